This is an optimization exercise on Yosys and OpenROAD, whose aim is small area, not a production implementation.
Where RTL was checked, it was by simulation tests only, not by an equivalence proof against the original.
Runs are listed by start time; runs that overlapped did not see each other's results, and the first one shown may already differ from the original design.
The series may have gaps, and a smaller design here may also do less where the tests do not look.
Function not checked in runs 1, 2, 6 to 8, 13 and 14: the RTL went through the layout flow alone.

==> flow/design.v <==
`timescale 1ns/100ps
module mul1 (
    input clock,
    input reset,
    input logic FU_unit,
    input [32-1:0]regA,
    input [32-1:0]regB,
    input logic [4:0] func,
    input logic rollback,
    input logic [$clog2(64)-1:0] tag_in,
    output logic [32-1:0]result,
    output logic [$clog2(64)-1:0] tag_out,
    output done
);
    localparam logic [4:0] ALU_MUL    = 5'h0a;
    localparam logic [4:0] ALU_MULH   = 5'h0b;
    localparam logic [4:0] ALU_MULHSU = 5'h0c;
    localparam logic [4:0] ALU_MULHU  = 5'h0d;
    logic start;
    logic changed_tag;
    logic [4:0] func_out;
    logic [5:0] tag_old;
    wire [63:0] result1;
    assign changed_tag = (tag_old != tag_in);
    assign start  = ((changed_tag||(tag_in==6'd0|FU_unit)) & (func == ALU_MUL || func == ALU_MULH || func == ALU_MULHSU || func == ALU_MULHU)) ? 1 : 0;
    wire [63:0] opA, opB;
    assign opA = (func == ALU_MUL || func == ALU_MULH || func == ALU_MULHSU) ? {{32{regA[31]}},regA}: {{32{1'b0}},regA};  	
	assign opB = (func == ALU_MUL || func == ALU_MULH ) ? {{32{regB[31]}},regB}: {{32{1'b0}},regB} ; 
    logic [63:0] mcand_out, mplier_out;
    logic [((4-1)*64)-1 :0] internal_products, internal_mcands, internal_mpliers;
    logic [(4-2):0] internal_dones, tinternal_dones; 
    assign tinternal_dones = (rollback) ? 0: internal_dones; 
    logic [17:0] internal_tags;
    logic [14:0] internal_funcs; 
    mult_stage2 mstage2 [3:0](
        .clock(clock),
        .reset(reset),
        .func_in({internal_funcs, func}),
        .func_out({func_out, internal_funcs}),
        .product_in({internal_products,64'h0}),
        .mplier_in({internal_mpliers,opB}),
        .mcand_in({internal_mcands,opA}),
        .start({tinternal_dones,start}),
        .product_out({result1,internal_products}),
        .mplier_out({mplier_out,internal_mpliers}),
        .mcand_out({mcand_out,internal_mcands}),
        .done({done,internal_dones}),
        .tag_in({internal_tags, tag_in}),
        .tag_out({tag_out, internal_tags})
    );
    assign result = ((func_out == ALU_MULH) || (func_out == ALU_MULHSU) || (func_out == ALU_MULHU) ) ? result1[63 : 32 ] : result1 [32 - 1: 0] ;
    always_ff@(posedge clock) begin
        if(reset)
            tag_old <= -1;
        else if(FU_unit) begin
            tag_old <= tag_in;
        end
    end
endmodule
module mult_stage2 (
    input clock,
    input reset,
    input start,
    input logic [4:0] func_in,
    output logic [4:0] func_out,
    input [63:0]product_in, mplier_in, mcand_in,
    input  logic [$clog2(64)-1:0] tag_in,
    output logic [$clog2(64)-1:0] tag_out,
    output logic done,
    output logic [63:0] product_out, mplier_out, mcand_out
);
    logic [63:0] prod_in_reg, partial_prod_reg;
    logic [63:0] partial_product, next_mplier, next_mcand;
    assign product_out = prod_in_reg + partial_prod_reg;
    assign partial_product = mplier_in[(64/4 -1):0] * mcand_in;
    assign next_mplier = mplier_in >>(64/4);
    assign next_mcand  = mcand_in <<(64/4);
    always_ff @(posedge clock) begin
        prod_in_reg      <= product_in;
        partial_prod_reg <= partial_product;
        mplier_out       <= next_mplier;
        mcand_out        <= next_mcand;
    end
    always_ff @(posedge clock) begin
        if(reset) begin
            done <=  1'b0;
            tag_out <= 6'b0;
            func_out <= 0;
        end
        else begin
            done <= start;
            tag_out <= tag_in;
            func_out <= func_in;
        end
    end
endmodule
==> flow/run.sh <==
#!/bin/bash
# synth_recipe.tcl (not shown) runs the flow's synth.tcl, then flattens the netlist and writes it again
# the make line also repeats each setting of config.mk as NAME=value (left out here)
make -C /OpenROAD-flow-scripts/flow DESIGN_CONFIG=/design/flow/config.mk WORK_HOME=/design/flow/orfs CLKGATE_MAP_FILE= SYNTH_SCRIPT=/design/flow/synth_recipe.tcl finish
==> flow/config.mk <==
export PLATFORM = sky130hd
export DESIGN_NAME = mul1
export DESIGN_NICKNAME = mul1
export VERILOG_FILES = /design/flow/design.v
export SDC_FILE = /design/flow/constraint.sdc
export NUM_CORES = 4
export LEC_CHECK = 0
export CAP_MARGIN = 20
export CORE_MARGIN = 2
export CORE_UTILIZATION = 45
export PLACE_DENSITY = 0.6
export SLEW_MARGIN = 20
==> flow/constraint.sdc <==
create_clock -name core_clock -period 10.0 [get_ports {clock}]
set_input_delay 2.0000 -clock core_clock [delete_from_list [all_inputs] [get_ports {clock}]]
set_output_delay 2.0000 -clock core_clock [all_outputs]
set_load 0.01 [all_outputs]
==> results of run 1 <==
-- worst paths after layout --
path | start | depth (start not counted) | to
min | mstage2[2].prod_in_reg[12] | 0 | mstage2[3].prod_in_reg[12]
min reg2reg | mstage2[2].prod_in_reg[12] | 0 | mstage2[3].prod_in_reg[12]
max | func[2] | 26 | mstage2[0].partial_prod_reg[61]
max reg2reg | mstage2[0].mplier_out[2] | 21 | mstage2[1].partial_prod_reg[61]
-- stage by stage --
| stage | setup slack, ps | instance area [um2] |
|---|---|---|
| after floorplan | 1650 | 58000 |
| after global placement | 249 | 61400 |
| after detailed placement | 198 | 61400 |
| after CTS | 839 | 63300 |
| after global routing | 340 | 63300 |
| final | 800 | 63300 |
-- synth_stat cells, types with 19 or more instances --
cell type	n	share of area
a211oi_1	28	0.0036
a21o_1	97	0.013
a21oi_1	182	0.016
a31oi_1	21	0.0023
and2_1	329	0.035
and3_1	34	0.0037
clkbuf_1	209	0.014
dfxtp_1	506	0.17
fa_1	1219	0.42
ha_1	320	0.069
inv_1	1208	0.078
mux2_2	19	0.0037
nand2_1	879	0.057
nand2b_1	31	0.0033
nand3_1	42	0.0036
nand4_1	20	0.0022
nor2_1	123	0.0080
nor2b_1	83	0.0089
nor3_1	39	0.0034
o21a_1	29	0.0038
o21ai_0	43	0.0037
o21ai_1	68	0.0059
o21bai_1	31	0.0040
xnor2_1	181	0.027
xor2_1	55	0.0083
-- cells by family (layout without fill, tap and decap cells) --
family                     after synthesis  in the layout  synth area share
and+or+nand+nor                       1639           1639             0.133
adders and majority gates             1539           1539             0.489
buffers and inverters                 1423           1543            0.0920
AOI/OAI and AO/OA                      627            627            0.0713
DFF                                    506            506             0.175
xor gates and xnor gates               236            236            0.0356
muxes                                   24             24           0.00457
other                                    0              3                 0
-- layout by cell type (no fill, tap or decap), types with 12 or more instances in the layout --
cell,count
xor2_1,55
a21oi_1,182
o21a_1,29
a211o_1,12
and3_1,34
dfxtp_2,13
or3_1,12
o21bai_1,31
fa_1,1219
clkdlybuf4s50_1,116
o31ai_1,15
clkbuf_16,54
a31oi_1,21
xnor2_1,181
inv_1,1208
a21o_1,97
nand4_1,20
nand2b_1,31
and2_1,329
nor3_1,39
nand2_1,879
o21ai_0,43
nor2_1,123
nand3_1,42
mux2_2,19
o21ai_1,68
ha_1,320
a211oi_1,28
nor2b_1,83
dfxtp_1,493
buf_4,115
-- final cells by class --
class                      instances  share of cell area
antenna                            3            0.000119
clock buffer                      73              0.0242
clock inverter                    28             0.00587
inverter                        1209              0.0717
multi-input combinational       4065               0.673
sequential                       506               0.160
tap                             1662              0.0328
timing repair buffer             233              0.0324
-- metal layers --
layer,vias to the layer above,share of wire,track usage
li1,18265,-,-
met1,20522,0.45,0.338
met2,1160,0.47,0.400
met3,238,0.057,0.0328
met4,0,0.025,0.0565
met5,-,0,0
==> impl_metrics.tcl, run 1 <==
set metrics [dict create \
    status "no timing/DRC/antenna violations" \
    rsz0062_at_grt "false" \
    clock-sinks 506 \
    cts_resized 0 \
    slew_violations 0 \
    synth-main-ff-cell "dfxtp_1" \
    post-cts-setup-buffer-count 0 \
    synth_nets 7612 \
    drt_iter0_markers 2597 \
    yosysSeqAreaShare 0.175 \
    ff2ff_setup_slack_ps 2190 \
    wire_per_inst_um 19.9 \
    antenna_found_initial 12 \
    num_rows 131 \
    maxCapViolCount 0 \
    hold_viol 0 \
    grt_pass1_wl_um 247000 \
    seqCellArea_um2 10100 \
    dieWidth_um 363 \
    numPortBuffers 117 \
    finalCritPeriodShare 0.920 \
    start_util 0.454 \
    holdWs_ps 300 \
    critPathKind "input port to flop" \
    dieHeight_um 363 \
    slew-limit-headroom 0.218 \
    synth_edf_count 0 \
    clk_latency_ps 650 \
    dp_cells 7675 \
    worstPathArrival_ps 9680 \
    route.detailed.drc 0 \
    period_needed_ps 9200 \
    path_common_cell "fa_1" \
    ctsHoldBuffers 0 \
    path_clk_slew_ps 70 \
    critical-path-max-stage-delay_ps 910 \
    end_kind "flop" \
    crit_path_max_fanout 17 \
    cp_slowest_cell "a21oi_1" \
    clockBufferDepth 3 \
    syn_inst 5994 \
    drt-pass1-iter-count 5 \
    grt.total_usage 0.242 \
    layout.nets 7687 \
    fill_cells 11930 \
    drive_gt1_frac 0.0435 \
    hp-class "flop to flop" \
    crit_required_ps 10480 \
    grt_max_degree 53 \
    ys.warnings.count 2 \
    area_growth_pct 9.05 \
    grt-ovfl-total 0 \
    largest_reg_flops 192 \
    globalplace.congestion 0.900 \
    skew_ps 63.4 \
    crit_family "adder cells" \
    path_buf_inv 8 \
    grt_pass1_vias 42951 \
    netlist_area_um2 58000 \
    finalSetupViolations 0 \
    vias 40185 \
    place_hpwl_um 128000 \
    cts_max_level 2 \
    clock.fmax_mhz 109 \
    multiInputGateArea_um2 42600 \
    finalWirelength_um 155000 \
    ys_ff_latch 506 \
    fin_util 0.495 \
    tightest_slew_ps 1170 \
    coreArea_um2 128000 \
    avgSynthCellArea_um2 9.68 \
    cts_tree "built" \
    tns_ps 0 \
    finalNonFillerCells 7779 \
    viasPerCell 5.17 \
    synth_cell_types 81 \
    cts-root-buf "clkbuf_16" \
    ios 118 \
    ant_nets 0 \
    cp-start-kind "input port" \
    die-area_um2 132000 \
    async_flop_share 0 \
    cts_inserted_buffers 54 \
]
Power of run 1 is not shown: default switching activity piles up to over one toggle a cycle in this logic, so the estimate is an artifact.
## Run 2: large edit since run 1, in outline
flow/design.v: 96 -> 3787 lines; modules unchanged: 0
  mul1: edited, 58 -> 3773 lines, shown in part
  mul1_fa: new, 4 lines
  mul1_ha: new, 4 lines
  mul1_bsel: new, 3 lines
  mul1_bseln: new, 3 lines
  removed: mult_stage2
  code outside the modules changed too, not shown
==> module mul1, changes in run 2, first 44 of 3813 lines <==
@@ -3,11 +3,11 @@
     input reset,
     input logic FU_unit,
-    input [32-1:0]regA,
-    input [32-1:0]regB,
+    input [31:0] regA,
+    input [31:0] regB,
     input logic [4:0] func,
     input logic rollback,
-    input logic [$clog2(64)-1:0] tag_in,
-    output logic [32-1:0]result,
-    output logic [$clog2(64)-1:0] tag_out,
+    input logic [5:0] tag_in,
+    output logic [31:0] result,
+    output logic [5:0] tag_out,
     output done
 );
@@ -16,43 +16,3758 @@
     localparam logic [4:0] ALU_MULHSU = 5'h0c;
     localparam logic [4:0] ALU_MULHU  = 5'h0d;
-    logic start;
-    logic changed_tag;
-    logic [4:0] func_out;
     logic [5:0] tag_old;
-    wire [63:0] result1;
-    assign changed_tag = (tag_old != tag_in);
-    assign start  = ((changed_tag||(tag_in==6'd0|FU_unit)) & (func == ALU_MUL || func == ALU_MULH || func == ALU_MULHSU || func == ALU_MULHU)) ? 1 : 0;
-    wire [63:0] opA, opB;
-    assign opA = (func == ALU_MUL || func == ALU_MULH || func == ALU_MULHSU) ? {{32{regA[31]}},regA}: {{32{1'b0}},regA};  	
-	assign opB = (func == ALU_MUL || func == ALU_MULH ) ? {{32{regB[31]}},regB}: {{32{1'b0}},regB} ; 
-    logic [63:0] mcand_out, mplier_out;
-    logic [((4-1)*64)-1 :0] internal_products, internal_mcands, internal_mpliers;
-    logic [(4-2):0] internal_dones, tinternal_dones; 
-    assign tinternal_dones = (rollback) ? 0: internal_dones; 
-    logic [17:0] internal_tags;
-    logic [14:0] internal_funcs; 
-    mult_stage2 mstage2 [3:0](
-        .clock(clock),
-        .reset(reset),
-        .func_in({internal_funcs, func}),
-        .func_out({func_out, internal_funcs}),
-        .product_in({internal_products,64'h0}),
-        .mplier_in({internal_mpliers,opB}),
-        .mcand_in({internal_mcands,opA}),
==> module mul1_fa as of run 2 <==
module mul1_fa (input a, input b, input c, output s, output co);
    assign s  = a ^ b ^ c;
    assign co = (a & b) | (a & c) | (b & c);
endmodule
==> module mul1_ha as of run 2 <==
module mul1_ha (input a, input b, output s, output co);
    assign s  = a ^ b;
    assign co = a & b;
endmodule
==> module mul1_bsel as of run 2 <==
module mul1_bsel (input one, input two, input neg, input a0, input a1, output pp);
    assign pp = ((one & a0) | (two & a1)) ^ neg;
endmodule
==> module mul1_bseln as of run 2 <==
module mul1_bseln (input one, input two, input neg, input a0, input a1, output pp);
    assign pp = ~(((one & a0) | (two & a1)) ^ neg);
endmodule
--- a/flow/config.mk
+++ b/flow/config.mk
@@ -6,4 +6,5 @@
 export NUM_CORES = 4
 export LEC_CHECK = 0
+export ABC_AREA = 1
 export CAP_MARGIN = 20
 export CORE_MARGIN = 2
@@ -11,2 +12,4 @@
 export PLACE_DENSITY = 0.6
 export SLEW_MARGIN = 20
+export SYNTH_HIERARCHICAL = 1
+export SYNTH_MINIMUM_KEEP_SIZE = 0
==> run 2 against run 1 <==
Still clean. Register-to-register slack worse by 360 ps. Synthesized area down 52%. Global-route usage up 9.7 points. Critical path type is now flop to flop.
==> impl_metrics.tcl, run 2 <==
set metrics [dict create \
    skew_ps 22.4 \
    synth_nets 3481 \
    synth-main-ff-cell "dfxtp_1" \
    synth_top_cell_area_share 0.369 \
    die-area_um2 63700 \
    place_hpwl_um 74600 \
    dieWidth_um 252 \
    ys.warnings.count 7 \
    ant_nets 0 \
    synth_common_cells "xor2_1, fa_1, o22ai_1" \
    slew_violations 0 \
    drt_iter0_markers 2666 \
    grt_pass1_wl_um 157000 \
    cts_max_level 4 \
    tightest_slew_ps 1050 \
    r2r_cells 27 \
    synth_most_common_cell "xor2_1" \
    tns_ps 0 \
    status "no timing/DRC/antenna violations" \
    ys_ff_latch 197 \
    finalCritPeriodShare 0.817 \
    antenna_found_initial 3 \
    numPortBuffers 117 \
    dp_cells 3486 \
    synth_area_leaders "fa_1, xor2_1, dfxtp_1" \
    mostFrequentLayoutCell "xor2_1" \
    hold_start "tag1[2]" \
    ff2ff_setup_slack_ps 1830 \
    fill_cells 5526 \
    cp-start-kind "flop" \
    area_growth_pct 8.71 \
    ios 118 \
    hold_end "tag2[2]" \
    cts_tree "built" \
    r2r-end "res2[19]" \
    cts-root-buf "clkbuf_16" \
    crit_required_ps 10420 \
    mostFrequentLayoutCells "xor2_1, o22ai_1, fa_1" \
    cts_inserted_buffers 17 \
    drive_gt1_frac 0.0733 \
    clk_latency_ps 500 \
    finalWirelength_um 107000 \
    globalplace.congestion 1.04 \
    async_flop_share 0 \
    start_util 0.452 \
    r2r-start "opb[5]" \
    hp-class "flop to flop" \
    viasPerCell 6.61 \
    clock-sinks 197 \
    finalNonFillerCells 3519 \
    num_rows 91 \
    post-cts-setup-buffer-count 0 \
    grt_pass1_vias 24838 \
    hold_viol 0 \
    critPathKind "flop to flop" \
    maxCapViolCount 0 \
    synth.largest_area_cell "fa_1" \
    vias 23250 \
    cts_resized 0 \
    slew-limit-headroom 0.301 \
    clock.fmax_mhz 122 \
    holdPathStages 0 \
    netlist_area_um2 27800 \
    yosysSeqAreaShare 0.142 \
    worstPathArrival_ps 8590 \
    placed_cell_area_um2 29600 \
    syn_inst 2766 \
    path_clk_slew_ps 90 \
    clockBufferDepth 2 \
    finalSetupViolations 0 \
    dieHeight_um 252 \
    period_needed_ps 8170 \
    avgSynthCellArea_um2 10.0 \
    synth_edf_count 0 \
    layout.nets 3430 \
    grt_max_degree 46 \
    end_kind "flop" \
    ctsHoldBuffers 0 \
    coreArea_um2 61400 \
    drt-pass1-iter-count 5 \
    grt.total_usage 0.339 \
    crit_path_max_fanout 15 \
    rsz0062_at_grt "false" \
    fin_area_um2 30200 \
    grt-ovfl-total 0 \
    synth_cell_types 37 \
    route.detailed.drc 0 \
    wire_per_inst_um 30.5 \
]
run 2: cell count changes after synthesis, sizes merged, moves of 73 or more:
cell,before,now
nor2b,84,0
and2,329,0
buf,5,132
o22ai,5,511
fa,1219,511
a21oi,183,37
o21ai,111,38
dfxtp,506,197
ha,320,125
xnor2,181,24
inv,1209,118
a21o,97,6
xor2,55,574
nand2,879,233
run 2: critical path: stages (launching register included):
cell and delay (ps):
dfxtp_2 710, nor2_1 180, inv_1 80, nand2_1 360, o22ai_1 340, xor2_1 470, inv_1 130, fa_1 490
fa_1 550, fa_1 450, fa_1 460, fa_1 600, fa_1 450, ha_1 290, ha_1 350, a21o_1 200
nand3_1 70, nand2_1 60, nand2_1 60, nand3_1 110, a21oi_4 180, nand2_4 100, nand3_1 80, nand2_1 60
fa_1 390, xor2_1 650, nand2_1 120, o21ai_0 110
run 2: how the worst max path moves through the flow:
stage | start | to | slack, ps | cells after the start
6_report | opb[5] | res2[19] | 1830 | 27
5_1_grt | opb[5] | res2[31] | 1630 | 31
4_1_cts | opb[5] | res2[31] | 2070 | 31
3_5_place_dp | opb[5] | res2[31] | 2120 | 31
3_3_place_gp | opb[5] | res2[31] | 2160 | 31
2_1_floorplan | opb[31] | res2[31] | 3530 | 32
run 2: cell families after synthesis:
family | share of synthesized area
and+or+nand+nor | 0.0472
AOI/OAI and AO/OA | 0.140
buffers and inverters | 0.0573
adders and majority gates | 0.425
xor gates and xnor gates | 0.189
DFF | 0.142
run 2: area by class of cell:
cell class                 count  area, um2  share of cell area
antenna                        1       2.50           0.0000829
tap                          790        988              0.0328
clock buffer                  17        425              0.0141
inverter                     120        450              0.0149
sequential                   197       3960               0.131
clock inverter                15        181             0.00601
multi-input combinational   2176      22300               0.741
timing repair buffer         203       1820              0.0602
run 2: routing by layer:
| metal | vias up | part of all wire | global-route usage | wire length (um) |
|---|---|---|---|---|
| li1 | 9208 | - | - | - |
| met1 | 11650 | 0.37 | 0.420 | 39400 |
| met2 | 1889 | 0.44 | 0.509 | 46800 |
| met3 | 501 | 0.12 | 0.111 | 13400 |
| met4 | 2 | 0.071 | 0.216 | 7590 |
| met5 | - | 0.00011 | 0 | 12 |
run 2: stage by stage:
step	utilization	setup WS, ps	hold WS [ps]
5_1_grt	0.492	1630	336
3_3_place_gp	0.482	2160	311
6_report	0.492	1830	311
2_1_floorplan	-	3530	310
3_5_place_dp	0.482	2120	312
4_1_cts	0.492	2070	322
run 2: modules after synthesis, one instance, submodules excluded:
module / cells / area, um2
mul1_fa: 1 / 20.0
mul1_ha: 1 / 12.5
mul1: 2224 / 17400
Power of run 2 is left out for the same reason.
==> run 3, diff against run 2 <==
--- a/flow/design.v
+++ b/flow/design.v
@@ -25,13 +25,9 @@
     logic [5:0]  tag1, tag2, tag3, tag4;
     logic        v1, v2, v3, v4;
-    logic [31:0] opa, opb;
-    logic a32, b32, hi;
-    always_ff @(posedge clock) begin
-        opa <= regA;
-        opb <= regB;
-        a32 <= sign_a & regA[31];
-        b32 <= sign_b & regB[31];
-        hi  <= hi_in;
-    end
+    wire [31:0] opa = regA;
+    wire [31:0] opb = regB;
+    wire a32 = sign_a & regA[31];
+    wire b32 = sign_b & regB[31];
+    wire hi  = hi_in;
     wire [63:0] prod;
     wire neg0;
@@ -3750,5 +3746,5 @@
     end
     always_ff @(posedge clock) begin
-        res2 <= r0; res3 <= res2; res4 <= res3;
+        res1 <= r0; res2 <= res1; res3 <= res2; res4 <= res3;
     end
     always_ff @(posedge clock) begin
==> run 3 against run 2 <==
Still clean. First-iteration DRC count down 5.4%. Global-route usage down 0.77 points. Clock-buffer cell count is the same. Synthesized cell count down 3.6%. Sequential cell count is 35 lower. Cell area fell by 1.8%. Synthesized area shrank 3.7%. Worst setup slack lost 1200 ps.
==> impl_metrics.tcl, run 3 <==
set metrics [dict create \
    setup.worst_path.start "regB[8]" \
    synth_nets 3380 \
    coreArea_um2 58900 \
    drt_iter0_markers 2523 \
    rsz0062_at_grt "false" \
    netlist_area_um2 26700 \
    worstPathArrival_ps 9690 \
    globalplace.congestion 0.995 \
    synth_area_leaders "fa_1, xor2_1, dfxtp_1" \
    mostFrequentLayoutCells "xor2_1, o22ai_1, fa_1" \
    ys_ff_latch 162 \
    ff2ff_setup_slack_ps 8850 \
    hp-class "flop to flop" \
    mostFrequentLayoutCell "xor2_1" \
    cp-start-kind "input port" \
    num_rows 89 \
    grt_pass1_vias 23601 \
    drive_gt1_frac 0.0956 \
    cts-root-buf "clkbuf_16" \
    post-cts-setup-buffer-count 0 \
    path_clk_slew_ps 90 \
    die-area_um2 61300 \
    finalWirelength_um 100000 \
    grtUsageMet1 0.433 \
    end_kind "flop" \
    cts_max_level 4 \
    vias 22318 \
    dp_cells 3441 \
    ant_nets 0 \
    synth.largest_area_cell "fa_1" \
    synth_top_cell_area_share 0.383 \
    critPathKind "input port to flop" \
    yosysSeqAreaShare 0.121 \
    async_flop_share 0 \
    cts_inserted_buffers 17 \
    viasPerCell 6.42 \
    dieWidth_um 248 \
    grt.total_usage 0.331 \
    grt-ovfl-total 0 \
    path_common_cell "fa_1" \
    layout.nets 3401 \
    crit_required_ps 10350 \
    crit_path_max_fanout 15 \
    synth_cell_types 36 \
    tns_ps 0 \
    r2r-end "v1" \
    clock.fmax_mhz 107 \
    place_hpwl_um 72800 \
    cts_resized 0 \
    wire_per_inst_um 28.8 \
    synth_most_common_cell "xor2_1" \
    critical-path-max-stage-delay_ps 550 \
    drt-pass1-iter-count 8 \
    busiest_layer "met2" \
    clk_latency_ps 450 \
    grt_max_degree 53 \
    slew_violations 0 \
    r2r_cells 6 \
    finalSetupViolations 0 \
    start_util 0.454 \
    route.detailed.drc 0 \
    r2r-start "tag_old[1]" \
    finalNonFillerCells 3474 \
    avgSynthCellArea_um2 10.0 \
    cts_tree "built" \
    maxCapViolCount 0 \
    cp_slowest_cell "xor2_1" \
    grt_pass1_wl_um 150000 \
    numPortBuffers 117 \
    ys.warnings.count 7 \
    area_growth_pct 10.9 \
    clock-sinks 162 \
    use_met2 0.505 \
    hold_viol 0 \
    endpoint "res1[15]" \
    slew-limit-headroom 0.376 \
    skew_ps 23.3 \
    status "no timing/DRC/antenna violations" \
    dieHeight_um 248 \
    syn_inst 2666 \
    synth_edf_count 0 \
    tightest_slew_ps 934 \
    clockBufferDepth 2 \
    ctsHoldBuffers 0 \
    synth_common_cells "xor2_1, o22ai_1, fa_1" \
    finalCritPeriodShare 0.934 \
    period_needed_ps 9340 \
    gr-usage-met3 0.0762 \
    synth-main-ff-cell "dfxtp_1" \
    ios 118 \
    antenna_found_initial 4 \
]
==> run 3: cell count changes in the layout (fill, tap and decap cells not counted), moves of 17 or more <==
cell / delta
nand2_1: -73
buf_4: +54
nor2_1: +32
xor2_1: -29
inv_1: +23
dfxtp_1: -19
o21ai_0: +17
==> run 3: cell type report <==
cell class | instances | area, um2
diodes | 1 | 2.50
clock buffers | 17 | 425
clock inverters | 15 | 164
fillers | 5344 | 29300
inverters | 123 | 462
multi-input cells | 2112 | 22000
flip-flops and latches | 162 | 3240
well taps | 773 | 967
repair buffers | 271 | 2420
==> run 3: metrics by stage <==
stage / utilization / area [um2] / setup slack [ps] / hold WS [ps]
floorplan: - / 26700 / 1650 / 310
global placement: 0.493 / 29100 / 481 / 311
detailed placement: 0.493 / 29100 / 400 / 312
CTS: 0.503 / 29600 / 857 / 317
global route: 0.503 / 29600 / 358 / 328
finish: 0.503 / 29600 / 662 / 313
==> run 3: worst max-delay path, delay by kind of cell <==
| kind | cells | cell delay, ps |
|---|---|---|
| adders and majority gates | 9 | 3660 |
| xor gates and xnor gates | 2 | 750 |
| and+or+nand+nor | 11 | 1550 |
| buffers and inverters | 4 | 950 |
| AOI/OAI and AO/OA | 5 | 760 |
==> run 3: kinds of logic (layout without fill, tap and decap cells) <==
group                    Yosys count  after routing  share of synthesized area
AO/OA/AOI/OAI                    638            638                      0.148
adder cells (fa/ha/maj)          635            635                      0.441
XOR/XNOR                         561            561                      0.184
buffers and inverters            392            426                     0.0591
AND/OR/NAND/NOR                  265            265                     0.0414
flip-flops                       162            162                      0.121
multiplexers                      12             12                    0.00506
other                              1              2                   0.000140
==> run 3: modules after synthesis (local to each module, per instance) <==
module | times used | cells inside
mul1_ha | 62 | 1
mul1_fa | 480 | 1
mul1 | 1 | 2124
==> run 3: metal layers <==
metal,share of wire,wire (um)
met3,0.11,11000
met5,0.000070,7
met2,0.44,44300
met4,0.062,6200
met1,0.39,38600
==> run 3: worst min-delay path by stage <==
stage                     cells after the start     start  endpoint
after floorplan                               0   res1[0]   res2[0]
after global placement                        0   tag1[3]   tag2[3]
after detailed placement                      0   res1[5]   res2[5]
after CTS                                     0  res2[19]  res3[19]
after global routing                          0   res2[2]   res3[2]
final                                         0  res2[19]  res3[19]
Power of run 3 is left out for the same reason.
==> run 4, diff against run 3 <==
--- a/flow/config.mk
+++ b/flow/config.mk
@@ -7,9 +7,9 @@
 export LEC_CHECK = 0
 export ABC_AREA = 1
-export CAP_MARGIN = 20
+export CAP_MARGIN = 0
 export CORE_MARGIN = 2
 export CORE_UTILIZATION = 45
 export PLACE_DENSITY = 0.6
-export SLEW_MARGIN = 20
+export SLEW_MARGIN = 0
 export SYNTH_HIERARCHICAL = 1
 export SYNTH_MINIMUM_KEEP_SIZE = 0
==> run 4 against run 3 <==
Fmax stayed put. Utilization stayed put. Die area stayed put. Final cell count stayed put. Critical endpoint unchanged. Highest routed layer unchanged.
==> impl_metrics.tcl, run 4 <==
set metrics [dict create \
    status "no timing/DRC/antenna violations" \
    synth_most_common_cell "xor2_1" \
    drive_gt1_frac 0.0956 \
    hold_start "res2[19]" \
    async_flop_share 0 \
    cts_resized 0 \
    ys_ff_latch 162 \
    syn_inst 2666 \
    tightest_slew_ps 934 \
    critical-path-max-stage-delay_ps 550 \
    finalSetupViolations 0 \
    ant_nets 0 \
    clk_latency_ps 450 \
    mostFrequentLayoutCells "xor2_1, o22ai_1, fa_1" \
    cp-start-kind "input port" \
    clock.fmax_mhz 107 \
    skew_ps 23.3 \
    synth-main-ff-cell "dfxtp_1" \
    maxCapViolCount 0 \
    setup.worst_path.start "regB[8]" \
    grt.total_usage 0.331 \
    cts_max_level 4 \
    tns_ps 0 \
    place_hpwl_um 72800 \
    end_kind "flop" \
    grt_max_degree 53 \
    area_growth_pct 10.9 \
    synth_nets 3380 \
    clockBufferDepth 2 \
    hold_viol 0 \
    crit_required_ps 10350 \
    antenna_found_initial 4 \
    synth_cell_types 36 \
    numPortBuffers 117 \
    vias 22318 \
    synth_edf_count 0 \
    rsz0062_at_grt "false" \
    worstPathArrival_ps 9690 \
    ctsHoldBuffers 0 \
    wire_per_inst_um 28.8 \
    cp_slowest_cell "xor2_1" \
    hp-class "flop to flop" \
    viasPerCell 6.42 \
    grt_pass1_wl_um 150000 \
    coreArea_um2 58900 \
    post-cts-setup-buffer-count 0 \
    num_rows 89 \
    grtUsageMet1 0.433 \
    crit_path_max_fanout 15 \
    gr-usage-met3 0.0762 \
    pre_cts_slack_ps 400 \
    r2r-start "tag_old[1]" \
    dieHeight_um 248 \
    period_needed_ps 9340 \
    drt_iter0_markers 2523 \
    cts_inserted_buffers 17 \
    path_clk_slew_ps 90 \
    finalNonFillerCells 3474 \
    drt-pass1-iter-count 8 \
    use_met2 0.505 \
    globalplace.congestion 0.995 \
    dieWidth_um 248 \
    slew_violations 0 \
    start_util 0.454 \
    clock-sinks 162 \
    die-area_um2 61300 \
    mostFrequentLayoutCell "xor2_1" \
    avgSynthCellArea_um2 10.0 \
    synth_area_leaders "fa_1, xor2_1, dfxtp_1" \
    grt_pass1_vias 23601 \
    synth_top_cell_area_share 0.383 \
    dp_cells 3441 \
    ys.warnings.count 7 \
    yosysSeqAreaShare 0.121 \
    finalCritPeriodShare 0.934 \
    netlist_area_um2 26700 \
    path_common_cell "fa_1" \
    ios 118 \
    busiest_layer "met2" \
    layout.nets 3401 \
    fin_ws_ps 662 \
    fill_cells 5344 \
    synth.largest_area_cell "fa_1" \
    grt-ovfl-total 0 \
    slew-limit-headroom 0.376 \
    route.detailed.drc 0 \
    holdPathStages 0 \
    r2r_cells 6 \
    critPathKind "input port to flop" \
    cts-root-buf "clkbuf_16" \
    cts_tree "built" \
    synth_common_cells "xor2_1, o22ai_1, fa_1" \
    finalWirelength_um 100000 \
]
==> run 4: cell counts in the layout (fill, tap and decap cells not counted) <==
Identical to the previous run, type by type.
==> run 4: area by class of cell <==
class | count | area, um2 | share of cell area
inverter | 123 | 462 | 0.0156
antenna | 1 | 2.50 | 0.0000844
sequential | 162 | 3240 | 0.109
clock inverter | 15 | 164 | 0.00553
timing repair buffer | 271 | 2420 | 0.0817
multi-input combinational | 2112 | 22000 | 0.741
tap | 773 | 967 | 0.0326
clock buffer | 17 | 425 | 0.0144
==> run 4: per-stage QoR <==
| step | utilization | hold slack (ps) | area, um2 |
|---|---|---|---|
| after floorplan | - | 310 | 26700 |
| after global placement | 0.493 | 311 | 29100 |
| after detailed placement | 0.493 | 312 | 29100 |
| after CTS | 0.503 | 317 | 29600 |
| after global routing | 0.503 | 328 | 29600 |
| final | 0.503 | 313 | 29600 |
==> run 4: worst paths after layout <==
| check | endpoint | slack [ps] |
|---|---|---|
| hold / removal | res3[19] | 310 |
| setup / recovery | res1[15] | 660 |
| hold reg to reg | res3[19] | 310 |
| setup reg to reg | v1 | 8850 |
==> run 4: worst max-delay path: cells and delay by family <==
family                     cells  cell delay, ps
buffers and inverters          4             950
adders and majority gates      9            3660
xor gates and xnor gates       2             750
AOI/OAI and AO/OA              5             760
and+or+nand+nor               11            1550
==> run 4: logic make-up (layout without fill, tap and decap cells) <==
kind of cell             after synthesis  count (layout)  share of synthesized area
AO/OA/AOI/OAI                        638             638                      0.148
XOR/XNOR                             561             561                      0.184
adder cells (fa/ha/maj)              635             635                      0.441
buffers and inverters                392             426                     0.0591
flip-flops                           162             162                      0.121
multiplexers                          12              12                    0.00506
other                                  1               2                   0.000140
AND/OR/NAND/NOR                      265             265                     0.0414
==> run 4: metal layers <==
metal / vias to the layer above / routed length (um)
met5: - / 7
met4: 2 / 6200
met3: 330 / 11000
met2: 1631 / 44300
met1: 11268 / 38600
li1: 9087 / -
==> run 4: per-module statistics from Yosys, one instance, submodules excluded <==
module   times used  flip-flops and latches  cell area (um2)
mul1              1                     162            16300
mul1_fa         480                       0             20.0
mul1_ha          62                       0             12.5
Power of run 4 is left out for the same reason.
==> run 5, diff against run 4 <==
--- a/flow/config.mk
+++ b/flow/config.mk
@@ -7,9 +7,9 @@
 export LEC_CHECK = 0
 export ABC_AREA = 1
-export CAP_MARGIN = 0
+export CAP_MARGIN = 20
 export CORE_MARGIN = 2
-export CORE_UTILIZATION = 45
-export PLACE_DENSITY = 0.6
-export SLEW_MARGIN = 0
+export CORE_UTILIZATION = 70
+export PLACE_DENSITY = 0.8
+export SLEW_MARGIN = 20
 export SYNTH_HIERARCHICAL = 1
 export SYNTH_MINIMUM_KEEP_SIZE = 0
==> run 5 against run 4 <==
Critical path type unchanged. Largest cell class unchanged. Synthesized cell count did not move. Global-route usage rose by 18 points. First-iteration DRC count rose by 35%. Wire length fell by 0.66%. Utilization rose by 27 points. Critical endpoint is now res1[13]. Critical path depth fell by 5.
==> impl_metrics.tcl, run 5 <==
set metrics [dict create \
    fin_util 0.773 \
    synth_top_cell_area_share 0.383 \
    clock.fmax_mhz 102 \
    multiInputGateArea_um2 22000 \
    start_util 0.709 \
    hold_viol 0 \
    fill_cells 2518 \
    cts_inserted_buffers 17 \
    finalWirelength_um 99500 \
    clockBufferDepth 2 \
    syn_inst 2666 \
    slew-limit-headroom 0.254 \
    die-area_um2 39800 \
    wire_per_inst_um 31.0 \
    critPathKind "input port to flop" \
    route.detailed.drc 0 \
    fin_area_um2 29100 \
    r2r-start "tag_old[4]" \
    viasPerCell 7.32 \
    antenna_found_initial 6 \
    dieWidth_um 199 \
    area_growth_pct 8.93 \
    synth_most_common_cell "xor2_1" \
    finalCritPeriodShare 0.978 \
    synth_edf_count 0 \
    ys.warnings.count 7 \
    synth_area_leaders "fa_1, xor2_1, dfxtp_1" \
    cts_max_level 4 \
    tightest_slew_ps 1110 \
    ctsHoldBuffers 0 \
    grt.total_usage 0.513 \
    crit_path_max_fanout 9 \
    drt_iter0_markers 3407 \
    finalNonFillerCells 3204 \
    period_needed_ps 9780 \
    synth_cell_types 36 \
    layout.nets 3389 \
    cts-root-buf "clkbuf_16" \
    numPortBuffers 117 \
    rsz0062_at_grt "false" \
    synth-main-ff-cell "dfxtp_1" \
    synth_common_cells "xor2_1, o22ai_1, fa_1" \
    grt_max_degree 53 \
    path_clk_slew_ps 70 \
    crit_required_ps 10280 \
    grt_pass1_vias 24800 \
    dp_cells 3167 \
    placed_cell_area_um2 28500 \
    synth.largest_area_cell "fa_1" \
    cp-start-kind "input port" \
    netlist_area_um2 26700 \
    cts_tree "built" \
    synth_nets 3380 \
    clock-sinks 162 \
    ys_ff_latch 162 \
    mostFrequentLayoutCell "xor2_1" \
    seqCellArea_um2 3240 \
    post-cts-setup-buffer-count 0 \
    end_kind "flop" \
    hold_start "res1[21]" \
    globalplace.congestion 1.05 \
    vias 23468 \
    clk_latency_ps 440 \
    drive_gt1_frac 0.0911 \
    grt-ovfl-total 0 \
    cts_resized 0 \
    worstPathArrival_ps 10060 \
    slew_violations 0 \
    grt_pass1_wl_um 148000 \
    maxCapViolCount 0 \
    place_hpwl_um 69600 \
    status "no timing/DRC/antenna violations" \
    drt-pass1-iter-count 9 \
    ant_nets 0 \
    coreArea_um2 37700 \
    tns_ps 0 \
    dieHeight_um 199 \
    ios 118 \
    finalSetupViolations 0 \
    avgSynthCellArea_um2 10.0 \
    async_flop_share 0 \
    setup.worst_path.start "regB[24]" \
    hp-class "flop to flop" \
    skew_ps 11.7 \
    yosysSeqAreaShare 0.121 \
    num_rows 71 \
    mostFrequentLayoutCells "xor2_1, o22ai_1, fa_1" \
]
==> run 5: area by class of cell <==
| class | count | area share |
|---|---|---|
| multi-input combinational | 2112 | 0.754 |
| sequential | 162 | 0.111 |
| timing repair buffer | 259 | 0.0754 |
| tap | 511 | 0.0220 |
| inverter | 123 | 0.0159 |
| clock buffer | 18 | 0.0147 |
| clock inverter | 14 | 0.00589 |
| antenna | 5 | 0.000430 |
==> run 5: worst paths after layout <==
kind	cells after the start	slack, ps	to
hold / removal	0	320	res2[21]
setup reg to reg	6	8690	v1
hold reg to reg	0	320	res2[21]
setup / recovery	26	220	res1[13]
==> run 5: cells by family (layout without fill, tap and decap cells) <==
family / count (synthesis) / in the layout / share of synthesized area
buffers and inverters: 392 / 414 / 0.0591
other: 1 / 6 / 0.000140
AOI/OAI and AO/OA: 638 / 638 / 0.148
muxes: 12 / 12 / 0.00506
adders and majority gates: 635 / 635 / 0.441
and+or+nand+nor: 265 / 265 / 0.0414
DFF: 162 / 162 / 0.121
xor gates and xnor gates: 561 / 561 / 0.184
==> run 5: per-module statistics from Yosys (local to each module, per instance) <==
module | area [um2] | times used | cells inside | flip-flops and latches
mul1 | 16300 | 1 | 2124 | 162
mul1_fa | 20.0 | 480 | 1 | 0
mul1_ha | 12.5 | 62 | 1 | 0
==> run 5: metrics by stage <==
stage	setup slack, ps	hold WS (ps)
floorplan	1650	310
global placement	547	310
detailed placement	369	312
CTS	754	320
global route	195	330
finish	223	315
==> run 5: worst max-delay path: stages <==
cell and delay (ps):
clkdlybuf4s50_1 480, nor2_1 260, inv_1 70, nand2_1 610
buf_4 300, o22ai_1 110, xor2_1 210, fa_1 440
fa_1 500, fa_1 420, fa_1 410, fa_1 410
fa_1 500, ha_1 300, ha_1 320, a21o_1 190
nor2_1 90, nand2_1 50, a21oi_1 210, nand2_4 180
a21oi_1 290, o21bai_1 140, fa_1 390, xor2_1 730
nand2_1 160, o21ai_0 250
==> run 5: per-layer routing <==
| layer | part of all wire | vias up | track usage |
|---|---|---|---|
| met3 | 0.15 | 713 | 0.201 |
| li1 | - | 9055 | - |
| met1 | 0.33 | 11329 | 0.612 |
| met5 | 0.00049 | - | 0 |
| met4 | 0.091 | 6 | 0.379 |
| met2 | 0.43 | 2365 | 0.756 |
Power of run 5 is left out for the same reason.
## Run 6: large edit since run 5, in outline
flow/design.v: 3783 -> 3717 lines; modules unchanged: 4
  mul1: edited, 3769 -> 3703 lines, shown in part
==> module mul1 as of run 6, first 79 of 3703 lines <==
module mul1 (
    input clock,
    input reset,
    input logic FU_unit,
    input [31:0] regA,
    input [31:0] regB,
    input logic [4:0] func,
    input logic rollback,
    input logic [5:0] tag_in,
    output logic [31:0] result,
    output logic [5:0] tag_out,
    output done
);
    localparam logic [4:0] ALU_MUL    = 5'h0a;
    localparam logic [4:0] ALU_MULH   = 5'h0b;
    localparam logic [4:0] ALU_MULHSU = 5'h0c;
    localparam logic [4:0] ALU_MULHU  = 5'h0d;
    logic [5:0] tag_old;
    wire is_mul = (func == ALU_MUL) || (func == ALU_MULH) || (func == ALU_MULHSU) || (func == ALU_MULHU);
    wire start  = is_mul & ((tag_old != tag_in) | (tag_in == 6'd0) | FU_unit);
    wire sign_a = func[1] | ~func[0];    
    wire sign_b = func[1];               
    wire hi_in  = ~func[1] | func[0];    
    logic [31:0] res1, res2, res3, res4;
    logic [5:0]  tag1, tag2, tag3, tag4;
    logic        v1, v2, v3, v4;
    wire [31:0] opa = regA;
    wire [31:0] opb = regB;
    wire a32 = sign_a & regA[31];
    wire b32 = sign_b & regB[31];
    wire hi  = hi_in;
    wire [63:0] prod;
    wire neg0;
    wire one1;
    wire two2;
    wire pp3;
    wire pp4;
    wire pp5;
    wire pp6;
    wire pp7;
    wire pp8;
    wire pp9;
    wire pp10;
    wire pp11;
    wire pp12;
    wire pp13;
    wire pp14;
    wire pp15;
    wire pp16;
    wire pp17;
    wire pp18;
    wire pp19;
    wire pp20;
    wire pp21;
    wire pp22;
    wire pp23;
    wire pp24;
    wire pp25;
    wire pp26;
    wire pp27;
    wire pp28;
    wire pp29;
    wire pp30;
    wire pp31;
    wire pp32;
    wire pp33;
    wire pp34;
    wire pp35;
    wire ppn36;
    wire neg37;
    wire one38;
    wire two39;
    wire pp40;
    wire pp41;
    wire pp42;
    wire pp43;
    wire pp44;
    wire pp45;
    wire pp46;
removed: flow/run.sh
==> flow/flow/run.sh (new file) <==
#!/bin/bash
# Standard ORFS layout (standard.sh, standard synthesis unchanged) with
# minimum-size port buffers and power/area recovery after global routing.
set -euo pipefail
bash standard.sh BUFFER_PORTS_ARGS="-buffer_cell sky130_fd_sc_hd__buf_1" RECOVER_POWER=100 finish > standard.log 2>&1
==> flow/standard.sh (new file) <==
#!/bin/bash
# synth_recipe.tcl (not shown) runs the flow's synth.tcl, then flattens the netlist and writes it again
# the make line also repeats each setting of config.mk as NAME=value (left out here)
make -C /OpenROAD-flow-scripts/flow DESIGN_CONFIG=/design/flow/config.mk WORK_HOME=/design/flow/orfs CLKGATE_MAP_FILE= SYNTH_SCRIPT=/design/flow/synth_recipe.tcl "${@:-finish}"
==> run 6 against run 5 <==
Worst setup slack improved by 180 ps. Worst hold slack improved by 9.0 ps. Global-route usage grew 4.4 points. Sequential cell count did not move. Sequential share of layout area increased by 0.32 points. Register-to-register slack better by 130 ps. Clock skew up 4.2 ps. Non-clock buffer count is 2 higher.
==> impl_metrics.tcl, run 6 <==
set metrics [dict create \
    fin_ws_ps 406 \
    layout.nets 3387 \
    pre_cts_slack_ps 343 \
    critPathKind "input port to flop" \
    num_rows 71 \
    synth_edf_count 0 \
    ctsHoldBuffers 0 \
    numPortBuffers 117 \
    avgSynthCellArea_um2 9.87 \
    cts_inserted_buffers 17 \
    cts_resized 0 \
    synth-main-ff-cell "dfxtp_1" \
    yosysSeqAreaShare 0.123 \
    grt_pass1_vias 24794 \
    setup.worst_path.start "regB[5]" \
    hold_viol 0 \
    cts_tree "built" \
    globalplace.congestion 1.06 \
    grt_pass1_wl_um 156000 \
    ys_ff_latch 162 \
    grt.total_usage 0.557 \
    seqCellArea_um2 3240 \
    mostFrequentLayoutCell "xor2_1" \
    status "no timing/DRC/antenna violations" \
    place_hpwl_um 73600 \
    r2r-start "tag_old[3]" \
    drive_gt1_frac 0.0859 \
    synth_area_leaders "fa_1, xor2_1, dfxtp_1" \
    tightest_slew_ps 1020 \
    start_util 0.707 \
    netlist_area_um2 26400 \
    synth_top_cell_area_share 0.375 \
    cts-root-buf "clkbuf_16" \
    route.detailed.drc 0 \
    skew_ps 15.8 \
    crit_required_ps 10340 \
    drt_iter0_markers 3765 \
    synth_cell_types 35 \
    vias 23772 \
    cp-start-kind "input port" \
    hp-class "flop to flop" \
    area_growth_pct 6.99 \
    dieHeight_um 198 \
    antenna_found_initial 12 \
    wire_per_inst_um 32.5 \
    syn_inst 2678 \
    ant_nets 0 \
    fin_area_um2 28300 \
    drt-pass1-iter-count 12 \
    hold_start "res3[28]" \
    rsz0062_at_grt "false" \
    synth_nets 3376 \
    synth_common_cells "xor2_1, o22ai_1, fa_1" \
    die-area_um2 39300 \
    cts_max_level 4 \
    grt_max_degree 53 \
    maxCapViolCount 0 \
    r2r_cells 5 \
    path_clk_slew_ps 70 \
    worstPathArrival_ps 9930 \
    fin_util 0.756 \
    crit_path_max_fanout 21 \
    clockBufferDepth 2 \
    clk_latency_ps 460 \
    synth_most_common_cell "xor2_1" \
    multiInputGateArea_um2 21600 \
    end_kind "flop" \
    slew_violations 0 \
    period_needed_ps 9590 \
    dieWidth_um 198 \
    ys.warnings.count 7 \
    grt-ovfl-total 0 \
    holdPathStages 0 \
    mostFrequentLayoutCells "xor2_1, o22ai_1, fa_1" \
    finalSetupViolations 0 \
    finalCritPeriodShare 0.959 \
    finalWirelength_um 105000 \
    tns_ps 0 \
    post-cts-setup-buffer-count 0 \
    viasPerCell 7.37 \
    placed_cell_area_um2 27700 \
    coreArea_um2 37400 \
    slew-limit-headroom 0.318 \
    ios 118 \
    clock-sinks 162 \
    synth.largest_area_cell "fa_1" \
    clock.fmax_mhz 104 \
    async_flop_share 0 \
    fill_cells 2539 \
]
==> run 6: changes by cell type after synthesis, moves of 4 or more <==
cell,previous run,this run
a211oi_1,1,15
a21oi_1,31,40
buf_1,65,81
buf_2,87,55
clkbuf_1,117,133
fa_1,511,495
inv_1,120,145
nand2_1,138,149
nand3_1,18,22
o211ai_1,16,3
o21ai_0,40,22
xor2_1,545,549
==> run 6: cell type report <==
cell class              count  area share
clock inverters            14     0.00579
inverters                 149      0.0198
repair buffers            261      0.0571
flip-flops and latches    162       0.115
diodes                     11    0.000973
clock buffers              18      0.0155
multi-input cells        2098       0.764
well taps                 511      0.0226
==> run 6: cell families after synthesis <==
family / share of synthesized area
compound gates: 0.147
xor+xnor: 0.187
fa+ha+maj: 0.433
buf+inv: 0.0619
flops: 0.123
mux: 0.00511
simple gates: 0.0431
==> run 6: worst paths after layout <==
path	endpoint	slack [ps]
worst max-delay path	res1[7]	410
worst min-delay path	res4[28]	320
worst max register to register	v1	8820
worst min register to register	res4[28]	320
==> run 6: metal layers <==
| metal | share of wire | routed length (um) | GRT usage | up-vias |
|---|---|---|---|---|
| met4 | 0.11 | 11200 | 0.450 | 18 |
| met5 | 0.0049 | 517 | 0.0779 | - |
| met1 | 0.32 | 33200 | 0.634 | 11430 |
| li1 | - | - | - | 9069 |
| met2 | 0.41 | 43500 | 0.787 | 2401 |
| met3 | 0.16 | 16500 | 0.270 | 854 |
==> run 6: modules after synthesis, one instance, submodules excluded <==
module / flip-flops and latches / cells / cell area (um2)
mul1: 162 / 2168 / 16600
mul1_fa: 0 / 1 / 20.0
mul1_ha: 0 / 1 / 12.5
==> run 6: critical path: stages <==
cell,delay [ps]
clkbuf_2,330
nor2_1,330
nor2_1,100
inv_1,630
clkbuf_2,440
o22ai_1,160
xor2_1,370
fa_1,510
fa_1,520
fa_1,430
fa_1,480
ha_1,210
ha_1,290
ha_1,350
a21oi_1,300
nand2_1,120
nand2_1,80
nand2_1,150
a21oi_1,270
nand2_4,170
a21o_1,220
a31o_2,210
fa_1,370
xor2_1,160
clkbuf_1,370
nand2_1,140
o21ai_0,170
==> run 6: stage by stage <==
stage	std cells	hold slack [ps]
after detailed placement	3181	312
after CTS	3213	323
after global placement	3181	310
final	3224	324
after floorplan	2678	310
after global routing	3218	324
Power of run 6 is left out for the same reason.
==> run 7, diff against run 6 <==
==> flow/run.sh (new file) <==
#!/bin/bash
# synth_recipe.tcl (not shown) runs the flow's synth.tcl, then flattens the netlist and writes it again
# the make line also repeats each setting of config.mk as NAME=value (left out here)
make -C /OpenROAD-flow-scripts/flow DESIGN_CONFIG=/design/flow/config.mk WORK_HOME=/design/flow/orfs CLKGATE_MAP_FILE= SYNTH_SCRIPT=/design/flow/synth_recipe.tcl finish
--- a/flow/config.mk
+++ b/flow/config.mk
@@ -9,6 +9,7 @@
 export CAP_MARGIN = 20
 export CORE_MARGIN = 2
-export CORE_UTILIZATION = 70
-export PLACE_DENSITY = 0.8
+export CORE_UTILIZATION = 45
+export CTS_BUF_LIST = sky130_fd_sc_hd__clkbuf_8
+export PLACE_DENSITY = 0.6
 export SLEW_MARGIN = 20
 export SYNTH_HIERARCHICAL = 1
removed: flow/flow/run.sh
removed: flow/standard.sh
==> run 7 against run 6 <==
Global-route usage fell by 22 points. Clock skew barely moved. First-iteration DRC count fell by 39%. Utilization fell by 25 points. Still clean on timing, DRC and antenna. Synthesized area did not move. Critical endpoint is now res1[31].
==> impl_metrics.tcl, run 7 <==
set metrics [dict create \
    status "no timing/DRC/antenna violations" \
    cp_slowest_cell "clkdlybuf4s50_1" \
    ys_ff_latch 162 \
    cts_max_level 4 \
    end_kind "flop" \
    critPathKind "input port to flop" \
    r2r-start "tag_old[3]" \
    post-cts-setup-buffer-count 0 \
    fin_area_um2 29400 \
    synth_area_leaders "fa_1, xor2_1, dfxtp_1" \
    finalWirelength_um 102000 \
    hold_end "res4[27]" \
    clock-sinks 162 \
    cts_inserted_buffers 17 \
    synth_mux_area_frac 0.00511 \
    synth.largest_area_cell "fa_1" \
    vias 22140 \
    layout.nets 3425 \
    ios 118 \
    grt_pass1_vias 23288 \
    clockBufferDepth 2 \
    cp-start-kind "input port" \
    worstPathArrival_ps 9820 \
    finalCritPeriodShare 0.946 \
    synth-xor-area-share 0.187 \
    async_flop_share 0 \
    drt_iter0_markers 2304 \
    period_needed_ps 9460 \
    synth_cell_types 35 \
    crit_path_max_fanout 18 \
    dieWidth_um 246 \
    die-area_um2 60700 \
    synth_common_cells "xor2_1, o22ai_1, fa_1" \
    slew_violations 0 \
    hp-class "flop to flop" \
    ant_nets 0 \
    grt-ovfl-total 0 \
    synth_top_cell_area_share 0.375 \
    synth_edf_count 0 \
    mostFrequentLayoutCells "xor2_1, o22ai_1, fa_1" \
    critical-path-max-stage-delay_ps 560 \
    numPortBuffers 117 \
    wl_met3_um 10200 \
    grt_pass1_wl_um 151000 \
    area_growth_pct 11.1 \
    skew_ps 15.5 \
    netlist_area_um2 26400 \
    crit_required_ps 10360 \
    dieHeight_um 246 \
    setup.worst_path.start "regB[20]" \
    syn_inst 2678 \
    ff2ff_setup_slack_ps 8780 \
    antenna_found_initial 2 \
    tightest_slew_ps 1210 \
    start_util 0.457 \
    tns_ps 0 \
    clk_latency_ps 500 \
    drive_gt1_frac 0.102 \
    diodes 0 \
    hold_viol 0 \
    num_rows 88 \
    route.detailed.drc 0 \
    yosys.area_share.adder 0.433 \
    mostFrequentLayoutCell "xor2_1" \
    yosysSeqAreaShare 0.123 \
    met1_length_um 39200 \
    path_common_cell "fa_1" \
    ys.warnings.count 7 \
    drt-pass1-iter-count 8 \
    synth-main-ff-cell "dfxtp_1" \
    placed_cell_area_um2 29000 \
    globalplace.congestion 0.993 \
    grt.total_usage 0.339 \
    place_hpwl_um 78200 \
    maxCapViolCount 0 \
    slew-limit-headroom 0.193 \
    avgSynthCellArea_um2 9.87 \
    r2r-end "v1" \
    grt_max_degree 34 \
    ctsHoldBuffers 0 \
    synth_nets 3376 \
    top_layer "met4" \
    r2r_cells 5 \
    cts_tree "built" \
    path_clk_slew_ps 110 \
    clock.fmax_mhz 106 \
    synth_most_common_cell "xor2_1" \
    cts-root-buf "clkbuf_8" \
    cts_resized 0 \
    wl_met2_um 46100 \
    finalSetupViolations 0 \
    synth_simple_gate_area_frac 0.0431 \
    fin_util 0.507 \
    synth-compound-area-share 0.147 \
    holdPathStages 0 \
    rsz0062_at_grt "false" \
    holdWs_ps 319 \
    coreArea_um2 57900 \
    wire_per_inst_um 29.1 \
    viasPerCell 6.32 \
    hold_start "res3[27]" \
    synth_top_family_by_area "adder cells" \
]
-- run 7: cell types whose count changed in the layout (fill, tap and decap cells not counted), sizes merged --
cell,delta
clkdlybuf4s50,+101
clkinv,+3
clkinvlp,-2
clkbuf,-23
buf,-41
diode,-11
-- run 7: worst max-delay path: cells and delay by family --
family          cells  cell delay (ps)
compound gates      5              830
buf+inv             3             1030
xor+xnor            1              250
fa+ha+maj           8             3640
simple gates       13             2040
-- run 7: metrics by stage --
stage,setup slack [ps],instances
after floorplan,1570,2678
after global placement,225,3473
after detailed placement,172,3473
after CTS,715,3505
after global routing,299,3505
final,544,3505
-- run 7: worst max path at each step --
stage                    end  slack, ps  cells after the start
floorplan           res1[31]       1570                     29
global placement    res1[31]        230                     30
detailed placement  res1[31]        170                     29
CTS                 res1[31]        720                     30
global route        res1[31]        300                     29
finish              res1[31]        540                     30
-- run 7: modules after synthesis (local to each module, per instance) --
module | copies in the design | flip-flops and latches | cells inside | cell area, um2
mul1_fa | 464 | 0 | 1 | 20.0
mul1_ha | 46 | 0 | 1 | 12.5
mul1 | 1 | 162 | 2168 | 16600
-- run 7: layout make-up --
| type | instances | area, um2 |
|---|---|---|
| fill | 5342 | 28500 |
| multi-input combinational | 2098 | 21600 |
| sequential | 162 | 3240 |
| timing repair buffer | 299 | 2590 |
| tap | 765 | 957 |
| inverter | 149 | 559 |
| clock buffer | 17 | 234 |
| clock inverter | 15 | 166 |
-- run 7: per-layer routing --
layer  vias to the layer above  global-route usage
li1                       9126                   -
met1                     11255               0.432
met2                      1440               0.534
met3                       319              0.0775
met4                         0               0.188
met5                         -                   0
-- run 7: cells by family after synthesis --
group | Yosys count
DFF | 162
AOI/OAI and AO/OA | 626
buffers and inverters | 418
adders and majority gates | 619
xor gates and xnor gates | 564
muxes | 12
and+or+nand+nor | 277
Power of run 7 is left out for the same reason.
==> run 8, diff against run 7 <==
==> flow/flow/run.sh (new file) <==
#!/bin/bash
# Standard ORFS layout (standard.sh, standard synthesis unchanged) with
# minimum-size port buffers and power/area recovery after global routing.
set -euo pipefail
bash standard.sh BUFFER_PORTS_ARGS="-buffer_cell sky130_fd_sc_hd__buf_1" RECOVER_POWER=100 finish > standard.log 2>&1
==> flow/standard.sh (new file) <==
#!/bin/bash
# synth_recipe.tcl (not shown) runs the flow's synth.tcl, then flattens the netlist and writes it again
# the make line also repeats each setting of config.mk as NAME=value (left out here)
make -C /OpenROAD-flow-scripts/flow DESIGN_CONFIG=/design/flow/config.mk WORK_HOME=/design/flow/orfs CLKGATE_MAP_FILE= SYNTH_SCRIPT=/design/flow/synth_recipe.tcl "${@:-finish}"
removed: flow/run.sh
==> run 8 against run 7 <==
Still clean. Die area is the same. Via count fell by 1.2%. Clock skew increased by 15 ps. Utilization is 1.3 points lower. Cell area is 2.6% lower. Global-route usage down 1.3 points. Non-clock buffer count decreased by 1. Sequential cell count is the same. Clock-buffer cell count is 1 higher. Synthesized area stayed put. Register-to-register slack hardly changed. Synthesized cell count did not move.
==> impl_metrics.tcl, run 8 <==
set metrics [dict create \
    status "no timing/DRC/antenna violations" \
    synth_common_cells "xor2_1, o22ai_1, fa_1" \
    r2r_cells 5 \
    skew_ps 30.1 \
    dieHeight_um 246 \
    r2r-start "tag_old[3]" \
    clk_latency_ps 480 \
    mostFrequentLayoutCells "xor2_1, o22ai_1, fa_1" \
    vias 21866 \
    drive_gt1_frac 0.0982 \
    netlist_area_um2 26400 \
    ant_nets 0 \
    critPathKind "input port to flop" \
    syn_inst 2678 \
    end_kind "flop" \
    synth_top_cell_area_share 0.375 \
    drt-pass1-iter-count 6 \
    grt_pass1_vias 22658 \
    synth_simple_gate_area_frac 0.0431 \
    critical-path-max-stage-delay_ps 520 \
    hold_viol 0 \
    synth.largest_area_cell "fa_1" \
    tns_ps 0 \
    clock.fmax_mhz 107 \
    cts-root-buf "clkbuf_8" \
    cts_resized 0 \
    clock-sinks 162 \
    ff2ff_setup_slack_ps 8780 \
    ios 118 \
    r2r-end "v1" \
    fill_cells 5483 \
    num_rows 88 \
    hold_start "res2[11]" \
    grt_pass1_wl_um 146000 \
    post-cts-setup-buffer-count 0 \
    finalNonFillerCells 3507 \
    numPortBuffers 117 \
    hp-class "flop to flop" \
    synth_top_family_by_area "adder cells" \
    crit_cells 31 \
    finalCritPeriodShare 0.937 \
    synth_most_common_cell "xor2_1" \
    yosysSeqAreaShare 0.123 \
    holdPathStages 0 \
    maxCapViolCount 0 \
    slew_violations 0 \
    ctsHoldBuffers 0 \
    synth-main-ff-cell "dfxtp_1" \
    grt_max_degree 53 \
    rsz0062_at_grt "false" \
    crit_required_ps 10340 \
    dieWidth_um 246 \
    layout.nets 3424 \
    cts_max_level 4 \
    finalSetupViolations 0 \
    ys.warnings.count 7 \
    hold_end "res3[11]" \
    cts_tree "built" \
    mostFrequentLayoutCell "xor2_1" \
    synth_cell_types 35 \
    grt-ovfl-total 0 \
    dp_cells 3472 \
    async_flop_share 0 \
    coreArea_um2 57900 \
    route.detailed.drc 0 \
    cp-start-kind "input port" \
    viasPerCell 6.23 \
    place_hpwl_um 78000 \
    synth-compound-area-share 0.147 \
    antenna_found_initial 5 \
    worstPathArrival_ps 9710 \
    globalplace.congestion 1.05 \
    drt_iter0_markers 2357 \
    synth_mux_area_frac 0.00511 \
    crit_path_max_fanout 29 \
    ys_ff_latch 162 \
    start_util 0.457 \
    path_clk_slew_ps 120 \
    area_growth_pct 8.17 \
    yosys.area_share.adder 0.433 \
    period_needed_ps 9370 \
    die-area_um2 60700 \
    clockBufferDepth 2 \
    synth_nets 3376 \
    cts_inserted_buffers 17 \
    grt.total_usage 0.327 \
    avgSynthCellArea_um2 9.87 \
    synth_area_leaders "fa_1, xor2_1, dfxtp_1" \
    finalWirelength_um 98100 \
    wire_per_inst_um 28.0 \
    path_buf_inv 3 \
    synth_edf_count 0 \
    crit_family "adder cells" \
    tightest_slew_ps 1020 \
    synth-xor-area-share 0.187 \
    cp_slowest_cell "fa_1" \
    slew-limit-headroom 0.323 \
]
run 8: changes by cell type in the layout (fill, tap and decap cells not counted), moves of 3 or more:
cell / before / now
clkbuf_2: 0 / 16
diode_2: 0 / 3
clkdlybuf4s50_1: 101 / 0
clkinv_4: 3 / 0
inv_6: 2 / 7
nand2_1: 149 / 153
buf_1: 0 / 99
buf_2: 16 / 0
buf_12: 11 / 3
clkbuf_1: 0 / 7
run 8: worst max path at each step:
stage,from,to
6_report,regB[11],res1[31]
5_1_grt,regB[13],res1[31]
3_3_place_gp,regB[11],res1[14]
3_5_place_dp,regB[11],res1[14]
4_1_cts,regB[11],res1[14]
2_1_floorplan,regB[15],res1[31]
run 8: final cells by class:
class | count | area, um2 | area share
multi-input cells | 2098 | 21600 | 0.755
clock buffers | 18 | 248 | 0.00866
inverters | 149 | 559 | 0.0196
flip-flops and latches | 162 | 3240 | 0.113
clock inverters | 14 | 151 | 0.00529
repair buffers | 298 | 1840 | 0.0642
diodes | 3 | 7.51 | 0.000262
well taps | 765 | 957 | 0.0335
run 8: Yosys stat by module (local to each module, per instance):
module	flops+latches	copies in the design	cells inside	cell area, um2
mul1	162	1	2168	16600
mul1_ha	0	46	1	12.5
mul1_fa	0	464	1	20.0
run 8: cells by family after synthesis:
logic type,Yosys count
compound gates,626
fa+ha+maj,619
xor+xnor,564
buf+inv,418
simple gates,277
flops,162
mux,12
run 8: per-layer routing:
layer	global-route usage	part of all wire
met1	0.422	0.38
met2	0.504	0.45
met3	0.0796	0.10
met4	0.178	0.062
met5	0	0.00011
run 8: per-stage QoR:
step	cell area (um2)	utilization	hold slack [ps]	setup WS [ps]
after CTS	28600	0.494	326	936
after detailed placement	28200	0.487	312	418
after floorplan	26400	-	310	1570
final	28600	0.494	320	627
after global placement	28200	0.487	310	445
after global routing	28600	0.494	336	317
Power of run 8 is left out for the same reason.
==> run 9, diff against run 8 <==
--- a/flow/design.v
+++ b/flow/design.v
@@ -2701,34 +2701,34 @@
     assign pp623 = (one592 & opa[30]);
     assign pp624 = (one592 & opa[31]);
-    mul1_ha u_s625 (.a(neg37), .b(pp40), .s(s625), .co(c626));
-    mul1_ha u_s627 (.a(pp41), .b(pp6), .s(s627), .co(c628));
+    mul1_fa u_s625 (.a(neg37), .b(pp40), .c(pp5), .s(s625), .co(c626));
+    mul1_fa u_s627 (.a(pp41), .b(pp6), .c(c626), .s(s627), .co(c628));
     mul1_fa u_s629 (.a(neg74), .b(pp42), .c(pp7), .s(s629), .co(c630));
-    mul1_ha u_s631 (.a(pp77), .b(c628), .s(s631), .co(c632));
+    mul1_fa u_s631 (.a(pp77), .b(s629), .c(c628), .s(s631), .co(c632));
     mul1_fa u_s633 (.a(pp43), .b(pp78), .c(pp8), .s(s633), .co(c634));
-    mul1_ha u_s635 (.a(c630), .b(s633), .s(s635), .co(c636));
+    mul1_fa u_s635 (.a(c630), .b(s633), .c(c632), .s(s635), .co(c636));
     mul1_fa u_s637 (.a(neg111), .b(pp114), .c(pp44), .s(s637), .co(c638));
     mul1_fa u_s639 (.a(pp79), .b(pp9), .c(c634), .s(s639), .co(c640));
-    mul1_ha u_s641 (.a(s637), .b(c636), .s(s641), .co(c642));
+    mul1_fa u_s641 (.a(s637), .b(s639), .c(c636), .s(s641), .co(c642));
     mul1_fa u_s643 (.a(pp10), .b(pp115), .c(pp45), .s(s643), .co(c644));
     mul1_fa u_s645 (.a(pp80), .b(c638), .c(s643), .s(s645), .co(c646));
-    mul1_ha u_s647 (.a(c640), .b(s645), .s(s647), .co(c648));
+    mul1_fa u_s647 (.a(c640), .b(s645), .c(c642), .s(s647), .co(c648));
     mul1_fa u_s649 (.a(neg148), .b(pp11), .c(pp116), .s(s649), .co(c650));
     mul1_fa u_s651 (.a(pp151), .b(pp46), .c(pp81), .s(s651), .co(c652));
     mul1_fa u_s653 (.a(c644), .b(s649), .c(s651), .s(s653), .co(c654));
-    mul1_ha u_s655 (.a(c646), .b(s653), .s(s655), .co(c656));
+    mul1_fa u_s655 (.a(c646), .b(s653), .c(c648), .s(s655), .co(c656));
     mul1_fa u_s657 (.a(pp117), .b(pp12), .c(pp152), .s(s657), .co(c658));
     mul1_fa u_s659 (.a(pp47), .b(pp82), .c(c650), .s(s659), .co(c660));
     mul1_fa u_s661 (.a(c652), .b(s657), .c(c654), .s(s661), .co(c662));
-    mul1_ha u_s663 (.a(s659), .b(c656), .s(s663), .co(c664));
+    mul1_ha u_s663 (.a(s659), .b(s661), .s(s663), .co(c664));
     mul1_fa u_s665 (.a(neg185), .b(pp118), .c(pp13), .s(s665), .co(c666));
     mul1_fa u_s667 (.a(pp153), .b(pp188), .c(pp48), .s(s667), .co(c668));
     mul1_fa u_s669 (.a(pp83), .b(c658), .c(s665), .s(s669), .co(c670));
     mul1_fa u_s671 (.a(s667), .b(c660), .c(s669), .s(s671), .co(c672));
-    mul1_ha u_s673 (.a(c662), .b(s671), .s(s673), .co(c674));
+    mul1_fa u_s673 (.a(c662), .b(s671), .c(c664), .s(s673), .co(c674));
     mul1_fa u_s675 (.a(pp119), .b(pp14), .c(pp154), .s(s675), .co(c676));
     mul1_fa u_s677 (.a(pp189), .b(pp49), .c(pp84), .s(s677), .co(c678));
     mul1_fa u_s679 (.a(c666), .b(c668), .c(s675), .s(s679), .co(c680));
     mul1_fa u_s681 (.a(s677), .b(c670), .c(s679), .s(s681), .co(c682));
-    mul1_ha u_s683 (.a(c672), .b(s681), .s(s683), .co(c684));
+    mul1_fa u_s683 (.a(c672), .b(s681), .c(c674), .s(s683), .co(c684));
     mul1_fa u_s685 (.a(neg222), .b(pp120), .c(pp15), .s(s685), .co(c686));
     mul1_fa u_s687 (.a(pp155), .b(pp190), .c(pp225), .s(s687), .co(c688));
@@ -2736,5 +2736,5 @@
     mul1_fa u_s691 (.a(c678), .b(s685), .c(s687), .s(s691), .co(c692));
     mul1_fa u_s693 (.a(c680), .b(s689), .c(s691), .s(s693), .co(c694));
-    mul1_ha u_s695 (.a(c682), .b(s693), .s(s695), .co(c696));
+    mul1_fa u_s695 (.a(c682), .b(s693), .c(c684), .s(s695), .co(c696));
     mul1_fa u_s697 (.a(pp121), .b(pp156), .c(pp16), .s(s697), .co(c698));
     mul1_fa u_s699 (.a(pp191), .b(pp226), .c(pp51), .s(s699), .co(c700));
@@ -2742,5 +2742,5 @@
     mul1_fa u_s703 (.a(s697), .b(s699), .c(c690), .s(s703), .co(c704));
     mul1_fa u_s705 (.a(c692), .b(s701), .c(s703), .s(s705), .co(c706));
-    mul1_ha u_s707 (.a(c694), .b(c696), .s(s707), .co(c708));
+    mul1_ha u_s707 (.a(c694), .b(s705), .s(s707), .co(c708));
     mul1_fa u_s709 (.a(neg259), .b(pp122), .c(pp157), .s(s709), .co(c710));
     mul1_fa u_s711 (.a(pp17), .b(pp192), .c(pp227), .s(s711), .co(c712));
@@ -2749,5 +2749,5 @@
     mul1_fa u_s717 (.a(s711), .b(s713), .c(c702), .s(s717), .co(c718));
     mul1_fa u_s719 (.a(s715), .b(c704), .c(s717), .s(s719), .co(c720));
-    mul1_ha u_s721 (.a(c706), .b(s719), .s(s721), .co(c722));
+    mul1_fa u_s721 (.a(c706), .b(s719), .c(c708), .s(s721), .co(c722));
     mul1_fa u_s723 (.a(pp123), .b(pp158), .c(pp18), .s(s723), .co(c724));
     mul1_fa u_s725 (.a(pp193), .b(pp228), .c(pp263), .s(s725), .co(c726));
@@ -2756,5 +2756,5 @@
     mul1_fa u_s731 (.a(s725), .b(c716), .c(s727), .s(s731), .co(c732));
     mul1_fa u_s733 (.a(s729), .b(c718), .c(s731), .s(s733), .co(c734));
-    mul1_ha u_s735 (.a(c720), .b(s733), .s(s735), .co(c736));
+    mul1_fa u_s735 (.a(c720), .b(s733), .c(c722), .s(s735), .co(c736));
     mul1_fa u_s737 (.a(neg296), .b(pp124), .c(pp159), .s(s737), .co(c738));
     mul1_fa u_s739 (.a(pp19), .b(pp194), .c(pp229), .s(s739), .co(c740));
@@ -2772,5 +2772,5 @@
     mul1_fa u_s763 (.a(c744), .b(c746), .c(s759), .s(s763), .co(c764));
     mul1_fa u_s765 (.a(s761), .b(c748), .c(s763), .s(s765), .co(c766));
-    mul1_ha u_s767 (.a(c750), .b(s765), .s(s767), .co(c768));
+    mul1_fa u_s767 (.a(c750), .b(s765), .c(c752), .s(s767), .co(c768));
     mul1_fa u_s769 (.a(neg333), .b(pp126), .c(pp161), .s(s769), .co(c770));
     mul1_fa u_s771 (.a(pp196), .b(pp21), .c(pp231), .s(s771), .co(c772));
@@ -2781,5 +2781,5 @@
     mul1_fa u_s781 (.a(c762), .b(s775), .c(s777), .s(s781), .co(c782));
     mul1_fa u_s783 (.a(c764), .b(s779), .c(s781), .s(s783), .co(c784));
-    mul1_ha u_s785 (.a(c766), .b(s783), .s(s785), .co(c786));
+    mul1_fa u_s785 (.a(c766), .b(s783), .c(c768), .s(s785), .co(c786));
     mul1_fa u_s787 (.a(pp127), .b(pp162), .c(pp197), .s(s787), .co(c788));
     mul1_fa u_s789 (.a(pp22), .b(pp232), .c(pp267), .s(s789), .co(c790));
@@ -2790,5 +2790,5 @@
     mul1_fa u_s799 (.a(s793), .b(s795), .c(c780), .s(s799), .co(c800));
     mul1_fa u_s801 (.a(c782), .b(s797), .c(s799), .s(s801), .co(c802));
-    mul1_ha u_s803 (.a(c784), .b(c786), .s(s803), .co(c804));
+    mul1_ha u_s803 (.a(c784), .b(s801), .s(s803), .co(c804));
     mul1_fa u_s805 (.a(neg370), .b(pp128), .c(pp163), .s(s805), .co(c806));
     mul1_fa u_s807 (.a(pp198), .b(pp23), .c(pp233), .s(s807), .co(c808));
@@ -2800,5 +2800,5 @@
     mul1_fa u_s819 (.a(s813), .b(s815), .c(c798), .s(s819), .co(c820));
     mul1_fa u_s821 (.a(s817), .b(c800), .c(s819), .s(s821), .co(c822));
-    mul1_ha u_s823 (.a(c802), .b(s821), .s(s823), .co(c824));
+    mul1_fa u_s823 (.a(c802), .b(s821), .c(c804), .s(s823), .co(c824));
     mul1_fa u_s825 (.a(pp129), .b(pp164), .c(pp199), .s(s825), .co(c826));
     mul1_fa u_s827 (.a(pp234), .b(pp24), .c(pp269), .s(s827), .co(c828));
@@ -2821,5 +2821,5 @@
     mul1_fa u_s861 (.a(s855), .b(c838), .c(s857), .s(s861), .co(c862));
     mul1_fa u_s863 (.a(s859), .b(c840), .c(s861), .s(s863), .co(c864));
-    mul1_ha u_s865 (.a(c842), .b(s863), .s(s865), .co(c866));
+    mul1_fa u_s865 (.a(c842), .b(s863), .c(c844), .s(s865), .co(c866));
     mul1_fa u_s867 (.a(pp131), .b(pp166), .c(pp201), .s(s867), .co(c868));
     mul1_fa u_s869 (.a(pp236), .b(pp26), .c(pp271), .s(s869), .co(c870));
@@ -2844,5 +2844,5 @@
     mul1_fa u_s907 (.a(c880), .b(c882), .c(s903), .s(s907), .co(c908));
     mul1_fa u_s909 (.a(s905), .b(c884), .c(s907), .s(s909), .co(c910));
-    mul1_ha u_s911 (.a(c886), .b(s909), .s(s911), .co(c912));
+    mul1_fa u_s911 (.a(c886), .b(s909), .c(c888), .s(s911), .co(c912));
     mul1_fa u_s913 (.a(pp133), .b(pp168), .c(pp203), .s(s913), .co(c914));
     mul1_fa u_s915 (.a(pp238), .b(pp273), .c(pp28), .s(s915), .co(c916));
@@ -2869,5 +2869,5 @@
     mul1_fa u_s957 (.a(c928), .b(c930), .c(s953), .s(s957), .co(c958));
     mul1_fa u_s959 (.a(s955), .b(c932), .c(s957), .s(s959), .co(c960));
-    mul1_ha u_s961 (.a(c934), .b(s959), .s(s961), .co(c962));
+    mul1_fa u_s961 (.a(c934), .b(s959), .c(c936), .s(s961), .co(c962));
     mul1_fa u_s963 (.a(pp100), .b(pp135), .c(pp170), .s(s963), .co(c964));
     mul1_fa u_s965 (.a(pp205), .b(pp240), .c(pp275), .s(s965), .co(c966));
@@ -2896,5 +2896,5 @@
     mul1_fa u_s1011 (.a(s1005), .b(s1007), .c(c982), .s(s1011), .co(c1012));
     mul1_fa u_s1013 (.a(s1009), .b(c984), .c(s1011), .s(s1013), .co(c1014));
-    mul1_ha u_s1015 (.a(c986), .b(c988), .s(s1015), .co(c1016));
+    mul1_fa u_s1015 (.a(c986), .b(c988), .c(s1013), .s(s1015), .co(c1016));
     mul1_fa u_s1017 (.a(pp102), .b(pp137), .c(pp172), .s(s1017), .co(c1018));
     mul1_fa u_s1019 (.a(pp207), .b(pp242), .c(pp277), .s(s1019), .co(c1020));
@@ -3124,5 +3124,5 @@
     mul1_fa u_s1453 (.a(c1428), .b(c1430), .c(s1449), .s(s1453), .co(c1454));
     mul1_fa u_s1455 (.a(s1451), .b(c1432), .c(s1453), .s(s1455), .co(c1456));
-    mul1_ha u_s1457 (.a(c1434), .b(s1455), .s(s1457), .co(c1458));
+    mul1_fa u_s1457 (.a(c1434), .b(s1455), .c(c1436), .s(s1457), .co(c1458));
     mul1_fa u_s1459 (.a(pp293), .b(pp328), .c(pp363), .s(s1459), .co(c1460));
     mul1_fa u_s1461 (.a(pp398), .b(pp433), .c(pp468), .s(s1461), .co(c1462));
@@ -3145,5 +3145,5 @@
     mul1_fa u_s1493 (.a(s1487), .b(c1472), .c(s1489), .s(s1493), .co(c1494));
     mul1_fa u_s1495 (.a(s1491), .b(c1474), .c(s1493), .s(s1495), .co(c1496));
-    mul1_ha u_s1497 (.a(c1476), .b(s1495), .s(s1497), .co(c1498));
+    mul1_fa u_s1497 (.a(c1476), .b(s1495), .c(c1478), .s(s1497), .co(c1498));
     mul1_fa u_s1499 (.a(pp330), .b(pp365), .c(pp400), .s(s1499), .co(c1500));
     mul1_fa u_s1501 (.a(pp435), .b(pp470), .c(pp505), .s(s1501), .co(c1502));
@@ -3164,5 +3164,5 @@
     mul1_fa u_s1529 (.a(s1523), .b(s1525), .c(c1510), .s(s1529), .co(c1530));
     mul1_fa u_s1531 (.a(s1527), .b(c1512), .c(s1529), .s(s1531), .co(c1532));
-    mul1_ha u_s1533 (.a(c1514), .b(s1531), .s(s1533), .co(c1534));
+    mul1_fa u_s1533 (.a(c1514), .b(s1531), .c(c1516), .s(s1533), .co(c1534));
     mul1_fa u_s1535 (.a(pp367), .b(pp402), .c(pp437), .s(s1535), .co(c1536));
     mul1_fa u_s1537 (.a(pp472), .b(pp507), .c(pp542), .s(s1537), .co(c1538));
@@ -3181,5 +3181,5 @@
     mul1_fa u_s1561 (.a(c1542), .b(c1544), .c(s1557), .s(s1561), .co(c1562));
     mul1_fa u_s1563 (.a(s1559), .b(c1546), .c(s1561), .s(s1563), .co(c1564));
-    mul1_ha u_s1565 (.a(c1548), .b(s1563), .s(s1565), .co(c1566));
+    mul1_fa u_s1565 (.a(c1548), .b(s1563), .c(c1550), .s(s1565), .co(c1566));
     mul1_fa u_s1567 (.a(pp404), .b(pp439), .c(pp474), .s(s1567), .co(c1568));
     mul1_fa u_s1569 (.a(pp509), .b(pp544), .c(pp579), .s(s1569), .co(c1570));
@@ -3196,5 +3196,5 @@
     mul1_fa u_s1589 (.a(c1572), .b(c1574), .c(s1585), .s(s1589), .co(c1590));
     mul1_fa u_s1591 (.a(s1587), .b(c1576), .c(s1589), .s(s1591), .co(c1592));
-    mul1_ha u_s1593 (.a(c1578), .b(s1591), .s(s1593), .co(c1594));
+    mul1_fa u_s1593 (.a(c1578), .b(s1591), .c(c1580), .s(s1593), .co(c1594));
     mul1_fa u_s1595 (.a(pp441), .b(pp476), .c(pp511), .s(s1595), .co(c1596));
     mul1_fa u_s1597 (.a(pp546), .b(pp581), .c(pp614), .s(s1597), .co(c1598));
@@ -3209,5 +3209,5 @@
     mul1_fa u_s1613 (.a(s1607), .b(s1609), .c(c1600), .s(s1613), .co(c1614));
     mul1_fa u_s1615 (.a(s1611), .b(c1602), .c(s1613), .s(s1615), .co(c1616));
-    mul1_ha u_s1617 (.a(c1604), .b(s1615), .s(s1617), .co(c1618));
+    mul1_fa u_s1617 (.a(c1604), .b(s1615), .c(c1606), .s(s1617), .co(c1618));
     mul1_fa u_s1619 (.a(pp478), .b(pp513), .c(pp548), .s(s1619), .co(c1620));
     mul1_fa u_s1621 (.a(pp583), .b(pp616), .c(ppn443), .s(s1621), .co(c1622));
@@ -3220,5 +3220,5 @@
     mul1_fa u_s1633 (.a(c1620), .b(c1622), .c(s1629), .s(s1633), .co(c1634));
     mul1_fa u_s1635 (.a(s1631), .b(c1624), .c(s1633), .s(s1635), .co(c1636));
-    mul1_ha u_s1637 (.a(c1626), .b(s1635), .s(s1637), .co(c1638));
+    mul1_fa u_s1637 (.a(c1626), .b(s1635), .c(c1628), .s(s1637), .co(c1638));
     mul1_fa u_s1639 (.a(pp515), .b(pp550), .c(pp585), .s(s1639), .co(c1640));
     mul1_fa u_s1641 (.a(pp618), .b(ppn480), .c(c1630), .s(s1641), .co(c1642));
@@ -3229,5 +3229,5 @@
     mul1_fa u_s1649 (.a(pp586), .b(pp619), .c(c1640), .s(s1649), .co(c1650));
     mul1_fa u_s1651 (.a(s1647), .b(c1642), .c(s1649), .s(s1651), .co(c1652));
-    mul1_ha u_s1653 (.a(c1644), .b(s1651), .s(s1653), .co(c1654));
+    mul1_fa u_s1653 (.a(c1644), .b(s1651), .c(c1646), .s(s1653), .co(c1654));
     mul1_fa u_s1655 (.a(pp552), .b(pp587), .c(pp620), .s(s1655), .co(c1656));
     mul1_fa u_s1657 (.a(ppn517), .b(c1648), .c(s1655), .s(s1657), .co(c1658));
@@ -3236,10 +3236,10 @@
     assign c1662 = pp553 | pp588;
     mul1_fa u_s1663 (.a(pp621), .b(c1656), .c(s1661), .s(s1663), .co(c1664));
-    mul1_ha u_s1665 (.a(c1658), .b(s1663), .s(s1665), .co(c1666));
+    mul1_fa u_s1665 (.a(c1658), .b(s1663), .c(c1660), .s(s1665), .co(c1666));
     mul1_fa u_s1667 (.a(pp589), .b(pp622), .c(ppn554), .s(s1667), .co(c1668));
     mul1_fa u_s1669 (.a(c1662), .b(s1667), .c(c1664), .s(s1669), .co(c1670));
     assign s1671 = ~(pp590 ^ pp623);
     assign c1672 = pp590 | pp623;
-    mul1_ha u_s1673 (.a(c1668), .b(s1671), .s(s1673), .co(c1674));
+    mul1_fa u_s1673 (.a(c1668), .b(s1671), .c(c1670), .s(s1673), .co(c1674));
     mul1_fa u_s1675 (.a(pp624), .b(ppn591), .c(c1672), .s(s1675), .co(c1676));
     assign g1677 = neg0 & pp3;
@@ -3247,60 +3247,60 @@
     assign g1679 = pp4 & 1'b0;
     assign p1680 = pp4 ^ 1'b0;
-    assign g1681 = pp5 & s625;
-    assign p1682 = pp5 ^ s625;
-    assign g1683 = c626 & s627;
-    assign p1684 = c626 ^ s627;
-    assign g1685 = s629 & s631;
-    assign p1686 = s629 ^ s631;
-    assign g1687 = c632 & s635;
-    assign p1688 = c632 ^ s635;
-    assign g1689 = s639 & s641;
-    assign p1690 = s639 ^ s641;
-    assign g1691 = c642 & s647;
-    assign p1692 = c642 ^ s647;
-    assign g1693 = c648 & s655;
-    assign p1694 = c648 ^ s655;
-    assign g1695 = s661 & s663;
-    assign p1696 = s661 ^ s663;
-    assign g1697 = c664 & s673;
-    assign p1698 = c664 ^ s673;
-    assign g1699 = c674 & s683;
-    assign p1700 = c674 ^ s683;
-    assign g1701 = c684 & s695;
-    assign p1702 = c684 ^ s695;
-    assign g1703 = s705 & s707;
-    assign p1704 = s705 ^ s707;
-    assign g1705 = c708 & s721;
-    assign p1706 = c708 ^ s721;
-    assign g1707 = c722 & s735;
-    assign p1708 = c722 ^ s735;
-    assign g1709 = c736 & s751;
-    assign p1710 = c736 ^ s751;
-    assign g1711 = c752 & s767;
-    assign p1712 = c752 ^ s767;
-    assign g1713 = c768 & s785;
-    assign p1714 = c768 ^ s785;
-    assign g1715 = s801 & s803;
-    assign p1716 = s801 ^ s803;
-    assign g1717 = c804 & s823;
-    assign p1718 = c804 ^ s823;
-    assign g1719 = c824 & s843;
-    assign p1720 = c824 ^ s843;
-    assign g1721 = c844 & s865;
-    assign p1722 = c844 ^ s865;
-    assign g1723 = c866 & s887;
-    assign p1724 = c866 ^ s887;
-    assign g1725 = c888 & s911;
-    assign p1726 = c888 ^ s911;
-    assign g1727 = c912 & s935;
-    assign p1728 = c912 ^ s935;
-    assign g1729 = c936 & s961;
-    assign p1730 = c936 ^ s961;
-    assign g1731 = c962 & s987;
-    assign p1732 = c962 ^ s987;
-    assign g1733 = s1013 & s1015;
-    assign p1734 = s1013 ^ s1015;
-    assign g1735 = c1016 & s1043;
-    assign p1736 = c1016 ^ s1043;
+    assign g1681 = s625 & 1'b0;
+    assign p1682 = s625 ^ 1'b0;
+    assign g1683 = s627 & 1'b0;
+    assign p1684 = s627 ^ 1'b0;
+    assign g1685 = s631 & 1'b0;
+    assign p1686 = s631 ^ 1'b0;
+    assign g1687 = s635 & 1'b0;
+    assign p1688 = s635 ^ 1'b0;
+    assign g1689 = s641 & 1'b0;
+    assign p1690 = s641 ^ 1'b0;
+    assign g1691 = s647 & 1'b0;
+    assign p1692 = s647 ^ 1'b0;
+    assign g1693 = s655 & 1'b0;
+    assign p1694 = s655 ^ 1'b0;
+    assign g1695 = s663 & c656;
+    assign p1696 = s663 ^ c656;
+    assign g1697 = s673 & 1'b0;
+    assign p1698 = s673 ^ 1'b0;
+    assign g1699 = s683 & 1'b0;
+    assign p1700 = s683 ^ 1'b0;
+    assign g1701 = s695 & 1'b0;
+    assign p1702 = s695 ^ 1'b0;
+    assign g1703 = s707 & c696;
+    assign p1704 = s707 ^ c696;
+    assign g1705 = s721 & 1'b0;
+    assign p1706 = s721 ^ 1'b0;
+    assign g1707 = s735 & 1'b0;
+    assign p1708 = s735 ^ 1'b0;
+    assign g1709 = s751 & c736;
+    assign p1710 = s751 ^ c736;
+    assign g1711 = s767 & 1'b0;
+    assign p1712 = s767 ^ 1'b0;
+    assign g1713 = s785 & 1'b0;
+    assign p1714 = s785 ^ 1'b0;
+    assign g1715 = s803 & c786;
+    assign p1716 = s803 ^ c786;
+    assign g1717 = s823 & 1'b0;
+    assign p1718 = s823 ^ 1'b0;
+    assign g1719 = s843 & c824;
+    assign p1720 = s843 ^ c824;
+    assign g1721 = s865 & 1'b0;
+    assign p1722 = s865 ^ 1'b0;
+    assign g1723 = s887 & c866;
+    assign p1724 = s887 ^ c866;
+    assign g1725 = s911 & 1'b0;
+    assign p1726 = s911 ^ 1'b0;
+    assign g1727 = s935 & c912;
+    assign p1728 = s935 ^ c912;
+    assign g1729 = s961 & 1'b0;
+    assign p1730 = s961 ^ 1'b0;
+    assign g1731 = s987 & c962;
+    assign p1732 = s987 ^ c962;
+    assign g1733 = s1015 & 1'b0;
+    assign p1734 = s1015 ^ 1'b0;
+    assign g1735 = s1043 & c1016;
+    assign p1736 = s1043 ^ c1016;
     assign g1737 = c1044 & s1073;
     assign p1738 = c1044 ^ s1073;
@@ -3331,44 +3331,44 @@
     assign g1763 = c1414 & s1435;
     assign p1764 = c1414 ^ s1435;
-    assign g1765 = s1457 & c1436;
-    assign p1766 = s1457 ^ c1436;
-    assign g1767 = c1458 & s1477;
-    assign p1768 = c1458 ^ s1477;
-    assign g1769 = s1497 & c1478;
-    assign p1770 = s1497 ^ c1478;
-    assign g1771 = c1498 & s1515;
-    assign p1772 = c1498 ^ s1515;
-    assign g1773 = s1533 & c1516;
-    assign p1774 = s1533 ^ c1516;
-    assign g1775 = c1534 & s1549;
-    assign p1776 = c1534 ^ s1549;
-    assign g1777 = s1565 & c1550;
-    assign p1778 = s1565 ^ c1550;
-    assign g1779 = c1566 & s1579;
-    assign p1780 = c1566 ^ s1579;
-    assign g1781 = s1593 & c1580;
-    assign p1782 = s1593 ^ c1580;
-    assign g1783 = c1594 & s1605;
-    assign p1784 = c1594 ^ s1605;
-    assign g1785 = s1617 & c1606;
-    assign p1786 = s1617 ^ c1606;
-    assign g1787 = c1618 & s1627;
-    assign p1788 = c1618 ^ s1627;
-    assign g1789 = s1637 & c1628;
-    assign p1790 = s1637 ^ c1628;
-    assign g1791 = c1638 & s1645;
-    assign p1792 = c1638 ^ s1645;
-    assign g1793 = s1653 & c1646;
-    assign p1794 = s1653 ^ c1646;
-    assign g1795 = c1654 & s1659;
-    assign p1796 = c1654 ^ s1659;
-    assign g1797 = s1665 & c1660;
-    assign p1798 = s1665 ^ c1660;
-    assign g1799 = c1666 & s1669;
-    assign p1800 = c1666 ^ s1669;
-    assign g1801 = s1673 & c1670;
-    assign p1802 = s1673 ^ c1670;
-    assign g1803 = c1674 & s1675;
-    assign p1804 = c1674 ^ s1675;
+    assign g1765 = s1457 & 1'b0;
+    assign p1766 = s1457 ^ 1'b0;
+    assign g1767 = s1477 & c1458;
+    assign p1768 = s1477 ^ c1458;
+    assign g1769 = s1497 & 1'b0;
+    assign p1770 = s1497 ^ 1'b0;
+    assign g1771 = s1515 & c1498;
+    assign p1772 = s1515 ^ c1498;
+    assign g1773 = s1533 & 1'b0;
+    assign p1774 = s1533 ^ 1'b0;
+    assign g1775 = s1549 & c1534;
+    assign p1776 = s1549 ^ c1534;
+    assign g1777 = s1565 & 1'b0;
+    assign p1778 = s1565 ^ 1'b0;
+    assign g1779 = s1579 & c1566;
+    assign p1780 = s1579 ^ c1566;
+    assign g1781 = s1593 & 1'b0;
+    assign p1782 = s1593 ^ 1'b0;
+    assign g1783 = s1605 & c1594;
+    assign p1784 = s1605 ^ c1594;
+    assign g1785 = s1617 & 1'b0;
+    assign p1786 = s1617 ^ 1'b0;
+    assign g1787 = s1627 & c1618;
+    assign p1788 = s1627 ^ c1618;
+    assign g1789 = s1637 & 1'b0;
+    assign p1790 = s1637 ^ 1'b0;
+    assign g1791 = s1645 & c1638;
+    assign p1792 = s1645 ^ c1638;
+    assign g1793 = s1653 & 1'b0;
+    assign p1794 = s1653 ^ 1'b0;
+    assign g1795 = s1659 & c1654;
+    assign p1796 = s1659 ^ c1654;
+    assign g1797 = s1665 & 1'b0;
+    assign p1798 = s1665 ^ 1'b0;
+    assign g1799 = s1669 & c1666;
+    assign p1800 = s1669 ^ c1666;
+    assign g1801 = s1673 & 1'b0;
+    assign p1802 = s1673 ^ 1'b0;
+    assign g1803 = s1675 & c1674;
+    assign p1804 = s1675 ^ c1674;
     assign G1805 = g1679 | (p1680 & g1677);
     assign P1806 = p1680 & p1678;
==> run 9 against run 8 <==
Still clean. Worst hold slack hardly changed. Wire length is 2.1% lower. Register-to-register slack better by 20 ps. Sequential share of layout area is 0.19 points higher. Fmax decreased by 0.87%. Non-clock buffer count fell by 24.
==> impl_metrics.tcl, run 9 <==
set metrics [dict create \
    place_hpwl_um 72100 \
    synth_cell_types 39 \
    clock-sinks 162 \
    r2r_cells 4 \
    maxCapViolCount 0 \
    synth_top_cell_area_share 0.384 \
    grt_pass1_vias 22598 \
    antenna_found_initial 7 \
    ant_nets 0 \
    hold_end "res4[6]" \
    finalNonFillerCells 3450 \
    skew_ps 18.8 \
    ys.warnings.count 7 \
    r2r-end "v1" \
    tightest_slew_ps 1100 \
    area_growth_pct 7.68 \
    grt-ovfl-total 0 \
    finalSetupViolations 0 \
    holdWs_ps 320 \
    drt_iter0_markers 2676 \
    mostFrequentLayoutCells "xor2_1, o22ai_1, fa_1" \
    period_needed_ps 9460 \
    dieWidth_um 245 \
    finalCritPeriodShare 0.946 \
    async_flop_share 0 \
    holdPathStages 0 \
    cp-start-kind "input port" \
    ys_ff_latch 162 \
    critPathKind "input port to flop" \
    synth-main-ff-cell "dfxtp_1" \
    r2r-start "tag_old[3]" \
    finalWirelength_um 96000 \
    hold_start "res3[6]" \
    cts_max_level 4 \
    path_clk_slew_ps 120 \
    slew_violations 0 \
    clock.fmax_mhz 106 \
    crit_required_ps 10380 \
    ctsHoldBuffers 0 \
    viasPerCell 6.29 \
    seqCellArea_um2 3240 \
    grt.total_usage 0.322 \
    num_rows 88 \
    vias 21709 \
    mostFrequentLayoutCell "xor2_1" \
    clockBufferDepth 2 \
    grt_pass1_wl_um 143000 \
    globalplace.congestion 0.988 \
    cp_slowest_cell "fa_1" \
    grt_max_degree 35 \
    post-cts-setup-buffer-count 0 \
    synth_most_common_cell "xor2_1" \
    cts_inserted_buffers 17 \
    cts_resized 0 \
    layout.nets 3340 \
    status "no timing/DRC/antenna violations" \
    path_buf_inv 5 \
    path_common_cell "nand2_1" \
    ff2ff_setup_slack_ps 8800 \
    coreArea_um2 57600 \
    numPortBuffers 117 \
    dieHeight_um 245 \
    synth.largest_area_cell "fa_1" \
    fin_ws_ps 545 \
    hp-class "flop to flop" \
    cts_tree "built" \
    avgSynthCellArea_um2 9.87 \
    crit_cells 36 \
    syn_inst 2646 \
    critical-path-max-stage-delay_ps 530 \
    wire_per_inst_um 27.8 \
    fill_cells 5330 \
    pre_cts_slack_ps 556 \
    synth_area_leaders "fa_1, xor2_1, dfxtp_1" \
    dp_cells 3416 \
    multiInputGateArea_um2 21200 \
    slew-limit-headroom 0.264 \
    worstPathArrival_ps 9830 \
    crit_family "adder cells" \
    drt-pass1-iter-count 8 \
    synth_edf_count 0 \
    start_util 0.454 \
    tns_ps 0 \
    yosysSeqAreaShare 0.124 \
    rsz0062_at_grt "false" \
    clk_latency_ps 500 \
    hold_viol 0 \
    end_kind "flop" \
    synth_nets 3316 \
    drive_gt1_frac 0.0954 \
    netlist_area_um2 26100 \
    synth_common_cells "xor2_1, o22ai_1, fa_1" \
    cts-root-buf "clkbuf_8" \
    route.detailed.drc 0 \
    ios 118 \
    crit_path_max_fanout 15 \
    die-area_um2 60000 \
]
==> run 9: modules after synthesis, one instance, submodules excluded <==
| module | cell area [um2] | cells inside | copies in the design |
|---|---|---|---|
| mul1_fa | 20.0 | 1 | 493 |
| mul1 | 16000 | 2136 | 1 |
| mul1_ha | 12.5 | 1 | 17 |
==> run 9: metrics by stage <==
stage	instance area, um2	utilization
finish	28100	0.488
global route	28100	0.488
CTS	28100	0.489
detailed placement	27700	0.481
global placement	27700	0.481
floorplan	26100	-
==> run 9: layout make-up <==
cell class,instances,area share
diodes,2,0.000178
clock buffers,17,0.00832
clock inverters,15,0.00743
inverters,151,0.0202
multi-input cells,2064,0.754
flip-flops and latches,162,0.115
well taps,765,0.0340
repair buffers,274,0.0605
==> run 9: worst max path at each step <==
stage                   from        to  slack [ps]
floorplan            regB[9]  res1[31]        1750
global placement    regB[12]  res1[31]         560
detailed placement  regB[12]  res1[31]         560
CTS                 regB[12]  res1[31]        1110
global route        regB[12]  res1[31]         340
finish              regB[12]  res1[31]         540
==> run 9: routing by layer <==
layer  wire length, um  up-vias  track usage  part of all wire
met5                68        -            0           0.00071
met4              5900       10        0.180             0.061
met1             37100    10945        0.427              0.39
li1                  -     8920            -                 -
met2             42100     1483        0.487              0.44
met3             10800      351       0.0749              0.11
==> run 9: logic make-up after synthesis <==
logic type | after synthesis | share of synthesized area
and+or+nand+nor | 296 | 0.0485
xor gates and xnor gates | 564 | 0.189
adders and majority gates | 591 | 0.427
AOI/OAI and AO/OA | 613 | 0.146
DFF | 162 | 0.124
buffers and inverters | 420 | 0.0652
Power of run 9 is left out for the same reason.
==> run 10, diff against run 9 <==
--- a/flow/config.mk
+++ b/flow/config.mk
@@ -9,7 +9,7 @@
 export CAP_MARGIN = 20
 export CORE_MARGIN = 2
-export CORE_UTILIZATION = 45
+export CORE_UTILIZATION = 60
 export CTS_BUF_LIST = sky130_fd_sc_hd__clkbuf_8
-export PLACE_DENSITY = 0.6
+export PLACE_DENSITY = 0.7
 export SLEW_MARGIN = 20
 export SYNTH_HIERARCHICAL = 1
==> run 10 against run 9 <==
Fmax grew 0.23%. Worst hold slack better by 1.4 ps. Non-clock buffer count fell by 12. First-iteration DRC count is 9.9% lower. Sequential share of layout area grew 0.13 points. Critical path type unchanged. Largest cell class unchanged.
==> impl_metrics.tcl, run 10 <==
set metrics [dict create \
    synth.largest_area_cell "fa_1" \
    syn_inst 2646 \
    grt_pass1_wl_um 136000 \
    hp-class "flop to flop" \
    area_growth_pct 6.47 \
    slew_violations 0 \
    synth_most_common_cell "xor2_1" \
    cp-start-kind "input port" \
    multiInputGateArea_um2 21200 \
    synth_area_leaders "fa_1, xor2_1, dfxtp_1" \
    async_flop_share 0 \
    synth-main-ff-cell "dfxtp_1" \
    pre_cts_slack_ps 412 \
    fin_ws_ps 566 \
    drive_gt1_frac 0.0902 \
    ctsHoldBuffers 0 \
    holdPathStages 0 \
    placed_cell_area_um2 27400 \
    finalSetupViolations 0 \
    clock.fmax_mhz 106 \
    synth_common_cells "xor2_1, o22ai_1, fa_1" \
    path_clk_slew_ps 110 \
    start_util 0.608 \
    numPortBuffers 117 \
    synth_top_cell_area_share 0.384 \
    ys_ff_latch 162 \
    worstPathArrival_ps 9800 \
    end_kind "flop" \
    skew_ps 24.8 \
    status "no timing/DRC/antenna violations" \
    mostFrequentLayoutCell "xor2_1" \
    avgSynthCellArea_um2 9.87 \
    crit_path_max_fanout 19 \
    dieHeight_um 213 \
    num_rows 76 \
    finalCritPeriodShare 0.943 \
    route.detailed.drc 0 \
    mostFrequentLayoutCells "xor2_1, o22ai_1, fa_1" \
    cts_resized 0 \
    grt_pass1_vias 22633 \
    slew-limit-headroom 0.340 \
    fin_area_um2 27800 \
    maxCapViolCount 0 \
    die-area_um2 45200 \
    layout.nets 3328 \
    cts_max_level 4 \
    cp_slowest_cell "inv_1" \
    netlist_area_um2 26100 \
    cts_inserted_buffers 17 \
    vias 21852 \
    r2r_cells 4 \
    cts-root-buf "clkbuf_8" \
    clock-sinks 162 \
    crit_required_ps 10370 \
    tns_ps 0 \
    cts_tree "built" \
    place_hpwl_um 68000 \
    post-cts-setup-buffer-count 0 \
    seqCellArea_um2 3240 \
    critical-path-max-stage-delay_ps 570 \
    grt-ovfl-total 0 \
    fill_cells 3590 \
    antenna_found_initial 6 \
    synth_edf_count 0 \
    finalWirelength_um 90600 \
    dieWidth_um 213 \
    drt-pass1-iter-count 8 \
    ios 118 \
    grt.total_usage 0.411 \
    tightest_slew_ps 990 \
    coreArea_um2 43000 \
    synth_cell_types 39 \
    period_needed_ps 9430 \
    path_common_cell "nand2_1" \
    clk_latency_ps 500 \
    viasPerCell 6.71 \
    clockBufferDepth 2 \
    grt_max_degree 39 \
    rsz0062_at_grt "false" \
    wire_per_inst_um 27.8 \
    hold_viol 0 \
    synth_nets 3316 \
    ant_nets 0 \
    yosysSeqAreaShare 0.124 \
    globalplace.congestion 1.00 \
    drt_iter0_markers 2411 \
    ys.warnings.count 7 \
    critPathKind "input port to flop" \
]
run 10: cell counts after synthesis:
Identical to the previous run, type by type.
run 10: worst max-delay path: cells and delay by family:
| kind | cells | cell delay, ps |
|---|---|---|
| fa+ha+maj | 9 | 3690 |
| xor+xnor | 2 | 260 |
| buf+inv | 3 | 1210 |
| compound gates | 2 | 190 |
| simple gates | 18 | 2430 |
run 10: kinds of logic (layout without fill, tap and decap cells):
kind of cell,Yosys count,count (layout),synth area share
flip-flops,162,162,0.124
XOR/XNOR,564,564,0.189
AND/OR/NAND/NOR,296,296,0.0485
buffers and inverters,420,445,0.0652
other,0,1,0
AO/OA/AOI/OAI,613,613,0.146
adder cells (fa/ha/maj),591,591,0.427
run 10: worst paths after layout:
path                                 start        to  slack, ps
worst max-delay path              regB[11]  res1[31]        570
worst min-delay path              res3[21]  res4[21]        320
worst max register to register  tag_old[2]        v1       8840
worst min register to register    res3[21]  res4[21]        320
run 10: area by class of cell:
cell class                      instances  share of cell area
Inverter                              151              0.0204
Tap cell                              585              0.0263
Multi-Input combinational cell       2064               0.763
Clock inverter                         15             0.00724
Sequential cell                       162               0.117
Clock buffer                           17             0.00841
Antenna cell                            1           0.0000900
Timing Repair Buffer                  262              0.0583
run 10: per-layer routing:
| metal | vias up | routed length (um) | track usage | part of all wire |
|---|---|---|---|---|
| li1 | 8881 | - | - | - |
| met1 | 10849 | 32700 | 0.522 | 0.36 |
| met2 | 1718 | 39900 | 0.623 | 0.44 |
| met3 | 396 | 11800 | 0.125 | 0.13 |
| met4 | 8 | 6120 | 0.246 | 0.068 |
| met5 | - | 56 | 0 | 0.00062 |
run 10: per-stage QoR:
| stage | utilization | hold slack, ps | instances |
|---|---|---|---|
| final | 0.647 | 322 | 3257 |
| after global routing | 0.647 | 325 | 3256 |
| after CTS | 0.648 | 322 | 3256 |
| after detailed placement | 0.637 | 312 | 3224 |
| after global placement | 0.637 | 309 | 3224 |
| after floorplan | - | 310 | 2646 |
run 10: Yosys stat by module, one instance, submodules excluded:
module   area, um2  copies in the design  cells  flops+latches
mul1         16000                     1   2136            162
mul1_ha       12.5                    17      1              0
mul1_fa       20.0                   493      1              0
Power of run 10 is left out for the same reason.
==> run 11, diff against run 10 <==
==> flow/flow/run.sh (replaced) <==
#!/bin/bash
# Standard ORFS layout (standard.sh, standard synthesis unchanged) with
# minimum-size port buffers, no CTS dummy loads, and power/area recovery after
# global routing.
set -euo pipefail
bash standard.sh BUFFER_PORTS_ARGS="-buffer_cell sky130_fd_sc_hd__buf_1" \
  CTS_ARGS="-sink_clustering_enable -repair_clock_nets -dont_use_dummy_load -buf_list sky130_fd_sc_hd__clkbuf_8" \
  RECOVER_POWER=100 finish > standard.log 2>&1
==> run 11 against run 10 <==
Synthesized area unchanged. First-iteration DRC count up 4.9%. Clock-buffer cell count unchanged. Non-clock buffer count unchanged. Synthesized cell count unchanged. Wire length down 0.18%. Still clean. Critical endpoint unchanged. Global-route usage down 0.055 points. Utilization down 0.47 points. Largest cell class unchanged.
==> impl_metrics.tcl, run 11 <==
set metrics [dict create \
    synth_nets 3316 \
    wire_per_inst_um 27.9 \
    viasPerCell 6.72 \
    dieHeight_um 213 \
    synth-main-ff-cell "dfxtp_1" \
    slew_violations 0 \
    rsz0062_at_grt "false" \
    critPathKind "input port to flop" \
    dieWidth_um 213 \
    ys.warnings.count 7 \
    r2r_cells 4 \
    cp-start-kind "input port" \
    synth_common_cells "xor2_1, o22ai_1, fa_1" \
    grt_pass1_vias 22628 \
    die-area_um2 45200 \
    syn_inst 2646 \
    r2r-end "v1" \
    finalSetupViolations 0 \
    clockBufferDepth 2 \
    synth_area_leaders "fa_1, xor2_1, dfxtp_1" \
    crit_required_ps 10340 \
    ios 118 \
    place_hpwl_um 68000 \
    holdPathStages 0 \
    hold_end "res4[21]" \
    end_kind "flop" \
    drt_iter0_markers 2530 \
    num_rows 76 \
    coreArea_um2 43000 \
    hold_viol 0 \
    clock.fmax_mhz 105 \
    async_flop_share 0 \
    route.detailed.drc 0 \
    cts_max_level 4 \
    antenna_found_initial 5 \
    avgSynthCellArea_um2 9.87 \
    netlist_area_um2 26100 \
    synth.largest_area_cell "fa_1" \
    path_clk_slew_ps 110 \
    yosysSeqAreaShare 0.124 \
    ys_ff_latch 162 \
    vias 21786 \
    crit_family "adder cells" \
    cts_resized 0 \
    tightest_slew_ps 979 \
    skew_ps 30.3 \
    clock-sinks 162 \
    fill_cells 3634 \
    status "no timing/DRC/antenna violations" \
    crit_path_max_fanout 19 \
    globalplace.congestion 1.00 \
    grt_pass1_wl_um 136000 \
    hold_start "res3[21]" \
    drt-pass1-iter-count 8 \
    path_buf_inv 3 \
    layout.nets 3328 \
    clk_latency_ps 500 \
    ctsHoldBuffers 0 \
    synth_top_cell_area_share 0.384 \
    ff2ff_setup_slack_ps 8890 \
    critical-path-max-stage-delay_ps 590 \
    mostFrequentLayoutCells "xor2_1, o22ai_1, fa_1" \
    post-cts-setup-buffer-count 0 \
    slew-limit-headroom 0.347 \
    hp-class "flop to flop" \
    area_growth_pct 5.70 \
    grt.total_usage 0.411 \
    path_common_cell "nand2_1" \
    cts-root-buf "clkbuf_8" \
    mostFrequentLayoutCell "xor2_1" \
    finalWirelength_um 90400 \
    ant_nets 0 \
    worstPathArrival_ps 9870 \
    synth_most_common_cell "xor2_1" \
    synth_cell_types 39 \
    tns_ps 0 \
    numPortBuffers 117 \
    r2r-start "tag_old[2]" \
    grt_max_degree 39 \
    cp_slowest_cell "inv_1" \
    cts_inserted_buffers 17 \
    period_needed_ps 9530 \
    drive_gt1_frac 0.0847 \
    synth_edf_count 0 \
    finalCritPeriodShare 0.953 \
    cts_tree "built" \
    maxCapViolCount 0 \
    grt-ovfl-total 0 \
    start_util 0.608 \
]
## run 11: cell count changes in the layout (fill, tap and decap cells not counted), sizes merged
| cell | change |
|---|---|
| clkinv | -9 |
| diode | +1 |
| inv | -6 |
## run 11: layout make-up
type | count | area, um2 | share of cell area
Timing Repair Buffer | 262 | 1620 | 0.0588
Tap cell | 585 | 732 | 0.0265
Clock buffer | 17 | 234 | 0.00847
Inverter | 151 | 567 | 0.0205
Antenna cell | 2 | 5.00 | 0.000181
Sequential cell | 162 | 3240 | 0.117
Multi-Input combinational cell | 2064 | 21200 | 0.768
## run 11: cell families after synthesis
family	Yosys count	synth area share
AOI/OAI and AO/OA	613	0.146
adders and majority gates	591	0.427
xor gates and xnor gates	564	0.189
buffers and inverters	420	0.0652
and+or+nand+nor	296	0.0485
DFF	162	0.124
## run 11: how the worst max path moves through the flow
stage,end,cells past startpoint,from
final,res1[31],34,regB[11]
after global routing,res1[31],34,regB[11]
after CTS,res1[31],32,regB[11]
after detailed placement,res1[31],32,regB[11]
after global placement,res1[31],32,regB[11]
after floorplan,res1[31],32,regB[9]
## run 11: modules after synthesis (local to each module, per instance)
module | cells | cell area [um2] | times used | flip-flops and latches
mul1 | 2136 | 16000 | 1 | 162
mul1_fa | 1 | 20.0 | 493 | 0
mul1_ha | 1 | 12.5 | 17 | 0
## run 11: stage by stage
step                hold WS (ps)  area [um2]  utilization  cells  setup WS (ps)
finish                       303       27600        0.642   3243            466
global route                 304       27600        0.642   3241            294
CTS                          302       27600        0.643   3241            916
detailed placement           312       27400        0.637   3224            412
global placement             309       27400        0.637   3224            503
floorplan                    310       26100            -   2646           1750
## run 11: metal layers
layer / track usage / wire (um)
met5: 0 / 24
met4: 0.235 / 5810
met3: 0.136 / 12000
met2: 0.622 / 39800
met1: 0.518 / 32700
Power of run 11 is left out for the same reason.
==> run 12, diff against run 11 <==
--- a/flow/config.mk
+++ b/flow/config.mk
@@ -11,5 +11,5 @@
 export CORE_UTILIZATION = 60
 export CTS_BUF_LIST = sky130_fd_sc_hd__clkbuf_8
-export PLACE_DENSITY = 0.7
+export PLACE_DENSITY = 0.85
 export SLEW_MARGIN = 20
 export SYNTH_HIERARCHICAL = 1
==> run 12 against run 11 <==
Critical path type unchanged. Via count is 1.8% higher. Synthesized cell count stayed put. Die area is the same. Still clean. Largest cell class unchanged.
==> impl_metrics.tcl, run 12 <==
set metrics [dict create \
    slew_violations 0 \
    avgSynthCellArea_um2 9.87 \
    synth_most_common_cell "xor2_1" \
    cts_tree "built" \
    finalWirelength_um 93200 \
    clock-sinks 162 \
    area_growth_pct 5.74 \
    ys.warnings.count 7 \
    die-area_um2 45200 \
    maxCapViolCount 0 \
    drt_iter0_markers 2878 \
    post-cts-setup-buffer-count 0 \
    status "no timing/DRC/antenna violations" \
    grt.total_usage 0.421 \
    path_clk_slew_ps 90 \
    ios 118 \
    synth_edf_count 0 \
    syn_inst 2646 \
    drt-pass1-iter-count 9 \
    cp-start-kind "input port" \
    grt_pass1_wl_um 139000 \
    synth-main-ff-cell "dfxtp_1" \
    cts-root-buf "clkbuf_8" \
    grt-ovfl-total 0 \
    r2r-start "tag_old[2]" \
    drive_gt1_frac 0.0857 \
    tightest_slew_ps 992 \
    endpoint "res1[11]" \
    skew_ps 27.0 \
    mostFrequentLayoutCell "xor2_1" \
    synth_cell_types 39 \
    yosysSeqAreaShare 0.124 \
    start_util 0.608 \
    worstPathArrival_ps 9720 \
    viasPerCell 6.83 \
    grt_pass1_vias 22602 \
    dieHeight_um 213 \
    antenna_found_initial 3 \
    synth_area_leaders "fa_1, xor2_1, dfxtp_1" \
    netlist_area_um2 26100 \
    setup.worst_path.start "regB[9]" \
    seqCellArea_um2 3240 \
    hold_viol 0 \
    r2r_cells 4 \
    slew-limit-headroom 0.338 \
    numPortBuffers 117 \
    coreArea_um2 43000 \
    critical-path-max-stage-delay_ps 580 \
    cts_resized 0 \
    synth_common_cells "xor2_1, o22ai_1, fa_1" \
    synth_nets 3316 \
    dieWidth_um 213 \
    route.detailed.drc 0 \
    async_flop_share 0 \
    mostFrequentLayoutCells "xor2_1, o22ai_1, fa_1" \
    period_needed_ps 9330 \
    num_rows 76 \
    crit_required_ps 10390 \
    r2r-end "v1" \
    finalCritPeriodShare 0.933 \
    clk_latency_ps 480 \
    ys_ff_latch 162 \
    cts_inserted_buffers 17 \
    cts_max_level 4 \
    multiInputGateArea_um2 21200 \
    path_common_cell "fa_1" \
    rsz0062_at_grt "false" \
    ant_nets 0 \
    grt_max_degree 36 \
    synth_top_cell_area_share 0.384 \
    clockBufferDepth 2 \
    cp_slowest_cell "clkbuf_1" \
    place_hpwl_um 72500 \
    end_kind "flop" \
    tns_ps 0 \
    ctsHoldBuffers 0 \
    layout.nets 3331 \
    globalplace.congestion 1.07 \
    vias 22169 \
    crit_path_max_fanout 16 \
    wire_per_inst_um 28.7 \
    synth.largest_area_cell "fa_1" \
    hp-class "flop to flop" \
    ff2ff_setup_slack_ps 8790 \
    finalSetupViolations 0 \
    clock.fmax_mhz 107 \
    critPathKind "input port to flop" \
    fill_cells 3453 \
]
==> run 12: cells by family (layout without fill, tap and decap cells) <==
group | Yosys count | after routing | share of synthesized area
AOI/OAI and AO/OA | 613 | 613 | 0.146
xor gates and xnor gates | 564 | 564 | 0.189
adders and majority gates | 591 | 591 | 0.427
buffers and inverters | 420 | 433 | 0.0652
DFF | 162 | 162 | 0.124
other | 0 | 3 | 0
and+or+nand+nor | 296 | 296 | 0.0485
==> run 12: per-module statistics from Yosys (local to each module, per instance) <==
module,flip-flops and latches,times used,cells inside,area (um2)
mul1,162,1,2136,16000
mul1_fa,0,493,1,20.0
mul1_ha,0,17,1,12.5
==> run 12: worst max-delay path: cells and delay by family <==
kind / cells / cell delay, ps
adders and majority gates: 9 / 3620
AOI/OAI and AO/OA: 5 / 880
xor gates and xnor gates: 2 / 660
and+or+nand+nor: 8 / 1130
buffers and inverters: 3 / 1370
==> run 12: area by class of cell <==
class	count	share of cell area
antenna	3	0.000272
clock buffer	17	0.00847
inverter	151	0.0205
multi-input combinational	2064	0.768
sequential	162	0.117
tap	585	0.0265
timing repair buffer	265	0.0590
==> run 12: worst min path at each step <==
stage,slack (ps),cells after the start,from,to
after floorplan,310,0,res1[0],res2[0]
after global placement,310,0,res2[31],res3[31]
after detailed placement,310,0,res1[21],res2[21]
after CTS,310,0,res1[18],res2[18]
after global routing,310,0,res1[20],res2[20]
final,300,0,res1[18],res2[18]
==> run 12: routing by layer <==
| layer | routed length (um) | vias to the layer above | GRT usage | part of all wire |
|---|---|---|---|---|
| met5 | 11 | - | 0 | 0.00012 |
| li1 | - | 8882 | - | - |
| met3 | 12200 | 438 | 0.115 | 0.13 |
| met4 | 6430 | 2 | 0.233 | 0.069 |
| met1 | 33500 | 10897 | 0.544 | 0.36 |
| met2 | 41000 | 1950 | 0.645 | 0.44 |
==> run 12: through the flow <==
step | instance area (um2) | setup slack [ps] | utilization | cells | hold slack, ps
final | 27600 | 668 | 0.643 | 3247 | 305
after global routing | 27600 | 392 | 0.642 | 3244 | 306
after CTS | 27600 | 1110 | 0.643 | 3244 | 305
after detailed placement | 27400 | 621 | 0.638 | 3227 | 312
after global placement | 27400 | 729 | 0.638 | 3227 | 310
after floorplan | 26100 | 1750 | - | 2646 | 310
Power of run 12 is left out for the same reason.
--- run 13: outline of the changes from run 12 ---
flow/design.v: 3717 -> 3741 lines; modules unchanged: 4
  mul1: edited, 3703 -> 3727 lines, shown in part
==> module mul1, changes in run 13, first 98 of 2049 lines <==
@@ -1708,20 +1708,20 @@
     wire s1675;
     wire c1676;
-    wire g1677;
-    wire p1678;
-    wire g1679;
-    wire p1680;
-    wire g1681;
-    wire p1682;
-    wire g1683;
-    wire p1684;
-    wire g1685;
-    wire p1686;
-    wire g1687;
-    wire p1688;
-    wire g1689;
-    wire p1690;
-    wire g1691;
-    wire p1692;
+    wire s1677;
+    wire c1678;
+    wire s1679;
+    wire c1680;
+    wire s1681;
+    wire c1682;
+    wire s1683;
+    wire c1684;
+    wire s1685;
+    wire c1686;
+    wire s1687;
+    wire c1688;
+    wire s1689;
+    wire c1690;
+    wire s1691;
+    wire c1692;
     wire g1693;
     wire p1694;
@@ -1836,20 +1836,20 @@
     wire g1803;
     wire p1804;
-    wire G1805;
-    wire P1806;
-    wire G1807;
-    wire P1808;
-    wire G1809;
-    wire P1810;
-    wire G1811;
-    wire P1812;
-    wire G1813;
-    wire P1814;
-    wire G1815;
-    wire P1816;
-    wire G1817;
-    wire P1818;
-    wire G1819;
-    wire P1820;
+    wire g1805;
+    wire p1806;
+    wire g1807;
+    wire p1808;
+    wire g1809;
+    wire p1810;
+    wire g1811;
+    wire p1812;
+    wire g1813;
+    wire p1814;
+    wire g1815;
+    wire p1816;
+    wire g1817;
+    wire p1818;
+    wire g1819;
+    wire p1820;
     wire G1821;
     wire P1822;
@@ -2076,4 +2076,20 @@
     wire G2043;
     wire P2044;
+    wire G2045;
+    wire P2046;
+    wire G2047;
+    wire P2048;
+    wire G2049;
+    wire P2050;
+    wire G2051;
+    wire P2052;
+    wire G2053;
+    wire P2054;
+    wire G2055;
+    wire P2056;
+    wire G2057;
+    wire P2058;
+    wire G2059;
+    wire P2060;
     assign neg0 = opb[1];
     assign one1 = opb[0];
@@ -2701,978 +2717,986 @@
     assign pp623 = (one592 & opa[30]);
     assign pp624 = (one592 & opa[31]);
--- a/flow/config.mk
+++ b/flow/config.mk
@@ -11,5 +11,5 @@
 export CORE_UTILIZATION = 60
 export CTS_BUF_LIST = sky130_fd_sc_hd__clkbuf_8
-export PLACE_DENSITY = 0.85
+export PLACE_DENSITY = 0.7
 export SLEW_MARGIN = 20
 export SYNTH_HIERARCHICAL = 1
==> run 13 against run 12 <==
Still clean. Utilization up 0.28 points. Critical path depth up 6. Wire length up 3.3%. Sequential cell count unchanged. Global-route usage up 1.3 points. Clock skew up 6.4 ps. Synthesized area down 0.51%. Sequential share of layout area about the same. Fmax down 1.3%. Die area down 0.50%. Clock-buffer cell count unchanged. Highest routed layer is now met4.
==> impl_metrics.tcl, run 13 <==
set metrics [dict create \
    status "no timing/DRC/antenna violations" \
    path_clk_slew_ps 90 \
    syn_inst 2603 \
    dieWidth_um 212 \
    finalCritPeriodShare 0.946 \
    finalSetupViolations 0 \
    crit_path_max_fanout 15 \
    cp-start-kind "input port" \
    grt_pass1_vias 22942 \
    wire_per_inst_um 29.8 \
    placed_cell_area_um2 27500 \
    clock-sinks 162 \
    hp-class "flop to flop" \
    viasPerCell 6.91 \
    critPathKind "input port to flop" \
    worstPathArrival_ps 9770 \
    drive_gt1_frac 0.0928 \
    critical-path-max-stage-delay_ps 690 \
    cts_resized 0 \
    drt-pass1-iter-count 8 \
    dieHeight_um 212 \
    grt_pass1_wl_um 142000 \
    grt_max_degree 37 \
    busiest_layer "met2" \
    mostFrequentLayoutCells "xor2_1, o22ai_1, fa_1" \
    tightest_slew_ps 1010 \
    maxCapViolCount 0 \
    cts_max_level 4 \
    dp_cells 3209 \
    grt.total_usage 0.434 \
    drt_iter0_markers 3055 \
    gr-usage-met3 0.129 \
    mostFrequentLayoutCell "xor2_1" \
    synth_top_cell_area_share 0.387 \
    clk_latency_ps 460 \
    cts_inserted_buffers 17 \
    cts-root-buf "clkbuf_8" \
    grt-ovfl-total 0 \
    crit_required_ps 10310 \
    start_util 0.606 \
    globalplace.congestion 1.04 \
    period_needed_ps 9460 \
    clock.fmax_mhz 106 \
    path_common_cell "nand2_1" \
    synth_nets 3276 \
    synth_most_common_cell "xor2_1" \
    slew-limit-headroom 0.323 \
    path_buf_inv 3 \
    use_met2 0.631 \
    post-cts-setup-buffer-count 0 \
    hold_viol 0 \
    synth.largest_area_cell "fa_1" \
    synth_edf_count 0 \
    fin_area_um2 27700 \
    ant_nets 0 \
    ios 118 \
    synth-main-ff-cell "dfxtp_1" \
    ys.warnings.count 7 \
    synth_area_leaders "fa_1, xor2_1, dfxtp_1" \
    antenna_found_initial 2 \
    finalNonFillerCells 3230 \
    end_kind "flop" \
    finalWirelength_um 96200 \
    crit_family "adder cells" \
    seqCellArea_um2 3240 \
    route.detailed.drc 0 \
    grtUsageMet1 0.571 \
    yosysSeqAreaShare 0.125 \
    num_rows 76 \
    vias 22320 \
    netlist_area_um2 26000 \
    skew_ps 33.4 \
    coreArea_um2 42900 \
    async_flop_share 0 \
    area_growth_pct 6.51 \
    tns_ps 0 \
    place_hpwl_um 73100 \
    die-area_um2 45000 \
    layout.nets 3316 \
    rsz0062_at_grt "false" \
    numPortBuffers 117 \
    synth_cell_types 41 \
    clockBufferDepth 2 \
    cts_tree "built" \
    ys_ff_latch 162 \
    synth_common_cells "xor2_1, o22ai_1, fa_1" \
    avgSynthCellArea_um2 9.98 \
    fill_cells 3532 \
    multiInputGateArea_um2 21100 \
    ctsHoldBuffers 0 \
    cp_slowest_cell "fa_1" \
    slew_violations 0 \
]
[run 13: cell families after synthesis]
| family | share of synthesized area |
|---|---|
| buffers and inverters | 0.0649 |
| XOR/XNOR | 0.188 |
| multiplexers | 0.00520 |
| AND/OR/NAND/NOR | 0.0394 |
| adder cells (fa/ha/maj) | 0.431 |
| flip-flops | 0.125 |
| AO/OA/AOI/OAI | 0.146 |
[run 13: path summary, 6_finish.rpt]
| check | cells past startpoint | endpoint | start | slack, ps |
|---|---|---|---|---|
| setup / recovery | 33 | res1[31] | regB[11] | 540 |
| hold / removal | 0 | res2[13] | res1[13] | 290 |
| setup reg to reg | 4 | v1 | tag_old[0] | 8820 |
| hold reg to reg | 0 | res2[13] | res1[13] | 290 |
[run 13: layer usage]
metal	vias to the layer above	wire [um]
li1	8847	-
met1	10912	33500
met2	2047	40700
met3	514	14800
met4	0	7210
met5	-	0
[run 13: layout make-up]
class                   count  area share
diodes                      4    0.000362
clock buffers              17     0.00845
flip-flops and latches    162       0.117
repair buffers            290      0.0658
well taps                 585      0.0264
inverters                 144      0.0195
multi-input cells        2028       0.762
[run 13: stage by stage]
stage | setup WS (ps) | utilization | hold WS, ps
floorplan | 1750 | - | 310
global placement | 730 | 0.640 | 310
detailed placement | 601 | 0.640 | 312
CTS | 1050 | 0.646 | 293
global route | 207 | 0.645 | 296
finish | 542 | 0.645 | 289
[run 13: modules after synthesis, one instance, submodules excluded]
module | cells inside | copies in the design | flip-flops and latches
mul1_ha | 1 | 25 | 0
mul1 | 2085 | 1 | 162
mul1_fa | 1 | 493 | 0
Power of run 13 is left out for the same reason.
==> run 14, diff against run 13 <==
--- a/flow/design.v
+++ b/flow/design.v
@@ -2744,10 +2744,10 @@
     mul1_fa u_s675 (.a(pp47), .b(pp82), .c(c666), .s(s675), .co(c676));
     mul1_fa u_s677 (.a(c668), .b(s673), .c(c670), .s(s677), .co(c678));
-    mul1_ha u_s679 (.a(s675), .b(s677), .s(s679), .co(c680));
+    mul1_fa u_s679 (.a(s675), .b(s677), .c(c672), .s(s679), .co(c680));
     mul1_fa u_s681 (.a(neg185), .b(pp118), .c(pp13), .s(s681), .co(c682));
     mul1_fa u_s683 (.a(pp153), .b(pp188), .c(pp48), .s(s683), .co(c684));
     mul1_fa u_s685 (.a(pp83), .b(c674), .c(s681), .s(s685), .co(c686));
     mul1_fa u_s687 (.a(s683), .b(c676), .c(s685), .s(s687), .co(c688));
-    mul1_fa u_s689 (.a(c678), .b(s687), .c(c680), .s(s689), .co(c690));
+    mul1_ha u_s689 (.a(c678), .b(s687), .s(s689), .co(c690));
     mul1_fa u_s691 (.a(pp119), .b(pp14), .c(pp154), .s(s691), .co(c692));
     mul1_fa u_s693 (.a(pp189), .b(pp49), .c(pp84), .s(s693), .co(c694));
@@ -2766,5 +2766,5 @@
     mul1_fa u_s719 (.a(s713), .b(s715), .c(c706), .s(s719), .co(c720));
     mul1_fa u_s721 (.a(c708), .b(s717), .c(s719), .s(s721), .co(c722));
-    mul1_ha u_s723 (.a(c710), .b(s721), .s(s723), .co(c724));
+    mul1_fa u_s723 (.a(c710), .b(s721), .c(c712), .s(s723), .co(c724));
     mul1_fa u_s725 (.a(neg259), .b(pp122), .c(pp157), .s(s725), .co(c726));
     mul1_fa u_s727 (.a(pp17), .b(pp192), .c(pp227), .s(s727), .co(c728));
@@ -2780,5 +2780,5 @@
     mul1_fa u_s747 (.a(s741), .b(c732), .c(s743), .s(s747), .co(c748));
     mul1_fa u_s749 (.a(s745), .b(c734), .c(s747), .s(s749), .co(c750));
-    mul1_fa u_s751 (.a(c736), .b(s749), .c(c738), .s(s751), .co(c752));
+    mul1_ha u_s751 (.a(c736), .b(s749), .s(s751), .co(c752));
     mul1_fa u_s753 (.a(neg296), .b(pp124), .c(pp159), .s(s753), .co(c754));
     mul1_fa u_s755 (.a(pp19), .b(pp194), .c(pp229), .s(s755), .co(c756));
@@ -2788,5 +2788,5 @@
     mul1_fa u_s763 (.a(c744), .b(c746), .c(s759), .s(s763), .co(c764));
     mul1_fa u_s765 (.a(s761), .b(c748), .c(s763), .s(s765), .co(c766));
-    mul1_ha u_s767 (.a(c750), .b(s765), .s(s767), .co(c768));
+    mul1_fa u_s767 (.a(c750), .b(s765), .c(c752), .s(s767), .co(c768));
     mul1_fa u_s769 (.a(pp125), .b(pp160), .c(pp195), .s(s769), .co(c770));
     mul1_fa u_s771 (.a(pp20), .b(pp230), .c(pp265), .s(s771), .co(c772));
@@ -2834,5 +2834,5 @@
     mul1_fa u_s855 (.a(s849), .b(s851), .c(c834), .s(s855), .co(c856));
     mul1_fa u_s857 (.a(s853), .b(c836), .c(s855), .s(s857), .co(c858));
-    mul1_ha u_s859 (.a(c838), .b(s857), .s(s859), .co(c860));
+    mul1_fa u_s859 (.a(c838), .b(s857), .c(c840), .s(s859), .co(c860));
     mul1_fa u_s861 (.a(neg407), .b(pp130), .c(pp165), .s(s861), .co(c862));
     mul1_fa u_s863 (.a(pp200), .b(pp235), .c(pp25), .s(s863), .co(c864));
@@ -2845,5 +2845,5 @@
     mul1_fa u_s877 (.a(s871), .b(c854), .c(s873), .s(s877), .co(c878));
     mul1_fa u_s879 (.a(s875), .b(c856), .c(s877), .s(s879), .co(c880));
-    mul1_fa u_s881 (.a(c858), .b(s879), .c(c860), .s(s881), .co(c882));
+    mul1_ha u_s881 (.a(c858), .b(s879), .s(s881), .co(c882));
     mul1_fa u_s883 (.a(pp131), .b(pp166), .c(pp201), .s(s883), .co(c884));
     mul1_fa u_s885 (.a(pp236), .b(pp26), .c(pp271), .s(s885), .co(c886));
@@ -2856,5 +2856,5 @@
     mul1_fa u_s899 (.a(c874), .b(c876), .c(s895), .s(s899), .co(c900));
     mul1_fa u_s901 (.a(s897), .b(c878), .c(s899), .s(s901), .co(c902));
-    mul1_ha u_s903 (.a(c880), .b(s901), .s(s903), .co(c904));
+    mul1_fa u_s903 (.a(c880), .b(s901), .c(c882), .s(s903), .co(c904));
     mul1_fa u_s905 (.a(neg444), .b(pp132), .c(pp167), .s(s905), .co(c906));
     mul1_fa u_s907 (.a(pp202), .b(pp237), .c(pp27), .s(s907), .co(c908));
@@ -2906,5 +2906,5 @@
     mul1_fa u_s999 (.a(s993), .b(c972), .c(s995), .s(s999), .co(c1000));
     mul1_fa u_s1001 (.a(s997), .b(c974), .c(s999), .s(s1001), .co(c1002));
-    mul1_ha u_s1003 (.a(c976), .b(s1001), .s(s1003), .co(c1004));
+    mul1_fa u_s1003 (.a(c976), .b(s1001), .c(c978), .s(s1003), .co(c1004));
     mul1_fa u_s1005 (.a(neg518), .b(pp101), .c(pp136), .s(s1005), .co(c1006));
     mul1_fa u_s1007 (.a(pp171), .b(pp206), .c(pp241), .s(s1007), .co(c1008));
@@ -2920,5 +2920,5 @@
     mul1_fa u_s1027 (.a(s1021), .b(s1023), .c(c998), .s(s1027), .co(c1028));
     mul1_fa u_s1029 (.a(s1025), .b(c1000), .c(s1027), .s(s1029), .co(c1030));
-    mul1_fa u_s1031 (.a(c1002), .b(c1004), .c(s1029), .s(s1031), .co(c1032));
+    mul1_ha u_s1031 (.a(c1002), .b(s1029), .s(s1031), .co(c1032));
     mul1_fa u_s1033 (.a(pp102), .b(pp137), .c(pp172), .s(s1033), .co(c1034));
     mul1_fa u_s1035 (.a(pp207), .b(pp242), .c(pp277), .s(s1035), .co(c1036));
@@ -2934,5 +2934,5 @@
     mul1_fa u_s1055 (.a(s1049), .b(s1051), .c(c1026), .s(s1055), .co(c1056));
     mul1_fa u_s1057 (.a(s1053), .b(c1028), .c(s1055), .s(s1057), .co(c1058));
-    mul1_ha u_s1059 (.a(c1030), .b(s1057), .s(s1059), .co(c1060));
+    mul1_fa u_s1059 (.a(c1030), .b(s1057), .c(c1032), .s(s1059), .co(c1060));
     mul1_fa u_s1061 (.a(neg555), .b(pp103), .c(pp138), .s(s1061), .co(c1062));
     mul1_fa u_s1063 (.a(pp173), .b(pp208), .c(pp243), .s(s1063), .co(c1064));
@@ -2964,5 +2964,5 @@
     mul1_fa u_s1115 (.a(s1109), .b(s1111), .c(c1084), .s(s1115), .co(c1116));
     mul1_fa u_s1117 (.a(s1113), .b(c1086), .c(s1115), .s(s1117), .co(c1118));
-    mul1_ha u_s1119 (.a(c1088), .b(s1117), .s(s1119), .co(c1120));
+    mul1_fa u_s1119 (.a(c1088), .b(s1117), .c(c1090), .s(s1119), .co(c1120));
     mul1_fa u_s1121 (.a(pp105), .b(pp140), .c(pp175), .s(s1121), .co(c1122));
     mul1_fa u_s1123 (.a(pp210), .b(pp245), .c(pp280), .s(s1123), .co(c1124));
@@ -3013,5 +3013,5 @@
     mul1_fa u_s1209 (.a(s1203), .b(s1205), .c(c1176), .s(s1209), .co(c1210));
     mul1_fa u_s1211 (.a(s1207), .b(c1178), .c(s1209), .s(s1211), .co(c1212));
-    mul1_ha u_s1213 (.a(c1180), .b(s1211), .s(s1213), .co(c1214));
+    mul1_fa u_s1213 (.a(c1180), .b(s1211), .c(c1182), .s(s1213), .co(c1214));
     mul1_fa u_s1215 (.a(pp108), .b(pp143), .c(pp178), .s(s1215), .co(c1216));
     mul1_fa u_s1217 (.a(pp213), .b(pp248), .c(pp283), .s(s1217), .co(c1218));
@@ -3073,5 +3073,5 @@
     mul1_fa u_s1325 (.a(s1319), .b(s1321), .c(c1296), .s(s1325), .co(c1326));
     mul1_fa u_s1327 (.a(s1323), .b(c1298), .c(s1325), .s(s1327), .co(c1328));
-    mul1_ha u_s1329 (.a(c1300), .b(s1327), .s(s1329), .co(c1330));
+    mul1_fa u_s1329 (.a(c1300), .b(s1327), .c(c1302), .s(s1329), .co(c1330));
     mul1_fa u_s1331 (.a(pp182), .b(pp217), .c(pp252), .s(s1331), .co(c1332));
     mul1_fa u_s1333 (.a(pp287), .b(pp322), .c(pp357), .s(s1333), .co(c1334));
@@ -3100,5 +3100,5 @@
     mul1_fa u_s1377 (.a(s1371), .b(s1373), .c(c1350), .s(s1377), .co(c1378));
     mul1_fa u_s1379 (.a(s1375), .b(c1352), .c(s1377), .s(s1379), .co(c1380));
-    mul1_ha u_s1381 (.a(c1354), .b(s1379), .s(s1381), .co(c1382));
+    mul1_fa u_s1381 (.a(c1354), .b(s1379), .c(c1356), .s(s1381), .co(c1382));
     mul1_fa u_s1383 (.a(pp219), .b(pp254), .c(pp289), .s(s1383), .co(c1384));
     mul1_fa u_s1385 (.a(pp324), .b(pp359), .c(pp394), .s(s1385), .co(c1386));
@@ -3125,5 +3125,5 @@
     mul1_fa u_s1425 (.a(c1398), .b(c1400), .c(s1421), .s(s1425), .co(c1426));
     mul1_fa u_s1427 (.a(s1423), .b(c1402), .c(s1425), .s(s1427), .co(c1428));
-    mul1_ha u_s1429 (.a(c1404), .b(s1427), .s(s1429), .co(c1430));
+    mul1_fa u_s1429 (.a(c1404), .b(s1427), .c(c1406), .s(s1429), .co(c1430));
     mul1_fa u_s1431 (.a(pp256), .b(pp291), .c(pp326), .s(s1431), .co(c1432));
     mul1_fa u_s1433 (.a(pp361), .b(pp396), .c(pp431), .s(s1433), .co(c1434));
@@ -3285,20 +3285,20 @@
     assign g1709 = c664 & s671;
     assign p1710 = c664 ^ s671;
-    assign g1711 = s679 & c672;
-    assign p1712 = s679 ^ c672;
-    assign g1713 = s689 & 1'b0;
-    assign p1714 = s689 ^ 1'b0;
+    assign g1711 = s679 & 1'b0;
+    assign p1712 = s679 ^ 1'b0;
+    assign g1713 = s689 & c680;
+    assign p1714 = s689 ^ c680;
     assign g1715 = s699 & 1'b0;
     assign p1716 = s699 ^ 1'b0;
     assign g1717 = s711 & 1'b0;
     assign p1718 = s711 ^ 1'b0;
-    assign g1719 = s723 & c712;
-    assign p1720 = s723 ^ c712;
+    assign g1719 = s723 & 1'b0;
+    assign p1720 = s723 ^ 1'b0;
     assign g1721 = s737 & 1'b0;
     assign p1722 = s737 ^ 1'b0;
-    assign g1723 = s751 & 1'b0;
-    assign p1724 = s751 ^ 1'b0;
-    assign g1725 = s767 & c752;
-    assign p1726 = s767 ^ c752;
+    assign g1723 = s751 & c738;
+    assign p1724 = s751 ^ c738;
+    assign g1725 = s767 & 1'b0;
+    assign p1726 = s767 ^ 1'b0;
     assign g1727 = s783 & 1'b0;
     assign p1728 = s783 ^ 1'b0;
@@ -3309,10 +3309,10 @@
     assign g1733 = s839 & 1'b0;
     assign p1734 = s839 ^ 1'b0;
-    assign g1735 = s859 & c840;
-    assign p1736 = s859 ^ c840;
-    assign g1737 = s881 & 1'b0;
-    assign p1738 = s881 ^ 1'b0;
-    assign g1739 = s903 & c882;
-    assign p1740 = s903 ^ c882;
+    assign g1735 = s859 & 1'b0;
+    assign p1736 = s859 ^ 1'b0;
+    assign g1737 = s881 & c860;
+    assign p1738 = s881 ^ c860;
+    assign g1739 = s903 & 1'b0;
+    assign p1740 = s903 ^ 1'b0;
     assign g1741 = s927 & 1'b0;
     assign p1742 = s927 ^ 1'b0;
@@ -3321,38 +3321,38 @@
     assign g1745 = s977 & 1'b0;
     assign p1746 = s977 ^ 1'b0;
-    assign g1747 = s1003 & c978;
-    assign p1748 = s1003 ^ c978;
-    assign g1749 = s1031 & 1'b0;
-    assign p1750 = s1031 ^ 1'b0;
-    assign g1751 = s1059 & c1032;
-    assign p1752 = s1059 ^ c1032;
-    assign g1753 = c1060 & s1089;
-    assign p1754 = c1060 ^ s1089;
-    assign g1755 = c1090 & s1119;
-    assign p1756 = c1090 ^ s1119;
-    assign g1757 = c1120 & s1149;
-    assign p1758 = c1120 ^ s1149;
+    assign g1747 = s1003 & 1'b0;
+    assign p1748 = s1003 ^ 1'b0;
+    assign g1749 = s1031 & c1004;
+    assign p1750 = s1031 ^ c1004;
+    assign g1751 = s1059 & 1'b0;
+    assign p1752 = s1059 ^ 1'b0;
+    assign g1753 = s1089 & c1060;
+    assign p1754 = s1089 ^ c1060;
+    assign g1755 = s1119 & 1'b0;
+    assign p1756 = s1119 ^ 1'b0;
+    assign g1757 = s1149 & c1120;
+    assign p1758 = s1149 ^ c1120;
     assign g1759 = s1181 & c1150;
     assign p1760 = s1181 ^ c1150;
-    assign g1761 = c1182 & s1213;
-    assign p1762 = c1182 ^ s1213;
-    assign g1763 = c1214 & s1243;
-    assign p1764 = c1214 ^ s1243;
+    assign g1761 = s1213 & 1'b0;
+    assign p1762 = s1213 ^ 1'b0;
+    assign g1763 = s1243 & c1214;
+    assign p1764 = s1243 ^ c1214;
     assign g1765 = s1273 & c1244;
     assign p1766 = s1273 ^ c1244;
     assign g1767 = c1274 & s1301;
     assign p1768 = c1274 ^ s1301;
-    assign g1769 = s1329 & c1302;
-    assign p1770 = s1329 ^ c1302;
-    assign g1771 = c1330 & s1355;
-    assign p1772 = c1330 ^ s1355;
-    assign g1773 = s1381 & c1356;
-    assign p1774 = s1381 ^ c1356;
-    assign g1775 = c1382 & s1405;
-    assign p1776 = c1382 ^ s1405;
-    assign g1777 = s1429 & c1406;
-    assign p1778 = s1429 ^ c1406;
-    assign g1779 = c1430 & s1451;
-    assign p1780 = c1430 ^ s1451;
+    assign g1769 = s1329 & 1'b0;
+    assign p1770 = s1329 ^ 1'b0;
+    assign g1771 = s1355 & c1330;
+    assign p1772 = s1355 ^ c1330;
+    assign g1773 = s1381 & 1'b0;
+    assign p1774 = s1381 ^ 1'b0;
+    assign g1775 = s1405 & c1382;
+    assign p1776 = s1405 ^ c1382;
+    assign g1777 = s1429 & 1'b0;
+    assign p1778 = s1429 ^ 1'b0;
+    assign g1779 = s1451 & c1430;
+    assign p1780 = s1451 ^ c1430;
     assign g1781 = s1473 & 1'b0;
     assign p1782 = s1473 ^ 1'b0;
==> run 14 against run 13 <==
Clock skew down 2.5 ps. Cell area is essentially flat. Synthesized cell count down 0.54%. First-iteration DRC count is 16% lower. Die area fell by 0.29%. Still clean. Critical path depth is 1 higher. Sequential share of layout area hardly changed. Worst setup slack worse by 170 ps. Non-clock buffer count up 9.
==> impl_metrics.tcl, run 14 <==
set metrics [dict create \
    status "no timing/DRC/antenna violations" \
    period_needed_ps 9620 \
    path_clk_slew_ps 100 \
    synth-main-ff-cell "dfxtp_1" \
    dieHeight_um 212 \
    mostFrequentLayoutCells "xor2_1, o22ai_1, fa_1" \
    tightest_slew_ps 1010 \
    ys_ff_latch 162 \
    globalplace.congestion 1.07 \
    clock.fmax_mhz 104 \
    crit_required_ps 10350 \
    dieWidth_um 212 \
    critical-path-max-stage-delay_ps 730 \
    die-area_um2 44900 \
    ctsHoldBuffers 0 \
    post-cts-setup-buffer-count 0 \
    drt_iter0_markers 2564 \
    layout.nets 3304 \
    tns_ps 0 \
    place_hpwl_um 74300 \
    clockBufferDepth 2 \
    avgSynthCellArea_um2 10.0 \
    ios 118 \
    crit_path_max_fanout 8 \
    coreArea_um2 42900 \
    vias 21835 \
    synth_common_cells "xor2_1, o22ai_1, fa_1" \
    wire_per_inst_um 30.1 \
    grt_max_degree 51 \
    cts_max_level 4 \
    cp-start-kind "input port" \
    start_util 0.604 \
    num_rows 76 \
    synth_top_cell_area_share 0.392 \
    ys.warnings.count 7 \
    numPortBuffers 117 \
    cts-root-buf "clkbuf_8" \
    finalSetupViolations 0 \
    synth.largest_area_cell "fa_1" \
    clk_latency_ps 490 \
    slew-limit-headroom 0.324 \
    grt.total_usage 0.444 \
    ant_nets 0 \
    slew_violations 0 \
    clock-sinks 162 \
    route.detailed.drc 0 \
    worstPathArrival_ps 9980 \
    finalCritPeriodShare 0.962 \
    grt_pass1_wl_um 144000 \
    fin_area_um2 27700 \
    cp_slowest_cell "o21ai_2" \
    synth_cell_types 38 \
    drt-pass1-iter-count 6 \
    drive_gt1_frac 0.0998 \
    critPathKind "input port to flop" \
    r2r-start "tag_old[5]" \
    cts_inserted_buffers 17 \
    synth_most_common_cell "xor2_1" \
    seqCellArea_um2 3240 \
    hold_viol 0 \
    synth_nets 3255 \
    finalWirelength_um 96900 \
    antenna_found_initial 2 \
    synth_area_leaders "fa_1, xor2_1, dfxtp_1" \
    hp-class "flop to flop" \
    cts_tree "built" \
    hold_start "tag3[2]" \
    cts_resized 0 \
    placed_cell_area_um2 27400 \
    netlist_area_um2 25900 \
    fill_cells 3573 \
    viasPerCell 6.78 \
    syn_inst 2589 \
    maxCapViolCount 0 \
    rsz0062_at_grt "false" \
    area_growth_pct 6.85 \
    async_flop_share 0 \
    mostFrequentLayoutCell "xor2_1" \
    multiInputGateArea_um2 21000 \
    yosysSeqAreaShare 0.125 \
    setup.worst_path.start "regB[9]" \
    skew_ps 30.9 \
    synth_edf_count 0 \
    grt_pass1_vias 22536 \
    grt-ovfl-total 0 \
    end_kind "flop" \
]
==> run 14: kinds of logic after synthesis <==
group,share of synthesized area
AOI/OAI and AO/OA,0.146
adders and majority gates,0.430
xor gates and xnor gates,0.188
buffers and inverters,0.0659
and+or+nand+nor,0.0385
DFF,0.125
muxes,0.00608
==> run 14: final cells by class <==
cell class / instances / share of cell area
timing repair buffer: 299 / 0.0694
antenna: 1 / 0.0000904
tap: 585 / 0.0264
clock buffer: 17 / 0.00845
multi-input combinational: 2011 / 0.759
sequential: 162 / 0.117
inverter: 147 / 0.0199
==> run 14: metrics by stage <==
stage | hold WS [ps] | setup slack (ps) | utilization | instances
6_report | 292 | 375 | 0.646 | 3222
5_1_grt | 284 | 279 | 0.646 | 3221
4_1_cts | 288 | 863 | 0.645 | 3220
3_5_place_dp | 312 | 375 | 0.640 | 3203
3_3_place_gp | 310 | 402 | 0.640 | 3203
2_1_floorplan | 310 | 1490 | - | 2589
==> run 14: worst max-delay path, delay by kind of cell <==
kind / cells / cell delay, ps
AOI/OAI and AO/OA: 3 / 920
buffers and inverters: 3 / 600
xor gates and xnor gates: 2 / 490
adders and majority gates: 10 / 3980
and+or+nand+nor: 16 / 1950
==> run 14: per-module statistics from Yosys, one instance, submodules excluded <==
module	area [um2]	cells
mul1_fa	20.0	1
mul1	15700	2071
mul1_ha	12.5	1
==> run 14: path summary, 6_finish.rpt <==
kind	endpoint	slack (ps)	depth (start not counted)
setup / recovery	res1[31]	380	34
hold / removal	tag4[2]	290	0
hold reg to reg	tag4[2]	290	0
setup reg to reg	v1	8900	5
==> run 14: per-layer routing <==
layer,global-route usage,part of all wire
met5,0,0.00013
met4,0.258,0.070
met2,0.670,0.44
met3,0.119,0.12
met1,0.577,0.37
Power of run 14 is left out for the same reason.
==> run 15, diff against run 14 <==
==> flow/design.v: back to that of run 9 <==
==> flow/flow/run.sh (replaced) <==
#!/bin/bash
# Standard ORFS layout (standard.sh, standard synthesis unchanged) with
# minimum-size port buffers, no CTS dummy loads, and power/area recovery after
# global routing.
set -euo pipefail
bash standard.sh BUFFER_PORTS_ARGS="-buffer_cell sky130_fd_sc_hd__buf_1" \
  CTS_ARGS="-sink_clustering_enable -repair_clock_nets -dont_use_dummy_load -sink_clustering_size 24 -sink_clustering_max_diameter 120 -buf_list sky130_fd_sc_hd__clkbuf_8" \
  RECOVER_POWER=100 finish > standard.log 2>&1
==> run 15 against run 14 <==
Still clean on timing, DRC and antenna. Register-to-register slack barely moved. Cell area fell by 0.27%. Die area rose by 0.80%. Synthesized area rose by 0.82%. Critical path depth did not move. Fmax rose by 0.95%. Via count fell by 0.22%. Non-clock buffer count fell by 37. Highest routed layer unchanged.
==> impl_metrics.tcl, run 15 <==
set metrics [dict create \
    synth_top_family_by_area "adder cells" \
    cts_max_level 4 \
    synth-main-ff-cell "dfxtp_1" \
    drt_iter0_markers 2530 \
    cp-start-kind "input port" \
    viasPerCell 6.72 \
    finalCritPeriodShare 0.953 \
    ys_ff_latch 162 \
    yosysSeqAreaShare 0.124 \
    drive_gt1_frac 0.0847 \
    cts_tree "built" \
    synth_edf_count 0 \
    status "no timing/DRC/antenna violations" \
    mostFrequentLayoutCell "xor2_1" \
    path_clk_slew_ps 110 \
    globalplace.congestion 1.00 \
    hold_viol 0 \
    synth_simple_gate_area_frac 0.0485 \
    slew-limit-headroom 0.347 \
    die-area_um2 45200 \
    end_kind "flop" \
    ant_nets 0 \
    synth_mux_area_frac 0 \
    path_common_cell "nand2_1" \
    fin_ws_ps 466 \
    hp-class "flop to flop" \
    drt-pass1-iter-count 8 \
    cp_slowest_cell "inv_1" \
    vias 21786 \
    grt_max_degree 39 \
    holdWs_ps 303 \
    pre_cts_slack_ps 412 \
    numPortBuffers 117 \
    coreArea_um2 43000 \
    r2r_cells 4 \
    synth-compound-area-share 0.146 \
    area_growth_pct 5.70 \
    place_hpwl_um 68000 \
    antenna_found_initial 5 \
    async_flop_share 0 \
    maxCapViolCount 0 \
    layout.nets 3328 \
    critical-path-max-stage-delay_ps 590 \
    rsz0062_at_grt "false" \
    skew_ps 30.3 \
    clockBufferDepth 2 \
    crit_required_ps 10340 \
    clk_latency_ps 500 \
    ys.warnings.count 7 \
    fill_cells 3634 \
    slew_violations 0 \
    yosys.area_share.adder 0.427 \
    dieHeight_um 213 \
    finalNonFillerCells 3243 \
    grt_pass1_vias 22628 \
    synth_cell_types 39 \
    tns_ps 0 \
    synth.largest_area_cell "fa_1" \
    tightest_slew_ps 979 \
    finalWirelength_um 90400 \
    ctsHoldBuffers 0 \
    grt_pass1_wl_um 136000 \
    dieWidth_um 213 \
    ios 118 \
    clock-sinks 162 \
    synth_area_leaders "fa_1, xor2_1, dfxtp_1" \
    cts_resized 0 \
    synth_common_cells "xor2_1, o22ai_1, fa_1" \
    synth_nets 3316 \
    grt.total_usage 0.411 \
    cts-root-buf "clkbuf_8" \
    netlist_area_um2 26100 \
    critPathKind "input port to flop" \
    holdPathStages 0 \
    worstPathArrival_ps 9870 \
    finalSetupViolations 0 \
    mostFrequentLayoutCells "xor2_1, o22ai_1, fa_1" \
    wire_per_inst_um 27.9 \
    start_util 0.608 \
    grt-ovfl-total 0 \
    dp_cells 3224 \
    period_needed_ps 9530 \
    synth_top_cell_area_share 0.384 \
    cts_inserted_buffers 17 \
    synth-xor-area-share 0.189 \
    syn_inst 2646 \
    avgSynthCellArea_um2 9.87 \
    clock.fmax_mhz 105 \
    crit_path_max_fanout 19 \
    synth_most_common_cell "xor2_1" \
    route.detailed.drc 0 \
    post-cts-setup-buffer-count 0 \
    num_rows 76 \
]
run 15: changes by cell type after synthesis, moves of 7 or more:
cell      previous run  this run
clkbuf_1           122        97
xor2_1             525       541
nor2_1              88        79
inv_1              129       138
o21ai_0             18        25
ha_1                80        90
mux2_1              10         0
nand2_1            127       171
a21oi_1             31        24
nand3_1             11        19
xnor2_1             30        23
buf_1               37        70
run 15: metal layers:
layer  part of all wire  track usage  vias up
met3               0.13        0.136      403
met2               0.44        0.622     1693
met1               0.36        0.518    10819
met4              0.064        0.235        4
li1                   -            -     8867
met5            0.00027            0        -
run 15: cells by family (layout without fill, tap and decap cells):
family	count (synthesis)	after routing
other cells	0	2
flops	162	162
fa+ha+maj	591	591
xor+xnor	564	564
compound gates	613	613
simple gates	296	296
buf+inv	420	430
run 15: Yosys stat by module (local to each module, per instance):
| module | times used | flip-flops and latches |
|---|---|---|
| mul1_ha | 17 | 0 |
| mul1_fa | 493 | 0 |
| mul1 | 1 | 162 |
run 15: worst paths after layout:
kind | startpoint | end | slack, ps
setup / recovery | regB[11] | res1[31] | 470
hold / removal | res3[21] | res4[21] | 300
setup reg to reg | tag_old[2] | v1 | 8890
hold reg to reg | res3[21] | res4[21] | 300
run 15: area by class of cell:
type                            instances  area [um2]  share of cell area
Antenna cell                            2        5.00            0.000181
Sequential cell                       162        3240               0.117
Timing Repair Buffer                  262        1620              0.0588
Tap cell                              585         732              0.0265
Clock buffer                           17         234             0.00847
Inverter                              151         567              0.0205
Multi-Input combinational cell       2064       21200               0.768
run 15: metrics by stage:
step / instance area [um2] / utilization
6_report: 27600 / 0.642
5_1_grt: 27600 / 0.642
4_1_cts: 27600 / 0.643
3_5_place_dp: 27400 / 0.637
3_3_place_gp: 27400 / 0.637
2_1_floorplan: 26100 / -
run 15: worst max-delay path, delay by kind of cell:
| kind | cells | cell delay [ps] |
|---|---|---|
| compound gates | 2 | 190 |
| xor+xnor | 2 | 260 |
| fa+ha+maj | 9 | 3710 |
| buf+inv | 3 | 1230 |
| simple gates | 18 | 2450 |
Power of run 15 is left out for the same reason.
==> run 16, diff against run 15 <==
==> flow/flow/run.sh (replaced) <==
#!/bin/bash
# Standard ORFS layout (standard.sh, standard synthesis unchanged) with
# minimum-size port buffers, no CTS dummy loads, and power/area recovery after
# global routing.
set -euo pipefail
bash standard.sh BUFFER_PORTS_ARGS="-buffer_cell sky130_fd_sc_hd__buf_1" \
  CTS_ARGS="-sink_clustering_enable -repair_clock_nets -dont_use_dummy_load -buf_list sky130_fd_sc_hd__clkbuf_8" \
  RECOVER_POWER=100 finish > standard.log 2>&1
--- a/flow/config.mk
+++ b/flow/config.mk
@@ -9,7 +9,7 @@
 export CAP_MARGIN = 20
 export CORE_MARGIN = 2
-export CORE_UTILIZATION = 60
+export CORE_UTILIZATION = 70
 export CTS_BUF_LIST = sky130_fd_sc_hd__clkbuf_8
-export PLACE_DENSITY = 0.7
+export PLACE_DENSITY = 0.7999999999999999
 export SLEW_MARGIN = 20
 export SYNTH_HIERARCHICAL = 1
==> run 16 against run 15 <==
Still clean. Die area decreased by 14%. Global-route usage grew 6.9 points. Critical path depth fell by 7. Clock skew rose by 7.4 ps.
==> impl_metrics.tcl, run 16 <==
set metrics [dict create \
    status "no timing/DRC/antenna violations" \
    post-cts-setup-buffer-count 0 \
    ctsHoldBuffers 0 \
    cts_tree "built" \
    avgSynthCellArea_um2 9.87 \
    numPortBuffers 117 \
    cp-start-kind "input port" \
    vias 22507 \
    cts_inserted_buffers 17 \
    synth_simple_gate_area_frac 0.0485 \
    synth-compound-area-share 0.146 \
    synth_mux_area_frac 0 \
    grt_pass1_vias 23588 \
    grt_pass1_wl_um 138000 \
    ys_ff_latch 162 \
    finalWirelength_um 91700 \
    end_kind "flop" \
    cts-root-buf "clkbuf_8" \
    async_flop_share 0 \
    num_rows 70 \
    worstPathArrival_ps 9740 \
    clock.fmax_mhz 107 \
    grt_max_degree 38 \
    cts_max_level 4 \
    synth_area_leaders "fa_1, xor2_1, dfxtp_1" \
    layout.nets 3337 \
    crit_required_ps 10360 \
    period_needed_ps 9380 \
    synth_common_cells "xor2_1, o22ai_1, fa_1" \
    viasPerCell 7.18 \
    ys.warnings.count 7 \
    grt-ovfl-total 0 \
    rsz0062_at_grt "false" \
    synth_edf_count 0 \
    finalSetupViolations 0 \
    synth-xor-area-share 0.189 \
    crit_family "adder cells" \
    wire_per_inst_um 29.3 \
    cp_slowest_cell "xor2_1" \
    area_growth_pct 5.31 \
    dieHeight_um 197 \
    mostFrequentLayoutCells "xor2_1, o22ai_1, fa_1" \
    globalplace.congestion 1.01 \
    drt-pass1-iter-count 9 \
    synth_most_common_cell "xor2_1" \
    crit_path_max_fanout 22 \
    drt_iter0_markers 2976 \
    route.detailed.drc 0 \
    synth.largest_area_cell "fa_1" \
    drive_gt1_frac 0.0867 \
    synth_top_cell_area_share 0.384 \
    netlist_area_um2 26100 \
    yosysSeqAreaShare 0.124 \
    tns_ps 0 \
    slew_violations 0 \
    path_buf_inv 5 \
    place_hpwl_um 68700 \
    ios 118 \
    dieWidth_um 197 \
    yosys.area_share.adder 0.427 \
    syn_inst 2646 \
    clockBufferDepth 2 \
    skew_ps 37.7 \
    synth_nets 3316 \
    multiInputGateArea_um2 21200 \
    tightest_slew_ps 1020 \
    mostFrequentLayoutCell "xor2_1" \
    maxCapViolCount 0 \
    synth_cell_types 39 \
    cts_resized 0 \
    path_common_cell "fa_1" \
    hp-class "flop to flop" \
    critical-path-max-stage-delay_ps 660 \
    finalCritPeriodShare 0.938 \
    fill_cells 2547 \
    synth_top_family_by_area "adder cells" \
    path_clk_slew_ps 110 \
    clk_latency_ps 490 \
    start_util 0.712 \
    antenna_found_initial 4 \
    coreArea_um2 36700 \
    ant_nets 0 \
    die-area_um2 38900 \
    grt.total_usage 0.480 \
    critPathKind "input port to flop" \
    synth-main-ff-cell "dfxtp_1" \
    clock-sinks 162 \
    slew-limit-headroom 0.317 \
    seqCellArea_um2 3240 \
    hold_viol 0 \
]
## run 16: cell counts after synthesis
No cell type changed its count.
## run 16: final cells by class
cell class                      count  area share
Antenna cell                        1   0.0000910
Clock buffer                       17     0.00851
Inverter                          151      0.0206
Multi-Input combinational cell   2064       0.771
Sequential cell                   162       0.118
Tap cell                          468      0.0213
Timing Repair Buffer              271      0.0607
## run 16: kinds of logic (layout without fill, tap and decap cells)
logic type,count (synthesis),after routing
flip-flops,162,162
AO/OA/AOI/OAI,613,613
AND/OR/NAND/NOR,296,296
XOR/XNOR,564,564
other,0,1
adder cells (fa/ha/maj),591,591
buffers and inverters,420,439
## run 16: path summary, 6_finish.rpt
check	start	end	slack, ps	cells after the start
worst max-delay path	regB[23]	res1[13]	620	27
worst min-delay path	tag3[2]	tag4[2]	300	0
worst max register to register	tag_old[1]	v1	8850	4
worst min register to register	tag3[2]	tag4[2]	300	0
## run 16: metrics by stage
stage | utilization | worst slack (ps) | hold WS (ps) | cells | area [um2]
6_report | 0.750 | 622 | 303 | 3134 | 27500
3_5_place_dp | 0.744 | 724 | 312 | 3116 | 27300
3_3_place_gp | 0.744 | 883 | 310 | 3116 | 27300
5_1_grt | 0.750 | 431 | 305 | 3133 | 27500
4_1_cts | 0.750 | 1140 | 298 | 3133 | 27500
2_1_floorplan | - | 1750 | 310 | 2646 | 26100
## run 16: per-module statistics from Yosys (local to each module, per instance)
module	times used	flip-flops and latches
mul1_ha	17	0
mul1	1	162
mul1_fa	493	0
## run 16: metal layers
layer | track usage | wire, um
met1 | 0.594 | 31700
met5 | 0 | 28
met2 | 0.729 | 40500
met3 | 0.175 | 13100
met4 | 0.277 | 6420
Power of run 16 is left out for the same reason.
==> run 17, diff against run 16 <==
--- a/flow/config.mk
+++ b/flow/config.mk
@@ -9,7 +9,7 @@
 export CAP_MARGIN = 20
 export CORE_MARGIN = 2
-export CORE_UTILIZATION = 70
+export CORE_UTILIZATION = 75
 export CTS_BUF_LIST = sky130_fd_sc_hd__clkbuf_8
-export PLACE_DENSITY = 0.7999999999999999
+export PLACE_DENSITY = 0.85
 export SLEW_MARGIN = 20
 export SYNTH_HIERARCHICAL = 1
==> run 17 against run 16 <==
Worst hold slack got worse by 6.9 ps. Utilization increased by 4.4 points. Cell area decreased by 0.55%. Synthesized cell count unchanged. Worst setup slack got worse by 180 ps. Clock-buffer cell count unchanged. Non-clock buffer count decreased by 16. Clock skew increased by 5.4 ps. Sequential share of layout area increased by 0.065 points. Final cell count decreased by 0.93%. Fmax decreased by 1.9%. Wire length increased by 7.0%.
==> impl_metrics.tcl, run 17 <==
set metrics [dict create \
    cts_tree "built" \
    globalplace.congestion 1.08 \
    critPathKind "input port to flop" \
    route.detailed.drc 0 \
    cts_inserted_buffers 17 \
    period_needed_ps 9560 \
    synth-main-ff-cell "dfxtp_1" \
    async_flop_share 0 \
    hold_viol 0 \
    cp_slowest_cell "o21ai_2" \
    r2r-start "tag_old[2]" \
    path_common_cell "nand2_1" \
    finalCritPeriodShare 0.956 \
    worstPathArrival_ps 9910 \
    cp-start-kind "input port" \
    path_buf_inv 3 \
    crit_path_max_fanout 21 \
    skew_ps 43.1 \
    setup.worst_path.start "regB[7]" \
    syn_inst 2646 \
    ios 118 \
    r2r_cells 4 \
    clockBufferDepth 2 \
    coreArea_um2 34500 \
    clk_latency_ps 530 \
    synth_cell_types 39 \
    antenna_found_initial 4 \
    clock.fmax_mhz 105 \
    synth_nets 3316 \
    critical-path-max-stage-delay_ps 860 \
    wire_per_inst_um 31.6 \
    ff2ff_setup_slack_ps 8800 \
    grt_pass1_vias 24044 \
    vias 23422 \
    synth.largest_area_cell "fa_1" \
    mostFrequentLayoutCell "xor2_1" \
    ant_nets 0 \
    finalSetupViolations 0 \
    start_util 0.758 \
    synth_most_common_cell "xor2_1" \
    dieWidth_um 191 \
    synth_edf_count 0 \
    endpoint "res1[31]" \
    rsz0062_at_grt "false" \
    path_clk_slew_ps 110 \
    maxCapViolCount 0 \
    numPortBuffers 117 \
    grt_pass1_wl_um 145000 \
    place_hpwl_um 71500 \
    die-area_um2 36300 \
    grt_max_degree 43 \
    end_kind "flop" \
    grt-ovfl-total 0 \
    yosysSeqAreaShare 0.124 \
    dieHeight_um 191 \
    status "no timing/DRC/antenna violations" \
    r2r-end "v1" \
    drt_iter0_markers 4603 \
    netlist_area_um2 26100 \
    drt-pass1-iter-count 15 \
    slew_violations 0 \
    viasPerCell 7.54 \
    mostFrequentLayoutCells "xor2_1, o22ai_1, fa_1" \
    synth_top_cell_area_share 0.384 \
    layout.nets 3321 \
    slew-limit-headroom 0.251 \
    post-cts-setup-buffer-count 0 \
    tns_ps 0 \
    crit_family "adder cells" \
    ys_ff_latch 162 \
    ctsHoldBuffers 0 \
    avgSynthCellArea_um2 9.87 \
    cts_resized 0 \
    area_growth_pct 4.73 \
    crit_required_ps 10360 \
    cts_max_level 4 \
    hp-class "flop to flop" \
    crit_cells 33 \
    cts-root-buf "clkbuf_8" \
    ys.warnings.count 7 \
    tightest_slew_ps 1120 \
    drive_gt1_frac 0.0834 \
    synth_area_leaders "fa_1, xor2_1, dfxtp_1" \
    synth_common_cells "xor2_1, o22ai_1, fa_1" \
    grt.total_usage 0.552 \
    num_rows 68 \
    finalWirelength_um 98100 \
    clock-sinks 162 \
]
[run 17: layout make-up]
class / count / area (um2)
timing repair buffer: 255 / 1520
clock buffer: 17 / 234
tap: 455 / 569
antenna: 1 / 2.50
multi-input combinational: 2064 / 21200
fill: 2148 / 7100
sequential: 162 / 3240
inverter: 151 / 567
[run 17: cell families after synthesis]
group           count (synthesis)  share of synthesized area
compound gates                613                      0.146
xor+xnor                      564                      0.189
fa+ha+maj                     591                      0.427
buf+inv                       420                     0.0652
flops                         162                      0.124
simple gates                  296                     0.0485
[run 17: through the flow]
| step | worst slack [ps] | cells | hold WS [ps] | instance area [um2] | utilization |
|---|---|---|---|---|---|
| floorplan | 1750 | 2646 | 310 | 26100 | - |
| global placement | 652 | 3087 | 310 | 27100 | 0.787 |
| detailed placement | 480 | 3087 | 312 | 27100 | 0.787 |
| CTS | 955 | 3104 | 289 | 27400 | 0.794 |
| global route | 254 | 3104 | 293 | 27400 | 0.794 |
| finish | 445 | 3105 | 297 | 27400 | 0.794 |
[run 17: metal layers]
metal,up-vias,global-route usage,wire [um]
li1,8859,-,-
met1,11064,0.660,31200
met2,2592,0.791,40300
met3,895,0.242,16200
met4,12,0.406,10200
met5,-,0.0234,240
[run 17: how the worst min path moves through the flow]
stage,from,cells after the start,end,slack (ps)
5_1_grt,tag3[5],0,tag4[5],290
6_report,tag3[5],0,tag4[5],300
3_5_place_dp,res1[10],0,res2[10],310
3_3_place_gp,res3[19],0,res4[19],310
4_1_cts,tag3[5],0,tag4[5],290
2_1_floorplan,res1[0],0,res2[0],310
[run 17: Yosys stat by module (local to each module, per instance)]
module / copies in the design / flip-flops and latches / cells / cell area [um2]
mul1_ha: 17 / 0 / 1 / 12.5
mul1: 1 / 162 / 2136 / 16000
mul1_fa: 493 / 0 / 1 / 20.0
Power of run 17 is left out for the same reason.
==> run 18, diff against run 17 <==
--- a/flow/config.mk
+++ b/flow/config.mk
@@ -9,7 +9,7 @@
 export CAP_MARGIN = 20
 export CORE_MARGIN = 2
-export CORE_UTILIZATION = 75
+export CORE_UTILIZATION = 65
 export CTS_BUF_LIST = sky130_fd_sc_hd__clkbuf_8
-export PLACE_DENSITY = 0.85
+export PLACE_DENSITY = 0.75
 export SLEW_MARGIN = 20
 export SYNTH_HIERARCHICAL = 1
==> run 18 against run 17 <==
Clock-buffer cell count is the same. Die area grew 15%. Still clean. Cell area grew 0.20%. Worst setup slack gained 250 ps.
==> impl_metrics.tcl, run 18 <==
set metrics [dict create \
    async_flop_share 0 \
    ff2ff_setup_slack_ps 8790 \
    ctsHoldBuffers 0 \
    fill_cells 3094 \
    skew_ps 24.4 \
    setup.worst_path.start "regB[7]" \
    status "no timing/DRC/antenna violations" \
    globalplace.congestion 1.03 \
    r2r-start "tag_old[1]" \
    maxCapViolCount 0 \
    synth_edf_count 0 \
    period_needed_ps 9310 \
    start_util 0.657 \
    synth.largest_area_cell "fa_1" \
    wire_per_inst_um 27.9 \
    cts_inserted_buffers 17 \
    synth_area_leaders "fa_1, xor2_1, dfxtp_1" \
    ios 118 \
    slew_violations 0 \
    synth_common_cells "xor2_1, o22ai_1, fa_1" \
    mostFrequentLayoutCell "xor2_1" \
    finalWirelength_um 88200 \
    path_clk_slew_ps 90 \
    ant_nets 0 \
    numPortBuffers 117 \
    dieHeight_um 204 \
    layout.nets 3312 \
    route.detailed.drc 0 \
    tightest_slew_ps 1170 \
    grt_pass1_vias 22492 \
    post-cts-setup-buffer-count 0 \
    dp_cells 3148 \
    cts_resized 0 \
    grt_max_degree 43 \
    finalSetupViolations 0 \
    worstPathArrival_ps 9660 \
    hp-class "flop to flop" \
    cts_max_level 4 \
    grt.total_usage 0.432 \
    netlist_area_um2 26100 \
    hold_start "res2[18]" \
    mostFrequentLayoutCells "xor2_1, o22ai_1, fa_1" \
    synth-main-ff-cell "dfxtp_1" \
    avgSynthCellArea_um2 9.87 \
    cts_tree "built" \
    syn_inst 2646 \
    cts-root-buf "clkbuf_8" \
    clock-sinks 162 \
    dieWidth_um 204 \
    grt-ovfl-total 0 \
    slew-limit-headroom 0.218 \
    coreArea_um2 39700 \
    ys_ff_latch 162 \
    cp-start-kind "input port" \
    critPathKind "input port to flop" \
    ys.warnings.count 7 \
    num_rows 73 \
    area_growth_pct 4.94 \
    path_common_cell "nand2_1" \
    synth_top_cell_area_share 0.384 \
    clockBufferDepth 2 \
    antenna_found_initial 3 \
    synth_nets 3316 \
    rsz0062_at_grt "false" \
    drt_iter0_markers 2735 \
    crit_path_max_fanout 17 \
    end_kind "flop" \
    hold_viol 0 \
    crit_required_ps 10350 \
    finalCritPeriodShare 0.931 \
    drive_gt1_frac 0.0803 \
    vias 21859 \
    clk_latency_ps 490 \
    finalNonFillerCells 3166 \
    synth_cell_types 39 \
    drt-pass1-iter-count 6 \
    tns_ps 0 \
    cp_slowest_cell "clkbuf_1" \
    viasPerCell 6.90 \
    die-area_um2 41800 \
    clock.fmax_mhz 107 \
    grt_pass1_wl_um 134000 \
    place_hpwl_um 66900 \
    critical-path-max-stage-delay_ps 680 \
    synth_most_common_cell "xor2_1" \
    yosysSeqAreaShare 0.124 \
]
-- run 18: worst paths after layout --
path         endpoint  depth (start not counted)
max reg2reg        v1                          4
max          res1[31]                         34
min          res3[18]                          0
min reg2reg  res3[18]                          0
-- run 18: area by class of cell --
cell class,instances,area (um2),share of cell area
clock buffers,17,234,0.00854
repair buffers,246,1490,0.0542
inverters,151,567,0.0207
multi-input cells,2064,21200,0.774
well taps,525,657,0.0240
diodes,1,2.50,0.0000913
flip-flops and latches,162,3240,0.118
-- run 18: cells by family after synthesis --
| logic type | synth area share |
|---|---|
| flip-flops | 0.124 |
| XOR/XNOR | 0.189 |
| AND/OR/NAND/NOR | 0.0485 |
| adder cells (fa/ha/maj) | 0.427 |
| AO/OA/AOI/OAI | 0.146 |
| buffers and inverters | 0.0652 |
-- run 18: Yosys stat by module (local to each module, per instance) --
module | flops+latches | area (um2) | copies in the design
mul1_ha | 0 | 12.5 | 17
mul1_fa | 0 | 20.0 | 493
mul1 | 162 | 16000 | 1
-- run 18: per-stage QoR --
| stage | setup WS (ps) | util | instance area (um2) | hold slack [ps] |
|---|---|---|---|---|
| after floorplan | 1750 | - | 26100 | 310 |
| after global placement | 644 | 0.684 | 27200 | 310 |
| after detailed placement | 627 | 0.684 | 27200 | 312 |
| after CTS | 1160 | 0.690 | 27400 | 304 |
| after global routing | 417 | 0.690 | 27400 | 303 |
| final | 690 | 0.690 | 27400 | 299 |
-- run 18: worst max-delay path, delay by kind of cell --
kind,cells,cell delay [ps]
AOI/OAI and AO/OA,3,490
xor gates and xnor gates,2,360
adders and majority gates,9,3360
buffers and inverters,3,1400
and+or+nand+nor,17,2050
-- run 18: layer usage --
layer / vias up / global-route usage / wire length (um)
li1: 8818 / - / -
met1: 10754 / 0.560 / 32100
met2: 1883 / 0.654 / 38900
met3: 402 / 0.134 / 12100
met4: 2 / 0.224 / 5190
met5: - / 0 / 11
Power of run 18 is left out for the same reason.
==> run 19, diff against run 18 <==
--- a/flow/config.mk
+++ b/flow/config.mk
@@ -11,4 +11,5 @@
 export CORE_UTILIZATION = 65
 export CTS_BUF_LIST = sky130_fd_sc_hd__clkbuf_8
+export GPL_ROUTABILITY_DRIVEN = 0
 export PLACE_DENSITY = 0.75
 export SLEW_MARGIN = 20
==> run 19 against run 18 <==
Clock skew increased by 2.9 ps. Critical path depth decreased by 3. Sequential share of layout area barely moved. Worst hold slack worse by 3.1 ps. Synthesized cell count is the same. Non-clock buffer count grew 2. Register-to-register slack better by 120 ps. Critical path type unchanged.
==> impl_metrics.tcl, run 19 <==
set metrics [dict create \
    clk_latency_ps 470 \
    numPortBuffers 117 \
    path_clk_slew_ps 80 \
    mostFrequentLayoutCells "xor2_1, o22ai_1, fa_1" \
    layout.nets 3314 \
    crit_cells 31 \
    critical-path-max-stage-delay_ps 600 \
    tightest_slew_ps 1120 \
    synth_area_leaders "fa_1, xor2_1, dfxtp_1" \
    hold_start "res1[11]" \
    viasPerCell 7.04 \
    crit_family "adder cells" \
    grt_pass1_vias 23207 \
    clockBufferDepth 2 \
    drt-pass1-iter-count 10 \
    ant_nets 0 \
    r2r-end "v1" \
    synth_nets 3316 \
    drive_gt1_frac 0.0810 \
    antenna_found_initial 6 \
    cts_tree "built" \
    wire_per_inst_um 27.5 \
    crit_required_ps 10350 \
    synth_top_cell_area_share 0.384 \
    fill_cells 3025 \
    synth_cell_types 39 \
    grt_max_degree 43 \
    ff2ff_setup_slack_ps 8910 \
    maxCapViolCount 0 \
    fin_util 0.690 \
    syn_inst 2646 \
    finalSetupViolations 0 \
    cts_resized 0 \
    cp_slowest_cell "a21oi_2" \
    ctsHoldBuffers 0 \
    synth_edf_count 0 \
    critPathKind "input port to flop" \
    die-area_um2 41800 \
    dieHeight_um 204 \
    rsz0062_at_grt "false" \
    period_needed_ps 9650 \
    ys_ff_latch 162 \
    synth.largest_area_cell "fa_1" \
    async_flop_share 0 \
    path_buf_inv 4 \
    end_kind "flop" \
    cp-start-kind "input port" \
    avgSynthCellArea_um2 9.87 \
    coreArea_um2 39700 \
    synth_most_common_cell "xor2_1" \
    num_rows 73 \
    grt.total_usage 0.426 \
    start_util 0.657 \
    cts_max_level 4 \
    holdPathStages 0 \
    route.detailed.drc 0 \
    hp-class "flop to flop" \
    post-cts-setup-buffer-count 0 \
    mostFrequentLayoutCell "xor2_1" \
    r2r_cells 4 \
    path_common_cell "fa_1" \
    drt_iter0_markers 3756 \
    grt-ovfl-total 0 \
    r2r-start "tag_old[1]" \
    grt_pass1_wl_um 133000 \
    place_hpwl_um 65100 \
    netlist_area_um2 26100 \
    hold_end "res2[11]" \
    ys.warnings.count 7 \
    clock-sinks 162 \
    area_growth_pct 4.97 \
    slew_violations 0 \
    slew-limit-headroom 0.252 \
    finalCritPeriodShare 0.965 \
    synth-main-ff-cell "dfxtp_1" \
    crit_path_max_fanout 16 \
    status "no timing/DRC/antenna violations" \
    synth_common_cells "xor2_1, o22ai_1, fa_1" \
    worstPathArrival_ps 10000 \
    yosysSeqAreaShare 0.124 \
    dieWidth_um 204 \
    cts-root-buf "clkbuf_8" \
    ios 118 \
    hold_viol 0 \
    skew_ps 27.3 \
    tns_ps 0 \
    finalWirelength_um 87200 \
    clock.fmax_mhz 104 \
    cts_inserted_buffers 17 \
    vias 22323 \
]
run 19: cell types whose count changed in the layout (fill, tap and decap cells not counted):
cell,previous run,this run
diode_2,1,4
buf_4,123,127
nand2_1,173,172
inv_2,12,10
buf_6,0,1
buf_1,99,98
inv_1,138,140
buf_12,5,3
nand2_2,6,7
run 19: per-stage QoR:
| stage | setup slack, ps | instances | cell area [um2] | hold WS [ps] |
|---|---|---|---|---|
| after floorplan | 1750 | 2646 | 26100 | 310 |
| after global placement | 600 | 3149 | 27200 | 310 |
| after detailed placement | 449 | 3149 | 27200 | 312 |
| after CTS | 957 | 3166 | 27400 | 294 |
| after global routing | 236 | 3167 | 27400 | 302 |
| final | 351 | 3171 | 27400 | 296 |
run 19: cell type report:
type / instances / area, um2 / share of cell area
inverter: 151 / 567 / 0.0207
sequential: 162 / 3240 / 0.118
timing repair buffer: 248 / 1480 / 0.0541
antenna: 4 / 10.0 / 0.000365
clock buffer: 17 / 234 / 0.00853
tap: 525 / 657 / 0.0240
multi-input combinational: 2064 / 21200 / 0.774
run 19: worst max path at each step:
stage                  start  endpoint
global route        regA[31]  res1[31]
global placement    regB[23]  res1[31]
CTS                 regB[13]  res1[31]
floorplan            regB[9]  res1[31]
detailed placement  regB[13]  res1[31]
finish              regA[31]  res1[31]
run 19: Yosys stat by module (local to each module, per instance):
module / area (um2) / cells
mul1: 16000 / 2136
mul1_fa: 20.0 / 1
mul1_ha: 12.5 / 1
run 19: cells by family after synthesis:
family          Yosys count  synth area share
compound gates          613             0.146
xor+xnor                564             0.189
simple gates            296            0.0485
flops                   162             0.124
buf+inv                 420            0.0652
fa+ha+maj               591             0.427
run 19: worst reg2reg max path, stage by stage (launching register included):
cell and delay, ps:
dfxtp_1 320, xnor2_1 160, nand4_1 100, a2111oi_0 280, a21oi_1 110
run 19: layer usage:
layer  wire [um]  global-route usage
met5         211                   0
met4        6770               0.260
met1       29600               0.519
met2       37300               0.633
met3       13300               0.171
Power of run 19 is left out for the same reason.
==> run 20, diff against run 19 <==
--- a/flow/config.mk
+++ b/flow/config.mk
@@ -11,6 +11,6 @@
 export CORE_UTILIZATION = 65
 export CTS_BUF_LIST = sky130_fd_sc_hd__clkbuf_8
-export GPL_ROUTABILITY_DRIVEN = 0
-export PLACE_DENSITY = 0.75
+export GPL_ROUTABILITY_DRIVEN = 1
+export PLACE_DENSITY = 0.65
 export SLEW_MARGIN = 20
 export SYNTH_HIERARCHICAL = 1
==> run 20 against run 19 <==
Still clean on timing, DRC and antenna. Wire length is 5.3% higher. Cell area down 0.13%. Global-route usage is 2.2 points higher. Utilization is 0.088 points lower. Critical path type unchanged.
==> impl_metrics.tcl, run 20 <==
set metrics [dict create \
    synth-main-ff-cell "dfxtp_1" \
    finalCritPeriodShare 0.955 \
    cts_inserted_buffers 17 \
    ys_ff_latch 162 \
    ctsHoldBuffers 0 \
    fill_cells 3140 \
    start_util 0.657 \
    route.detailed.drc 0 \
    period_needed_ps 9550 \
    path_common_cell "fa_1" \
    synth_cell_types 39 \
    ff2ff_setup_slack_ps 8730 \
    cp_slowest_cell "o21ai_2" \
    synth_edf_count 0 \
    hp-class "flop to flop" \
    die-area_um2 41800 \
    synth_common_cells "xor2_1, o22ai_1, fa_1" \
    grt.total_usage 0.447 \
    critical-path-max-stage-delay_ps 770 \
    fin_area_um2 27400 \
    r2r-start "tag_old[2]" \
    critPathKind "input port to flop" \
    tightest_slew_ps 1110 \
    netlist_area_um2 26100 \
    vias 21964 \
    drive_gt1_frac 0.0809 \
    synth_area_leaders "fa_1, xor2_1, dfxtp_1" \
    status "no timing/DRC/antenna violations" \
    tns_ps 0 \
    hold_viol 0 \
    clock.fmax_mhz 105 \
    cts_max_level 4 \
    clockBufferDepth 2 \
    slew-limit-headroom 0.258 \
    drt_iter0_markers 2693 \
    synth.largest_area_cell "fa_1" \
    cts_resized 0 \
    num_rows 73 \
    hold_start "res1[12]" \
    worstPathArrival_ps 9900 \
    avgSynthCellArea_um2 9.87 \
    rsz0062_at_grt "false" \
    path_buf_inv 3 \
    clk_latency_ps 470 \
    syn_inst 2646 \
    area_growth_pct 4.83 \
    crit_required_ps 10340 \
    viasPerCell 6.92 \
    numPortBuffers 117 \
    grt_pass1_wl_um 138000 \
    holdPathStages 0 \
    path_clk_slew_ps 80 \
    mostFrequentLayoutCell "xor2_1" \
    drt-pass1-iter-count 9 \
    ant_nets 0 \
    finalSetupViolations 0 \
    maxCapViolCount 0 \
    mostFrequentLayoutCells "xor2_1, o22ai_1, fa_1" \
    slew_violations 0 \
    skew_ps 35.4 \
    r2r-end "v1" \
    synth_top_cell_area_share 0.384 \
    r2r_cells 4 \
    dieHeight_um 204 \
    coreArea_um2 39700 \
    grt_pass1_vias 22572 \
    antenna_found_initial 2 \
    holdWs_ps 286 \
    async_flop_share 0 \
    post-cts-setup-buffer-count 0 \
    cts-root-buf "clkbuf_8" \
    synth_nets 3316 \
    finalWirelength_um 91800 \
    ys.warnings.count 7 \
    placed_cell_area_um2 27200 \
    crit_family "adder cells" \
    dieWidth_um 204 \
    cp-start-kind "input port" \
    yosysSeqAreaShare 0.124 \
    crit_path_max_fanout 13 \
    ios 118 \
    end_kind "flop" \
    grt-ovfl-total 0 \
    wire_per_inst_um 28.9 \
    globalplace.congestion 1.06 \
    hold_end "res2[12]" \
    cts_tree "built" \
    place_hpwl_um 69400 \
    grt_max_degree 42 \
    clock-sinks 162 \
    synth_most_common_cell "xor2_1" \
    layout.nets 3316 \
]
[run 20: cell count changes in the layout (fill, tap and decap cells not counted)]
cell,before,now
nand2_2,7,6
clkbuf_1,3,2
nor2_1,79,80
inv_1,140,138
inv_2,10,12
buf_4,127,131
buf_1,98,100
nand3_4,2,1
buf_6,1,0
nand3_1,19,20
buf_12,3,1
nand2_1,172,173
nor2_2,3,2
[run 20: metrics by stage]
step | utilization | instances | worst slack, ps
6_report | 0.689 | 3173 | 448
5_1_grt | 0.689 | 3169 | 239
4_1_cts | 0.690 | 3169 | 886
3_5_place_dp | 0.684 | 3152 | 404
3_3_place_gp | 0.684 | 3152 | 520
2_1_floorplan | - | 2646 | 1750
[run 20: routing by layer]
layer / track usage / part of all wire / up-vias
met5: 0 / 0 / -
met4: 0.260 / 0.068 / 0
met3: 0.136 / 0.13 / 391
met2: 0.669 / 0.44 / 1835
met1: 0.578 / 0.36 / 10893
li1: - / - / 8845
[run 20: per-module statistics from Yosys, one instance, submodules excluded]
module   flip-flops and latches  cells inside
mul1                        162          2136
mul1_ha                       0             1
mul1_fa                       0             1
[run 20: logic make-up after synthesis]
logic type	count (synthesis)	share of synthesized area
AOI/OAI and AO/OA	613	0.146
adders and majority gates	591	0.427
xor gates and xnor gates	564	0.189
buffers and inverters	420	0.0652
and+or+nand+nor	296	0.0485
DFF	162	0.124
[run 20: layout make-up]
| cell class | instances | area, um2 | area share |
|---|---|---|---|
| repair buffers | 250 | 1470 | 0.0535 |
| well taps | 525 | 657 | 0.0240 |
| flip-flops and latches | 162 | 3240 | 0.118 |
| inverters | 151 | 567 | 0.0207 |
| diodes | 4 | 10.0 | 0.000366 |
| clock buffers | 17 | 234 | 0.00854 |
| multi-input cells | 2064 | 21200 | 0.774 |
[run 20: worst max path at each step]
| stage | start | to | slack, ps | depth (start not counted) |
|---|---|---|---|---|
| floorplan | regB[9] | res1[31] | 1750 | 32 |
| global placement | regB[19] | res1[31] | 520 | 31 |
| detailed placement | regB[19] | res1[31] | 400 | 30 |
| CTS | regB[19] | res1[31] | 890 | 30 |
| global route | regB[19] | res1[31] | 240 | 33 |
| finish | regB[19] | res1[31] | 450 | 33 |
Power of run 20 is left out for the same reason.

## what the ideal ports hide
No port has a modelled driver above. Below, the same layouts with a new extraction and two added sets of constraints. Step 1: set_driving_cell puts a clkbuf_16 on clock and a buf_2 on each other input, an assumption about the parent block. Step 2 moves the port delays by t, midway between the first and last clock arrival at a register: inputs arrive t later, outputs are due t later. That takes back most of the time a late clock gives input paths. Slacks: ideal / step 1 / step 2; pairs: ideal / step 1.
| run | t (ns) | setup slack, ns | worst setup path after step 2 |
|---|---|---|---|
| run 1 | 0.691 | 0.800 / 0.844 / 0.153 | input to register |
| run 2 | 0.552 | 1.832 / 1.832 / 1.832 | register to register |
| run 3 | 0.491 | 0.662 / 0.692 / 0.201 | input to register |
| run 4 | 0.491 | 0.662 / 0.692 / 0.201 | input to register |
| run 5 | 0.482 | 0.223 / 0.240 / -0.243 | input to register |
| run 6 | 0.509 | 0.406 / 0.441 / -0.068 | input to register |
| run 7 | 0.531 | 0.544 / 0.559 / 0.028 | input to register |
| run 8 | 0.508 | 0.627 / 0.546 / 0.037 | input to register |
| run 9 | 0.538 | 0.545 / 0.564 / 0.025 | input to register |
| run 10 | 0.538 | 0.566 / 0.584 / 0.046 | input to register |
| run 11 | 0.522 | 0.466 / 0.485 / -0.037 | input to register |
| run 12 | 0.517 | 0.668 / 0.659 / 0.142 | input to register |
| run 13 | 0.493 | 0.542 / 0.563 / 0.070 | input to register |
| run 14 | 0.508 | 0.375 / 0.394 / -0.113 | input to register |
| run 15 | 0.522 | 0.466 / 0.485 / -0.037 | input to register |
| run 16 | 0.510 | 0.622 / 0.512 / 0.002 | input to register |
| run 17 | 0.544 | 0.445 / 0.425 / -0.119 | input to register |
| run 18 | 0.516 | 0.690 / 0.699 / 0.182 | input to register |
| run 19 | 0.510 | 0.351 / 0.367 / -0.142 | input to register |
| run 20 | 0.508 | 0.448 / 0.475 / -0.034 | input to register |
With both steps, setup timing fails in 8 of these runs, where it was met with ideal ports. The setup slack of run 1, which loses most, moves by +0.044 ns with the drivers and by -0.647 ns with both steps.
